This is an optimization exercise on Yosys and OpenROAD, whose aim is small area, not a production implementation. At most, simulation tests tie the RTL to the original design; equivalence was not proved. Runs are listed by start time; runs that overlapped did not see each other's results, and the first one shown may already differ from the original design. Some runs may be left out. An edit can pass the tests and still lose a function that they never use. Function not checked in runs 3 and 4: the RTL went through the layout flow alone.

**flow/run.sh**
```bash
#!/bin/bash
# synth_recipe.tcl (not shown) runs the flow's synth.tcl, then flattens the netlist and writes it again
# the make line also repeats each setting of config.mk as NAME=value (left out here)
make -C /OpenROAD-flow-scripts/flow DESIGN_CONFIG=/design/flow/config.mk WORK_HOME=/design/flow/orfs CLKGATE_MAP_FILE= SYNTH_SCRIPT=/design/flow/synth_recipe.tcl finish
```
**flow/config.mk**
```make
export PLATFORM = sky130hd
export DESIGN_NAME = fpgaDriver
export DESIGN_NICKNAME = fpgaDriver
export VERILOG_FILES = /design/flow/design.v
export SDC_FILE = /design/flow/constraint.sdc
export NUM_CORES = 4
export LEC_CHECK = 0
export CAP_MARGIN = 20
export CORE_MARGIN = 2
export CORE_UTILIZATION = 40
export SLEW_MARGIN = 20
```
**flow/constraint.sdc**
```tcl
create_clock -name core_clock -period 25.0 [get_ports {clk}]
set_input_delay 5.0000 -clock core_clock [delete_from_list [all_inputs] [get_ports {clk}]]
set_output_delay 5.0000 -clock core_clock [all_outputs]
set_load 0.01 [all_outputs]
```
**flow/design.v**
```verilog
module sevenSegmentDriver(
     hex,
     seg
);
	input [3:0] hex;
	output [6:0] seg;
	reg [6:0] seg;
	always @(hex)
	begin
		case (hex)
			'h0 : seg = 7'b1000000;
			'h1 : seg = 7'b1111001;
			'h2 : seg = 7'b0100100;
			'h3 : seg = 7'b0110000;
			'h4 : seg = 7'b0011001;
			'h5 : seg = 7'b0010010;
			'h6 : seg = 7'b0000010;
			'h7 : seg = 7'b1111000;
			'h8 : seg = 7'b0000000;
			'h9 : seg = 7'b0010000;
			'ha : seg = 7'b0001000;  
			'hb : seg = 7'b1111111;  
			'hc : seg = 7'b1000110;  
			'hd : seg = 7'b1000111;  
			'he : seg = 7'b0000110;  
			'hf : seg = 7'b0001110;  
			default : seg = 7'b1111111; 
		endcase
	end
endmodule
`timescale 1ns / 1ps
module fpgaDriver(clk, rst, led0, led1, led2, led3, led4, led5, led6, led7, led8, led9,
	switch0, switch1, switch2, switch8, switch9,
	button0, button1, button2, button3,
	hex0, hex1, hex2, hex3, hex4, hex5
);
	input rst;
	input clk, switch0, switch1, switch2, switch8, switch9, button0, button1, button2, button3;
	output wire led0, led1, led2, led3, led4, led5, led6, led7, led8, led9;
	output wire [6:0] hex0, hex1, hex2, hex3, hex4, hex5;
	wire [1:0] deviceState;
	parameter showCartTotal = 'b01;
	parameter addItemToCart = 'b10;
	parameter removeItemFromCart = 'b11;
	assign led9 = deviceState[1];
	assign led8 = deviceState[0];
	assign deviceState[0] = switch8;
	assign deviceState[1] = switch9;
	wire inputState;
	assign led0 = inputState;
	assign led1 = 1'b0;
	assign led6 = 1'b0;
	assign led7 = 1'b0;
	assign inputState = switch0;
	reg [3:0] hexD0;
	reg [3:0] hexD1;
	reg [3:0] hexD2;
	reg [3:0] hexD3;
	reg [3:0] hexD4;
	reg [3:0] hexD5;
	sevenSegmentDriver sSegDriver0(hexD0, hex0);
	sevenSegmentDriver sSegDriver1(hexD1, hex1);
	sevenSegmentDriver sSegDriver2(hexD2, hex2);
	sevenSegmentDriver sSegDriver3(hexD3, hex3);
	sevenSegmentDriver sSegDriver4(hexD4, hex4);
	sevenSegmentDriver sSegDriver5(hexD5, hex5);
	reg [3:0] input3;
	reg [3:0] input2;
	reg [3:0] input1;
	reg [3:0] input0;
	reg [3:0] inputDisplay3;
	reg [3:0] inputDisplay2;
	reg [3:0] inputDisplay1;
	reg [3:0] inputDisplay0;
	reg [3:0] inputAmount;
	reg [3:0] inputDisplayAmount;
	reg inputCounter;
	reg buttonPressed;
	reg [15:0] inputtedId;
	reg [3:0] inputtedAmount;
	reg success;
	assign led2 = ~button0;
	assign led3 = ~button1;
	assign led4 = ~button2;
	assign led5 = ~button3;
	always @(posedge clk) begin
		if (rst) begin
			buttonPressed <= 0;
		end
		else if (~button3 || ~button2 || ~button1 || ~button0) begin
			buttonPressed <= 1;
		end
		else begin
			buttonPressed <= 0;
		end
	end
	always @(posedge clk) begin
		if (rst) begin
			input3 <= 'hb;
			input2 <= 'hb;
			input1 <= 'hb;
			input0 <= 'hb;
			inputAmount <= 'h0;
			inputDisplay3 <= 'hb;
			inputDisplay2 <= 'hb;
			inputDisplay1 <= 'hb;
			inputDisplay0 <= 'hb;
			inputDisplayAmount <= 'h0;
			inputCounter = 0;
			bananaCount = 'd0;
			potatoCount = 'd0;
			tomatoCount = 'd0;
			peachCount = 'd0;
			appleCount = 'd0;
			pineappleCount = 'd0;
			orangeCount = 'd0;
			mandarinCount = 'd0;
			cherryCount = 'd0;
			grapeCount = 'd0;
			pearCount = 'd0;
			cucumberCount = 'd0;
			cartItemCount = 'd0;
			cartTotal = 'd0;
		end
		else if (inputState == 1 && deviceState == addItemToCart && inputCounter == 0) begin
			if (input3 == 'hb) begin
				if (~button0) begin
					input3 <= 'h4;
					inputDisplay3 <= 'h4;
				end
				else if (~button1) begin
					input3 <= 'h3;
					inputDisplay3 <= 'h3;
				end
				else if (~button2) begin
					input3 <= 'h2;
					inputDisplay3 <= 'h2;
				end
				else if (~button3) begin
					input3 <= 'h1;
					inputDisplay3 <= 'h1;
				end
			end
			else if (input2 == 'hb) begin
				if (~button0) begin
					input2 <= 'h4;
					inputDisplay2 <= 'h4;
				end
				else if (~button1) begin
					input2 <= 'h3;
					inputDisplay2 <= 'h3;
				end
				else if (~button2) begin
					input2 <= 'h2;
					inputDisplay2 <= 'h2;
				end
				else if (~button3) begin
					input2 <= 'h1;
					inputDisplay2 <= 'h1;
				end
			end
			else if (input1 == 'hb) begin
				if (~button0) begin
					input1 <= 'h4;
					inputDisplay1 <= 'h4;
				end
				else if (~button1) begin
					input1 <= 'h3;
					inputDisplay1 <= 'h3;
				end
				else if (~button2) begin
					input1 <= 'h2;
					inputDisplay1 <= 'h2;
				end
				else if (~button3) begin
					input1 = 'h1;
					inputDisplay1 = 'h1;
				end
			end
			else if (input0 == 'hb) begin
				if (~button0) begin
					input0 <= 'h4;
					inputDisplay0 <= 'h4;
				end
				else if (~button1) begin
					input0 <= 'h3;
					inputDisplay0 <= 'h3;
				end
				else if (~button2) begin
					input0 <= 'h2;
					inputDisplay0 <= 'h2;
				end
				else if (~button3) begin
					input0 <= 'h1;
					inputDisplay0 <= 'h1;
				end
			end
			else if (inputAmount == 'h0) begin
				if (~button0) begin
					inputAmount <= 'h4;
					inputDisplayAmount <= 'h4;
				end
				else if (~button1) begin
					inputAmount <= 'h3;
					inputDisplayAmount <= 'h3;
				end
				else if (~button2) begin
					inputAmount <= 'h2;
					inputDisplayAmount <= 'h2;
				end
				else if (~button3) begin
					inputAmount <= 'h1;
					inputDisplayAmount <= 'h1;
				end
			end
			else if (input3 != 'hb && input2 != 'hb && input1 != 'hb && input0 != 'hb && inputAmount != 'h0) begin
				inputtedId = input3 * 1000 + input2 * 100 + input1 * 10 + input0;
				inputtedAmount = inputAmount;
				addItemToCartTask(inputtedId, inputtedAmount, success);
				input3 <= 'hb;
				input2 <= 'hb;
				input1 <= 'hb;
				input0 <= 'hb;
				inputAmount <= 'h0;
			end
			inputCounter = 1;
		end
		else if (inputState == 1 && deviceState == removeItemFromCart && inputCounter == 0) begin
			if (input3 == 'hb) begin
				if (~button0) begin
					input3 <= 'h4;
					inputDisplay3 <= 'h4;
				end
				else if (~button1) begin
					input3 <= 'h3;
					inputDisplay3 <= 'h3;
				end
				else if (~button2) begin
					input3 <= 'h2;
					inputDisplay3 <= 'h2;
				end
				else if (~button3) begin
					input3 <= 'h1;
					inputDisplay3 <= 'h1;
				end
			end
			else if (input2 == 'hb) begin
				if (~button0) begin
					input2 <= 'h4;
					inputDisplay2 <= 'h4;
				end
				else if (~button1) begin
					input2 <= 'h3;
					inputDisplay2 <= 'h3;
				end
				else if (~button2) begin
					input2 <= 'h2;
					inputDisplay2 <= 'h2;
				end
				else if (~button3) begin
					input2 <= 'h1;
					inputDisplay2 <= 'h1;
				end
			end
			else if (input1 == 'hb) begin
				if (~button0) begin
					input1 <= 'h4;
					inputDisplay1 <= 'h4;
				end
				else if (~button1) begin
					input1 <= 'h3;
					inputDisplay1 <= 'h3;
				end
				else if (~button2) begin
					input1 <= 'h2;
					inputDisplay1 <= 'h2;
				end
				else if (~button3) begin
					input1 = 'h1;
					inputDisplay1 = 'h1;
				end
			end
			else if (input0 == 'hb) begin
				if (~button0) begin
					input0 <= 'h4;
					inputDisplay0 <= 'h4;
				end
				else if (~button1) begin
					input0 <= 'h3;
					inputDisplay0 <= 'h3;
				end
				else if (~button2) begin
					input0 <= 'h2;
					inputDisplay0 <= 'h2;
				end
				else if (~button3) begin
					input0 <= 'h1;
					inputDisplay0 <= 'h1;
				end
			end
			else if (input3 != 'hb && input2 != 'hb && input1 != 'hb && input0 != 'hb) begin
				inputtedId = input3 * 1000 + input2 * 100 + input1 * 10 + input0;
				removeItemFromCartTask(inputtedId, success);
				input3 <= 'hb;
				input2 <= 'hb;
				input1 <= 'hb;
				input0 <= 'hb;
			end
			inputCounter = 1;
		end
		else if (inputCounter == 1 && buttonPressed == 0) begin
			inputCounter = 0;
		end
		else if (~button3 && ~button2) begin
			input3 <= 'hb;
			input2 <= 'hb;
			input1 <= 'hb;
			input0 <= 'hb;
			inputAmount <= 'h0;
			inputDisplay3 <= 'hb;
			inputDisplay2 <= 'hb;
			inputDisplay1 <= 'hb;
			inputDisplay0 <= 'hb;
			inputDisplayAmount <= 'h0;
		end
	end
	always @* begin
		case (deviceState)
			showCartTotal:
				begin
					hexD0 = cartTotal % 10;
					hexD1 = (cartTotal % 100) / 10;
					hexD2 = (cartTotal % 1000) / 100;
					hexD3 = (cartTotal % 10000) / 1000 == 0 ? 'hb : (cartTotal % 10000) / 1000;
					hexD4 = (cartTotal % 100000) / 10000 == 0 ? 'hb : (cartTotal % 100000) / 10000;
					hexD5 = (cartTotal / 100000) == 0 ? 'hb : cartTotal / 100000;
				end
			addItemToCart:
				begin
					if (inputDisplay3 == 'hb) begin
						hexD0 = 'h0;
						hexD1 = 'h0;
						hexD2 = 'ha;
						hexD3 = 'hb;
						hexD4 = 'hb;
						hexD5 = 'hb;
					end
					else begin
						hexD0 = inputDisplayAmount;
						hexD1 = 'hb;
						hexD2 = inputDisplay0;
						hexD3 = inputDisplay1;
						hexD4 = inputDisplay2;
						hexD5 = inputDisplay3;
					end
				end
			removeItemFromCart:
				begin
					if (inputDisplay3 == 'hb) begin
						hexD0 = 'hd;
						hexD1 = 'he;
						hexD2 = 'h0;
						hexD3 = 'hb;
						hexD4 = 'hb;
						hexD5 = 'hb;
					end
					else begin
						hexD0 = 'hb;
						hexD1 = inputDisplay0;
						hexD2 = inputDisplay1;
						hexD3 = inputDisplay2;
						hexD4 = inputDisplay3;
						hexD5 = 'hb;
					end
				end
			default:
				begin
					hexD0 = 'hb;
					hexD1 = 'hb;
					hexD2 = 'hb;
					hexD3 = 'hb;
					hexD4 = 'hb;
					hexD5 = 'hb;
				end
		endcase
	end
	reg [3:0] bananaCount;
	reg [3:0] potatoCount;
	reg [3:0] tomatoCount;
	reg [3:0] peachCount;
	reg [3:0] appleCount;
	reg [3:0] pineappleCount;
	reg [3:0] orangeCount;
	reg [3:0] mandarinCount;
	reg [3:0] cherryCount;
	reg [3:0] grapeCount;
	reg [3:0] pearCount;
	reg [3:0] cucumberCount;
	reg [4:0] cartItemCount;
	reg [15:0] cartTotal;
	parameter viewItemsMode = 1'b0;
	parameter viewCartMode = 1'b1;
	parameter addItemMode = 1'b0;
	parameter removeItemMode = 1'b1;
	parameter bananaId = 'd3124;
	parameter potatoId = 'd4132;
	parameter tomatoId = 'd4133;
	parameter peachId = 'd3121;
	parameter appleId = 'd3133;
	parameter pineappleId = 'd3214;
	parameter orangeId = 'd1111;
	parameter mandarinId = 'd2222;
	parameter cherryId = 'd3333;
	parameter grapeId = 'd4444;
	parameter pearId = 'd1122;
	parameter cucumberId = 'd3344;
	parameter bananaPrice = 'd250;
	parameter potatoPrice = 'd50 ;
	parameter tomatoPrice = 'd75;
	parameter peachPrice = 'd200;
	parameter applePrice = 'd100;
	parameter pineapplePrice = 'd995;
	parameter orangePrice = 'd450;
	parameter mandarinPrice = 'd300;
	parameter cherryPrice = 'd400;
	parameter grapePrice = 'd600;
	parameter pearPrice = 'd500;
	parameter cucumberPrice = 'd150;
	parameter maxItemTypeInCart= 'd6;
	parameter maxItemCountOfOneType = 'd4;
	task addItemToCartTask;
		input [15:0] addedItemId;
		input [3:0] addedItemAmount;
		output success;
		begin
			if (cartItemCount < maxItemTypeInCart) begin
				case (addedItemId)
				bananaId:
					begin
						if (bananaCount < maxItemCountOfOneType) begin
							if ((bananaCount + addedItemAmount) <= maxItemCountOfOneType) begin
								if (bananaCount == 'd0) begin
									cartItemCount = cartItemCount + 'd1;
								end
								bananaCount = bananaCount + addedItemAmount;
								cartTotal = cartTotal + (addedItemAmount * bananaPrice);
								success = 'b1;
							end
							else begin
								success = 'b0;
							end
						end
						else begin
							success = 'b0;
						end
					end
				potatoId:
					begin
						if (potatoCount < maxItemCountOfOneType) begin
							if ((potatoCount + addedItemAmount) <= maxItemCountOfOneType) begin
								if (potatoCount == 'd0) begin
									cartItemCount = cartItemCount + 'd1;
								end
								potatoCount = potatoCount+ addedItemAmount;
								cartTotal = cartTotal + (addedItemAmount * potatoPrice);
								success = 'b1;
							end
							else begin
								success = 'b0;
							end
						end
						else begin
							success = 'b0;
						end
					end
				tomatoId:
					begin
						if (tomatoCount < maxItemCountOfOneType) begin
							if ((tomatoCount + addedItemAmount) <= maxItemCountOfOneType) begin
								if (tomatoCount == 'd0) begin
									cartItemCount = cartItemCount + 'd1;
								end
								tomatoCount = tomatoCount + addedItemAmount;
								cartTotal = cartTotal + (addedItemAmount * tomatoPrice);
								success = 'b1;
							end
							else begin
								success = 'b0;
							end
						end
						else begin
							success = 'b0;
						end
					end
				peachId:
					begin
						if (peachCount < maxItemCountOfOneType) begin
							if ((peachCount + addedItemAmount) <= maxItemCountOfOneType) begin
								if (peachCount == 'd0) begin
									cartItemCount = cartItemCount + 'd1;
								end
								peachCount = peachCount+ addedItemAmount;
								cartTotal = cartTotal + (addedItemAmount * peachPrice);
								success = 'b1;
							end
							else begin
								success = 'b0;
							end
						end
						else begin
							success = 'b0;
						end
					end
				appleId:
					begin
						if (appleCount < maxItemCountOfOneType) begin
							if ((appleCount + addedItemAmount) <= maxItemCountOfOneType) begin
								if (appleCount == 'd0) begin
									cartItemCount = cartItemCount + 'd1;
								end
								appleCount = appleCount+ addedItemAmount;
								cartTotal = cartTotal + (addedItemAmount * applePrice);
								success = 'b1;
							end
							else begin
								success = 'b0;
							end
						end
						else begin
							success = 'b0;
						end
					end
				pineappleId:
					begin
						if (pineappleCount < maxItemCountOfOneType) begin
							if ((pineappleCount + addedItemAmount) <= maxItemCountOfOneType) begin
								if (pineappleCount == 'd0) begin
									cartItemCount = cartItemCount + 'd1;
								end
								pineappleCount = pineappleCount + addedItemAmount;
								cartTotal = cartTotal + (addedItemAmount * pineapplePrice);
								success = 'b1;
							end
							else begin
								success = 'b0;
							end
						end
						else begin
							success = 'b0;
						end
					end
				orangeId:
					begin
						if (orangeCount < maxItemCountOfOneType) begin
							if ((orangeCount + addedItemAmount) <= maxItemCountOfOneType) begin
								if (orangeCount == 'd0) begin
									cartItemCount = cartItemCount + 'd1;
								end
								orangeCount = orangeCount + addedItemAmount;
								cartTotal = cartTotal + (addedItemAmount * orangePrice);
								success = 'b1;
							end
							else begin
								success = 'b0;
							end
						end
						else begin
							success = 'b0;
						end
					end
				mandarinId:
					begin
						if (mandarinCount < maxItemCountOfOneType) begin
							if ((mandarinCount + addedItemAmount) <= maxItemCountOfOneType) begin
								if (mandarinCount == 'd0) begin
									cartItemCount = cartItemCount + 'd1;
								end
								mandarinCount = mandarinCount + addedItemAmount;
								cartTotal = cartTotal + (addedItemAmount * mandarinPrice);
							end
							else begin
								success = 'b0;
							end
						end
						else begin
							success = 'b0;
						end
					end
				cherryId:
					begin
						if (cherryCount < maxItemCountOfOneType) begin
							if ((cherryCount + addedItemAmount) <= maxItemCountOfOneType) begin
								if (cherryCount == 'd0) begin
									cartItemCount = cartItemCount + 'd1;
								end
								cherryCount = cherryCount + addedItemAmount;
								cartTotal = cartTotal + (addedItemAmount * cherryPrice);
								success = 'b1;
							end
							else begin
								success = 'b0;
							end
						end
						else begin
							success = 'b0;
						end
					end
				grapeId:
					begin
						if (grapeCount < maxItemCountOfOneType) begin
							if ((grapeCount + addedItemAmount) <= maxItemCountOfOneType) begin
								if (grapeCount == 'd0) begin
									cartItemCount = cartItemCount + 'd1;
								end
								grapeCount = grapeCount + addedItemAmount;
								cartTotal = cartTotal + (addedItemAmount * grapePrice);
								success = 'b1;
							end
							else begin
								success = 'b0;
							end
						end
						else begin
							success = 'b0;
						end
					end
				pearId:
					begin
						if (pearCount < maxItemCountOfOneType) begin
							if ((pearCount + addedItemAmount) <= maxItemCountOfOneType) begin
								if (pearCount == 'd0) begin
									cartItemCount = cartItemCount + 'd1;
								end
								pearCount = pearCount + addedItemAmount;
								cartTotal = cartTotal + (addedItemAmount * pearPrice);
								success = 'b1;
							end
							else begin
								success = 'b0;
							end
						end
						else begin
							success = 'b0;
						end
					end
				cucumberId:
					begin
						if (cucumberCount < maxItemCountOfOneType) begin
							if ((cucumberCount + addedItemAmount) <= maxItemCountOfOneType) begin
								if (cucumberCount == 'd0) begin
									cartItemCount = cartItemCount + 'd1;
								end
								cucumberCount = cucumberCount + addedItemAmount;
								cartTotal = cartTotal + (addedItemAmount * cucumberPrice);
								success = 'b1;
							end
							else begin
								success = 'b0;
							end
						end
						else begin
							success = 'b0;
						end
					end
				endcase
			end
			else begin
				success = 'b0;
			end
		end
	endtask
	task removeItemFromCartTask;
		input [15:0] removedItemId;
		output success;
		begin
			if (cartItemCount > 'd0) begin
				case (removedItemId)
				bananaId:
					begin
						if (bananaCount > 'd0) begin
							cartTotal = cartTotal - (bananaCount * bananaPrice);
							bananaCount = 'd0;
							cartItemCount = cartItemCount - 'd1;
							success = 'b1;
						end
						else begin
							success = 'b0;
						end
					end
				potatoId:
					begin
						if (potatoCount > 'd0) begin
							cartTotal = cartTotal - (potatoCount * potatoPrice);
							potatoCount = 'd0;
							cartItemCount = cartItemCount - 'd1;
							success = 'b1;
						end
						else begin
							success = 'b0;
						end
					end
				tomatoId:
					begin
						if (tomatoCount > 'd0) begin
							cartTotal = cartTotal - (tomatoCount * tomatoPrice);
							tomatoCount = 'd0;
							cartItemCount = cartItemCount - 'd1;
							success = 'b1;
						end
						else begin
							success = 'b0;
						end
					end
				peachId:
					begin
						if (peachCount > 'd0) begin
							cartTotal = cartTotal - (peachCount * peachPrice);
							peachCount = 'd0;
							cartItemCount = cartItemCount - 'd1;
							success = 'b1;
						end
						else begin
							success = 'b0;
						end
					end
				appleId:
					begin
						if (appleCount > 'd0) begin
							cartTotal = cartTotal - (appleCount * applePrice);
							appleCount = 'd0;
							cartItemCount = cartItemCount - 'd1;
							success = 'b1;
						end
						else begin
							success = 'b0;
						end
					end
				pineappleId:
					begin
						if (pineappleCount > 'd0) begin
							cartTotal = cartTotal - (pineappleCount * pineapplePrice);
							pineappleCount = 'd0;
							cartItemCount = cartItemCount - 'd1;
							success = 'b1;
						end
						else begin
							success = 'b0;
						end
					end
				orangeId:
					begin
						if (orangeCount > 'd0) begin
							cartTotal = cartTotal - (orangeCount * orangePrice);
							orangeCount = 'd0;
							cartItemCount = cartItemCount - 'd1;
							success = 'b1;
						end
						else begin
							success = 'b0;
						end
					end
				mandarinId:
					begin
						if (mandarinCount > 'd0) begin
							cartTotal = cartTotal - (mandarinCount * mandarinPrice);
							mandarinCount = 'd0;
							cartItemCount = cartItemCount - 'd1;
							success = 'b1;
						end
						else begin
							success = 'b0;
						end
					end
				cherryId:
					begin
						if (cherryCount > 'd0) begin
							cartTotal = cartTotal - (cherryCount * cherryPrice);
							cherryCount = 'd0;
							cartItemCount = cartItemCount - 'd1;
							success = 'b1;
						end
						else begin
							success = 'b0;
						end
					end
				grapeId:
					begin
						if (grapeCount > 'd0) begin
							cartTotal = cartTotal - (grapeCount * grapePrice);
							grapeCount = 'd0;
							cartItemCount = cartItemCount - 'd1;
							success = 'b1;
						end
						else begin
							success = 'b0;
						end
					end
				pearId:
					begin
						if (pearCount > 'd0) begin
							cartTotal = cartTotal - (pearCount * pearPrice);
							pearCount = 'd0;
							cartItemCount = cartItemCount - 'd1;
							success = 'b1;
						end
						else begin
							success = 'b0;
						end
					end
				cucumberId:
					begin
						if (cucumberCount > 'd0) begin
							cartTotal = cartTotal - (cucumberCount * cucumberPrice);
							cucumberCount = 'd0;
							cartItemCount = cartItemCount - 'd1;
							success = 'b1;
						end
						else begin
							success = 'b0;
						end
					end
				endcase
			end
			else begin
			success = 'b0;
			end
		end
	endtask
endmodule
```
==> results of run 1 <==
worst paths after layout:
| path | depth (start not counted) | slack, ns | from | to |
|---|---|---|---|---|
| setup / recovery | 44 | 4.85 | cartTotal[14]$_SDFFE_PP0P_ | hex1[3] |
| hold / removal | 2 | 0.48 | inputDisplay2[3]$_SDFFE_PP1P_ | inputDisplay2[3]$_SDFFE_PP1P_ |
| setup reg to reg | 42 | 14.81 | input3[2]$_SDFFE_PP0P_ | cartTotal[15]$_SDFFE_PP0P_ |
| hold reg to reg | 2 | 0.48 | inputDisplay2[3]$_SDFFE_PP1P_ | inputDisplay2[3]$_SDFFE_PP1P_ |
worst register-to-register path, delay by kind of cell, from the launching register on:
kind | cells | cell delay [ns]
buf+inv | 4 | 0.32
flops | 1 | 0.57
simple gates | 12 | 3.17
fa+ha+maj | 7 | 2.69
xor+xnor | 1 | 0.11
compound gates | 18 | 3.21
per-stage QoR:
stage               hold WS (ns)  cells
finish                     0.477   5713
global route               0.499   5713
CTS                        0.481   5713
detailed placement         0.466   5697
global placement           0.463   5697
floorplan                  0.436   4647
area by class of cell:
type,count,area (µm²),area share [%]
inverter,345,1290,3.61
timing repair buffer,106,936,2.61
multi-input combinational,3993,29700,82.8
tap,1144,1430,3.99
clock buffer,9,225,0.628
clock inverter,7,82.6,0.230
sequential,109,2200,6.13
logic make-up after synthesis:
family	after synthesis	share of synthesized area [%]
AO/OA/AOI/OAI	1550	31.5
AND/OR/NAND/NOR	1448	21.3
adder cells (fa/ha/maj)	573	22.9
buffers and inverters	545	6.69
XOR/XNOR	337	8.69
flip-flops	109	6.39
multiplexers	82	2.53
other	1	0.0110
cell usage in the layout (no fill, tap or decap), drive strengths merged, types with 43 or more instances in the layout:
| master | n |
|---|---|
| a211oi | 68 |
| a21o | 132 |
| a21oi | 358 |
| a221oi | 51 |
| a31oi | 69 |
| and2 | 51 |
| buf | 50 |
| clkdlybuf4s50 | 56 |
| dfxtp | 109 |
| fa | 92 |
| ha | 464 |
| inv | 345 |
| mux2i | 60 |
| nand2 | 342 |
| nand2b | 84 |
| nand3 | 148 |
| nor2 | 360 |
| nor2b | 55 |
| nor3 | 131 |
| o211ai | 48 |
| o21a | 44 |
| o21ai | 289 |
| o21bai | 54 |
| o22ai | 43 |
| o31ai | 45 |
| xnor2 | 236 |
| xor2 | 101 |
metal layers:
metal | vias to the layer above | part of all wire (%) | global-route usage [%]
li1 | 17000 | - | -
met1 | 16600 | 45 | 33.0
met2 | 1113 | 47 | 41.8
met3 | 184 | 5.4 | 1.96
met4 | 2 | 2.7 | 7.10
met5 | - | 0.012 | 0
==> metrics.md, run 1 <==
| Metric | Value |
|---|---|
| Layout cell share with drive strength beyond 1 | `5.03%` |
| Final instance area | `0.0359 mm²` |
| Number of buffers created by CTS | `9` |
| Sequential area share after synthesis | `6.39%` |
| Clock Latency Late Sink | `0.41 ns` |
| Relative slew slack | `28.7%` |
| Place WS | `5.54 ns` |
| Via count | `34,900` |
| Post-CTS Setup Bufs | `0` |
| Vias in the first global route | `32,300` |
| Worst hold path type | `reg -> reg` |
| Critical path peak fanout | `17` |
| Worst Path Arrival | `15.15 ns` |
| Hold_buf cts | `0` |
| Worst Path Required | `20.00 ns` |
| # diodes | `0` |
| Most frequent cells after synthesis | `ha_1, nor2_1, a21oi_1, nand2_1, inv_1` |
| Final min period | `20.15 ns` |
| Initial Util | `40.2%` |
| First-pass GRT wire length | `176 mm` |
| Post-cts sizing count | `0` |
| Synthesized cell area | `0.0341 mm²` |
| Ys async rst share | `0%` |
| Initial antenna violation count | `3` |
| Buf/Inv on CP | `3` |
| RSZ-0062 raised after global routing | `no` |
| TNS Setup | `0 ns` |
| Grt ovf | `0` |
| Cell family with most CP delay | `compound AO/OA/AOI/OAI gates` |
| CORE AREA | `0.0849 mm²` |
| Top FF cell, synth | `dfxtp_1` |
| CTS root buf | `clkbuf_16` |
| GPL Wtd Cong | `0.968` |
| Share of the synthesized area in the top cell type | `17.0%` |
| Layout Nets | `5,131` |
| CTS tree | `yes` |
| Fin. Hold Viols | `0` |
| Worst-path clk slew | `0.11 ns` |
| Placed Area | `0.0356 mm²` |
| All-layer global routing usage | `24.6%` |
| Crit path largest cell delay | `0.81 ns` |
| Via density | `6.11` |
| Synthesis-to-layout area growth | `5.11%` |
| Tcrit/Tclk final | `80.6%` |
| Post-DP HPWL | `83.8 mm` |
| Worst path slowest cell | `mux2i_2` |
| Die ar. | `0.0877 mm²` |
| Slew @ Worst Pin | `1.06 ns` |
| Pin count of the biggest net entering global routing | `57` |
| H-Tree Depth | `3` |
| Most numerous cell in the Yosys netlist | `ha_1` |
| Fmax achieved | `0.0496 GHz` |
| Synth cell types | `132` |
| Post-synth EDFFs | `0` |
| Critical path class | `reg -> out` |
| Num rows | `107` |
| PnR worst setup slack | `4.85 ns` |
| Fin. max-slew vios | `0` |
| Yosys warning total | `2` |
| DRC viols | `0` |
| Post-Syn Instances | `4,645` |
| Synth Register Bits | `109` |
| Number of flip-flops in the largest register | `16` |
| Num ports | `63` |
| Setup Viol. Count Final | `0` |
| Crit. End Element | `primary output` |
| Yosys top cell by area | `ha_1` |
| Die W | `296 µm` |
| Skew final | `0.0226 ns` |
| Die Y | `296 µm` |
| Outcome | `no timing/DRC/antenna violations` |
| Routed Antenna Nets | `0` |
| Initial drt markers | `2,937` |
| Port Buf Inserts | `57` |
| Mapped Avg Cell Area | `7.35 µm²` |
| CTS sink count | `109` |
| Longest Clk Path Bufs | `2` |
| Fillers | `8,985` |
| Max-Cap Viols | `0` |
| First-pass iteration count of the detailed router | `8` |
| Final Util | `42.3%` |
| Synth top area cells | `ha_1, dfxtp_1, xnor2_1, fa_1, a21oi_1` |
| Routed wire length | `110 mm` |
| Setup crit start kind | `register` |
| Wire per inst | `19.3 µm` |
Power of run 1 is not shown: the default activity estimate is doubtful for this run.
==> inputs of run 2 (changes only) <==
==> flow/design.v (replaced) <==
module sevenSegmentDriver(
     hex,
     seg
);
	input [3:0] hex;
	output [6:0] seg;
	reg [6:0] seg;
	always @(hex)
	begin
		case (hex)
			'h0 : seg = 7'b1000000;
			'h1 : seg = 7'b1111001;
			'h2 : seg = 7'b0100100;
			'h3 : seg = 7'b0110000;
			'h4 : seg = 7'b0011001;
			'h5 : seg = 7'b0010010;
			'h6 : seg = 7'b0000010;
			'h7 : seg = 7'b1111000;
			'h8 : seg = 7'b0000000;
			'h9 : seg = 7'b0010000;
			'ha : seg = 7'b0001000;  
			'hb : seg = 7'b1111111;  
			'hc : seg = 7'b1000110;  
			'hd : seg = 7'b1000111;  
			'he : seg = 7'b0000110;  
			'hf : seg = 7'b0001110;  
			default : seg = 7'b1111111; 
		endcase
	end
endmodule
`timescale 1ns / 1ps
module fpgaDriver(clk, rst, led0, led1, led2, led3, led4, led5, led6, led7, led8, led9,
	switch0, switch1, switch2, switch8, switch9,
	button0, button1, button2, button3,
	hex0, hex1, hex2, hex3, hex4, hex5
);
	input rst;
	input clk, switch0, switch1, switch2, switch8, switch9, button0, button1, button2, button3;
	output wire led0, led1, led2, led3, led4, led5, led6, led7, led8, led9;
	output wire [6:0] hex0, hex1, hex2, hex3, hex4, hex5;
	assign led0 = switch0;
	assign led1 = 1'b0;
	assign led2 = ~button0;
	assign led3 = ~button1;
	assign led4 = ~button2;
	assign led5 = ~button3;
	assign led6 = 1'b0;
	assign led7 = 1'b0;
	assign led8 = switch8;
	assign led9 = switch9;
	reg buttonPressed;
	reg inputCounter;
	reg [2:0] p;             
	reg [3:0] dv;            
	reg [1:0] dg3, dg2, dg1, dg0;  
	reg av;                  
	reg af;                  
	reg [1:0] ag;            
	reg [2:0] cnt [0:11];
	reg [2:0] nItems;
	reg th;                  
	reg [3:0] t0, t1, t2;    
	reg t3;
	wire anyBtn = ~button0 | ~button1 | ~button2 | ~button3;
	wire [1:0] v = ~button0 ? 2'd3 : ~button1 ? 2'd2 : ~button2 ? 2'd1 : 2'd0;
	wire entry = switch0 & switch9 & ~inputCounter;
	wire addMode = ~switch8;
	wire [7:0] code = {dg3, dg2, dg1, dg0};
	wire [11:0] hit;
	assign hit[0] = code == {2'd2,2'd0,2'd1,2'd3};   
	assign hit[1] = code == {2'd3,2'd0,2'd2,2'd1};   
	assign hit[2] = code == {2'd3,2'd0,2'd2,2'd2};   
	assign hit[3] = code == {2'd2,2'd0,2'd1,2'd0};   
	assign hit[4] = code == {2'd2,2'd0,2'd2,2'd2};   
	assign hit[5] = code == {2'd2,2'd1,2'd0,2'd3};   
	assign hit[6] = code == {2'd0,2'd0,2'd0,2'd0};   
	assign hit[7] = code == {2'd1,2'd1,2'd1,2'd1};   
	assign hit[8] = code == {2'd2,2'd2,2'd2,2'd2};   
	assign hit[9] = code == {2'd3,2'd3,2'd3,2'd3};   
	assign hit[10] = code == {2'd0,2'd0,2'd1,2'd1};  
	assign hit[11] = code == {2'd2,2'd2,2'd3,2'd3};  
	wire anyHit = |hit;
	function [11:0] price;
		input integer n;
		case (n)
			0: price = 250; 1: price = 50; 2: price = 75; 3: price = 200;
			4: price = 100; 5: price = 995; 6: price = 450; 7: price = 300;
			8: price = 400; 9: price = 600; 10: price = 500; 11: price = 150;
			default: price = 0;
		endcase
	endfunction
	function [12:0] dec;
		input [11:0] x;
		dec = {x % 10 == 5, 4'(x / 1000 % 10), 4'(x / 100 % 10), 4'(x / 10 % 10)};
	endfunction
	reg [2:0] cs;
	integer j;
	always @* begin
		cs = 3'd0;
		for (j = 0; j < 12; j = j + 1)
			cs = cs | ({3{hit[j]}} & cnt[j]);
	end
	wire [2:0] sum = cs + {1'b0, ag} + 3'd1;
	wire addOk = anyHit & (nItems != 3'd6) & ({1'b0, cs} + {2'b00, ag} <= 4'd3);
	wire remOk = anyHit & (cs != 3'd0);
	wire [1:0] kk = addMode ? ag : cs[1:0] - 2'd1;
	reg [12:0] dd;
	always @* begin
		dd = 13'd0;
		for (j = 0; j < 12; j = j + 1)
			dd = dd | ({13{hit[j]}} & (kk == 2'd0 ? dec(price(j)) : kk == 2'd1 ? dec(price(j) * 2) :
				kk == 2'd2 ? dec(price(j) * 3) : dec(price(j) * 4)));
	end
	function [3:0] nine;
		input [3:0] d;
		nine = {~d[3] & ~d[2] & ~d[1], d[2] ^ d[1], d[1], ~d[0]};
	endfunction
	wire [3:0] a0 = addMode ? dd[3:0] : nine(dd[3:0]);
	wire [3:0] a1 = addMode ? dd[7:4] : nine(dd[7:4]);
	wire [3:0] a2 = addMode ? dd[11:8] : nine(dd[11:8]);
	wire dh = dd[12];
	wire nh = th ^ dh;
	wire c0 = addMode ? th & dh : th | ~dh;
	wire [4:0] s0 = t0 + a0 + c0;
	wire c1 = s0 > 5'd9;
	wire [3:0] n0 = c1 ? s0[3:0] + 4'd6 : s0[3:0];
	wire [4:0] s1 = t1 + a1 + c1;
	wire c2 = s1 > 5'd9;
	wire [3:0] n1 = c2 ? s1[3:0] + 4'd6 : s1[3:0];
	wire [4:0] s2 = t2 + a2 + c2;
	wire c3 = s2 > 5'd9;
	wire [3:0] n2 = c3 ? s2[3:0] + 4'd6 : s2[3:0];
	wire n3 = addMode ? t3 | c3 : t3 & c3;
	always @(posedge clk) begin
		if (rst) buttonPressed <= 1'b0;
		else buttonPressed <= anyBtn;
	end
	always @(posedge clk) begin
		if (p == 3'd0 & anyBtn & entry) dg3 <= v;
		if (p == 3'd1 & anyBtn & entry) dg2 <= v;
		if (p == 3'd2 & anyBtn & entry) dg1 <= v;
		if (p == 3'd3 & anyBtn & entry) dg0 <= v;
		if (p == 3'd4 & ~af & addMode & anyBtn & entry) ag <= v;
	end
	wire commit = entry & (p == 3'd4) & ~(addMode & ~af);
	wire addDo = commit & addMode & addOk;
	wire remDo = commit & ~addMode & remOk;
	wire clear = ~entry & ~(inputCounter & ~buttonPressed) & ~button3 & ~button2;
	wire take = entry & anyBtn & (p != 3'd4);
	always @(posedge clk) begin
		if (rst) inputCounter <= 1'b0;
		else if (entry) inputCounter <= 1'b1;
		else if (inputCounter & ~buttonPressed) inputCounter <= 1'b0;
	end
	always @(posedge clk) begin
		if (rst | clear | commit) p <= 3'd0;
		else if (take) p <= p + 3'd1;
	end
	always @(posedge clk) begin
		if (rst | clear) dv <= 4'd0;
		else if (take) dv <= dv | {p == 3'd0, p == 3'd1, p == 3'd2, p == 3'd3};
	end
	always @(posedge clk) begin
		if (rst | clear) av <= 1'b0;
		else if (p == 3'd4 & ~af & addMode & anyBtn & entry) av <= 1'b1;
	end
	always @(posedge clk) begin
		if (rst | clear | (commit & addMode)) af <= 1'b0;
		else if (p == 3'd4 & ~af & addMode & anyBtn & entry) af <= 1'b1;
	end
	genvar gi;
	generate
		for (gi = 0; gi < 12; gi = gi + 1) begin : g_cnt
			always @(posedge clk) begin
				if (rst | (remDo & hit[gi])) cnt[gi] <= 3'd0;
				else if (addDo & hit[gi]) cnt[gi] <= sum;
			end
		end
	endgenerate
	always @(posedge clk) begin
		if (rst) nItems <= 3'd0;
		else if (addDo & cs == 3'd0) nItems <= nItems + 3'd1;
		else if (remDo) nItems <= nItems - 3'd1;
	end
	always @(posedge clk) begin
		if (rst) begin
			th <= 1'b0; t0 <= 4'd0; t1 <= 4'd0; t2 <= 4'd0; t3 <= 1'b0;
		end else if (addDo | remDo) begin
			th <= nh; t0 <= n0; t1 <= n1; t2 <= n2; t3 <= n3;
		end
	end
	localparam [6:0] S0 = 7'b1000000, S1 = 7'b1111001, S2 = 7'b0100100,
		S3 = 7'b0110000, S4 = 7'b0011001, S5 = 7'b0010010, S6 = 7'b0000010,
		S7 = 7'b1111000, S8 = 7'b0000000, S9 = 7'b0010000, SA = 7'b0001000,
		SB = 7'b1111111, SD = 7'b1000111, SE = 7'b0000110;
	function [6:0] seg;
		input [3:0] h;
		seg = h == 4'h0 ? S0 : h == 4'h1 ? S1 : h == 4'h2 ? S2 : h == 4'h3 ? S3 :
			h == 4'h4 ? S4 : h == 4'h5 ? S5 : h == 4'h6 ? S6 : h == 4'h7 ? S7 :
			h == 4'h8 ? S8 : S9;
	endfunction
	function [6:0] seg4;
		input [1:0] g;
		seg4 = g == 2'd0 ? S1 : g == 2'd1 ? S2 : g == 2'd2 ? S3 : S4;
	endfunction
	wire [6:0] e0 = dv[0] ? seg4(dg0) : SB;
	wire [6:0] e1 = dv[1] ? seg4(dg1) : SB;
	wire [6:0] e2 = dv[2] ? seg4(dg2) : SB;
	wire [6:0] e3 = seg4(dg3);
	wire [6:0] ea = av ? seg4(ag) : S0;
	reg [6:0] h0, h1, h2, h3, h4, h5;
	always @* begin
		case ({switch9, switch8})
			2'b01: begin
				h0 = th ? S5 : S0;
				h1 = seg(t0);
				h2 = seg(t1);
				h3 = t2 == 4'd0 ? SB : seg(t2);
				h4 = t3 ? S1 : SB;
				h5 = SB;
			end
			2'b10: begin
				if (~dv[3]) begin
					h0 = S0; h1 = S0; h2 = SA; h3 = SB; h4 = SB; h5 = SB;
				end else begin
					h0 = ea; h1 = SB; h2 = e0; h3 = e1; h4 = e2; h5 = e3;
				end
			end
			2'b11: begin
				if (~dv[3]) begin
					h0 = SD; h1 = SE; h2 = S0; h3 = SB; h4 = SB; h5 = SB;
				end else begin
					h0 = SB; h1 = e0; h2 = e1; h3 = e2; h4 = e3; h5 = SB;
				end
			end
			default: begin
				h0 = SB; h1 = SB; h2 = SB; h3 = SB; h4 = SB; h5 = SB;
			end
		endcase
	end
	assign hex0 = h0;
	assign hex1 = h1;
	assign hex2 = h2;
	assign hex3 = h3;
	assign hex4 = h4;
	assign hex5 = h5;
endmodule
==> run 2 against run 1 <==
Synthesized cell count fell by 84%; critical path type is now in -> reg; non-clock buffer count fell by 46; largest cell class unchanged; synthesized area fell by 82%; highest routed layer is now met4; first-iteration DRC count fell by 82%.
==> metrics.md, run 2 <==
| Metric | Value |
|---|---|
| Outcome | `no timing/DRC/antenna violations` |
| Fin. max-slew vios | `0 (unchanged)` |
| Buf/Inv on CP | `4 (+1)` |
| Layout Nets | `833 (-84%)` |
| Via count | `5,700 (-84%)` |
| Worst Path Required | `25.28 ns (+5.28 ns)` |
| Commonest non-fill, non-tap cell in the layout | `inv_1` |
| Post-Syn Instances | `747 (-84%)` |
| CP most frequent cell | `fa_1` |
| Die ar. | `0.0160 mm² (-82%)` |
| Layout cell share with drive strength beyond 1 | `5.48% (+0.45 points)` |
| # diodes | `0 (unchanged)` |
| Num ports | `63 (unchanged)` |
| Most frequent cells in the layout | `inv_1, dfxtp_1, nor2_1, clkdlybuf4s50_1, ha_1` |
| Critical path peak fanout | `28 (+11)` |
| Routed Antenna Nets | `0 (unchanged)` |
| Die W | `126 µm (-57%)` |
| Share of the synthesized area in the top cell type | `21.4% (+4.3 points)` |
| Post-DP HPWL | `13.2 mm (-84%)` |
| Grt ovf | `0 (unchanged)` |
| Relative slew slack | `37.6% (+8.8 points)` |
| Worst Path Arrival | `13.81 ns (-1.34 ns)` |
| Ys async rst share | `0% (unchanged)` |
| Synthesis-to-layout area growth | `14.0%` |
| CTS root buf | `clkbuf_16` |
| Post-synth EDFFs | `10 (+10)` |
| Synth Register Bits | `74 (-32%)` |
| Final instance area | `0.00684 mm² (-81%)` |
| Pin count of the biggest net entering global routing | `71 (+25%)` |
| Worst path slowest cell | `o31ai_1` |
| Fillers | `1,409 (-84%)` |
| CORE AREA | `0.0146 mm² (-83%)` |
| Initial antenna violation count | `0 (-3)` |
| R2R cell count | `35 (-17%)` |
| Synthesized cell area | `0.00600 mm² (-82%)` |
| Yosys top cell by area | `dfxtp_1` |
| Cell family with most CP delay | `adder cells` |
| Skew final | `0.0110 ns (-0.0117 ns)` |
| Hold Path Sink | `inputCounter$_SDFFE_PP0P_` |
| Reg2Reg Setup Slack | `14.39 ns (-0.42 ns)` |
| Number of buffers created by CTS | `9 (unchanged)` |
| Longest Clk Path Bufs | `2 (unchanged)` |
| CTS sink count | `74 (-32%)` |
| Worst r2r src | `dg2[0]$_DFFE_PP_` |
| Sequential area share after synthesis | `26.4% (+20 points)` |
| Num rows | `44 (-59%)` |
| H-Tree Depth | `3 (unchanged)` |
| Hold_buf cts | `0 (unchanged)` |
| Die Y | `126 µm (-57%)` |
| Worst hold start | `buttonPressed$_SDFF_PP0_` |
| Yosys warning total | `2 (unchanged)` |
| Vias in the first global route | `5,264 (-84%)` |
| RR Endpoint | `t2[2]$_SDFFE_PP0P_` |
| RSZ-0062 raised after global routing | `no` |
| Post-cts sizing count | `0 (unchanged)` |
| Setup Viol. Count Final | `0 (unchanged)` |
| Placed Area | `0.00652 mm² (-82%)` |
| Critical path class | `in -> reg` |
| Port Buf Inserts | `57 (unchanged)` |
| Setup crit start kind | `input port` |
| Fmax achieved | `0.0739 GHz (+49%)` |
| Hold Path Depth | `2 (unchanged)` |
| Max-Cap Viols | `0 (unchanged)` |
| Worst hold path type | `reg -> reg` |
| Most numerous cell in the Yosys netlist | `inv_1` |
| Post-CTS Setup Bufs | `0 (unchanged)` |
| Final min period | `13.53 ns (-6.62 ns)` |
| Initial drt markers | `514 (-82%)` |
| Fin. Hold Viols | `0 (unchanged)` |
| Routed wire length | `17.9 mm (-84%)` |
| First-pass iteration count of the detailed router | `5 (-3)` |
| Top FF cell, synth | `dfxtp_1` |
| DRC viols | `0 (unchanged)` |
| Crit. End Element | `register` |
| Synth top area cells | `dfxtp_1, ha_1, o32ai_1, edfxtp_1, inv_1` |
| Tcrit/Tclk final | `54.1% (-26 points)` |
| GPL Wtd Cong | `0.931 (-3.8%)` |
| Worst-path clk slew | `0.07 ns (-0.04 ns)` |
| Number of flip-flops in the largest register | `36 (+20)` |
| CTS tree | `yes` |
| Crit path largest cell delay | `0.75 ns (-0.06 ns)` |
| Initial Util | `41.1% (+0.92 points)` |
| Most frequent cells after synthesis | `inv_1, dfxtp_1, nor2_1, ha_1, nand2_1` |
| Slew @ Worst Pin | `0.929 ns (-0.131 ns)` |
| All-layer global routing usage | `22.0% (-2.5 points)` |
| Mapped Avg Cell Area | `8.03 µm² (+9.3%)` |
| Via density | `6.00 (-1.8%)` |
| Synth cell types | `71 (-46%)` |
| Wire per inst | `18.8 µm (-2.7%)` |
| First-pass GRT wire length | `28.2 mm (-84%)` |
| Clock Latency Late Sink | `0.36 ns (-0.05 ns)` |
| TNS Setup | `0 ns (unchanged)` |
==> run 2: changes by cell type after synthesis, moves of 127 or more <==
cell     delta
nand2_1   -290
xnor2_1   -221
o21ai_0   -235
ha_1      -411
inv_1     -262
nor2_1    -295
a21o_1    -127
nand3_1   -132
a21oi_1   -304
==> run 2: cell families (layout without fill, tap and decap cells) <==
group,Yosys count,count (layout),share of synthesized area [%]
and+or+nand+nor,237,237,20.9
AOI/OAI and AO/OA,205,205,23.8
buffers and inverters,136,153,10.0
DFF,74,74,26.4
adders and majority gates,63,63,14.1
xor gates and xnor gates,19,19,2.77
muxes,12,12,2.06
other,1,3,0.0625
==> run 2: routing by layer <==
metal	vias to the layer above	part of all wire, %	GRT usage [%]
li1	2718	-	-
met1	2707	45	29.7
met2	239	46	34.9
met3	36	6.8	4.98
met4	0	2.3	7.43
met5	-	0	0
==> run 2: cell type report <==
type | instances | area, µm² | share of cell area (%)
multi-input cells | 539 | 3830 | 56.0
clock inverters | 7 | 98.8 | 1.45
clock buffers | 9 | 225 | 3.29
well taps | 184 | 230 | 3.37
flip-flops and latches | 74 | 1580 | 23.1
repair buffers | 60 | 588 | 8.60
inverters | 77 | 289 | 4.23
==> run 2: worst max path at each step <==
stage / start / endpoint / cells past startpoint / slack, ns
6_report: switch8 / t2[2]$_SDFFE_PP0P_ / 30 / 11.47
5_1_grt: switch8 / t2[2]$_SDFFE_PP0P_ / 32 / 10.87
4_1_cts: switch8 / t2[2]$_SDFFE_PP0P_ / 30 / 11.48
3_5_place_dp: switch8 / t2[1]$_SDFFE_PP0P_ / 30 / 11.13
3_3_place_gp: switch8 / t2[2]$_SDFFE_PP0P_ / 30 / 11.31
2_1_floorplan: switch8 / t2[2]$_SDFFE_PP0P_ / 31 / 12.73
==> run 2: tightest hold or removal path, delay by kind of cell, from the launching register on <==
family	cells	cell delay, ns
flops	1	0.30
compound gates	1	0.06
simple gates	1	0.06
==> run 2: stage by stage <==
step           hold slack, ns  std cells  setup slack (ns)  utilization, %
5_1_grt                 0.503        950             10.87            46.9
6_report                0.466        950             11.47            46.9
3_3_place_gp            0.449        934             11.31            44.7
4_1_cts                 0.468        950             11.48            46.9
2_1_floorplan           0.438        749             12.73               -
3_5_place_dp            0.461        934             11.13            44.7
Power of run 2 is not shown: the default activity estimate is doubtful for this run.
==> inputs of run 3 (changes only) <==
--- a/flow/design.v
+++ b/flow/design.v
@@ -56,29 +56,31 @@
 	reg av;                  
 	reg af;                  
 	reg [1:0] ag;            
-	reg [2:0] cnt [0:11];
+	reg [2:0] cnt [0:11];    
 	reg [2:0] nItems;
 	reg th;                  
 	reg [3:0] t0, t1, t2;    
 	reg t3;
 	wire anyBtn = ~button0 | ~button1 | ~button2 | ~button3;
-	wire [1:0] v = ~button0 ? 2'd3 : ~button1 ? 2'd2 : ~button2 ? 2'd1 : 2'd0;
+	wire [1:0] vd = {~button0 | (button1 & button2), ~button0 | ~button1};
+	wire [1:0] va = ~button0 ? 2'd3 : ~button1 ? 2'd2 : ~button2 ? 2'd1 : 2'd0;
 	wire entry = switch0 & switch9 & ~inputCounter;
 	wire addMode = ~switch8;
+	localparam [1:0] D1 = 2'b10, D2 = 2'b00, D3 = 2'b01, D4 = 2'b11;
 	wire [7:0] code = {dg3, dg2, dg1, dg0};
 	wire [11:0] hit;
-	assign hit[0] = code == {2'd2,2'd0,2'd1,2'd3};   
-	assign hit[1] = code == {2'd3,2'd0,2'd2,2'd1};   
-	assign hit[2] = code == {2'd3,2'd0,2'd2,2'd2};   
-	assign hit[3] = code == {2'd2,2'd0,2'd1,2'd0};   
-	assign hit[4] = code == {2'd2,2'd0,2'd2,2'd2};   
-	assign hit[5] = code == {2'd2,2'd1,2'd0,2'd3};   
-	assign hit[6] = code == {2'd0,2'd0,2'd0,2'd0};   
-	assign hit[7] = code == {2'd1,2'd1,2'd1,2'd1};   
-	assign hit[8] = code == {2'd2,2'd2,2'd2,2'd2};   
-	assign hit[9] = code == {2'd3,2'd3,2'd3,2'd3};   
-	assign hit[10] = code == {2'd0,2'd0,2'd1,2'd1};  
-	assign hit[11] = code == {2'd2,2'd2,2'd3,2'd3};  
+	assign hit[0] = code == {D3, D1, D2, D4};   
+	assign hit[1] = code == {D4, D1, D3, D2};   
+	assign hit[2] = code == {D4, D1, D3, D3};   
+	assign hit[3] = code == {D3, D1, D2, D1};   
+	assign hit[4] = code == {D3, D1, D3, D3};   
+	assign hit[5] = code == {D3, D2, D1, D4};   
+	assign hit[6] = code == {D1, D1, D1, D1};   
+	assign hit[7] = code == {D2, D2, D2, D2};   
+	assign hit[8] = code == {D3, D3, D3, D3};   
+	assign hit[9] = code == {D4, D4, D4, D4};   
+	assign hit[10] = code == {D1, D1, D2, D2};  
+	assign hit[11] = code == {D3, D3, D4, D4};  
 	wire anyHit = |hit;
 	function [11:0] price;
 		input integer n;
@@ -100,53 +102,55 @@
 		for (j = 0; j < 12; j = j + 1)
 			cs = cs | ({3{hit[j]}} & cnt[j]);
 	end
-	wire [2:0] sum = cs + {1'b0, ag} + 3'd1;
-	wire addOk = anyHit & (nItems != 3'd6) & ({1'b0, cs} + {2'b00, ag} <= 4'd3);
-	wire remOk = anyHit & (cs != 3'd0);
-	wire [1:0] kk = addMode ? ag : cs[1:0] - 2'd1;
-	reg [12:0] dd;
-	always @* begin
-		dd = 13'd0;
-		for (j = 0; j < 12; j = j + 1)
-			dd = dd | ({13{hit[j]}} & (kk == 2'd0 ? dec(price(j)) : kk == 2'd1 ? dec(price(j) * 2) :
-				kk == 2'd2 ? dec(price(j) * 3) : dec(price(j) * 4)));
-	end
-	function [3:0] nine;
-		input [3:0] d;
-		nine = {~d[3] & ~d[2] & ~d[1], d[2] ^ d[1], d[1], ~d[0]};
-	endfunction
-	wire [3:0] a0 = addMode ? dd[3:0] : nine(dd[3:0]);
-	wire [3:0] a1 = addMode ? dd[7:4] : nine(dd[7:4]);
-	wire [3:0] a2 = addMode ? dd[11:8] : nine(dd[11:8]);
-	wire dh = dd[12];
-	wire nh = th ^ dh;
-	wire c0 = addMode ? th & dh : th | ~dh;
-	wire [4:0] s0 = t0 + a0 + c0;
-	wire c1 = s0 > 5'd9;
-	wire [3:0] n0 = c1 ? s0[3:0] + 4'd6 : s0[3:0];
-	wire [4:0] s1 = t1 + a1 + c1;
-	wire c2 = s1 > 5'd9;
-	wire [3:0] n1 = c2 ? s1[3:0] + 4'd6 : s1[3:0];
-	wire [4:0] s2 = t2 + a2 + c2;
-	wire c3 = s2 > 5'd9;
-	wire [3:0] n2 = c3 ? s2[3:0] + 4'd6 : s2[3:0];
-	wire n3 = addMode ? t3 | c3 : t3 & c3;
-	always @(posedge clk) begin
-		if (rst) buttonPressed <= 1'b0;
-		else buttonPressed <= anyBtn;
-	end
-	always @(posedge clk) begin
-		if (p == 3'd0 & anyBtn & entry) dg3 <= v;
-		if (p == 3'd1 & anyBtn & entry) dg2 <= v;
-		if (p == 3'd2 & anyBtn & entry) dg1 <= v;
-		if (p == 3'd3 & anyBtn & entry) dg0 <= v;
-		if (p == 3'd4 & ~af & addMode & anyBtn & entry) ag <= v;
-	end
+	wire [2:0] sum = cs[2] ? {1'b1, cs[1:0] + ag + 2'd1} : {1'b1, ag};
+	wire addOk = anyHit & (nItems != 3'd6) & (~cs[2] | ({1'b0, cs[1:0]} + {1'b0, ag} <= 3'd2));
+	wire remOk = anyHit & cs[2];
 	wire commit = entry & (p == 3'd4) & ~(addMode & ~af);
 	wire addDo = commit & addMode & addOk;
 	wire remDo = commit & ~addMode & remOk;
 	wire clear = ~entry & ~(inputCounter & ~buttonPressed) & ~button3 & ~button2;
 	wire take = entry & anyBtn & (p != 3'd4);
+	wire takeAmt = entry & anyBtn & (p == 3'd4) & ~af & addMode;
+	wire [1:0] kk = addMode ? ag : cs[1:0];
+	wire [11:0] hitDo = hit & {12{addDo | remDo}};
+	reg [12:0] dd;
+	always @* begin
+		dd = 13'd0;
+		for (j = 0; j < 12; j = j + 1)
+			dd = dd | ({13{hitDo[j]}} & (kk == 2'd0 ? dec(price(j)) : kk == 2'd1 ? dec(price(j) * 2) :
+				kk == 2'd2 ? dec(price(j) * 3) : dec(price(j) * 4)));
+	end
+	function [4:0] dig;   
+		input [3:0] t;
+		input [3:0] b;
+		input sub;
+		input c;
+		reg [3:0] o;
+		reg [4:0] s;
+		begin
+			o = sub ? ~b : b + 4'd6;
+			s = t + o + c;
+			dig = {s[4], s[4] ? s[3:0] : {s[3] ? {1'b0, s[2:1]} + 3'd1 : 3'd0, s[0]}};
+		end
+	endfunction
+	wire dh = dd[12];
+	wire nh = th ^ dh;
+	wire c0 = addMode ? th & dh : th | ~dh;
+	wire [4:0] r0 = dig(t0, dd[3:0], ~addMode, c0);
+	wire [4:0] r1 = dig(t1, dd[7:4], ~addMode, r0[4]);
+	wire [4:0] r2 = dig(t2, dd[11:8], ~addMode, r1[4]);
+	wire n3 = addMode ? t3 | r2[4] : t3 & r2[4];
+	always @(posedge clk) begin
+		if (rst) buttonPressed <= 1'b0;
+		else buttonPressed <= anyBtn;
+	end
+	always @(posedge clk) begin
+		if (p == 3'd0 & take) dg3 <= vd;
+		if (p == 3'd1 & take) dg2 <= vd;
+		if (p == 3'd2 & take) dg1 <= vd;
+		if (p == 3'd3 & take) dg0 <= vd;
+		if (takeAmt) ag <= va;
+	end
 	always @(posedge clk) begin
 		if (rst) inputCounter <= 1'b0;
 		else if (entry) inputCounter <= 1'b1;
@@ -162,11 +166,11 @@
 	end
 	always @(posedge clk) begin
 		if (rst | clear) av <= 1'b0;
-		else if (p == 3'd4 & ~af & addMode & anyBtn & entry) av <= 1'b1;
+		else if (takeAmt) av <= 1'b1;
 	end
 	always @(posedge clk) begin
 		if (rst | clear | (commit & addMode)) af <= 1'b0;
-		else if (p == 3'd4 & ~af & addMode & anyBtn & entry) af <= 1'b1;
+		else if (takeAmt) af <= 1'b1;
 	end
 	genvar gi;
 	generate
@@ -179,14 +183,14 @@
 	endgenerate
 	always @(posedge clk) begin
 		if (rst) nItems <= 3'd0;
-		else if (addDo & cs == 3'd0) nItems <= nItems + 3'd1;
+		else if (addDo & ~cs[2]) nItems <= nItems + 3'd1;
 		else if (remDo) nItems <= nItems - 3'd1;
 	end
 	always @(posedge clk) begin
 		if (rst) begin
 			th <= 1'b0; t0 <= 4'd0; t1 <= 4'd0; t2 <= 4'd0; t3 <= 1'b0;
-		end else if (addDo | remDo) begin
-			th <= nh; t0 <= n0; t1 <= n1; t2 <= n2; t3 <= n3;
+		end else begin
+			th <= nh; t0 <= r0[3:0]; t1 <= r1[3:0]; t2 <= r2[3:0]; t3 <= n3;
 		end
 	end
 	localparam [6:0] S0 = 7'b1000000, S1 = 7'b1111001, S2 = 7'b0100100,
@@ -199,15 +203,19 @@
 			h == 4'h4 ? S4 : h == 4'h5 ? S5 : h == 4'h6 ? S6 : h == 4'h7 ? S7 :
 			h == 4'h8 ? S8 : S9;
 	endfunction
-	function [6:0] seg4;
+	function [6:0] segd;
 		input [1:0] g;
-		seg4 = g == 2'd0 ? S1 : g == 2'd1 ? S2 : g == 2'd2 ? S3 : S4;
-	endfunction
-	wire [6:0] e0 = dv[0] ? seg4(dg0) : SB;
-	wire [6:0] e1 = dv[1] ? seg4(dg1) : SB;
-	wire [6:0] e2 = dv[2] ? seg4(dg2) : SB;
-	wire [6:0] e3 = seg4(dg3);
-	wire [6:0] ea = av ? seg4(ag) : S0;
+		segd = {g[1] & ~g[0], ~(g[1] & g[0]), g[1] | g[0], g[1], ~g[1] & ~g[0], 1'b0, g[1]};
+	endfunction
+	function [6:0] sega;
+		input [1:0] g;
+		sega = g == 2'd0 ? S1 : g == 2'd1 ? S2 : g == 2'd2 ? S3 : S4;
+	endfunction
+	wire [6:0] e0 = dv[0] ? segd(dg0) : SB;
+	wire [6:0] e1 = dv[1] ? segd(dg1) : SB;
+	wire [6:0] e2 = dv[2] ? segd(dg2) : SB;
+	wire [6:0] e3 = segd(dg3);
+	wire [6:0] ea = av ? sega(ag) : S0;
 	reg [6:0] h0, h1, h2, h3, h4, h5;
 	always @* begin
 		case ({switch9, switch8})
==> flow/flow/run.sh (new file) <==
#!/bin/bash
# Layout flow: the standard flow with
#  * synthesis unchanged except for the ABC script (area oriented, flow/abc_area.script)
#  * port buffers of the smallest buffer (buf_1)
#  * CTS without dummy loads
#  * power recovery (downsizing) after global route
set -euo pipefail
W=$(pwd)
# synthesis script: the standard one with our ABC script
sed "s#^source \$::env(SCRIPTS_DIR)/synth_preamble.tcl#&\nset abc_args [list -script $W/flow/abc_area.script {*}\$lib_args {*}\$lib_dont_use_args -constr \$::env(OBJECTS_DIR)/abc.constr]#" \
  "$FLOW_HOME/scripts/synth.tcl" > my_synth.tcl
sed "s#\$::env(SCRIPTS_DIR)/synth.tcl#$W/my_synth.tcl#" synth_recipe.tcl > my_synth_recipe.tcl
sed "s#SYNTH_SCRIPT=[^ ]*#SYNTH_SCRIPT=$W/my_synth_recipe.tcl#" standard.sh > my_standard.sh
grep -q my_synth_recipe.tcl my_standard.sh
export BUFFER_PORTS_ARGS="-buffer_cell sky130_fd_sc_hd__buf_1"
export CTS_ARGS="-sink_clustering_enable -repair_clock_nets -dont_use_dummy_load"
export RECOVER_POWER=100
bash my_standard.sh > flow_make.log 2>&1
==> flow/flow/abc_area.script (new file) <==
strash
&get -n
&st
&syn2
&dch -f
&nf -R 1000
&put
strash
&get -n
&st
&dch -f
&nf -R 1000
&put
mfs3 -ae
==> flow/standard.sh (new file) <==
#!/bin/bash
# synth_recipe.tcl (not shown) runs the flow's synth.tcl, then flattens the netlist and writes it again
# the make line also repeats each setting of config.mk as NAME=value (left out here)
make -C /OpenROAD-flow-scripts/flow DESIGN_CONFIG=/design/flow/config.mk WORK_HOME=/design/flow/orfs CLKGATE_MAP_FILE= SYNTH_SCRIPT=/design/flow/synth_recipe.tcl "${@:-finish}"
removed: flow/run.sh
==> run 3 against run 2 <==
Now fails the layout checks on max-capacitance violations, max-slew violations; worst setup slack gained 0.68 ns; design area shrank 18%; hold slack lost 0.010 ns; via count shrank 13%; sequential share of layout area grew 5.1 points; register-to-register slack gained 2.0 ns; highest routed layer unchanged.
==> metrics.md, run 3 <==
| Metric | Value |
|---|---|
| Outcome | `finished with violations` |
| Fail Reasons | `max-capacitance violations, max-slew violations` |
| DRC viols | `0 (unchanged)` |
| CP most frequent cell | `a31oi_1` |
| Synthesis-to-layout area growth | `13.7%` |
| Synth Area in Simple Gates | `23.9% (+3.0 points)` |
| Num ports | `63 (unchanged)` |
| Commonest non-fill, non-tap cell in the layout | `nand2_1` |
| Met3 usage | `4.11% (-0.87 points)` |
| Final min period | `12.85 ns (-0.678 ns)` |
| CP cell instances | `clkbuf_1, nor2_1, a21oi_1, a31oi_1, a31oi_1, clkinv_1, buf_1` |
| Via count | `4,934 (-13%)` |
| Place WS | `12.38 ns (+1.25 ns)` |
| Slew @ Worst Pin | `2.70 ns (+1.77 ns)` |
| Share of the synthesized area in the top cell type | `26.0% (+4.7 points)` |
| Via density | `5.81 (-3.1%)` |
| Number of flip-flops in the largest register | `36 (unchanged)` |
| Top FF cell, synth | `dfxtp_1` |
| First-pass GRT wire length | `23.3 mm (-17%)` |
| Synthesized cell area | `0.00492 mm² (-18%)` |
| Sequential area share after synthesis | `32.1% (+5.8 points)` |
| Synth Register Bits | `74 (unchanged)` |
| Fmax achieved | `0.0778 GHz (+5.3%)` |
| GPL Wtd Cong | `0.990 (+6.3%)` |
| RR Endpoint | `t2[2]$_SDFF_PP0_` |
| Synth Area in Compound Gates | `24.4% (+0.59 points)` |
| Grt ovf | `0 (unchanged)` |
| Fin. max-slew vios | `98 (+98)` |
| Clock Latency Late Sink | `0.34 ns (-0.02 ns)` |
| Worst hold path type | `reg -> reg` |
| Die ar. | `0.0132 mm² (-17%)` |
| Mapped Avg Cell Area | `7.84 µm² (-2.4%)` |
| Tcrit/Tclk final | `51.4% (-2.7 points)` |
| Met1 Use GR | `29.3% (-0.45 points)` |
| Worst Path Required | `20.00 ns (-5.28 ns)` |
| Most frequent cells in the layout | `nand2_1, nor2_1, dfxtp_1, a21oi_1, buf_1` |
| Relative slew slack | `-80.0% (-120 points)` |
| Layout cell share with drive strength beyond 1 | `3.28% (-2.2 points)` |
| Die Y | `115 µm (-9.1%)` |
| Max-Cap Viols | `2 (+2)` |
| Synth top area cells | `dfxtp_1, ha_1, nand2_1, nor2_1, edfxtp_1` |
| Worst-path clk slew | `0.05 ns (-0.02 ns)` |
| Setup Viol. Count Final | `0 (unchanged)` |
| Routed wire length | `14.3 mm (-20%)` |
| Reg2Reg Setup Slack | `16.35 ns (+1.96 ns)` |
| Setup crit start kind | `input port` |
| All-layer global routing usage | `22.4% (+0.40 points)` |
| PnR worst setup slack | `12.15 ns (+0.678 ns)` |
| Grt peak-use layer | `met2` |
| Fin. Hold Viols | `0 (unchanged)` |
| # diodes | `0 (unchanged)` |
| Crit path largest cell delay | `1.21 ns (+0.46 ns)` |
| Most frequent cells after synthesis | `nand2_1, nor2_1, dfxtp_1, a21oi_1, clkinv_1` |
| Hold Path Sink | `cnt[5][1]$_SDFFE_PP0P_` |
| H-Tree Depth | `3 (unchanged)` |
| Port Buf Inserts | `57 (unchanged)` |
| Longest Clk Path Bufs | `2 (unchanged)` |
| Mux share of post-synthesis cell area | `1.02% (-1.0 points)` |
| Post-CTS Setup Bufs | `0 (unchanged)` |
| Met2 Usage GRT | `37.4% (+2.6 points)` |
| Initial antenna violation count | `0 (unchanged)` |
| CTS tree | `yes` |
| Layout Nets | `753 (-9.6%)` |
| Hold_buf cts | `0 (unchanged)` |
| Pin count of the biggest net entering global routing | `57 (-20%)` |
| Cell family with most CP delay | `buffers and inverters` |
| Most numerous cell in the Yosys netlist | `nand2_1` |
| Initial Util | `41.0% (-0.15 points)` |
| Skew final | `0.0160 ns (+0.00503 ns)` |
| Post-Syn Instances | `628 (-16%)` |
| R2R cell count | `33 (-5.7%)` |
| First-pass iteration count of the detailed router | `5 (unchanged)` |
| Yosys warning total | `2 (unchanged)` |
| CORE AREA | `0.0120 mm² (-18%)` |
| Critical path class | `in -> out` |
| Worst Path Arrival | `7.85 ns (-5.96 ns)` |
| Vias in the first global route | `4,681 (-11%)` |
| Synth cell types | `48 (-32%)` |
| Die W | `115 µm (-9.1%)` |
| Routed Antenna Nets | `0 (unchanged)` |
| FF+latch area | `0.00158 mm² (unchanged)` |
| Worst path slowest cell | `clkbuf_1` |
| Buf/Inv on CP | `3 (-1)` |
| RSZ-0062 raised after global routing | `no` |
| Post-DP HPWL | `10.6 mm (-20%)` |
| Worst r2r src | `dg1[1]$_DFFE_PP_` |
| CTS root buf | `clkbuf_16` |
| Initial drt markers | `395 (-23%)` |
| Hold Path Depth | `2 (unchanged)` |
| Critical path peak fanout | `40 (+43%)` |
| Fillers | `1,208 (-14%)` |
| Ys async rst share | `0% (unchanged)` |
| Num rows | `40 (-9.1%)` |
| Post-synth EDFFs | `10 (unchanged)` |
| Crit. End Element | `primary output` |
| TNS Setup | `0 ns (unchanged)` |
| CTS sink count | `74 (unchanged)` |
| Multi-input combinational cell area | `0.00317 mm² (-17%)` |
| Yosys top cell by area | `dfxtp_1` |
| Wire per inst | `16.9 µm (-10%)` |
| Post-cts sizing count | `0 (unchanged)` |
| Synth Area in XOR/XNOR | `3.74% (+0.96 points)` |
| Adder-Cell Fraction of Synth Area | `11.1% (-3.0 points)` |
| Number of buffers created by CTS | `9 (unchanged)` |
| Main combinational cell family by area after synthesis | `compound AO/OA/AOI/OAI gates` |
| Worst hold start | `cnt[5][1]$_SDFFE_PP0P_` |
-- run 3: metal layers --
metal,up-vias,part of all wire [%]
li1,2427,-
met1,2309,45
met2,179,46
met3,19,7.2
met4,0,1.7
met5,-,0
-- run 3: how the worst max path moves through the flow --
stage | from | to | slack, ns | depth (start not counted)
CTS | switch9 | t2[2]$_SDFF_PP0_ | 12.70 | 29
global route | switch8 | t2[2]$_SDFF_PP0_ | 11.55 | 27
finish | switch8 | hex1[0] | 12.15 | 7
detailed placement | switch9 | t2[2]$_SDFF_PP0_ | 12.38 | 29
global placement | switch9 | t2[2]$_SDFF_PP0_ | 12.51 | 29
floorplan | switch9 | hex2[2] | 13.90 | 5
-- run 3: kinds of logic after synthesis --
| logic type | count (synthesis) |
|---|---|
| other | 1 |
| buffers and inverters | 40 |
| XOR/XNOR | 21 |
| AND/OR/NAND/NOR | 263 |
| multiplexers | 5 |
| adder cells (fa/ha/maj) | 39 |
| flip-flops | 74 |
| AO/OA/AOI/OAI | 185 |
-- run 3: final cells by class --
class / instances / share of cell area [%]
well taps: 147 / 3.29
flip-flops and latches: 74 / 28.3
clock buffers: 9 / 4.02
multi-input cells: 516 / 56.6
inverters: 32 / 2.15
repair buffers: 71 / 5.66
-- run 3: tightest hold or removal path, cell delays in order (launching register included) --
cell     delay (ns)
dfxtp_1        0.30
nand2_1        0.05
a21oi_1        0.05
-- run 3: through the flow --
step / area (µm²) / util (%) / hold slack [ns] / cells
3_5_place_dp: 5380 / 44.8 / 0.451 / 840
6_report: 5600 / 46.6 / 0.456 / 849
5_1_grt: 5600 / 46.6 / 0.474 / 849
3_3_place_gp: 5380 / 44.8 / 0.440 / 840
4_1_cts: 5600 / 46.6 / 0.459 / 849
2_1_floorplan: 4930 / - / 0.425 / 630
Power of run 3 is not shown: the default activity estimate is doubtful for this run.
==> inputs of run 4 (changes only) <==
==> flow/flow/run.sh (replaced) <==
#!/bin/bash
# Layout flow: the standard flow with
#  * synthesis unchanged except that adders are left to ABC (no ADDER_MAP_FILE)
#    and ABC runs an area script (flow/abc_area.script)
#  * port buffers of the smallest buffer (buf_1)
#  * CTS without dummy loads
set -euo pipefail
W=$(pwd)
sed "s#^source \$::env(SCRIPTS_DIR)/synth_preamble.tcl#&\nset abc_args [list -script $W/flow/abc_area.script {*}\$lib_args {*}\$lib_dont_use_args -constr \$::env(OBJECTS_DIR)/abc.constr]#" \
  "$FLOW_HOME/scripts/synth.tcl" > my_synth.tcl
sed "s#\$::env(SCRIPTS_DIR)/synth.tcl#$W/my_synth.tcl#" synth_recipe.tcl > my_synth_recipe.tcl
sed "s#SYNTH_SCRIPT=[^ ]*#SYNTH_SCRIPT=$W/my_synth_recipe.tcl#" standard.sh > my_standard.sh
grep -q my_synth_recipe.tcl my_standard.sh
export ADDER_MAP_FILE=
export BUFFER_PORTS_ARGS="-buffer_cell sky130_fd_sc_hd__buf_1"
export CTS_ARGS="-sink_clustering_enable -repair_clock_nets -dont_use_dummy_load"
bash my_standard.sh > flow_make.log 2>&1
==> flow/flow/abc_area.script (replaced) <==
strash
&get -n
&st
&deepsyn -T 120
&dch -f
&nf -R 1000
&put
==> run 4 against run 3 <==
Now clean on timing, DRC and antenna; non-clock buffer count fell by 3; cell count decreased by 6.9%; flip-flop and latch count is the same; design area shrank 11%; utilization decreased by 0.60 points; hold slack got worse by 0.0012 ns; clock-buffer cell count stayed put.
==> metrics.md, run 4 <==
| Metric | Value |
|---|---|
| # diodes | `0 (unchanged)` |
| Setup crit start kind | `input port` |
| Die ar. | `0.0120 mm² (-9.5%)` |
| Die W | `109 µm (-4.9%)` |
| TNS Setup | `0 ns (unchanged)` |
| Worst Path Required | `20.00 ns (about the same)` |
| Yosys top cell by area | `dfxtp_1` |
| RSZ-0062 raised after global routing | `no` |
| CORE AREA | `0.0108 mm² (-9.7%)` |
| Post-cts sizing count | `0 (unchanged)` |
| Max-Cap Viols | `0 (-2)` |
| Tcrit/Tclk final | `49.9% (-1.5 points)` |
| First-pass iteration count of the detailed router | `5 (unchanged)` |
| Relative slew slack | `24.8% (+100 points)` |
| CTS sink count | `74 (unchanged)` |
| Place WS | `12.57 ns (+0.193 ns)` |
| Synth Register Bits | `74 (unchanged)` |
| Routed Antenna Nets | `0 (unchanged)` |
| Most frequent cells after synthesis | `a21oi_1, nor2_1, dfxtp_1, nand2_1, o21ai_0` |
| Die Y | `109 µm (-4.9%)` |
| Final Util | `46.0% (-0.60 points)` |
| Crit. End Element | `primary output` |
| Num rows | `38 (-5.0%)` |
| PnR worst setup slack | `12.51 ns (+0.366 ns)` |
| Port Buf Inserts | `57 (unchanged)` |
| Final min period | `12.49 ns (-0.366 ns)` |
| Routed wire length | `12.8 mm (-11%)` |
| Fin. max-slew vios | `0 (-100%)` |
| Critical path class | `in -> out` |
| Fin. Hold Viols | `0 (unchanged)` |
| DRC viols | `0 (unchanged)` |
| Pin count of the biggest net entering global routing | `39 (-32%)` |
| Longest Clk Path Bufs | `2 (unchanged)` |
| Initial antenna violation count | `0 (unchanged)` |
| Layout Nets | `663 (-12%)` |
| Synth cell types | `55 (+15%)` |
| Wire per inst | `16.2 µm (-4.3%)` |
| CTS root buf | `clkbuf_8` |
| Post-CTS Setup Bufs | `0 (unchanged)` |
| Layout cell share with drive strength beyond 1 | `3.38% (+0.11 points)` |
| CTS tree | `yes` |
| Vias in the first global route | `4,153 (-11%)` |
| Fillers | `1,136 (-6.0%)` |
| Synthesized cell area | `0.00444 mm² (-9.9%)` |
| Most frequent cells in the layout | `nor2_1, a21oi_1, dfxtp_1, nand2_1, buf_1` |
| Ys async rst share | `0% (unchanged)` |
| Synthesis-to-layout area growth | `12.4%` |
| Top FF cell, synth | `dfxtp_1` |
| Post-Syn Instances | `579 (-7.8%)` |
| First-pass GRT wire length | `20.6 mm (-12%)` |
| Num ports | `63 (unchanged)` |
| Number of buffers created by CTS | `9 (unchanged)` |
| Skew final | `0.0227 ns (+0.00672 ns)` |
| Setup Viol. Count Final | `0 (unchanged)` |
| Hold_buf cts | `0 (unchanged)` |
| Worst-path clk slew | `0.07 ns (+0.02 ns)` |
| H-Tree Depth | `3 (unchanged)` |
| Post-synth EDFFs | `10 (unchanged)` |
| Initial Util | `40.9% (-0.051 points)` |
| Worst hold path type | `reg -> reg` |
| Via count | `4,601 (-6.7%)` |
| GPL Wtd Cong | `0.949 (-4.1%)` |
| Critical path peak fanout | `38 (-5.0%)` |
| Mapped Avg Cell Area | `7.66 µm² (-2.2%)` |
| Share of the synthesized area in the top cell type | `28.9% (+2.8 points)` |
| Fmax achieved | `0.0801 GHz (+2.9%)` |
| Via density | `5.82 (+0.22%)` |
| Clock Latency Late Sink | `0.35 ns (about the same)` |
| R2R cell count | `36 (+9.1%)` |
| Sequential area share after synthesis | `35.6% (+3.5 points)` |
| Number of flip-flops in the largest register | `36 (unchanged)` |
| Slew @ Worst Pin | `1.12 ns (-1.58 ns)` |
| Initial drt markers | `358 (-9.4%)` |
| All-layer global routing usage | `22.1% (-0.32 points)` |
| Synth top area cells | `dfxtp_1, a21oi_1, edfxtp_1, o21ai_0, nor2_1` |
| Yosys warning total | `2 (unchanged)` |
| Hold Path Depth | `2 (unchanged)` |
| Post-DP HPWL | `9.46 mm (-11%)` |
| Outcome | `no timing/DRC/antenna violations` |
| Worst Path Arrival | `7.49 ns (-0.36 ns)` |
| Grt ovf | `0 (unchanged)` |
[run 4: cell count changes in the layout (fill, tap and decap cells not counted), moves of 9 or more]
| cell | change |
|---|---|
| clkbuf_16 | -9 |
| xnor2_1 | +9 |
| nand2_1 | -31 |
| a21oi_1 | +12 |
| o21a_1 | +16 |
| nor2_1 | -16 |
| o21ai_0 | +25 |
| clkbuf_8 | +9 |
| a21o_1 | -9 |
| and2_0 | +18 |
| ha_1 | -30 |
| a22oi_1 | -20 |
| clkinv_1 | -14 |
[run 4: cells by family after synthesis]
logic type	synth area share (%)
compound gates	28.2
xor+xnor	4.94
fa+ha+maj	0.451
buf+inv	2.88
flops	35.6
mux	0.733
other cells	0.0845
simple gates	27.1
[run 4: cell type report]
class / count / area [µm²] / share of cell area [%]
multi-input combinational: 481 / 2740 / 55.0
clock buffer: 9 / 124 / 2.48
tap: 140 / 175 / 3.51
inverter: 18 / 67.6 / 1.36
timing repair buffer: 68 / 298 / 5.97
sequential: 74 / 1580 / 31.7
[run 4: worst max-delay path: stages]
cell and delay (ns):
clkbuf_2 0.08, buf_4 0.37, clkinv_1 0.50, nor2_1 0.59, nor2_1 0.25, o221ai_1 0.18
o211ai_1 0.15, or2_0 0.24, buf_1 0.12
[run 4: layer usage]
metal	up-vias	share of wire (%)	track usage, %
li1	2287	-	-
met1	2157	47	30.1
met2	141	46	35.8
met3	16	5.6	4.03
met4	0	1.5	6.60
met5	-	0	0
[run 4: worst paths after layout]
check                                       startpoint                endpoint  slack [ns]
worst max-delay path                           switch8                 hex2[3]       12.51
worst min-delay path            cnt[5][0]$_SDFFE_PP0P_  cnt[5][0]$_SDFFE_PP0P_        0.45
worst max register to register        dg3[1]$_DFFE_PP_        t2[3]$_SDFF_PP0_       17.04
worst min register to register  cnt[5][0]$_SDFFE_PP0P_  cnt[5][0]$_SDFFE_PP0P_        0.45
[run 4: through the flow]
step                hold slack [ns]  std cells  cell area (µm²)
floorplan                     0.421        581             4440
global placement              0.436        781             4860
detailed placement            0.437        781             4860
CTS                           0.454        790             4990
global route                  0.477        790             4990
finish                        0.455        790             4990
Power of run 4 is not shown: the default activity estimate is doubtful for this run.
==> inputs of run 5 (changes only) <==
--- a/flow/design.v
+++ b/flow/design.v
@@ -63,7 +63,6 @@
 	reg t3;
 	wire anyBtn = ~button0 | ~button1 | ~button2 | ~button3;
 	wire [1:0] vd = {~button0 | (button1 & button2), ~button0 | ~button1};
-	wire [1:0] va = ~button0 ? 2'd3 : ~button1 ? 2'd2 : ~button2 ? 2'd1 : 2'd0;
 	wire entry = switch0 & switch9 & ~inputCounter;
 	wire addMode = ~switch8;
 	localparam [1:0] D1 = 2'b10, D2 = 2'b00, D3 = 2'b01, D4 = 2'b11;
@@ -82,6 +81,7 @@
 	assign hit[10] = code == {D1, D1, D2, D2};  
 	assign hit[11] = code == {D3, D3, D4, D4};  
 	wire anyHit = |hit;
+	wire [1:0] am1 = {ag[0], ~(ag[1] ^ ag[0])};  
 	function [11:0] price;
 		input integer n;
 		case (n)
@@ -102,8 +102,8 @@
 		for (j = 0; j < 12; j = j + 1)
 			cs = cs | ({3{hit[j]}} & cnt[j]);
 	end
-	wire [2:0] sum = cs[2] ? {1'b1, cs[1:0] + ag + 2'd1} : {1'b1, ag};
-	wire addOk = anyHit & (nItems != 3'd6) & (~cs[2] | ({1'b0, cs[1:0]} + {1'b0, ag} <= 3'd2));
+	wire [2:0] sum = cs[2] ? {1'b1, cs[1:0] + am1 + 2'd1} : {1'b1, am1};
+	wire addOk = anyHit & (nItems != 3'd6) & (~cs[2] | ({1'b0, cs[1:0]} + {1'b0, am1} <= 3'd2));
 	wire remOk = anyHit & cs[2];
 	wire commit = entry & (p == 3'd4) & ~(addMode & ~af);
 	wire addDo = commit & addMode & addOk;
@@ -111,7 +111,7 @@
 	wire clear = ~entry & ~(inputCounter & ~buttonPressed) & ~button3 & ~button2;
 	wire take = entry & anyBtn & (p != 3'd4);
 	wire takeAmt = entry & anyBtn & (p == 3'd4) & ~af & addMode;
-	wire [1:0] kk = addMode ? ag : cs[1:0];
+	wire [1:0] kk = addMode ? am1 : cs[1:0];
 	wire [11:0] hitDo = hit & {12{addDo | remDo}};
 	reg [12:0] dd;
 	always @* begin
@@ -140,16 +140,14 @@
 	wire [4:0] r1 = dig(t1, dd[7:4], ~addMode, r0[4]);
 	wire [4:0] r2 = dig(t2, dd[11:8], ~addMode, r1[4]);
 	wire n3 = addMode ? t3 | r2[4] : t3 & r2[4];
-	always @(posedge clk) begin
-		if (rst) buttonPressed <= 1'b0;
-		else buttonPressed <= anyBtn;
-	end
+	always @(posedge clk)
+		buttonPressed <= anyBtn;
 	always @(posedge clk) begin
 		if (p == 3'd0 & take) dg3 <= vd;
 		if (p == 3'd1 & take) dg2 <= vd;
 		if (p == 3'd2 & take) dg1 <= vd;
 		if (p == 3'd3 & take) dg0 <= vd;
-		if (takeAmt) ag <= va;
+		if (takeAmt) ag <= vd;
 	end
 	always @(posedge clk) begin
 		if (rst) inputCounter <= 1'b0;
@@ -199,9 +197,27 @@
 		SB = 7'b1111111, SD = 7'b1000111, SE = 7'b0000110;
 	function [6:0] seg;
 		input [3:0] h;
-		seg = h == 4'h0 ? S0 : h == 4'h1 ? S1 : h == 4'h2 ? S2 : h == 4'h3 ? S3 :
-			h == 4'h4 ? S4 : h == 4'h5 ? S5 : h == 4'h6 ? S6 : h == 4'h7 ? S7 :
-			h == 4'h8 ? S8 : S9;
+		begin
+			seg[0] = ~(h[3] | (~h[2] & ~h[0]) | (h[2] & h[0]) | h[1]);
+			seg[1] = ~(~h[2] | (~h[1] & ~h[0]) | (h[1] & h[0]));
+			seg[2] = ~h[2] & h[1] & ~h[0];
+			seg[3] = (~h[3] & ~h[2] & ~h[1] & h[0]) | (h[2] & ~h[1] & ~h[0]) | (h[2] & h[1] & h[0]);
+			seg[4] = (h[2] & ~h[1]) | h[0];
+			seg[5] = (~h[3] & ~h[2] & h[0]) | (~h[2] & h[1]) | (h[1] & h[0]);
+			seg[6] = (~h[3] & ~h[2] & ~h[1]) | (h[2] & h[1] & h[0]);
+		end
+	endfunction
+	function [6:0] segz;
+		input [3:0] h;
+		begin
+			segz[0] = ~(h[3] | (h[2] & h[0]) | h[1]);
+			segz[1] = (~h[3] & ~h[2] & ~h[1] & ~h[0]) | (h[2] & ~h[1] & h[0]) | (h[2] & h[1] & ~h[0]);
+			segz[2] = ~h[3] & ~h[2] & ~h[0];
+			segz[3] = ~(h[3] | (~h[2] & h[1]) | (h[2] & ~h[1] & h[0]) | (h[1] & ~h[0]));
+			segz[4] = (~h[3] & ~h[1]) | h[0];
+			segz[5] = (~h[3] & ~h[2]) | (h[1] & h[0]);
+			segz[6] = (~h[3] & ~h[2] & ~h[1]) | (h[2] & h[1] & h[0]);
+		end
 	endfunction
 	function [6:0] segd;
 		input [1:0] g;
@@ -214,8 +230,7 @@
 	wire [6:0] e0 = dv[0] ? segd(dg0) : SB;
 	wire [6:0] e1 = dv[1] ? segd(dg1) : SB;
 	wire [6:0] e2 = dv[2] ? segd(dg2) : SB;
-	wire [6:0] e3 = segd(dg3);
-	wire [6:0] ea = av ? sega(ag) : S0;
+	wire [6:0] e3 = dv[3] ? segd(dg3) : SB;
 	reg [6:0] h0, h1, h2, h3, h4, h5;
 	always @* begin
 		case ({switch9, switch8})
@@ -223,23 +238,25 @@
 				h0 = th ? S5 : S0;
 				h1 = seg(t0);
 				h2 = seg(t1);
-				h3 = t2 == 4'd0 ? SB : seg(t2);
+				h3 = segz(t2);
 				h4 = t3 ? S1 : SB;
 				h5 = SB;
 			end
 			2'b10: begin
-				if (~dv[3]) begin
-					h0 = S0; h1 = S0; h2 = SA; h3 = SB; h4 = SB; h5 = SB;
-				end else begin
-					h0 = ea; h1 = SB; h2 = e0; h3 = e1; h4 = e2; h5 = e3;
-				end
+				h0 = av ? segd(ag) : S0;
+				h1 = dv[3] ? SB : S0;
+				h2 = dv[3] ? e0 : SA;
+				h3 = e1;
+				h4 = e2;
+				h5 = e3;
 			end
 			2'b11: begin
-				if (~dv[3]) begin
-					h0 = SD; h1 = SE; h2 = S0; h3 = SB; h4 = SB; h5 = SB;
-				end else begin
-					h0 = SB; h1 = e0; h2 = e1; h3 = e2; h4 = e3; h5 = SB;
-				end
+				h0 = dv[3] ? SB : SD;
+				h1 = dv[3] ? e0 : SE;
+				h2 = dv[3] ? e1 : S0;
+				h3 = e2;
+				h4 = e3;
+				h5 = SB;
 			end
 			default: begin
 				h0 = SB; h1 = SB; h2 = SB; h3 = SB; h4 = SB; h5 = SB;
==> run 5 against run 4 <==
Critical path depth is 1 higher; hold slack gained 0.0024 ns; first-iteration DRC count is 19% higher; register-to-register slack worse by 0.74 ns; synthesized cell count grew 5.7%; via count grew 4.7%; design area increased by 4.0%; worst setup slack improved by 0.060 ns; clock-buffer cell count did not move; cell count is 4.1% higher.
==> metrics.md, run 5 <==
| Metric | Value |
|---|---|
| Critical path class | `in -> out` |
| Routed Antenna Nets | `0 (unchanged)` |
| Worst Path Arrival | `7.43 ns (-0.06 ns)` |
| Clock Latency Late Sink | `0.34 ns (about the same)` |
| Pin count of the biggest net entering global routing | `36 (-7.7%)` |
| Post-CTS Setup Bufs | `0 (unchanged)` |
| Sequential area share after synthesis | `34.8% (-0.86 points)` |
| Tcrit/Tclk final | `49.7% (-0.24 points)` |
| Hold_buf cts | `0 (unchanged)` |
| Post-DP HPWL | `10.0 mm (+6.2%)` |
| Routed wire length | `13.5 mm (+5.7%)` |
| Fin. max-slew vios | `0 (unchanged)` |
| Critical path peak fanout | `35 (-7.9%)` |
| Yosys top cell by area | `dfxtp_1` |
| Grt ovf | `0 (unchanged)` |
| Layout Nets | `695 (+4.8%)` |
| Layout cell share with drive strength beyond 1 | `2.79% (-0.60 points)` |
| First-pass iteration count of the detailed router | `5 (unchanged)` |
| Hold Path Sink | `cnt[10][2]$_SDFFE_PP0P_` |
| First-pass GRT wire length | `22.0 mm (+6.5%)` |
| Share of the synthesized area in the top cell type | `28.2% (-0.70 points)` |
| Via count | `4,817 (+4.7%)` |
| All-layer global routing usage | `21.9% (-0.18 points)` |
| RSZ-0062 raised after global routing | `no` |
| Initial Util | `41.4% (+0.47 points)` |
| Outcome | `no timing/DRC/antenna violations` |
| Post-cts sizing count | `0 (unchanged)` |
| Initial antenna violation count | `0 (unchanged)` |
| Num rows | `38 (unchanged)` |
| CTS sink count | `74 (unchanged)` |
| TNS Setup | `0 ns (unchanged)` |
| Relative slew slack | `35.6% (+11 points)` |
| Most frequent cells after synthesis | `nor2_1, dfxtp_1, nand2_1, a21oi_1, o21ai_0` |
| Skew final | `0.0145 ns (-0.00821 ns)` |
| Vias in the first global route | `4,434 (+6.8%)` |
| Initial drt markers | `426 (+19%)` |
| Top FF cell, synth | `dfxtp_1` |
| Yosys warning total | `2 (unchanged)` |
| Synthesized cell area | `0.00455 mm² (+2.5%)` |
| Worst r2r src | `dg3[0]$_DFFE_PP_` |
| Worst hold start | `cnt[10][2]$_SDFFE_PP0P_` |
| Post-Syn Instances | `612 (+5.7%)` |
| Commonest non-fill, non-tap cell in the layout | `nor2_1` |
| Worst hold path type | `reg -> reg` |
| # diodes | `0 (unchanged)` |
| Number of flip-flops in the largest register | `36 (unchanged)` |
| Max-Cap Viols | `0 (unchanged)` |
| Num ports | `63 (unchanged)` |
| Synthesis-to-layout area growth | `14.0%` |
| PnR worst setup slack | `12.57 ns (+0.0603 ns)` |
| Number of buffers created by CTS | `9 (unchanged)` |
| CTS root buf | `clkbuf_16` |
| GPL Wtd Cong | `0.897 (-5.4%)` |
| Most frequent cells in the layout | `nor2_1, dfxtp_1, buf_1, nand2_1, a21oi_1` |
| Synth top area cells | `dfxtp_1, nor2_1, edfxtp_1, a21oi_1, nand2_1` |
| Port Buf Inserts | `57 (unchanged)` |
| Fmax achieved | `0.0805 GHz (+0.48%)` |
| Ys async rst share | `0% (unchanged)` |
| RR Endpoint | `t2[2]$_SDFF_PP0_` |
| Fin. Hold Viols | `0 (unchanged)` |
| Most numerous cell in the Yosys netlist | `nor2_1` |
| Reg2Reg Setup Slack | `16.30 ns (-0.74 ns)` |
| Slew @ Worst Pin | `0.958 ns (-0.161 ns)` |
| Setup crit start kind | `input port` |
| Post-synth EDFFs | `10 (unchanged)` |
| H-Tree Depth | `3 (unchanged)` |
| Die W | `111 µm (+1.2%)` |
| Crit. End Element | `primary output` |
| Hold Path Depth | `2 (unchanged)` |
| Final min period | `12.43 ns (-0.0603 ns)` |
| Setup Viol. Count Final | `0 (unchanged)` |
| Place WS | `12.62 ns (+0.0472 ns)` |
| CTS tree | `yes` |
| Worst Path Required | `20.00 ns (about the same)` |
| DRC viols | `0 (unchanged)` |
| Synth Register Bits | `74 (unchanged)` |
| Synth cell types | `51 (-7.3%)` |
| Die Y | `111 µm (+1.2%)` |
| Worst-path clk slew | `0.05 ns (-0.02 ns)` |
| Longest Clk Path Bufs | `2 (unchanged)` |
| Wire per inst | `16.4 µm (+1.6%)` |
| Die ar. | `0.0122 mm² (+2.4%)` |
| R2R cell count | `31 (-14%)` |
| Via density | `5.86 (+0.62%)` |
| CORE AREA | `0.0110 mm² (+1.3%)` |
| Mapped Avg Cell Area | `7.43 µm² (-3.0%)` |
## run 5: per-stage QoR
step	util, %	area, µm²	hold WS (ns)	std cells
2_1_floorplan	-	4550	0.422	614
3_3_place_gp	45.1	4960	0.440	813
3_5_place_dp	45.1	4960	0.448	813
4_1_cts	47.2	5180	0.460	822
5_1_grt	47.2	5180	0.477	822
6_report	47.2	5180	0.457	822
## run 5: area by class of cell
class,instances,area (µm²)
clock buffer,9,225
multi-input combinational,513,2840
inverter,19,71.3
fill,1138,5800
sequential,74,1580
tap,140,175
timing repair buffer,67,289
## run 5: cell families (layout without fill, tap and decap cells)
| kind of cell | count (synthesis) | count (layout) | share of synthesized area (%) |
|---|---|---|---|
| simple gates | 309 | 309 | 31.5 |
| mux | 3 | 3 | 0.688 |
| fa+ha+maj | 3 | 3 | 0.660 |
| xor+xnor | 29 | 29 | 5.59 |
| other cells | 1 | 3 | 0.0825 |
| compound gates | 166 | 166 | 23.8 |
| buf+inv | 27 | 95 | 2.89 |
| flops | 74 | 74 | 34.8 |
## run 5: how the worst max path moves through the flow
stage	start	slack, ns	to
final	switch8	12.57	hex2[5]
after global routing	switch8	12.34	hex2[5]
after CTS	switch8	12.61	hex2[5]
after detailed placement	switch8	12.62	hex2[5]
after global placement	switch8	12.65	hex2[5]
after floorplan	switch8	13.79	hex2[5]
## run 5: per-layer routing
metal	vias up	part of all wire, %	GRT usage (%)
li1	2353	-	-
met1	2302	48	29.7
met2	140	45	34.8
met3	22	5.6	5.16
met4	0	1.8	6.67
met5	-	0	0
## run 5: critical path: stages
cell and delay, ns:
buf_1 0.07, buf_4 0.35, clkinv_1 0.54, nor2_1 0.50
nor2_1 0.16, nor2_1 0.12, a41oi_1 0.07, a31oi_1 0.26
xor2_1 0.17, buf_1 0.16
Power of run 5 is not shown: the default activity estimate is doubtful for this run.
==> inputs of run 6 (changes only) <==
--- a/flow/flow/run.sh
+++ b/flow/flow/run.sh
@@ -13,5 +13,5 @@
 grep -q my_synth_recipe.tcl my_standard.sh
 export ADDER_MAP_FILE=
 export BUFFER_PORTS_ARGS="-buffer_cell sky130_fd_sc_hd__buf_1"
-export CTS_ARGS="-sink_clustering_enable -repair_clock_nets -dont_use_dummy_load"
+export CTS_ARGS="-sink_clustering_enable -sink_clustering_size 40 -sink_clustering_max_diameter 300 -buf_list sky130_fd_sc_hd__clkbuf_8 -dont_use_dummy_load"
 bash my_standard.sh > flow_make.log 2>&1
==> run 6 against run 5 <==
Cell count is the same; routed wire length rose by 0.40%; register-to-register slack worse by 0.03 ns; design area is 2.0% lower; via count is 0.10% higher; die area unchanged; fmax about the same; sequential share of layout area increased by 0.61 points; worst setup slack worse by 0.0050 ns; clock skew up 0.0046 ns; critical path type unchanged; largest cell class unchanged.
==> metrics.md, run 6 <==
| Metric | Value |
|---|---|
| Finished Layout Cells | `822 (unchanged)` |
| TNS Setup | `0 ns (unchanged)` |
| Num rows | `38 (unchanged)` |
| Top FF cell, synth | `dfxtp_1` |
| Vias in the first global route | `4,451 (+0.38%)` |
| Worst r2r src | `dg3[0]$_DFFE_PP_` |
| Slew @ Worst Pin | `0.987 ns (+0.0288 ns)` |
| Critical path class | `in -> out` |
| Grt ovf | `0 (unchanged)` |
| Final min period | `12.43 ns (+0.00500 ns)` |
| Fillers | `1,147 (+0.79%)` |
| First-pass iteration count of the detailed router | `5 (unchanged)` |
| Post-CTS Setup Bufs | `0 (unchanged)` |
| Fmax achieved | `0.0804 GHz (about the same)` |
| Most frequent cells after synthesis | `nor2_1, dfxtp_1, nand2_1, a21oi_1, o21ai_0` |
| Layout Nets | `695 (unchanged)` |
| Die ar. | `0.0122 mm² (unchanged)` |
| Final Hold Slack | `0.459 ns (+0.00229 ns)` |
| Fin. Hold Viols | `0 (unchanged)` |
| Worst hold path type | `reg -> reg` |
| Post-cts sizing count | `0 (unchanged)` |
| Pin count of the biggest net entering global routing | `36 (unchanged)` |
| Most frequent cells in the layout | `nor2_1, dfxtp_1, buf_1, nand2_1, a21oi_1` |
| DRC viols | `0 (unchanged)` |
| Synth top area cells | `dfxtp_1, nor2_1, edfxtp_1, a21oi_1, nand2_1` |
| Wire per inst | `16.5 µm (+0.40%)` |
| First-pass GRT wire length | `21.9 mm (-0.12%)` |
| GPL Wtd Cong | `0.897 (unchanged)` |
| CTS root buf | `clkbuf_8` |
| Worst path slowest cell | `clkinv_1` |
| R2R cell count | `31 (unchanged)` |
| H-Tree Depth | `3 (unchanged)` |
| Num ports | `63 (unchanged)` |
| Initial Util | `41.4% (unchanged)` |
| Worst Path Required | `20.00 ns (about the same)` |
| Post-Syn Instances | `612 (unchanged)` |
| Share of the synthesized area in the top cell type | `28.2% (unchanged)` |
| Synthesized cell area | `0.00455 mm² (unchanged)` |
| Met3 usage | `4.77% (-0.38 points)` |
| Yosys top cell by area | `dfxtp_1` |
| Critical path peak fanout | `35 (unchanged)` |
| Sequential area share after synthesis | `34.8% (unchanged)` |
| Synth Register Bits | `74 (unchanged)` |
| RR Endpoint | `t2[2]$_SDFF_PP0_` |
| Initial drt markers | `431 (+1.2%)` |
| Setup Viol. Count Final | `0 (unchanged)` |
| Number of flip-flops in the largest register | `36 (unchanged)` |
| Tcrit/Tclk final | `49.7% (about the same)` |
| CTS tree | `yes` |
| Port Buf Inserts | `57 (unchanged)` |
| Outcome | `no timing/DRC/antenna violations` |
| CP most frequent cell | `nor2_1` |
| Die W | `111 µm (unchanged)` |
| Number of buffers created by CTS | `9 (unchanged)` |
| Yosys warning total | `2 (unchanged)` |
| Skew final | `0.0192 ns (+0.00465 ns)` |
| Worst Path Arrival | `7.43 ns (about the same)` |
| RSZ-0062 raised after global routing | `no` |
| CTS sink count | `74 (unchanged)` |
| Routed Antenna Nets | `0 (unchanged)` |
| Clock Latency Late Sink | `0.37 ns (+0.03 ns)` |
| Worst hold start | `cnt[10][2]$_SDFFE_PP0P_` |
| Met1 Use GR | `29.6% (-0.14 points)` |
| Worst setup path end | `hex2[5]` |
| Layout cell share with drive strength beyond 1 | `2.79% (unchanged)` |
| Commonest non-fill, non-tap cell in the layout | `nor2_1` |
| CORE AREA | `0.0110 mm² (unchanged)` |
| Placed cell count | `813 (unchanged)` |
| Met2 Usage GRT | `34.3% (-0.49 points)` |
| Synth cell types | `51 (unchanged)` |
| Setup crit start | `switch8` |
| Most numerous cell in the Yosys netlist | `nor2_1` |
| Routed wire length | `13.6 mm (+0.40%)` |
| Grt peak-use layer | `met2` |
| Setup crit start kind | `input port` |
| Via density | `5.87 (+0.10%)` |
| Via count | `4,822 (+0.10%)` |
| Post-synth EDFFs | `10 (unchanged)` |
| Crit path largest cell delay | `0.55 ns (about the same)` |
| Hold_buf cts | `0 (unchanged)` |
| All-layer global routing usage | `22.0% (+0.058 points)` |
| Longest Clk Path Bufs | `2 (unchanged)` |
| Synthesis-to-layout area growth | `11.8%` |
| Worst-path clk slew | `0.07 ns (+0.02 ns)` |
| Die Y | `111 µm (unchanged)` |
| Fin. max-slew vios | `0 (unchanged)` |
| CP cell instances | `buf_1, buf_4, clkinv_1, nor2_1, nor2_1, nor2_1, a41oi_1, a31oi_1, xor2_1, buf_1` |
| Ys async rst share | `0% (unchanged)` |
| Relative slew slack | `33.7% (-1.9 points)` |
| # diodes | `0 (unchanged)` |
| Initial antenna violation count | `0 (unchanged)` |
| Crit. End Element | `primary output` |
| Mapped Avg Cell Area | `7.43 µm² (unchanged)` |
| Post-DP HPWL | `10.0 mm (unchanged)` |
| Max-Cap Viols | `0 (unchanged)` |
| Reg2Reg Setup Slack | `16.27 ns (-0.03 ns)` |
## run 6: cell count changes in the layout (fill, tap and decap cells not counted)
cell / change
clkbuf_16: -9
clkbuf_8: +9
## run 6: per-layer routing
layer  routed length [µm]  vias to the layer above
met1                 6400                     2284
met3                  730                       31
met2                 6080                      154
met4                  347                        0
li1                     -                     2353
met5                    0                        -
## run 6: per-stage QoR
step	utilization, %	instance area [µm²]	worst slack (ns)
6_report	46.3	5080	12.57
5_1_grt	46.3	5080	12.34
4_1_cts	46.3	5080	12.61
3_5_place_dp	45.1	4960	12.62
3_3_place_gp	45.1	4960	12.65
2_1_floorplan	-	4550	13.79
## run 6: logic make-up (layout without fill, tap and decap cells)
logic type               count (synthesis)  count (layout)  synth area share, %
AND/OR/NAND/NOR                        309             309                 31.5
AO/OA/AOI/OAI                          166             166                 23.8
flip-flops                              74              74                 34.8
XOR/XNOR                                29              29                 5.59
buffers and inverters                   27              95                 2.89
adder cells (fa/ha/maj)                  3               3                0.660
multiplexers                             3               3                0.688
other                                    1               3               0.0825
## run 6: how the worst min path moves through the flow
stage / end / slack, ns / cells after the start
after floorplan: cnt[10][2]$_SDFFE_PP0P_ / 0.42 / 2
after global placement: nItems[2]$_SDFFE_PP0P_ / 0.44 / 1
after detailed placement: nItems[2]$_SDFFE_PP0P_ / 0.45 / 1
after CTS: nItems[2]$_SDFFE_PP0P_ / 0.46 / 1
after global routing: cnt[2][2]$_SDFFE_PP0P_ / 0.48 / 1
final: cnt[10][2]$_SDFFE_PP0P_ / 0.46 / 2
## run 6: layout make-up
cell class	count	area (µm²)	share of cell area, %
clock buffer	9	124	2.44
inverter	19	71.3	1.40
multi-input combinational	513	2840	55.9
sequential	74	1580	31.1
tap	140	175	3.45
timing repair buffer	67	289	5.69
## run 6: critical path, delay by kind of cell
kind	cells	cell delay [ns]
buf+inv	4	1.13
xor+xnor	1	0.17
compound gates	2	0.33
simple gates	3	0.79
Power of run 6 is not shown: the default activity estimate is doubtful for this run.
==> inputs of run 7 (changes only) <==
==> flow/flow/run.sh (replaced) <==
#!/bin/bash
# Layout flow: the standard flow with
#  * synthesis unchanged except for technology mapping: adders are left to ABC
#    (no ADDER_MAP_FILE), and ABC runs several area scripts (flow/abc_*.script)
#    in parallel, keeping the mapping with the least cell area (flow/abc_multi.sh)
#  * port buffers of the smallest buffer (buf_1)
#  * CTS with clkbuf_8 and without dummy loads
set -euo pipefail
W=$(pwd)
sed -e "s#^  log_cmd abc {\*}\$abc_args#  write_rtlil $W/pre_abc.il\n  exec bash $W/flow/abc_multi.sh $W/flow $W/pre_abc.il $W/post_abc.il {*}[lrange \$abc_args 2 end] >@ stdout 2>@ stderr\n  design -reset\n  read_rtlil $W/post_abc.il\n  hierarchy -top \$::env(DESIGN_NAME)#" \
  "$FLOW_HOME/scripts/synth.tcl" > my_synth.tcl
grep -q abc_multi my_synth.tcl
sed "s#\$::env(SCRIPTS_DIR)/synth.tcl#$W/my_synth.tcl#" synth_recipe.tcl > my_synth_recipe.tcl
sed "s#SYNTH_SCRIPT=[^ ]*#SYNTH_SCRIPT=$W/my_synth_recipe.tcl#" standard.sh > my_standard.sh
grep -q my_synth_recipe.tcl my_standard.sh
export ADDER_MAP_FILE=
export BUFFER_PORTS_ARGS="-buffer_cell sky130_fd_sc_hd__buf_1"
export CTS_ARGS="-sink_clustering_enable -buf_list sky130_fd_sc_hd__clkbuf_8 -dont_use_dummy_load"
bash my_standard.sh > flow_make.log 2>&1
==> flow/flow/abc_1.script (new file) <==
strash
&get -n
&st
&deepsyn -T 90 -S 1
&dch -f
&nf -R 1000
&put
==> flow/flow/abc_2.script (new file) <==
strash
&get -n
&st
&deepsyn -T 90 -S 2
&dch -f
&nf -R 1000
&put
==> flow/flow/abc_3.script (new file) <==
strash
&get -n
&st
&deepsyn -T 90 -S 3
&dch -f
&nf -R 1000
&put
==> flow/flow/abc_4.script (new file) <==
strash
&get -n
&st
&syn2
&dch -f
&nf -R 1000
&put
strash
&get -n
&st
&dch -f
&nf -R 1000
&put
==> flow/flow/abc_multi.sh (new file) <==
#!/bin/bash
# abc_multi.sh DIR PRE.il OUT.il ABC_ARGS... : runs ABC with each DIR/abc_*.script on the
# design in PRE.il in parallel, and writes the mapped design with the least cell area to OUT.il
set -uo pipefail
D=$1; PRE=$2; OUT=$3; shift 3
LIB=""
for ((i = 1; i <= $#; i++)); do if [[ ${!i} == -liberty ]]; then j=$((i + 1)); LIB=${!j}; fi; done
T=$(dirname "$OUT")/abc_multi; mkdir -p "$T"
for s in "$D"/abc_*.script; do
  n=$(basename "$s" .script)
  ( "${YOSYS_EXE:-yosys}" -p "read_rtlil $PRE; abc -script $s $*; tee -o $T/$n.stat stat -liberty $LIB; write_rtlil $T/$n.il" > "$T/$n.log" 2>&1 ) &
done
wait
best=""; bestA=""
for s in "$D"/abc_*.script; do
  n=$(basename "$s" .script)
  a=$(grep "Chip area" "$T/$n.stat" 2>/dev/null | awk '{print $NF}')
  echo "abc_multi: $n area ${a:-failed}"
  [[ -n "$a" && -f "$T/$n.il" ]] || continue
  if [[ -z "$best" ]] || awk "BEGIN{exit !($a < $bestA)}"; then best=$n; bestA=$a; fi
done
[[ -n "$best" ]] || { echo "abc_multi: every ABC run failed"; exit 1; }
echo "abc_multi: best $best area $bestA"
cp "$T/$best.il" "$OUT"
removed: flow/flow/abc_area.script
==> run 7 against run 6 <==
Flip-flop and latch count unchanged; cell count decreased by 4.9%; die area down 2.2%; synthesized area down 2.3%; global-route usage rose by 0.53 points; utilization is 0.27 points lower; first-iteration DRC count up 5.3%; design area shrank 1.9%; synthesized cell count shrank 6.7%; sequential share of layout area rose by 0.59 points; still clean on timing, DRC and antenna; register-to-register slack better by 0.63 ns; hold slack gained 0.0036 ns; critical path type unchanged.
==> metrics.md, run 7 <==
| Metric | Value |
|---|---|
| Die W | `109 µm (-1.1%)` |
| GPL Wtd Cong | `0.928 (+3.4%)` |
| TNS Setup | `0 ns (unchanged)` |
| First-pass iteration count of the detailed router | `5 (unchanged)` |
| Slew @ Worst Pin | `0.794 ns (-0.193 ns)` |
| Via density | `5.86 (-0.18%)` |
| Synthesized cell area | `0.00444 mm² (-2.3%)` |
| Max-Cap Viols | `0 (unchanged)` |
| CTS root buf | `clkbuf_8` |
| Routed wire length | `13.1 mm (-3.6%)` |
| Via count | `4,579 (-5.0%)` |
| Share of the synthesized area in the top cell type | `28.8% (+0.66 points)` |
| Worst Path Arrival | `7.12 ns (-0.31 ns)` |
| Post-synth EDFFs | `10 (unchanged)` |
| Num ports | `63 (unchanged)` |
| Final Util | `46.0% (-0.27 points)` |
| Initial antenna violation count | `0 (unchanged)` |
| Clock Latency Late Sink | `0.35 ns (-0.02 ns)` |
| Met3 usage | `4.74% (-0.033 points)` |
| Num rows | `38 (unchanged)` |
| Number of flip-flops in the largest register | `36 (unchanged)` |
| Worst hold path type | `reg -> reg` |
| Yosys warning total | `2 (unchanged)` |
| Grt peak-use layer | `met2` |
| Mapped Avg Cell Area | `7.78 µm² (+4.7%)` |
| CTS sink count | `74 (unchanged)` |
| Outcome | `no timing/DRC/antenna violations` |
| DRC viols | `0 (unchanged)` |
| Worst-path clk slew | `0.07 ns (about the same)` |
| Post-DP HPWL | `9.94 mm (-1.1%)` |
| Ys async rst share | `0% (unchanged)` |
| Synthesis-to-layout area growth | `12.3%` |
| Setup crit start | `switch8` |
| Longest Clk Path Bufs | `2 (unchanged)` |
| Initial Util | `41.0% (-0.41 points)` |
| Hold_buf cts | `0 (unchanged)` |
| Sequential area share after synthesis | `35.6% (+0.81 points)` |
| Routed Antenna Nets | `0 (unchanged)` |
| Wire per inst | `16.7 µm (+1.3%)` |
| Top FF cell, synth | `dfxtp_1` |
| Layout Nets | `655 (-5.8%)` |
| # diodes | `0 (unchanged)` |
| Relative slew slack | `46.4% (+13 points)` |
| Critical path peak fanout | `30 (-14%)` |
| Most numerous cell in the Yosys netlist | `nor2_1` |
| CTS tree | `yes` |
| Critical path class | `in -> out` |
| Die ar. | `0.0120 mm² (-2.2%)` |
| Post-cts sizing count | `0 (unchanged)` |
| Most frequent cells after synthesis | `nor2_1, dfxtp_1, nand2_1, o21ai_0, a21oi_1` |
| Synth top area cells | `dfxtp_1, nor2_1, edfxtp_1, o21ai_0, mux2_1` |
| Commonest non-fill, non-tap cell in the layout | `nor2_1` |
| Met2 Usage GRT | `35.4% (+1.1 points)` |
| Pin count of the biggest net entering global routing | `38 (+5.6%)` |
| Number of buffers created by CTS | `9 (unchanged)` |
| CORE AREA | `0.0108 mm² (-1.3%)` |
| Fin. Hold Viols | `0 (unchanged)` |
| Vias in the first global route | `4,211 (-5.4%)` |
| Grt ovf | `0 (unchanged)` |
| H-Tree Depth | `3 (unchanged)` |
| Fin. max-slew vios | `0 (unchanged)` |
| Tcrit/Tclk final | `48.5% (-1.2 points)` |
| First-pass GRT wire length | `21.0 mm (-4.3%)` |
| Post-CTS Setup Bufs | `0 (unchanged)` |
| Initial drt markers | `454 (+5.3%)` |
| Fmax achieved | `0.0825 GHz (+2.5%)` |
| Setup Viol. Count Final | `0 (unchanged)` |
| Yosys top cell by area | `dfxtp_1` |
| Worst hold start | `cnt[7][1]$_SDFFE_PP0P_` |
| Post-Syn Instances | `571 (-6.7%)` |
| Layout cell share with drive strength beyond 1 | `3.27% (+0.49 points)` |
| Worst r2r src | `dg0[1]$_DFFE_PP_` |
| Die Y | `109 µm (-1.1%)` |
| Skew final | `0.0174 ns (-0.00179 ns)` |
| Worst Path Required | `20.00 ns (about the same)` |
| RSZ-0062 raised after global routing | `no` |
| Most frequent cells in the layout | `nor2_1, dfxtp_1, nand2_1, buf_1, o21ai_0` |
| Crit. End Element | `primary output` |
| Met1 Use GR | `30.3% (+0.73 points)` |
| Fillers | `1,104 (-3.7%)` |
| Synth Register Bits | `74 (unchanged)` |
| Synth cell types | `55 (+7.8%)` |
| All-layer global routing usage | `22.5% (+0.53 points)` |
| Setup crit start kind | `input port` |
| Port Buf Inserts | `57 (unchanged)` |
| Final min period | `12.12 ns (-0.306 ns)` |
run 7: cell types whose count changed after synthesis, moves of 5 or more:
cell / before / now
nor2_1: 138 / 88
mux2_1: 1 / 20
o21ai_0: 29 / 47
a211oi_1: 18 / 5
and2_0: 19 / 11
xor2_1: 14 / 8
nor3b_1: 5 / 0
o21bai_1: 1 / 6
run 7: logic make-up (layout without fill, tap and decap cells):
kind of cell	Yosys count	after routing	share of synthesized area (%)
other	1	3	0.0844
AO/OA/AOI/OAI	169	169	24.6
flip-flops	74	74	35.6
adder cells (fa/ha/maj)	1	1	0.225
XOR/XNOR	21	21	4.14
multiplexers	22	22	5.52
buffers and inverters	30	99	3.21
AND/OR/NAND/NOR	253	253	26.7
run 7: stage by stage:
stage               cell area, µm²  worst slack [ns]  hold WS, ns  std cells
finish                        4990             12.88        0.463        782
global route                  4990             12.65        0.476        782
CTS                           4990             12.96        0.465        782
detailed placement            4860             12.97        0.448        773
global placement              4860             12.99        0.439        773
floorplan                     4450             13.66        0.420        573
run 7: metal layers:
metal	up-vias	part of all wire [%]
met3	21	6.6
li1	2238	-
met2	169	46
met1	2151	46
met5	-	0
met4	0	1.9
run 7: final timing paths:
path,end,slack [ns],depth (start not counted)
worst max register to register,t2[3]$_SDFF_PP0_,16.90,35
worst min register to register,cnt[7][1]$_SDFFE_PP0P_,0.46,1
worst min-delay path,cnt[7][1]$_SDFFE_PP0P_,0.46,1
worst max-delay path,hex2[6],12.88,10
run 7: critical path, cell delays in order:
cell and delay (ns):
buf_1 0.07, buf_4 0.31, clkinv_1 0.39, nor2_1 0.50, nor2_1 0.20, o211ai_1 0.19
nor2_1 0.09, a31oi_1 0.14, a21oi_1 0.07, buf_1 0.17
run 7: final cells by class:
| cell class | count | area [µm²] | area share (%) |
|---|---|---|---|
| inverters | 22 | 82.6 | 1.66 |
| well taps | 140 | 175 | 3.51 |
| repair buffers | 68 | 298 | 5.97 |
| clock buffers | 9 | 124 | 2.48 |
| flip-flops and latches | 74 | 1580 | 31.7 |
| multi-input cells | 469 | 2730 | 54.7 |
Power of run 7 is not shown: the default activity estimate is doubtful for this run.
==> inputs of run 8 (changes only) <==
--- a/flow/design.v
+++ b/flow/design.v
@@ -51,7 +51,8 @@
 	reg buttonPressed;
 	reg inputCounter;
 	reg [2:0] p;             
-	reg [3:0] dv;            
+	reg f;
+	wire [3:0] dv = {4{f}} | {p != 3'd0, p[2] | p[1], p[2] | (p[1] & p[0]), p[2]};
 	reg [1:0] dg3, dg2, dg1, dg0;  
 	reg av;                  
 	reg af;                  
@@ -159,8 +160,8 @@
 		else if (take) p <= p + 3'd1;
 	end
 	always @(posedge clk) begin
-		if (rst | clear) dv <= 4'd0;
-		else if (take) dv <= dv | {p == 3'd0, p == 3'd1, p == 3'd2, p == 3'd3};
+		if (rst | clear) f <= 1'b0;
+		else if (commit) f <= 1'b1;
 	end
 	always @(posedge clk) begin
 		if (rst | clear) av <= 1'b0;
==> run 8 against run 7 <==
Still clean; first-iteration DRC count shrank 2.6%; utilization fell by 0.51 points; clock skew is 0.00057 ns lower; synthesized area fell by 1.8%; design area decreased by 2.0%; fmax fell by 2.7%; critical path depth is 1 higher; critical path type unchanged; largest cell class unchanged.
==> metrics.md, run 8 <==
| Metric | Value |
|---|---|
| Mapped Avg Cell Area | `7.43 µm² (-4.5%)` |
| RSZ-0062 raised after global routing | `no` |
| Placed Area | `0.00475 mm² (-2.4%)` |
| Top FF cell, synth | `dfxtp_1` |
| Yosys top cell by area | `dfxtp_1` |
| RR Endpoint | `t2[3]$_SDFF_PP0_` |
| Wire per inst | `17.5 µm (+4.5%)` |
| Clock Latency Late Sink | `0.36 ns (about the same)` |
| Pin count of the biggest net entering global routing | `29 (-24%)` |
| Synth top area cells | `dfxtp_1, a21oi_1, o21ai_0, edfxtp_1, nor2_1` |
| Routed Antenna Nets | `0 (unchanged)` |
| Routed wire length | `13.8 mm (+5.9%)` |
| Num ports | `63 (unchanged)` |
| CTS sink count | `71 (-4.1%)` |
| Hold_buf cts | `0 (unchanged)` |
| H-Tree Depth | `3 (unchanged)` |
| Final instance area | `0.00489 mm² (-2.0%)` |
| Share of the synthesized area in the top cell type | `28.0% (-0.86 points)` |
| Ys async rst share | `0% (unchanged)` |
| Worst Path Required | `20.00 ns (about the same)` |
| Reg2Reg Setup Slack | `16.12 ns (-0.78 ns)` |
| Initial drt markers | `442 (-2.6%)` |
| Via count | `4,694 (+2.5%)` |
| Most frequent cells in the layout | `nor2_1, a21oi_1, o21ai_0, dfxtp_1, nand2_1` |
| Tcrit/Tclk final | `49.8% (+1.3 points)` |
| Fin. Hold Viols | `0 (unchanged)` |
| Sequential area share after synthesis | `34.9% (-0.73 points)` |
| Setup Viol. Count Final | `0 (unchanged)` |
| Setup crit start | `switch8` |
| Commonest non-fill, non-tap cell in the layout | `nor2_1` |
| Hold Path Depth | `2 (+1)` |
| Max-Cap Viols | `0 (unchanged)` |
| Worst-path clk slew | `0.06 ns (about the same)` |
| Num rows | `38 (unchanged)` |
| Synth Register Bits | `71 (-4.1%)` |
| Critical path class | `in -> out` |
| GPL Wtd Cong | `0.931 (+0.41%)` |
| Place WS | `12.55 ns (-0.419 ns)` |
| # diodes | `0 (unchanged)` |
| Grt ovf | `0 (unchanged)` |
| Fmax achieved | `0.0803 GHz (-2.7%)` |
| First-pass iteration count of the detailed router | `5 (unchanged)` |
| Layout Nets | `666 (+1.7%)` |
| CORE AREA | `0.0107 mm² (-0.88%)` |
| PnR worst setup slack | `12.54 ns (-0.333 ns)` |
| Post-DP HPWL | `10.3 mm (+3.7%)` |
| Die ar. | `0.0118 mm² (-1.7%)` |
| Number of flip-flops in the largest register | `36 (unchanged)` |
| Fin. max-slew vios | `0 (unchanged)` |
| All-layer global routing usage | `24.7% (+2.2 points)` |
| Final Util | `45.5% (-0.51 points)` |
| CTS root buf | `clkbuf_8` |
| R2R cell count | `39 (+11%)` |
| Post-CTS Setup Bufs | `0 (unchanged)` |
| Worst r2r src | `dg1[1]$_DFFE_PP_` |
| Post-synth EDFFs | `10 (unchanged)` |
| Synthesis-to-layout area growth | `12.0%` |
| Most frequent cells after synthesis | `nor2_1, a21oi_1, o21ai_0, dfxtp_1, nand2_1` |
| Worst hold start | `cnt[5][2]$_SDFFE_PP0P_` |
| Layout cell share with drive strength beyond 1 | `2.76% (-0.51 points)` |
| Crit. End Element | `primary output` |
| First-pass GRT wire length | `22.4 mm (+6.6%)` |
| Vias in the first global route | `4,276 (+1.5%)` |
| Longest Clk Path Bufs | `2 (unchanged)` |
| Via density | `5.92 (+1.1%)` |
| Relative slew slack | `40.8% (-5.5 points)` |
| Initial Util | `40.6% (-0.37 points)` |
| Yosys warning total | `2 (unchanged)` |
| Skew final | `0.0168 ns (-0.000574 ns)` |
| CTS tree | `yes` |
| TNS Setup | `0 ns (unchanged)` |
| Final min period | `12.46 ns (+0.333 ns)` |
| Synth cell types | `54 (-1.8%)` |
| Die W | `108 µm (-0.85%)` |
| Slew @ Worst Pin | `0.878 ns (+0.0840 ns)` |
| Post-cts sizing count | `0 (unchanged)` |
| Setup crit start kind | `input port` |
| Worst Path Arrival | `7.46 ns (+0.34 ns)` |
| Initial antenna violation count | `0 (unchanged)` |
| Die Y | `108 µm (-0.85%)` |
| Worst hold path type | `reg -> reg` |
| DRC viols | `0 (unchanged)` |
| Outcome | `no timing/DRC/antenna violations` |
| Port Buf Inserts | `57 (unchanged)` |
| Synthesized cell area | `0.00436 mm² (-1.8%)` |
| Number of buffers created by CTS | `9 (unchanged)` |
| Post-Syn Instances | `587 (+2.8%)` |
| Most numerous cell in the Yosys netlist | `nor2_1` |
| Critical path peak fanout | `28 (-6.7%)` |
| Hold Path Sink | `cnt[5][2]$_SDFFE_PP0P_` |
run 8: how the worst max path moves through the flow:
| stage | slack (ns) | end |
|---|---|---|
| floorplan | 13.72 | hex1[0] |
| global placement | 12.57 | hex1[0] |
| detailed placement | 12.55 | hex1[0] |
| CTS | 12.54 | hex1[0] |
| global route | 12.23 | t2[3]$_SDFF_PP0_ |
| finish | 12.54 | hex1[0] |
run 8: cell families (layout without fill, tap and decap cells):
kind of cell / after synthesis / in the layout / share of synthesized area (%)
muxes: 2 / 2 / 0.487
AOI/OAI and AO/OA: 211 / 211 / 28.9
DFF: 71 / 71 / 34.9
adders and majority gates: 3 / 3 / 0.688
other: 1 / 3 / 0.0859
and+or+nand+nor: 248 / 248 / 27.3
buffers and inverters: 28 / 92 / 3.10
xor gates and xnor gates: 23 / 23 / 4.62
run 8: cell type report:
| cell class | count | area [µm²] |
|---|---|---|
| Clock buffer | 9 | 124 |
| Inverter | 20 | 75.1 |
| Tap cell | 140 | 175 |
| Sequential cell | 71 | 1520 |
| Timing Repair Buffer | 63 | 259 |
| Fill cell | 1158 | 5860 |
| Multi-Input combinational cell | 490 | 2730 |
run 8: worst max-delay path: stages:
cell	delay, ns
buf_1	0.07
buf_4	0.30
clkinv_1	0.46
nor2_1	0.57
o21ai_0	0.23
o22ai_1	0.23
nand2_1	0.08
nand2_1	0.07
o21ai_0	0.12
and2_0	0.18
buf_1	0.12
run 8: metal layers:
layer / up-vias / global-route usage [%] / routed length, µm
li1: 2288 / - / -
met1: 2208 / 33.0 / 6430
met2: 162 / 38.9 / 6210
met3: 36 / 5.24 / 882
met4: 0 / 9.80 / 320
met5: - / 0 / 0
run 8: metrics by stage:
step	std cells	hold WS [ns]
3_5_place_dp	784	0.437
6_report	793	0.449
2_1_floorplan	589	0.422
3_3_place_gp	784	0.434
4_1_cts	793	0.447
5_1_grt	793	0.478
Power of run 8 is not shown: the default activity estimate is doubtful for this run.
==> inputs of run 9 (changes only) <==
--- a/flow/config.mk
+++ b/flow/config.mk
@@ -5,7 +5,7 @@
 export SDC_FILE = /design/flow/constraint.sdc
 export NUM_CORES = 4
 export LEC_CHECK = 0
-export CAP_MARGIN = 20
+export CAP_MARGIN = 0
 export CORE_MARGIN = 2
 export CORE_UTILIZATION = 40
-export SLEW_MARGIN = 20
+export SLEW_MARGIN = 0
==> run 9 against run 8 <==
Global-route usage is 1.2 points lower; clock-buffer cell count stayed put; sequential share of layout area is 0.25 points lower; cell count is 0.50% higher; die area is 0.35% higher; worst setup slack worse by 0.0038 ns; design area is 0.79% higher.
==> metrics.md, run 9 <==
| Metric | Value |
|---|---|
| Post-cts sizing count | `0 (unchanged)` |
| CORE AREA | `0.0107 mm² (unchanged)` |
| Top FF cell, synth | `dfxtp_1` |
| Share of the synthesized area in the top cell type | `27.9% (-0.10 points)` |
| First-pass GRT wire length | `21.6 mm (-3.3%)` |
| Number of flip-flops in the largest register | `36 (unchanged)` |
| Skew final | `0.0229 ns (+0.00609 ns)` |
| Die W | `109 µm (+0.18%)` |
| Fin. max-slew vios | `0 (unchanged)` |
| CTS tree | `yes` |
| Worst r2r src | `dg2[0]$_DFFE_PP_` |
| Slew @ Worst Pin | `1.14 ns (+0.262 ns)` |
| Synth Area in XOR/XNOR | `4.20% (-0.42 points)` |
| Most frequent cells in the layout | `nand2_1, a21oi_1, dfxtp_1, nor2_1, buf_1` |
| Worst-path clk slew | `0.06 ns (about the same)` |
| Post-Syn Instances | `587 (unchanged)` |
| Layout cell share with drive strength beyond 1 | `3.20% (+0.44 points)` |
| RSZ-0062 raised after global routing | `no` |
| Longest Clk Path Bufs | `2 (unchanged)` |
| Final min period | `12.46 ns (+0.00380 ns)` |
| Initial Util | `40.8% (+0.15 points)` |
| Metal-1 WL | `6.11 mm (-5.1%)` |
| Max-Cap Viols | `0 (unchanged)` |
| Yosys top cell by area | `dfxtp_1` |
| Setup Viol. Count Final | `0 (unchanged)` |
| Worst Path Arrival | `7.46 ns (about the same)` |
| Synth top area cells | `dfxtp_1, a21oi_1, edfxtp_1, nand2_1, o21ai_0` |
| Pin count of the biggest net entering global routing | `31 (+6.9%)` |
| Die ar. | `0.0118 mm² (+0.35%)` |
| Synth cell types | `48 (-11%)` |
| Layout Nets | `670 (+0.60%)` |
| Routed wire length | `13.4 mm (-2.9%)` |
| TNS Setup | `0 ns (unchanged)` |
| Synth Register Bits | `71 (unchanged)` |
| Met3 WL post-DR | `1.02 mm (+16%)` |
| H-Tree Depth | `3 (unchanged)` |
| Synth Area in Compound Gates | `28.9% (about the same)` |
| Initial drt markers | `581 (+31%)` |
| Most numerous cell in the Yosys netlist | `nand2_1` |
| Worst path depth | `10 (-1)` |
| Synth Area in Simple Gates | `27.6% (+0.27 points)` |
| R2R cell count | `36 (-7.7%)` |
| Synthesized cell area | `0.00438 mm² (+0.37%)` |
| Post-CTS Setup Bufs | `0 (unchanged)` |
| Via count | `4,689 (-0.11%)` |
| Crit. End Element | `primary output` |
| Post-synth EDFFs | `10 (unchanged)` |
| Yosys warning total | `2 (unchanged)` |
| First-pass iteration count of the detailed router | `7 (+2)` |
| Mapped Avg Cell Area | `7.46 µm² (+0.37%)` |
| Setup crit start kind | `input port` |
| Worst hold path type | `reg -> reg` |
| Setup crit start | `switch8` |
| CTS root buf | `clkbuf_8` |
| Cell family with most CP delay | `simple AND/OR/NAND/NOR gates` |
| Critical path class | `in -> out` |
| Via density | `5.88 (-0.61%)` |
| Placed Area | `0.00480 mm² (+1.2%)` |
| Final instance area | `0.00493 mm² (+0.79%)` |
| Ys async rst share | `0% (unchanged)` |
| CP cell instances | `buf_1, buf_4, clkinv_1, nand2_1, nor2_1, nor2_1, a21o_1, o211ai_1, and2_0, buf_1` |
| Die Y | `109 µm (+0.18%)` |
| Worst Path Required | `20.00 ns (about the same)` |
| Wire per inst | `16.9 µm (-3.4%)` |
| Max Used Layer | `met4` |
| Most frequent cells after synthesis | `nand2_1, a21oi_1, dfxtp_1, nor2_1, o21ai_0` |
| Sequential area share after synthesis | `34.7% (-0.13 points)` |
| Relative slew slack | `23.8% (-17 points)` |
| Synthesis-to-layout area growth | `12.5%` |
| Port Buf Inserts | `57 (unchanged)` |
| Adder-Cell Fraction of Synth Area | `1.37% (+0.68 points)` |
| Clock Latency Late Sink | `0.35 ns (about the same)` |
| Commonest non-fill, non-tap cell in the layout | `nand2_1` |
| Buf/Inv on CP | `4 (unchanged)` |
| # diodes | `0 (unchanged)` |
| GPL Wtd Cong | `0.927 (-0.43%)` |
| Number of buffers created by CTS | `9 (unchanged)` |
| All-layer global routing usage | `23.5% (-1.2 points)` |
| Mux share of post-synthesis cell area | `0% (-0.49 points)` |
| Initial antenna violation count | `0 (unchanged)` |
| Main combinational cell family by area after synthesis | `compound AO/OA/AOI/OAI gates` |
| Fin. Hold Viols | `0 (unchanged)` |
| DR WL met2 | `6.03 mm (-2.9%)` |
| Worst path slowest cell | `clkinv_1` |
| Outcome | `no timing/DRC/antenna violations` |
| DRC viols | `0 (unchanged)` |
| Num rows | `38 (unchanged)` |
| Tcrit/Tclk final | `49.8% (about the same)` |
| Grt ovf | `0 (unchanged)` |
| Hold Path Depth | `1 (-1)` |
| Worst hold start | `nItems[2]$_SDFFE_PP0P_` |
| Fmax achieved | `0.0802 GHz (about the same)` |
| Hold_buf cts | `0 (unchanged)` |
| Critical path peak fanout | `30 (+7.1%)` |
| Routed Antenna Nets | `0 (unchanged)` |
| Fillers | `1,111 (-4.1%)` |
| Post-DP HPWL | `9.96 mm (-3.4%)` |
| Crit path largest cell delay | `0.50 ns (-0.07 ns)` |
| Vias in the first global route | `4,209 (-1.6%)` |
| Num ports | `63 (unchanged)` |
| CTS sink count | `71 (unchanged)` |
==> run 9: changes by cell type after synthesis, moves of 4 or more <==
cell / previous run / this run
nor3_1: 25 / 32
or2_0: 5 / 10
and3_1: 11 / 5
nor2_1: 73 / 58
o21ai_0: 67 / 55
o22ai_1: 7 / 2
nand2_1: 60 / 75
nor4_1: 9 / 1
or3_1: 4 / 9
a22oi_1: 9 / 13
==> run 9: layer usage <==
layer	global-route usage, %	vias up
li1	-	2290
met1	32.9	2186
met2	36.3	185
met3	4.24	28
met4	7.97	0
met5	0	-
==> run 9: worst paths after layout <==
path                                                to  slack (ns)
worst max-delay path                           hex1[0]       12.54
worst min-delay path            nItems[2]$_SDFFE_PP0P_        0.46
worst max register to register        t2[3]$_SDFF_PP0_       15.87
worst min register to register  nItems[2]$_SDFFE_PP0P_        0.46
==> run 9: cell type report <==
cell class / count / area (µm²) / area share (%)
Timing Repair Buffer: 67 / 289 / 5.87
Multi-Input combinational cell: 489 / 2740 / 55.6
Tap cell: 140 / 175 / 3.56
Clock buffer: 9 / 124 / 2.51
Inverter: 21 / 78.8 / 1.60
Sequential cell: 71 / 1520 / 30.9
==> run 9: logic make-up after synthesis <==
kind of cell	count (synthesis)
compound gates	206
fa+ha+maj	6
xor+xnor	21
simple gates	253
buf+inv	29
other cells	1
flops	71
==> run 9: stage by stage <==
stage | utilization [%] | setup WS (ns) | hold WS (ns) | instances
after floorplan | - | 12.38 | 0.424 | 589
after global placement | 44.7 | 12.50 | 0.441 | 788
after detailed placement | 44.7 | 12.28 | 0.454 | 788
after CTS | 45.9 | 12.62 | 0.463 | 797
after global routing | 45.9 | 11.90 | 0.489 | 797
final | 45.9 | 12.54 | 0.458 | 797
Power of run 9 is not shown: the default activity estimate is doubtful for this run.
==> inputs of run 10 (changes only) <==
--- a/flow/flow/run.sh
+++ b/flow/flow/run.sh
@@ -1,7 +1,7 @@
 #!/bin/bash
 # Layout flow: the standard flow with
 #  * synthesis unchanged except for technology mapping: adders are left to ABC
-#    (no ADDER_MAP_FILE), and ABC runs several area scripts (flow/abc_*.script)
+#    (no ADDER_MAP_FILE), and ABC runs several area scripts (deepsyn with 8 seeds) (flow/abc_*.script)
 #    in parallel, keeping the mapping with the least cell area (flow/abc_multi.sh)
 #  * port buffers of the smallest buffer (buf_1)
 #  * CTS with clkbuf_8 and without dummy loads
==> flow/flow/abc_4.script (replaced) <==
strash
&get -n
&st
&deepsyn -T 90 -S 4
&dch -f
&nf -R 1000
&put
==> flow/flow/abc_5.script (new file) <==
strash
&get -n
&st
&deepsyn -T 90 -S 5
&dch -f
&nf -R 1000
&put
==> flow/flow/abc_6.script (new file) <==
strash
&get -n
&st
&deepsyn -T 90 -S 6
&dch -f
&nf -R 1000
&put
==> flow/flow/abc_7.script (new file) <==
strash
&get -n
&st
&deepsyn -T 90 -S 7
&dch -f
&nf -R 1000
&put
==> flow/flow/abc_8.script (new file) <==
strash
&get -n
&st
&deepsyn -T 90 -S 8
&dch -f
&nf -R 1000
&put
--- a/flow/flow/abc_multi.sh
+++ b/flow/flow/abc_multi.sh
@@ -6,11 +6,14 @@
 LIB=""
 for ((i = 1; i <= $#; i++)); do if [[ ${!i} == -liberty ]]; then j=$((i + 1)); LIB=${!j}; fi; done
 T=$(dirname "$OUT")/abc_multi; mkdir -p "$T"
-for s in "$D"/abc_*.script; do
-  n=$(basename "$s" .script)
-  ( "${YOSYS_EXE:-yosys}" -p "read_rtlil $PRE; abc -script $s $*; tee -o $T/$n.stat stat -liberty $LIB; write_rtlil $T/$n.il" > "$T/$n.log" 2>&1 ) &
-done
-wait
+run_one() {
+  local s=$1; shift
+  local n; n=$(basename "$s" .script)
+  "${YOSYS_EXE:-yosys}" -p "read_rtlil $PRE; abc -script $s $*; tee -o $T/$n.stat stat -liberty $LIB; write_rtlil $T/$n.il" > "$T/$n.log" 2>&1
+}
+export -f run_one
+export PRE T LIB YOSYS_EXE
+ls "$D"/abc_*.script | xargs -P "${NUM_CORES:-4}" -I{} bash -c 'run_one "$@"' _ {} "$@"
 best=""; bestA=""
 for s in "$D"/abc_*.script; do
   n=$(basename "$s" .script)
==> run 10 against run 9 <==
Synthesized area is 0.37% lower; via count is 0.51% higher; die area is 0.35% lower; register-to-register slack better by 0.34 ns; sequential share of layout area is 0.36 points higher; first-iteration DRC count is 30% lower; worst setup slack worse by 0.0052 ns; cell count is 0.50% lower; fmax hardly changed; critical path type unchanged; highest routed layer unchanged.
==> metrics.md, run 10 <==
| Metric | Value |
|---|---|
| Routed wire length | `13.8 mm (+2.6%)` |
| Num rows | `38 (unchanged)` |
| Synth cell types | `54 (+13%)` |
| Clock Latency Late Sink | `0.37 ns (+0.02 ns)` |
| Routed Antenna Nets | `0 (unchanged)` |
| CTS root buf | `clkbuf_8` |
| Crit. End Element | `primary output` |
| Fin. Hold Viols | `0 (unchanged)` |
| Skew final | `0.0166 ns (-0.00631 ns)` |
| Fmax achieved | `0.0802 GHz (about the same)` |
| Yosys top cell by area | `dfxtp_1` |
| Wire per inst | `17.4 µm (+3.2%)` |
| Hold_buf cts | `0 (unchanged)` |
| Most numerous cell in the Yosys netlist | `nor2_1` |
| # diodes | `0 (unchanged)` |
| Reg2Reg Setup Slack | `16.21 ns (+0.34 ns)` |
| Multi-input combinational cell area | `0.00272 mm² (-0.87%)` |
| CTS sink count | `71 (unchanged)` |
| Commonest non-fill, non-tap cell in the layout | `nor2_1` |
| CTS tree | `yes` |
| Tcrit/Tclk final | `49.9% (about the same)` |
| GPL Wtd Cong | `0.931 (+0.43%)` |
| Post-cts sizing count | `0 (unchanged)` |
| Via density | `5.94 (+1.0%)` |
| FF+latch area | `0.00152 mm² (unchanged)` |
| Post-CTS Setup Bufs | `0 (unchanged)` |
| Initial Util | `40.6% (-0.15 points)` |
| Synthesis-to-layout area growth | `11.6%` |
| Max-Cap Viols | `0 (unchanged)` |
| CORE AREA | `0.0107 mm² (unchanged)` |
| Most frequent cells after synthesis | `nor2_1, a21oi_1, o21ai_0, dfxtp_1, nand2_1` |
| Via count | `4,713 (+0.51%)` |
| Yosys warning total | `2 (unchanged)` |
| Worst Path Required | `20.00 ns (about the same)` |
| Ys async rst share | `0% (unchanged)` |
| Worst-path clk slew | `0.06 ns (about the same)` |
| TNS Setup | `0 ns (unchanged)` |
| DRC viols | `0 (unchanged)` |
| Port Buf Inserts | `57 (unchanged)` |
| Vias in the first global route | `4,276 (+1.6%)` |
| Outcome | `no timing/DRC/antenna violations` |
| First-pass iteration count of the detailed router | `5 (-2)` |
| Worst Path Arrival | `7.47 ns (about the same)` |
| Relative slew slack | `17.3% (-6.5 points)` |
| Slew @ Worst Pin | `1.22 ns (+0.0848 ns)` |
| First-pass GRT wire length | `22.4 mm (+3.4%)` |
| Longest Clk Path Bufs | `2 (unchanged)` |
| Synth Register Bits | `71 (unchanged)` |
| All-layer global routing usage | `24.7% (+1.2 points)` |
| Initial antenna violation count | `0 (unchanged)` |
| Fillers | `1,159 (+4.3%)` |
| Pin count of the biggest net entering global routing | `29 (-6.5%)` |
| Most frequent cells in the layout | `nor2_1, a21oi_1, o21ai_0, dfxtp_1, nand2_1` |
| Post-Syn Instances | `587 (unchanged)` |
| Synthesized cell area | `0.00436 mm² (-0.37%)` |
| Die W | `108 µm (-0.17%)` |
| Setup Viol. Count Final | `0 (unchanged)` |
| Post-synth EDFFs | `10 (unchanged)` |
| Die Y | `108 µm (-0.17%)` |
| Share of the synthesized area in the top cell type | `28.0% (+0.10 points)` |
| Critical path peak fanout | `28 (-6.7%)` |
| Post-DP HPWL | `10.3 mm (+3.5%)` |
| Setup crit start kind | `input port` |
| H-Tree Depth | `3 (unchanged)` |
| Layout cell share with drive strength beyond 1 | `2.30% (-0.90 points)` |
| Num ports | `63 (unchanged)` |
| RSZ-0062 raised after global routing | `no` |
| Fin. max-slew vios | `0 (unchanged)` |
| Mapped Avg Cell Area | `7.43 µm² (-0.37%)` |
| Initial drt markers | `406 (-30%)` |
| Number of flip-flops in the largest register | `36 (unchanged)` |
| Synth top area cells | `dfxtp_1, a21oi_1, o21ai_0, edfxtp_1, nor2_1` |
| Number of buffers created by CTS | `9 (unchanged)` |
| Worst hold path type | `reg -> reg` |
| Critical path class | `in -> out` |
| Sequential area share after synthesis | `34.9% (+0.13 points)` |
| Die ar. | `0.0118 mm² (-0.35%)` |
| Final min period | `12.47 ns (+0.00520 ns)` |
| Grt ovf | `0 (unchanged)` |
| Top FF cell, synth | `dfxtp_1` |
| Layout Nets | `666 (-0.60%)` |
## run 10: changes by cell type after synthesis, sizes merged, moves of 4 or more
cell / previous run / this run
and3: 5 / 11
o22ai: 2 / 7
or2: 10 / 5
o21ai: 55 / 67
or3: 9 / 4
nor3: 32 / 25
nor2: 58 / 73
a22oi: 13 / 9
nand2: 75 / 60
nor4: 1 / 9
## run 10: cell families after synthesis
family                     share of synthesized area [%]
xor gates and xnor gates                            4.62
other                                             0.0859
and+or+nand+nor                                     27.3
DFF                                                 34.9
muxes                                              0.487
adders and majority gates                          0.688
buffers and inverters                               3.10
AOI/OAI and AO/OA                                   28.9
## run 10: worst paths after layout
check	start	end	depth (start not counted)
setup / recovery	switch8	hex1[0]	11
hold / removal	cnt[5][2]$_SDFFE_PP0P_	cnt[5][2]$_SDFFE_PP0P_	2
setup reg to reg	dg1[1]$_DFFE_PP_	t2[3]$_SDFF_PP0_	39
hold reg to reg	cnt[5][2]$_SDFFE_PP0P_	cnt[5][2]$_SDFFE_PP0P_	2
## run 10: cell type report
cell class	count	share of cell area [%]
inverters	20	1.54
repair buffers	63	5.32
well taps	140	3.60
clock buffers	9	2.54
multi-input cells	490	55.8
flip-flops and latches	71	31.2
## run 10: critical path, cell delays in order
cell	delay, ns
buf_1	0.07
buf_4	0.30
clkinv_1	0.45
nor2_1	0.58
o21ai_0	0.23
o22ai_1	0.23
nand2_1	0.08
nand2_1	0.07
o21ai_0	0.12
and2_0	0.18
buf_1	0.12
## run 10: metal layers
metal | part of all wire, % | vias to the layer above | wire [µm] | global-route usage (%)
li1 | - | 2289 | - | -
met1 | 45 | 2205 | 6240 | 33.0
met2 | 45 | 184 | 6200 | 38.9
met3 | 7.4 | 35 | 1020 | 5.24
met4 | 2.4 | 0 | 331 | 9.80
met5 | 0 | - | 0 | 0
## run 10: per-stage QoR
| step | hold slack, ns | utilization [%] | instance area, µm² | worst slack (ns) | cells |
|---|---|---|---|---|---|
| after floorplan | 0.422 | - | 4370 | 13.72 | 589 |
| after global placement | 0.434 | 44.2 | 4750 | 12.57 | 784 |
| after detailed placement | 0.437 | 44.2 | 4750 | 12.55 | 784 |
| after CTS | 0.447 | 45.3 | 4870 | 12.54 | 793 |
| after global routing | 0.478 | 45.3 | 4870 | 12.26 | 793 |
| final | 0.449 | 45.3 | 4870 | 12.53 | 793 |
Power of run 10 is not shown: the default activity estimate is doubtful for this run.
==> inputs of run 11 (changes only) <==
==> flow/flow/run.sh (replaced) <==
#!/bin/bash
# Layout flow: the standard flow with
#  * synthesis unchanged except for technology mapping: adders are left to ABC
#    (no ADDER_MAP_FILE), and ABC runs several area scripts (flow/abc_*.script,
#    flow/abc_multi.sh); the NCAND mappings with the least cell area are each laid
#    out in full, and the layout with the least standard-cell area is kept
#  * port buffers of the smallest buffer (buf_1)
#  * CTS with clkbuf_8 and without dummy loads
set -euo pipefail
W=$(pwd)
NCAND=3
sed -e "s#^  log_cmd abc {\*}\$abc_args#  write_rtlil \$::env(RESULTS_DIR)/pre_abc.il\n  exec bash $W/flow/abc_multi.sh $W/flow \$::env(RESULTS_DIR)/pre_abc.il \$::env(RESULTS_DIR)/post_abc.il {*}[lrange \$abc_args 2 end] >@ stdout 2>@ stderr\n  design -reset\n  read_rtlil \$::env(RESULTS_DIR)/post_abc.il\n  hierarchy -top \$::env(DESIGN_NAME)#" \
  "$FLOW_HOME/scripts/synth.tcl" > my_synth.tcl
grep -q abc_multi my_synth.tcl
sed "s#\$::env(SCRIPTS_DIR)/synth.tcl#$W/my_synth.tcl#" synth_recipe.tcl > my_synth_recipe.tcl
export ADDER_MAP_FILE=
export BUFFER_PORTS_ARGS="-buffer_cell sky130_fd_sc_hd__buf_1"
export CTS_ARGS="-sink_clustering_enable -buf_list sky130_fd_sc_hd__clkbuf_8 -dont_use_dummy_load"
export ABC_CACHE=$W/abc_multi
for k in $(seq 1 $NCAND); do
  mkdir -p "$W/out_$k"
  sed -e "s#SYNTH_SCRIPT=[^ ]*#SYNTH_SCRIPT=$W/my_synth_recipe.tcl#" -e "s#$W/orfs#$W/orfs_$k#g" -e "s#$W/out/#$W/out_$k/#g" \
    standard.sh > my_standard_$k.sh
  ABC_PICK=$k bash my_standard_$k.sh synth > flow_synth_$k.log 2>&1
done
for k in $(seq 1 $NCAND); do
  bash my_standard_$k.sh > flow_make_$k.log 2>&1 &
done
wait || true
best=""; bestA=""
for k in $(seq 1 $NCAND); do
  odb=$W/orfs_$k/results/$FLOW_PLATFORM/fpgaDriver/base/6_final.odb
  [[ -f $odb && -f $W/out_$k/final.def ]] || { echo "candidate $k: no layout"; continue; }
  a=$(AREA_ODB=$odb openroad -no_init -exit "$W/flow/area.tcl" 2>&1 | tee area_$k.log | awk '/^CELLAREA/ {print $2}')
  echo "candidate $k: cell area $a"
  [[ -n "$a" ]] || continue
  if [[ -z "$best" ]] || awk "BEGIN{exit !($a < $bestA)}"; then best=$k; bestA=$a; fi
done
[[ -n "$best" ]] || { echo "no candidate layout"; exit 1; }
echo "kept candidate $best (cell area $bestA)"
rm -rf "$W/orfs"
mv "$W/orfs_$best" "$W/orfs"
cp "$W/out_$best/final.def" "$W/out/final.def"
==> flow/flow/abc_multi.sh (replaced) <==
#!/bin/bash
# abc_multi.sh DIR PRE.il OUT.il ABC_ARGS... : runs ABC with each DIR/abc_*.script on the
# design in PRE.il in parallel, and writes the mapped design with the least cell area to OUT.il
set -uo pipefail
D=$1; PRE=$2; OUT=$3; shift 3
LIB=""
for ((i = 1; i <= $#; i++)); do if [[ ${!i} == -liberty ]]; then j=$((i + 1)); LIB=${!j}; fi; done
T=${ABC_CACHE:-$(dirname "$OUT")/abc_multi}; mkdir -p "$T"
run_one() {
  local s=$1; shift
  local n; n=$(basename "$s" .script)
  [[ -f $T/$n.stat && -f $T/$n.il ]] && return 0
  "${YOSYS_EXE:-yosys}" -p "read_rtlil $PRE; abc -script $s $*; tee -o $T/$n.stat stat -liberty $LIB; write_rtlil $T/$n.il" > "$T/$n.log" 2>&1
}
export -f run_one
export PRE T LIB YOSYS_EXE
ls "$D"/abc_*.script | xargs -P "${NUM_CORES:-4}" -I{} bash -c 'run_one "$@"' _ {} "$@"
rank=$(for s in "$D"/abc_*.script; do
  n=$(basename "$s" .script)
  a=$(grep "Chip area" "$T/$n.stat" 2>/dev/null | awk '{print $NF}')
  echo "abc_multi: $n area ${a:-failed}" >&2
  [[ -n "$a" && -f "$T/$n.il" ]] && echo "$a $n"
done | sort -g -k1,1 -k2,2)
[[ -n "$rank" ]] || { echo "abc_multi: every ABC run failed"; exit 1; }
k=${ABC_PICK:-1}
n=$(echo "$rank" | sed -n "${k}p" | awk '{print $2}')
[[ -n "$n" ]] || n=$(echo "$rank" | head -1 | awk '{print $2}')
echo "abc_multi: pick $k: $n"
cp "$T/$n.il" "$OUT"
==> flow/flow/area.tcl (new file) <==
# prints the standard-cell area of a layout, without tap, fill and decap cells
read_db $::env(AREA_ODB)
set a 0.0
foreach inst [[ord::get_db_block] getInsts] {
  set m [$inst getMaster]
  set n [$m getName]
  if {[string match "*tapvpwrvgnd*" $n] || [string match "*fill*" $n] || [string match "*decap*" $n]} continue
  set a [expr {$a + [$m getWidth] * [$m getHeight] / 1e6}]
}
puts "CELLAREA $a"
removed: flow/flow/abc_5.script
removed: flow/flow/abc_6.script
removed: flow/flow/abc_7.script
removed: flow/flow/abc_8.script
==> run 11 against run 10 <==
Still clean on timing, DRC and antenna; worst setup slack stayed put; clock skew stayed put; sequential share of layout area stayed put; critical path depth stayed put; global-route usage stayed put; fmax stayed put; register-to-register slack hardly changed; die area stayed put; utilization stayed put; design area stayed put; critical path type unchanged.
==> metrics.md, run 11 <==
| Metric | Value |
|---|---|
| Die ar. | `0.0118 mm² (unchanged)` |
| CTS sink count | `71 (unchanged)` |
| Skew final | `0.0166 ns (unchanged)` |
| Initial antenna violation count | `0 (unchanged)` |
| Synth cell types | `54 (unchanged)` |
| Routed Antenna Nets | `0 (unchanged)` |
| Num rows | `38 (unchanged)` |
| Synthesized cell area | `0.00436 mm² (unchanged)` |
| Longest Clk Path Bufs | `2 (unchanged)` |
| Vias in the first global route | `4,276 (unchanged)` |
| Die Y | `108 µm (unchanged)` |
| Share of the synthesized area in the top cell type | `28.0% (unchanged)` |
| Layout Nets | `666 (unchanged)` |
| H-Tree Depth | `3 (unchanged)` |
| Synthesis-to-layout area growth | `11.6% (unchanged)` |
| CORE AREA | `0.0107 mm² (unchanged)` |
| Max-Cap Viols | `0 (unchanged)` |
| Post-Syn Instances | `587 (unchanged)` |
| Mapped Avg Cell Area | `7.43 µm² (unchanged)` |
| Via count | `4,713 (unchanged)` |
| Place WS | `12.55 ns (unchanged)` |
| CTS root buf | `clkbuf_8` |
| # diodes | `0 (unchanged)` |
| Worst Path Required | `20.00 ns (about the same)` |
| Wire per inst | `17.4 µm (unchanged)` |
| RSZ-0062 raised after global routing | `no` |
| Relative slew slack | `17.3% (unchanged)` |
| Synth Register Bits | `71 (unchanged)` |
| Fillers | `1,159 (unchanged)` |
| Port Buf Inserts | `57 (unchanged)` |
| Finished Layout Cells | `793 (unchanged)` |
| Setup Viol. Count Final | `0 (unchanged)` |
| Number of flip-flops in the largest register | `36 (unchanged)` |
| Critical path peak fanout | `28 (unchanged)` |
| Via density | `5.94 (unchanged)` |
| Worst hold path type | `reg -> reg` |
| Initial Util | `40.6% (unchanged)` |
| Fmax achieved | `0.0802 GHz (unchanged)` |
| Synth top area cells | `dfxtp_1, a21oi_1, o21ai_0, edfxtp_1, nor2_1` |
| Most numerous cell in the Yosys netlist | `nor2_1` |
| Die W | `108 µm (unchanged)` |
| Pin count of the biggest net entering global routing | `29 (unchanged)` |
| Post-cts sizing count | `0 (unchanged)` |
| Clock Latency Late Sink | `0.37 ns (about the same)` |
| Most frequent cells after synthesis | `nor2_1, a21oi_1, o21ai_0, dfxtp_1, nand2_1` |
| PnR worst setup slack | `12.53 ns (unchanged)` |
| Multi-input combinational cell area | `0.00272 mm² (unchanged)` |
| Fin. Hold Viols | `0 (unchanged)` |
| Most frequent cells in the layout | `nor2_1, a21oi_1, o21ai_0, dfxtp_1, nand2_1` |
| Sequential area share after synthesis | `34.9% (unchanged)` |
| Hold_buf cts | `0 (unchanged)` |
| TNS Setup | `0 ns (unchanged)` |
| Initial drt markers | `406 (unchanged)` |
| Post-DP HPWL | `10.3 mm (unchanged)` |
| Fin. max-slew vios | `0 (unchanged)` |
| Slew @ Worst Pin | `1.22 ns (unchanged)` |
| Post-CTS Setup Bufs | `0 (unchanged)` |
| First-pass iteration count of the detailed router | `5 (unchanged)` |
| Critical path class | `in -> out` |
| CTS tree | `yes` |
| DRC viols | `0 (unchanged)` |
| FF+latch area | `0.00152 mm² (unchanged)` |
| Num ports | `63 (unchanged)` |
| Top FF cell, synth | `dfxtp_1` |
| Setup crit start kind | `input port` |
| Worst Path Arrival | `7.47 ns (about the same)` |
| Yosys top cell by area | `dfxtp_1` |
| All-layer global routing usage | `24.7% (unchanged)` |
| Final Util | `45.3% (unchanged)` |
| Tcrit/Tclk final | `49.9% (unchanged)` |
| Post-synth EDFFs | `10 (unchanged)` |
| Commonest non-fill, non-tap cell in the layout | `nor2_1` |
| Routed wire length | `13.8 mm (unchanged)` |
| Layout cell share with drive strength beyond 1 | `2.30% (unchanged)` |
| Final min period | `12.47 ns (unchanged)` |
| Placed cell count | `784 (unchanged)` |
| Outcome | `no timing/DRC/antenna violations` |
| First-pass GRT wire length | `22.4 mm (unchanged)` |
| Ys async rst share | `0% (unchanged)` |
| Crit. End Element | `primary output` |
| Number of buffers created by CTS | `9 (unchanged)` |
| Yosys warning total | `2 (unchanged)` |
| Grt ovf | `0 (unchanged)` |
| Worst-path clk slew | `0.06 ns (about the same)` |
| GPL Wtd Cong | `0.931 (unchanged)` |
[run 11: cell counts in the layout (fill, tap and decap cells not counted)]
No cell type changed its count.
[run 11: per-stage QoR]
step / instance area, µm² / hold slack, ns
finish: 4870 / 0.449
global route: 4870 / 0.478
CTS: 4870 / 0.447
detailed placement: 4750 / 0.437
global placement: 4750 / 0.434
floorplan: 4370 / 0.422
[run 11: cells by family after synthesis]
family                     after synthesis  share of synthesized area, %
adders and majority gates                3                         0.688
and+or+nand+nor                        248                          27.3
other                                    1                        0.0859
xor gates and xnor gates                23                          4.62
DFF                                     71                          34.9
buffers and inverters                   28                          3.10
AOI/OAI and AO/OA                      211                          28.9
muxes                                    2                         0.487
[run 11: worst paths after layout]
check / slack, ns / to / start / depth (start not counted)
setup / recovery: 12.53 / hex1[0] / switch8 / 11
hold / removal: 0.45 / cnt[5][2]$_SDFFE_PP0P_ / cnt[5][2]$_SDFFE_PP0P_ / 2
setup reg to reg: 16.21 / t2[3]$_SDFF_PP0_ / dg1[1]$_DFFE_PP_ / 39
hold reg to reg: 0.45 / cnt[5][2]$_SDFFE_PP0P_ / cnt[5][2]$_SDFFE_PP0P_ / 2
[run 11: routing by layer]
layer,GRT usage [%],part of all wire [%],up-vias
li1,-,-,2289
met1,33.0,45,2205
met2,38.9,45,184
met3,5.24,7.4,35
met4,9.80,2.4,0
met5,0,0,-
[run 11: critical path: stages]
cell and delay [ns]:
buf_1 0.07, buf_4 0.30, clkinv_1 0.45, nor2_1 0.58, o21ai_0 0.23, o22ai_1 0.23, nand2_1 0.08, nand2_1 0.07
o21ai_0 0.12, and2_0 0.18, buf_1 0.12
[run 11: final cells by class]
type                       count  share of cell area, %
clock buffer                   9                   2.54
tap                          140                   3.60
timing repair buffer          63                   5.32
multi-input combinational    490                   55.8
sequential                    71                   31.2
inverter                      20                   1.54
Power of run 11 is not shown: the default activity estimate is doubtful for this run.
==> inputs of run 12 (changes only) <==
--- a/flow/design.v
+++ b/flow/design.v
@@ -104,8 +104,8 @@
 			cs = cs | ({3{hit[j]}} & cnt[j]);
 	end
 	wire [2:0] sum = cs[2] ? {1'b1, cs[1:0] + am1 + 2'd1} : {1'b1, am1};
-	wire addOk = anyHit & (nItems != 3'd6) & (~cs[2] | ({1'b0, cs[1:0]} + {1'b0, am1} <= 3'd2));
-	wire remOk = anyHit & cs[2];
+	wire addOk = (nItems != 3'd6) & (~cs[2] | ({1'b0, cs[1:0]} + {1'b0, am1} <= 3'd2));
+	wire remOk = cs[2];
 	wire commit = entry & (p == 3'd4) & ~(addMode & ~af);
 	wire addDo = commit & addMode & addOk;
 	wire remDo = commit & ~addMode & remOk;
@@ -182,7 +182,7 @@
 	endgenerate
 	always @(posedge clk) begin
 		if (rst) nItems <= 3'd0;
-		else if (addDo & ~cs[2]) nItems <= nItems + 3'd1;
+		else if (addDo & anyHit & ~cs[2]) nItems <= nItems + 3'd1;
 		else if (remDo) nItems <= nItems - 3'd1;
 	end
 	always @(posedge clk) begin
==> run 12 against run 11 <==
Cell count up 1.0%; non-clock buffer count down 2; critical path depth down 3; synthesized area about the same; first-iteration DRC count up 6.7%.
==> metrics.md, run 12 <==
| Metric | Value |
|---|---|
| Synth Area in Simple Gates | `29.4% (+2.1 points)` |
| Post-Syn Instances | `597 (+1.7%)` |
| Worst hold path type | `reg -> reg` |
| Adder-Cell Fraction of Synth Area | `0.458% (-0.23 points)` |
| Yosys top cell by area | `dfxtp_1` |
| Reg2Reg Setup Slack | `16.83 ns (+0.62 ns)` |
| Fmax achieved | `0.0811 GHz (+1.1%)` |
| Initial drt markers | `433 (+6.7%)` |
| Mux share of post-synthesis cell area | `0.458% (-0.029 points)` |
| Via count | `4,681 (-0.68%)` |
| Ys async rst share | `0% (unchanged)` |
| Via density | `5.84 (-1.7%)` |
| Critical path class | `in -> out` |
| Fillers | `1,132 (-2.3%)` |
| Hold Path Sink | `cnt[1][2]$_SDFFE_PP0P_` |
| Commonest non-fill, non-tap cell in the layout | `nor2_1` |
| Wire per inst | `17.1 µm (-1.7%)` |
| Number of flip-flops in the largest register | `36 (unchanged)` |
| Synth cell types | `51 (-5.6%)` |
| Final min period | `12.33 ns (-0.135 ns)` |
| Synth Area in Compound Gates | `26.8% (-2.1 points)` |
| Placed cell count | `792 (+1.0%)` |
| First-pass iteration count of the detailed router | `5 (unchanged)` |
| Worst Path Arrival | `7.33 ns (-0.14 ns)` |
| Num rows | `38 (unchanged)` |
| CTS tree | `yes` |
| Post-cts sizing count | `0 (unchanged)` |
| Worst-path clk slew | `0.06 ns (about the same)` |
| Critical path peak fanout | `19 (-32%)` |
| Setup crit start kind | `input port` |
| CTS sink count | `71 (unchanged)` |
| Hold Path Depth | `2 (unchanged)` |
| Most numerous cell in the Yosys netlist | `nor2_1` |
| Longest Clk Path Bufs | `2 (unchanged)` |
| Synth Area in XOR/XNOR | `4.81% (+0.20 points)` |
| Die ar. | `0.0118 mm² (about the same)` |
| Layout cell share with drive strength beyond 1 | `1.97% (-0.33 points)` |
| Relative slew slack | `35.6% (+18 points)` |
| Synthesis-to-layout area growth | `11.2%` |
| Crit. End Element | `primary output` |
| Final instance area | `0.00486 mm² (-0.26%)` |
| Mapped Avg Cell Area | `7.31 µm² (-1.6%)` |
| Post-DP HPWL | `10.3 mm (about the same)` |
| H-Tree Depth | `3 (unchanged)` |
| Multi-input combinational cell area | `0.00271 mm² (about the same)` |
| TNS Setup | `0 ns (unchanged)` |
| Synthesized cell area | `0.00437 mm² (about the same)` |
| Finished Layout Cells | `801 (+1.0%)` |
| CORE AREA | `0.0107 mm² (unchanged)` |
| Top FF cell, synth | `dfxtp_1` |
| R2R cell count | `34 (-13%)` |
| Setup Viol. Count Final | `0 (unchanged)` |
| Synth top area cells | `dfxtp_1, o21ai_0, nor2_1, edfxtp_1, nand2_1` |
| DRC viols | `0 (unchanged)` |
| Worst hold start | `cnt[1][2]$_SDFFE_PP0P_` |
| Post-CTS Setup Bufs | `0 (unchanged)` |
| All-layer global routing usage | `23.7% (-1.0 points)` |
| Worst r2r src | `dg2[1]$_DFFE_PP_` |
| RR Endpoint | `t2[3]$_SDFF_PP0_` |
| Slew @ Worst Pin | `0.953 ns (-0.271 ns)` |
| Outcome | `no timing/DRC/antenna violations` |
| Number of buffers created by CTS | `9 (unchanged)` |
| Max-Cap Viols | `0 (unchanged)` |
| GPL Wtd Cong | `0.927 (-0.52%)` |
| # diodes | `0 (unchanged)` |
| Hold_buf cts | `0 (unchanged)` |
| Fin. Hold Viols | `0 (unchanged)` |
| Most frequent cells in the layout | `nor2_1, o21ai_0, nand2_1, dfxtp_1, buf_1` |
| Pin count of the biggest net entering global routing | `38 (+31%)` |
| Tcrit/Tclk final | `49.3% (-0.54 points)` |
| CTS root buf | `clkbuf_8` |
| Initial antenna violation count | `0 (unchanged)` |
| Worst Path Required | `20.00 ns (about the same)` |
| Share of the synthesized area in the top cell type | `28.0% (about the same)` |
| Sequential area share after synthesis | `34.8% (about the same)` |
| Port Buf Inserts | `57 (unchanged)` |
| Die Y | `108 µm (about the same)` |
| Clock Latency Late Sink | `0.35 ns (-0.02 ns)` |
| Main combinational cell family by area after synthesis | `simple AND/OR/NAND/NOR gates` |
| Fin. max-slew vios | `0 (unchanged)` |
| RSZ-0062 raised after global routing | `no` |
| Synth Register Bits | `71 (unchanged)` |
| FF+latch area | `0.00152 mm² (unchanged)` |
| Placed Area | `0.00473 mm² (-0.26%)` |
| Most frequent cells after synthesis | `nor2_1, o21ai_0, nand2_1, dfxtp_1, a21oi_1` |
| Layout Nets | `674 (+1.2%)` |
| Die W | `108 µm (about the same)` |
| Post-synth EDFFs | `10 (unchanged)` |
| Routed wire length | `13.7 mm (-0.71%)` |
| Num ports | `63 (unchanged)` |
| Yosys warning total | `2 (unchanged)` |
| First-pass GRT wire length | `21.6 mm (-3.2%)` |
| Grt ovf | `0 (unchanged)` |
| Vias in the first global route | `4,320 (+1.0%)` |
| Routed Antenna Nets | `0 (unchanged)` |
| Initial Util | `40.6% (about the same)` |
| Skew final | `0.0103 ns (-0.00626 ns)` |
## run 12: cell types whose count changed in the layout (fill, tap and decap cells not counted), sizes merged, moves of 4 or more
cell,previous run,this run
nor4,9,5
o22ai,7,3
and2,20,13
a21oi,71,44
nor2b,8,13
o21a,15,3
o21ai,67,88
nor2,73,92
nand2,60,68
## run 12: layout make-up
cell class,count,area share (%)
Tap cell,140,3.61
Multi-Input combinational cell,499,55.9
Timing Repair Buffer,61,5.02
Inverter,21,1.62
Clock buffer,9,2.55
Sequential cell,71,31.3
## run 12: metal layers
metal	wire, µm	GRT usage (%)	share of wire [%]	vias up
li1	-	-	-	2290
met1	6330	31.8	46	2200
met2	6110	36.9	45	157
met3	874	5.18	6.4	34
met4	384	9.34	2.8	0
met5	0	0	0	-
## run 12: worst max path at each step
| stage | start | to | slack [ns] | cells past startpoint |
|---|---|---|---|---|
| after floorplan | switch8 | hex2[3] | 13.89 | 6 |
| after global placement | switch9 | hex1[0] | 12.76 | 8 |
| after detailed placement | switch9 | hex1[0] | 12.75 | 8 |
| after CTS | switch9 | hex1[0] | 12.76 | 8 |
| after global routing | switch9 | hex1[0] | 12.44 | 8 |
| final | switch9 | hex0[4] | 12.67 | 8 |
## run 12: logic make-up (layout without fill, tap and decap cells)
family	count (synthesis)	after routing
AND/OR/NAND/NOR	274	274
AO/OA/AOI/OAI	194	194
flip-flops	71	71
buffers and inverters	29	91
XOR/XNOR	24	24
adder cells (fa/ha/maj)	2	2
multiplexers	2	2
other	1	3
## run 12: stage by stage
stage               util [%]  hold WS, ns  worst slack [ns]
floorplan                  -        0.421             13.89
global placement        44.0        0.435             12.76
detailed placement      44.0        0.444             12.75
CTS                     45.2        0.453             12.76
global route            45.2        0.481             12.44
finish                  45.2        0.448             12.67
## run 12: critical path, stage by stage
cell	delay (ns)
buf_1	0.67
clkinv_1	0.38
nand2_1	0.43
a22o_1	0.26
nand2b_1	0.07
a22oi_1	0.23
a32oi_1	0.10
buf_1	0.18
Power of run 12 is not shown: the default activity estimate is doubtful for this run.

[static timing again, ports no longer ideal]
Ports are ideal in the flow. The routed layouts listed here were re-timed in OpenROAD.
Step 1 assumes that a clkbuf_16 drives the clock port and a buf_2 every other input.
Step 2 adds t to the input delays and takes it off the output delays; t is the mean of the earliest and latest rising clock arrival at the registers after step 1. Input paths then give back, and output paths get back, about the clock's delay inside the block.
Slacks: ideal ports / drivers / drivers and shift; pairs: ideal ports / drivers.
run	t (ns)	setup WS [ns]	worst hold slack (ns)	worst register clock-pin slew, ns
run 1	0.457	4.849 / 4.794 / 5.250	0.477 / 0.477 / 0.477	0.11 / 0.11
run 2	0.394	11.469 / 11.487 / 11.093	0.466 / 0.466 / 0.466	0.07 / 0.07
run 3	0.375	12.147 / 12.109 / 11.798	0.456 / 0.456 / 0.456	0.06 / 0.06
run 4	0.376	12.513 / 12.491 / 12.491	0.455 / 0.455 / 0.455	0.08 / 0.08
run 5	0.373	12.574 / 12.550 / 12.550	0.457 / 0.457 / 0.457	0.06 / 0.06
run 6	0.396	12.569 / 12.545 / 12.545	0.459 / 0.459 / 0.459	0.08 / 0.08
run 7	0.383	12.875 / 12.853 / 12.853	0.463 / 0.463 / 0.463	0.08 / 0.08
run 8	0.387	12.542 / 12.518 / 12.518	0.449 / 0.449 / 0.449	0.08 / 0.08
run 9	0.382	12.538 / 12.517 / 12.217	0.458 / 0.458 / 0.458	0.08 / 0.08
run 10	0.391	12.533 / 12.509 / 12.509	0.449 / 0.449 / 0.449	0.08 / 0.08
run 11	0.391	12.533 / 12.509 / 12.509	0.449 / 0.449 / 0.449	0.08 / 0.08
run 12	0.385	12.668 / 12.642 / 12.642	0.448 / 0.448 / 0.448	0.07 / 0.07
For run 2, which loses most, drivers alone change the setup slack by +0.018 ns; drivers and shift together by -0.376 ns.
